Background: an optimization exercise with open tools, aiming at small area, a short achievable clock period and few clock cycles per item. Do not read the settings as production practice.
Where RTL was checked, it was by simulation tests only, not by an equivalence proof against the original.
The runs stand in the order in which they began. Some may have run side by side, so a run need not build on the results above it, and the first need not be the original design.
Not every run is shown, and edits may drop behaviour that the tests do not exercise.
The RTL of runs 2 to 8, 10, 11, 22 and 24 was laid out without a check of its function.
Power figures rest on the tool's default switching activity, not on a simulated workload.

[flow/run.sh]
#!/bin/bash
# synth_recipe.tcl (not shown) runs the flow's synth.tcl, then flattens the netlist and writes it again
# the make line also repeats each setting of config.mk as NAME=value (left out here)
make -C /OpenROAD-flow-scripts/flow DESIGN_CONFIG=/design/flow/config.mk WORK_HOME=/design/flow/orfs CLKGATE_MAP_FILE= SYNTH_SCRIPT=/design/flow/synth_recipe.tcl finish
[flow/constraint.sdc]
create_clock -name core_clock -period 6.0 [get_ports {clk}]
set_input_delay 1.2000 -clock core_clock [delete_from_list [all_inputs] [get_ports {clk}]]
set_output_delay 1.2000 -clock core_clock [all_outputs]
set_load 0.01 [all_outputs]
[flow/config.mk]
export PLATFORM = sky130hd
export DESIGN_NAME = booth
export DESIGN_NICKNAME = booth
export VERILOG_FILES = /design/flow/design.v
export SDC_FILE = /design/flow/constraint.sdc
export NUM_CORES = 4
export LEC_CHECK = 0
export CAP_MARGIN = 20
export CORE_MARGIN = 2
export CORE_UTILIZATION = 40
export PLACE_DENSITY = 0.6
export SLEW_MARGIN = 20
[flow/design.v]
module booth(clk, rst, inp, mtpr, mtpd, done, adds, subs, prod);
    input clk;
    input rst;
    input inp;
    input [31:0] mtpr;
    input [31:0] mtpd;
    output reg done;
    output reg [5:0] adds;
    output reg [5:0] subs;
    output reg [63:0] prod;
    reg signed [63:0] multiplier;
    reg signed [63:0] multiplicand;
    localparam [63:0] tmp = 64'b1111111111111111111111111111111111111111111111111111111111111111;
    reg [5:0] pos;
    reg k;
    always @(posedge clk) begin
        if (rst == 1) begin
            done <= 1;
            pos <= 32;
        end
        else if (inp == 1) begin
            multiplier <= $signed(mtpr << 1);
            multiplicand <= $signed(mtpd);
            adds <= 0;
            subs <= 0;
            prod <= 0;
            done <= 0;
            pos <= 0;
        end
        else if (pos < 32) begin
            if (multiplier[0] == 1 && multiplier[1] == 0) begin
                adds = adds + 1;
                prod = prod + multiplicand;
            end
            else if (multiplier[1] == 1 && multiplier[0] == 0) begin
                subs = subs + 1;
                prod = prod - multiplicand;
            end
            pos <= pos+1;
            multiplier = multiplier >>> 1;
            multiplicand = multiplicand << 1;
            k = multiplier[0];
            if ((k == 0 && multiplier == 0) || (k == 1 && multiplier == tmp)) begin
                done <= 1;
                pos <= 32;
            end
        end
    end
endmodule
==> summary.md, run 1 <==
| Metric | Value |
|---|---|
| Status | `finished clean` |
| Inst Count DP | `roughly 1900` |
| Die X | `189.5 um` |
| Die area | `roughly 0.036 mm^2` |
| Critical path buffer and inverter count | `1` |
| Worst-Margin Slew | `1037 ps` |
| Hpwl dp | `about 26 mm` |
| Leakage power | `~6.2 nW` |
| First-pass GRT wire length | `around 56 mm` |
| Max IR drop VDD | `about 0.21 mV` |
| Gpl congestion | `approximately 0.94` |
| Initial Utilization | `between 40% and 50%` |
| Top delay family on crit path | `simple AND/OR/NAND/NOR gates` |
| Fin cells | `1947` |
| IO buf count | `approximately 140` |
| Post-CTS setup buffers | `0` |
| CTS tree | `yes` |
| Max-cap violation count | `0` |
| Detailed Route WL | `about 36 mm` |
| Synth top area cells | `edfxtp_1, ha_1, mux2_2, xnor2_1, a21oi_1` |
| Die Ht | `189.5 um` |
| Slew Viols, Final | `0` |
| Post-route clock period utilization | `between 90% and 100%` |
| Antenna violations before repair | `0` |
| Commonest non-fill, non-tap cell in the layout | `edfxtp_1` |
| Maximum operating frequency | `about 180 MHz` |
| Post-synth EDFFs | `between 200 and 250` |
| Crit-path cells | `inv_1, ha_1, or4b_2, and4bb_2, and2_1, nor2_1, xor2_1, ha_1, nand4_1, or3_1, a211oi_1, o311ai_2, a21oi_1, o31ai_1, nand2_1, a21boi_0, mux2_2` |
| Post-DRT Antenna Nets | `0` |
| GRT met1 Usage | `between 20 and 30%` |
| Relative slew slack | `30.78%` |
| CTS sink count | `211` |
| Pwr Density | `283.3 mW/mm^2` |
| Sequential share of power | `around two fifths` |
| DR vias/cell | `5.573` |
| Worst reg2reg setup slack | `360 ps` |
| Vias in the first global route | `~10000` |
| CP startpoint kind | `register` |
| Yosys top cell area share | `around 44%` |
| Share of layout cells above drive strength 1 | `under 10%` |
| GRT Residual Overflow | `0` |
| Crit. End Element | `register` |
| CTS buffer count | `26` |
| CP required | `between 6000 and 7000 ps` |
| Top FF cell, synth | `edfxtp_1` |
| Ports | `144` |
| Layout area overhead | `19.69%` |
| Clock buffer depth | `3` |
| Routing usage on met2 | `a little under a third` |
| Synth cell types | `74` |
| Sequential area share after synthesis | `between 40% and 50%` |
| Synth Cell Area | `~0.014 mm^2` |
| Residual DRC | `0` |
| DR vias | `between 10000 and 15000` |
| Clock Power Share | `between 30% and 40%` |
| Synthesized flop and latch total | `roughly 210` |
| Clock latency (worst-skew pair) | `~560 ps` |
| Mapped Avg Cell Area | `~10 um^2` |
| # H-tree levels | `1` |
| Largest net degree at the start of global routing | `88` |
| Final count of hold timing violations | `0` |
| PnR Total Power | `0.004669 W` |
| GRT met3 Usage | `between 2 and 3%` |
| Worst-path clk slew | `roughly 60 ps` |
| Worst Skew | `between 20 and 25 ps` |
| Yosys Warn Count | `1` |
| P_int | `about 0.0032 W` |
| N_diodes | `0` |
| GRT busiest layer | `met2` |
| Pre-CTS setup slack | `399.8 ps` |
| Combinational Power Share | `27.2%` |
| Cells after Synth | `1355` |
| Crit path time final | `5645 ps` |
| Synth area leader | `edfxtp_1` |
| GRT Total Usage | `a little under 20%` |
| Post-DR wirelength/cell | `between 15 and 20 um` |
| Max incr delay on CP | `660 ps` |
| Max FO, Critical Path | `7` |
| CP Class | `register to register` |
| Sw frac | `a little under a third` |
| Hold Path Class | `register to register` |
| Final Net Count | `roughly 1600` |
| Final setup viols | `0` |
| DRT Pass-1 Iters | `5` |
| Most frequent cells in the layout | `edfxtp_1, clkdlybuf4s50_1, nor2_1` |
| Fin Hold WS | `496.8 ps` |
| Worst Path Arrival | `about 6000 ps` |
| Final Util | `approximately 49%` |
| Fill cells | `approximately 3200` |
| Async SR Flop Fraction | `0%` |
| CP most frequent cell | `ha_1` |
| Core area | `0.03370 mm^2` |
| # hold bufs at CTS | `0` |
| Net switching power | `0.001451 W` |
| Clock root cell | `clkbuf_16` |
| Crit path max-delay cell type | `or4b_2` |
| Final setup margin | `355.1 ps` |
| Core Rows | `67` |
| Initial DRC Count | `~680` |
==> power groups by stage <==
stage | logic, W | clock network (W) | registers [W]
3_3_place_gp | 0.00125 | 0 | 0.00190
6_report | 0.00127 | 0.00153 | 0.00187
2_1_floorplan | 0.000877 | 0 | 0.00189
3_5_place_dp | 0.00126 | 0 | 0.00190
5_1_grt | 0.00141 | 0.00162 | 0.00188
4_1_cts | 0.00126 | 0.00157 | 0.00187
==> stage by stage <==
step	cell area, um^2	setup TNS, ps
after global placement	15640	0
final	16480	0
after floorplan	13770	0
after detailed placement	15640	0
after CTS	16460	0
after global routing	16480	-10.18
==> path summary, 6_finish.rpt <==
kind | startpoint | endpoint | cells past startpoint
setup / recovery | multiplicand[1] | prod[51] | 17
hold reg to reg | done | done | 2
hold / removal | done | done | 2
setup reg to reg | multiplicand[1] | prod[51] | 17
==> state kept, by name (all words and copies together) (netlist names) <==
register / cells
pos: 6
subs: 6
prod: 64
done: 1
multiplier: 64
adds: 6
multiplicand: 64
==> layer usage <==
layer,up-vias,share of wire [%]
li1,5293,-
met1,5215,47
met2,291,45
met3,51,5.4
met4,0,2.2
met5,-,0
==> cells by family after synthesis <==
| kind of cell | Yosys count | synth area share, % |
|---|---|---|
| buffers and inverters | 115 | 3.190 |
| AND/OR/NAND/NOR | 406 | 14.89 |
| multiplexers | 63 | 5.144 |
| XOR/XNOR | 125 | 7.952 |
| AO/OA/AOI/OAI | 353 | 15.81 |
| adder cells (fa/ha/maj) | 82 | 7.506 |
| flip-flops | 211 | 45.51 |
==> tightest hold or removal path, cell delays in order, from the launching register on <==
cell and delay (ps):
dfxtp_1 320, o21ai_0 80, nand2b_1 60
==> synthesized netlist by cell type (24+ instances only) <==
cell type  number
a21o_1         63
a21oi_1       105
clkbuf_1       48
edfxtp_1      204
ha_1           81
inv_1          58
mux2_2         62
nand2_1        79
nand4_1        43
nor2_1        138
nor3_1         27
nor4_1         24
o21ai_0        94
xnor2_1        75
xor2_1         50
==> area by class of cell <==
type                            count  area, um^2  area share (%)
Multi-Input combinational cell   1029        7094           43.05
Timing Repair Buffer              154        1513           9.179
Tap cell                          448       560.5           3.401
Clock inverter                     15       152.6          0.9263
Sequential cell                   211        6266           38.02
Clock buffer                       31       669.4           4.062
Inverter                           59       224.0           1.359
==> what timing repair did <==
action	in CTS	in global routing
endpoints found under the hold margin	0	0
gates resized for setup	0	3
endpoints found under the setup margin	0	6
Testbench counts, summed over its fixed seeds: cycles 54,804, items 2,400.
--- run 2: outline of the changes from run 1 ---
flow/design.v: 49 -> 2028 lines; modules unchanged: 0
  booth: edited, 49 -> 2028 lines, shown in part
==> module booth, changes in run 2, first 56 of 2061 lines <==
@@ -7,43 +7,2022 @@
     output reg done;
-    output reg [5:0] adds;
-    output reg [5:0] subs;
-    output reg [63:0] prod;
-    reg signed [63:0] multiplier;
-    reg signed [63:0] multiplicand;
-    localparam [63:0] tmp = 64'b1111111111111111111111111111111111111111111111111111111111111111;
-    reg [5:0] pos;
-    reg k;
+    output [5:0] adds;
+    output [5:0] subs;
+    output [63:0] prod;
+    reg [30:0] r;
+    reg [31:0] d;
     always @(posedge clk) begin
-        if (rst == 1) begin
-            done <= 1;
-            pos <= 32;
-        end
-        else if (inp == 1) begin
-            multiplier <= $signed(mtpr << 1);
-            multiplicand <= $signed(mtpd);
-            adds <= 0;
-            subs <= 0;
-            prod <= 0;
-            done <= 0;
-            pos <= 0;
-        end
-        else if (pos < 32) begin
-            if (multiplier[0] == 1 && multiplier[1] == 0) begin
-                adds = adds + 1;
-                prod = prod + multiplicand;
-            end
-            else if (multiplier[1] == 1 && multiplier[0] == 0) begin
-                subs = subs + 1;
-                prod = prod - multiplicand;
-            end
-            pos <= pos+1;
-            multiplier = multiplier >>> 1;
-            multiplicand = multiplicand << 1;
-            k = multiplier[0];
-            if ((k == 0 && multiplier == 0) || (k == 1 && multiplier == tmp)) begin
-                done <= 1;
-                pos <= 32;
-            end
+        if (rst || inp) done <= 1'b1;
+        if (inp) begin
+            r <= mtpr[30:0];
+            d <= mtpd;
         end
     end
+    wire [31:0] x = {r, 1'b0};
+    wire [30:0] tr = x[30:0] ^ x[31:1];
+    wire [5:0] tc = $countones(tr);
+    assign adds = (tc - r[30]) >> 1;
==> run 2 against run 1 <==
Compared with the run above:
- the layout now fails its checks (setup timing)
- sequential share of layout area decreased by 33 points
- area after synthesis increased by 94%
- count of clock-buffer cells in the layout decreased by 19
- cell count increased by 120%
- global-route usage increased by 12 points
- critical path depth increased by 9
- design area increased by 140%
- worst setup slack got worse by 3100 ps
- flip-flop and latch count decreased by 148
- wire length increased to 3.0 times the previous value
- die area increased by 92%
- fmax decreased by 35%
- critical path type is now register to primary output
==> summary.md, run 2 <==
| Metric | Value |
|---|---|
| Post-DRT Antenna Nets | `0` |
| Final setup margin | `-2713 ps` |
| Clock root cell | `clkbuf_16` |
| Max reg flops | `32` |
| DR vias | `roughly 25000` |
| Area of placed instances | `0.03540 mm^2` |
| Synth top area cells | `fa_1, xnor2_1, a22oi_1, ha_1, edfxtp_1` |
| # hold bufs at CTS | `0` |
| Async SR Flop Fraction | `0%` |
| Yosys Warn Count | `1` |
| Gpl congestion | `0.9344` |
| Initial DRC Count | `between 2000 and 2500` |
| Worst-Margin Slew | `834.5 ps` |
| Cells after Synth | `about 2700` |
| CP most frequent cell | `fa_1` |
| Die Ht | `262.5 um` |
| Synth Area in XOR/XNOR | `between 10% and 20%` |
| DRT Pass-1 Iters | `6` |
| Core area | `~0.066 mm^2` |
| GRT Residual Overflow | `0` |
| Largest registers | `d x32, r x31` |
| Post-synth EDFFs | `between 60 and 70` |
| # H-tree levels | `3` |
| Layout check failures | `setup timing` |
| Critical path startpoint | `r[27]` |
| Most frequent cell after synthesis | `xnor2_1` |
| Hpwl dp | `~83 mm` |
| Die X | `~260 um` |
| Share of layout cells above drive strength 1 | `47.17%` |
| Crit path max-delay cell type | `fa_1` |
| Status | `failed layout checks` |
| Final Util | `between 60% and 70%` |
| Yosys top cell area share | `between 30% and 40%` |
| CP startpoint kind | `register` |
| Main combinational cell family by area after synthesis | `adder cells` |
| Most frequent cells after synthesis | `xnor2_1, a22oi_1, fa_1` |
| Relative slew slack | `44.36%` |
| Core Rows | `94` |
| Most frequent cells in the layout | `buf_4, xnor2_1, a22oi_1` |
| Post-Synth Simple-Gate Area | `3.248%` |
| Slew Viols, Final | `0` |
| Top FF cell, synth | `edfxtp_1` |
| Hold Path Class | `primary input to register` |
| Fin Hold WS | `between 1000 and 1500 ps` |
| Ports | `about 140` |
| Vias in the first global route | `26610` |
| Post-DR wirelength/cell | `~26 um` |
| CTS sink count | `63` |
| FF/Latch Area | `roughly 0.0019 mm^2` |
| CP Class | `register to primary output` |
| Hold Startpoint | `mtpd[10]` |
| CP required | `~4800 ps` |
| Sequential area share after synthesis | `under 10%` |
| Crit path time final | `8713 ps` |
| Layout area overhead | `48.12%` |
| Mapped Avg Cell Area | `9.732 um^2` |
| Commonest non-fill, non-tap cell in the layout | `buf_4` |
| Detailed Route WL | `approximately 110 mm` |
| Synth cell types | `70` |
| Area occupied by multi-input gates | `0.02710 mm^2` |
| Synthesized flop and latch total | `63` |
| IO buf count | `between 100 and 150` |
| Post-route clock period utilization | `145.2%` |
| First-pass GRT wire length | `approximately 160 mm` |
| Compound-Gate Fraction of Synth Area | `19.14%` |
| Die area | `approximately 0.07 mm^2` |
| Hold depth | `1` |
| Post-route cell area | `just under 0.04 mm^2` |
| Post-synthesis mux area share | `about 1.9%` |
| Max incr delay on CP | `between 500 and 600 ps` |
| Final Net Count | `between 4000 and 5000` |
| Synth area leader | `fa_1` |
| Max FO, Critical Path | `8` |
| Worst Path Arrival | `around 7500 ps` |
| Reg with most FFs | `d` |
| Worst-path clk slew | `roughly 60 ps` |
| Fill cells | `between 5000 and 6000` |
| Final count of hold timing violations | `0` |
| Crit. End Element | `primary output` |
| Largest net degree at the start of global routing | `between 60 and 70` |
| CTS buffer count | `9` |
| CTS tree | `yes` |
| RSZ-0062 raised after global routing | `true` |
| DR vias/cell | `between 5 and 6` |
| Maximum operating frequency | `about 110 MHz` |
| Antenna violations before repair | `1` |
| Clock buffer depth | `2` |
| Max-cap violation count | `0` |
| Residual DRC | `0` |
| Initial Utilization | `approximately two fifths` |
| Synth Cell Area | `approximately 0.027 mm^2` |
| Post-Synth Adder-Cell Area | `41.79%` |
| GRT Total Usage | `a little under a third` |
| Final setup viols | `65` |
-- run 2: cell types whose count changed in the layout (fill, tap and decap cells not counted), moves of 71 or more --
cell / before / now
a22oi_1: 0 / 293
a22oi_2: 0 / 172
buf_12: 0 / 87
buf_4: 12 / 549
buf_6: 1 / 100
clkdlybuf4s50_1: 141 / 70
edfxtp_1: 204 / 63
fa_1: 1 / 273
fa_2: 0 / 185
ha_4: 0 / 77
inv_1: 57 / 244
nor2_1: 138 / 29
xnor2_1: 75 / 436
xnor2_2: 0 / 78
-- run 2: what timing repair did --
action	in CTS	in global routing
gates cloned	7	0
setup buffers	94	59
resized for setup	658	205
pin swaps	273	198
endpoints found under the setup margin	65	67
-- run 2: cell type report --
cell class                 count  area share (%)
tap                          864           2.730
sequential                    63           4.778
clock inverter                 4         0.05688
timing repair buffer         879           20.68
clock buffer                  12          0.5972
antenna                        1        0.006320
multi-input combinational   2139           68.44
inverter                     280           2.717
-- run 2: worst paths after layout --
path	end
max	prod[62]
min	d[10]
-- run 2: per-stage QoR --
step	std cells	TNS, ps	worst slack (ps)
floorplan	2748	-67090	-1946
global placement	4081	-136550	-3412
detailed placement	4081	-138780	-3306
CTS	4191	-119740	-2683
global route	4241	-137530	-2915
finish	4242	-125270	-2713
-- run 2: critical path: cells and delay by family (launching register included) --
| family | cells | cell delay, ps |
|---|---|---|
| AOI/OAI and AO/OA | 6 | 1240 |
| xor gates and xnor gates | 2 | 280 |
| adders and majority gates | 9 | 3510 |
| buffers and inverters | 5 | 730 |
| DFF | 1 | 480 |
| muxes | 1 | 370 |
| and+or+nand+nor | 3 | 510 |
-- run 2: cells by family after synthesis --
logic type               after synthesis
buffers and inverters                551
AND/OR/NAND/NOR                      182
flip-flops                            63
adder cells (fa/ha/maj)              618
AO/OA/AOI/OAI                        704
multiplexers                          47
other                                  2
XOR/XNOR                             580
-- run 2: layer usage --
| metal | part of all wire [%] | global-route usage (%) | wire length [um] |
|---|---|---|---|
| met5 | 0 | 0 | 0 |
| met2 | 47 | 51.74 | 51540 |
| met3 | 7.8 | 5.154 | 8497 |
| met1 | 39 | 40.20 | 42700 |
| met4 | 5.4 | 14.26 | 5830 |
Power of run 2 is left out: the tool's default activity adds up to more than one toggle a clock period on the data nets, which glitch-free logic cannot reach.
## Run 3: large edit since run 2, in outline
flow/design.v: 2028 -> 2032 lines; modules unchanged: 0
  booth: edited, 2028 -> 2032 lines, shown in part
==> module booth as of run 3, first 35 of 2032 lines <==
module booth(clk, rst, inp, mtpr, mtpd, done, adds, subs, prod);
    input clk;
    input rst;
    input inp;
    input [31:0] mtpr;
    input [31:0] mtpd;
    output reg done;
    output [5:0] adds;
    output [5:0] subs;
    output [63:0] prod;
    wire [31:0] x = {mtpr[30:0], 1'b0};
    wire [30:0] tr = x[30:0] ^ x[31:1];
    wire [4:0] tc = $countones(tr);
    wire m_0 = mtpr[0] ^ 1'b0;
    wire m_1 = (mtpr[1] & ~mtpr[0] & ~1'b0) | (~mtpr[1] & mtpr[0] & 1'b0);
    wire m_2 = (((m_0 & mtpd[0]) | (m_1 & 1'b0)) ^ mtpr[1]);
    wire m_3 = (((m_0 & mtpd[1]) | (m_1 & mtpd[0])) ^ mtpr[1]);
    wire m_4 = (((m_0 & mtpd[2]) | (m_1 & mtpd[1])) ^ mtpr[1]);
    wire m_5 = (((m_0 & mtpd[3]) | (m_1 & mtpd[2])) ^ mtpr[1]);
    wire m_6 = (((m_0 & mtpd[4]) | (m_1 & mtpd[3])) ^ mtpr[1]);
    wire m_7 = (((m_0 & mtpd[5]) | (m_1 & mtpd[4])) ^ mtpr[1]);
    wire m_8 = (((m_0 & mtpd[6]) | (m_1 & mtpd[5])) ^ mtpr[1]);
    wire m_9 = (((m_0 & mtpd[7]) | (m_1 & mtpd[6])) ^ mtpr[1]);
    wire m_10 = (((m_0 & mtpd[8]) | (m_1 & mtpd[7])) ^ mtpr[1]);
    wire m_11 = (((m_0 & mtpd[9]) | (m_1 & mtpd[8])) ^ mtpr[1]);
    wire m_12 = (((m_0 & mtpd[10]) | (m_1 & mtpd[9])) ^ mtpr[1]);
    wire m_13 = (((m_0 & mtpd[11]) | (m_1 & mtpd[10])) ^ mtpr[1]);
    wire m_14 = (((m_0 & mtpd[12]) | (m_1 & mtpd[11])) ^ mtpr[1]);
    wire m_15 = (((m_0 & mtpd[13]) | (m_1 & mtpd[12])) ^ mtpr[1]);
    wire m_16 = (((m_0 & mtpd[14]) | (m_1 & mtpd[13])) ^ mtpr[1]);
    wire m_17 = (((m_0 & mtpd[15]) | (m_1 & mtpd[14])) ^ mtpr[1]);
    wire m_18 = (((m_0 & mtpd[16]) | (m_1 & mtpd[15])) ^ mtpr[1]);
    wire m_19 = (((m_0 & mtpd[17]) | (m_1 & mtpd[16])) ^ mtpr[1]);
    wire m_20 = (((m_0 & mtpd[18]) | (m_1 & mtpd[17])) ^ mtpr[1]);
    wire m_21 = (((m_0 & mtpd[19]) | (m_1 & mtpd[18])) ^ mtpr[1]);
==> run 3 against run 2 <==
Compared with the run above:
- the layout still fails its checks (setup timing)
- worst setup slack better by 2700 ps
- non-clock buffer count down 522
- area after synthesis up 21%
- fmax up 45%
- via count up 0.26%
- count of clock-buffer cells in the layout up 24
- cell count down 0.75%
- first-iteration DRC count up 42%
- core utilization down 14 points
- wire length up 1.5%
- synthesized cell count up 9.8%
- critical path type unchanged
- sequential share of layout area up 15 points
==> summary.md, run 3 <==
| Metric | Value |
|---|---|
| Status | `failed layout checks` |
| Layout check failures | `setup timing` |
| # hold bufs at CTS | `0` |
| Synthesized flop and latch total | `roughly 240` |
| Yosys Warn Count | `1` |
| CTS tree | `yes` |
| CTS buffer count | `28` |
| Crit path time final | `around 6000 ps` |
| Fill cells | `7466` |
| Final Net Count | `between 3000 and 4000` |
| Layout area overhead | `15.31%` |
| FF/Latch Area | `approximately 0.0072 mm^2` |
| Max reg flops | `around 230` |
| Detailed Route WL | `~110 mm` |
| Die Ht | `around 290 um` |
| Relative slew slack | `about a third` |
| Final setup margin | `-12.59 ps` |
| Largest net degree at the start of global routing | `around 130` |
| Hpwl dp | `between 70 and 80 mm` |
| Fin Hold WS | `1048 ps` |
| Most frequent cell after synthesis | `xnor2_1` |
| Synth Cell Area | `between 0.03 and 0.04 mm^2` |
| Hold depth | `1` |
| Synth Area in XOR/XNOR | `15.57%` |
| Hold Path Class | `primary input to register` |
| # H-tree levels | `1` |
| Post-synthesis mux area share | `roughly 1.6%` |
| Post-Synth Simple-Gate Area | `2.779%` |
| Die X | `approximately 290 um` |
| Clock buffer depth | `3` |
| Cells after Synth | `about 3000` |
| Maximum operating frequency | `166.3 MHz` |
| Post-Synth Adder-Cell Area | `34.57%` |
| Worst-Margin Slew | `just under 1000 ps` |
| Top FF cell, synth | `edfxtp_1` |
| Gpl congestion | `between 0.9 and 1` |
| Die area | `around 0.083 mm^2` |
| Crit. End Element | `primary output` |
| Hold Startpoint | `inp` |
| CP Class | `register to primary output` |
| Critical path startpoint | `q[33]` |
| Final Util | `around 46%` |
| Final setup viols | `2` |
| RSZ-0062 raised after global routing | `true` |
| Yosys top cell area share | `between 20% and 30%` |
| Final count of hold timing violations | `0` |
| Clock root cell | `clkbuf_16` |
| CTS sink count | `approximately 240` |
| Most frequent cells in the layout | `xnor2_1, a22oi_1, fa_1` |
| Core Rows | `~100` |
| Post-route clock period utilization | `100.2%` |
| CP startpoint kind | `register` |
| Area occupied by multi-input gates | `0.02333 mm^2` |
| Share of layout cells above drive strength 1 | `a little over an eighth` |
| Worst Path Arrival | `~4800 ps` |
| Hold Path Sink | `q[162]` |
| Residual DRC | `0` |
| Compound-Gate Fraction of Synth Area | `15.49%` |
| DR vias/cell | `5.862` |
| GRT Residual Overflow | `0` |
| Worst-path clk slew | `70 ps` |
| Slew Viols, Final | `0` |
| Synth cell types | `66` |
| Core area | `0.08016 mm^2` |
| Vias in the first global route | `~26000` |
| Pre-CTS setup slack | `-703.4 ps` |
| Commonest non-fill, non-tap cell in the layout | `xnor2_1` |
| First-pass GRT wire length | `approximately 160 mm` |
| Mapped Avg Cell Area | `around 11 um^2` |
| Max FO, Critical Path | `5` |
| Post-DRT Antenna Nets | `0` |
| Reg with most FFs | `q` |
| Max-cap violation count | `0` |
| CP required | `roughly 4800 ps` |
| Post-DR wirelength/cell | `~26 um` |
| DR vias | `between 20000 and 25000` |
| Initial DRC Count | `between 2000 and 3000` |
| Synth top area cells | `fa_1, edfxtp_1, xnor2_1, a22oi_1, ha_1` |
| IO buf count | `~140` |
| Post-synth EDFFs | `239` |
| Main combinational cell family by area after synthesis | `adder cells` |
| Sequential area share after synthesis | `22.27%` |
| Most frequent cells after synthesis | `xnor2_1, a22oi_1, fa_1` |
| Synth area leader | `fa_1` |
| DRT Pass-1 Iters | `7` |
| GRT Total Usage | `a little over a quarter` |
| Ports | `between 100 and 150` |
| Largest registers | `q x234, half x4, sgn x1` |
| Async SR Flop Fraction | `0%` |
| Antenna violations before repair | `3` |
| Initial Utilization | `40.21%` |
==> run 3: timing repair <==
action | CTS | global route
setup buffers | 8 | 11
pin swaps | 19 | 38
gates resized for setup | 118 | 92
setup endpoints to repair | 40 | 35
==> run 3: critical path, cell delays in order, from the launching register on <==
cell and delay [ps]:
edfxtp_1 400, fa_2 640, fa_1 430, ha_1 320, buf_4 140, buf_6 120, a21oi_4 190, o21ai_4 110
a221oi_4 370, buf_6 160, a21oi_4 90, o31ai_4 240, buf_12 170, buf_8 110, o221ai_4 130, o21ai_2 200
buf_4 150, xnor2_2 90, buf_2 140
==> run 3: per-layer routing <==
layer,vias to the layer above,global-route usage (%),part of all wire [%]
li1,10430,-,-
met3,274,7.559,11
met1,12440,35.36,40
met4,2,10.83,4.3
met5,-,0,0.011
met2,1538,40.58,45
==> run 3: stage by stage <==
stage               instance area (um^2)  setup TNS [ps]  std cells
CTS                                36800          -77.26       4199
global placement                   35620           -3481       4141
detailed placement                 35620           -3852       4141
finish                             37170          -22.81       4210
global route                       37170          -675.1       4209
floorplan                          32600          -113.2       3018
==> run 3: worst max path at each step <==
stage | to | depth (start not counted) | slack (ps)
after floorplan | half[3] | 20 | -110
after global placement | half[3] | 19 | -740
after detailed placement | half[3] | 19 | -700
after CTS | prod[60] | 20 | -60
after global routing | prod[60] | 19 | -160
final | prod[55] | 18 | -10
==> run 3: kinds of logic (layout without fill, tap and decap cells) <==
logic type                 after synthesis  after routing
AOI/OAI and AO/OA                      699            699
xor gates and xnor gates               573            573
adders and majority gates              617            617
buffers and inverters                  653            782
DFF                                    239            239
muxes                                   47             47
other                                    2              7
and+or+nand+nor                        186            186
==> run 3: final cells by class <==
class,instances,area share [%]
Antenna cell,3,0.02020
Clock buffer,36,2.023
Clock inverter,15,0.2222
Inverter,374,3.777
Multi-Input combinational cell,2126,62.78
Sequential cell,239,19.31
Tap cell,1060,3.568
Timing Repair Buffer,357,8.301
Power of run 3 is left out for the same reason.
--- run 4: outline of the changes from run 3 ---
flow/design.v: 2032 -> 2032 lines; modules unchanged: 0
  booth: edited, 2032 -> 2032 lines, shown in part
==> module booth as of run 4, first 35 of 2032 lines <==
module booth(clk, rst, inp, mtpr, mtpd, done, adds, subs, prod);
    input clk;
    input rst;
    input inp;
    input [31:0] mtpr;
    input [31:0] mtpd;
    output reg done;
    output [5:0] adds;
    output [5:0] subs;
    output [63:0] prod;
    wire [31:0] x = {mtpr[30:0], 1'b0};
    wire [30:0] tr = x[30:0] ^ x[31:1];
    wire [4:0] tc = $countones(tr);
    wire m_0 = mtpr[0] ^ 1'b0;
    wire m_1 = (mtpr[1] & ~mtpr[0] & ~1'b0) | (~mtpr[1] & mtpr[0] & 1'b0);
    wire m_2 = (((m_0 & mtpd[0]) | (m_1 & 1'b0)) ^ mtpr[1]);
    wire m_3 = (((m_0 & mtpd[1]) | (m_1 & mtpd[0])) ^ mtpr[1]);
    wire m_4 = (((m_0 & mtpd[2]) | (m_1 & mtpd[1])) ^ mtpr[1]);
    wire m_5 = (((m_0 & mtpd[3]) | (m_1 & mtpd[2])) ^ mtpr[1]);
    wire m_6 = (((m_0 & mtpd[4]) | (m_1 & mtpd[3])) ^ mtpr[1]);
    wire m_7 = (((m_0 & mtpd[5]) | (m_1 & mtpd[4])) ^ mtpr[1]);
    wire m_8 = (((m_0 & mtpd[6]) | (m_1 & mtpd[5])) ^ mtpr[1]);
    wire m_9 = (((m_0 & mtpd[7]) | (m_1 & mtpd[6])) ^ mtpr[1]);
    wire m_10 = (((m_0 & mtpd[8]) | (m_1 & mtpd[7])) ^ mtpr[1]);
    wire m_11 = (((m_0 & mtpd[9]) | (m_1 & mtpd[8])) ^ mtpr[1]);
    wire m_12 = (((m_0 & mtpd[10]) | (m_1 & mtpd[9])) ^ mtpr[1]);
    wire m_13 = (((m_0 & mtpd[11]) | (m_1 & mtpd[10])) ^ mtpr[1]);
    wire m_14 = (((m_0 & mtpd[12]) | (m_1 & mtpd[11])) ^ mtpr[1]);
    wire m_15 = (((m_0 & mtpd[13]) | (m_1 & mtpd[12])) ^ mtpr[1]);
    wire m_16 = (((m_0 & mtpd[14]) | (m_1 & mtpd[13])) ^ mtpr[1]);
    wire m_17 = (((m_0 & mtpd[15]) | (m_1 & mtpd[14])) ^ mtpr[1]);
    wire m_18 = (((m_0 & mtpd[16]) | (m_1 & mtpd[15])) ^ mtpr[1]);
    wire m_19 = (((m_0 & mtpd[17]) | (m_1 & mtpd[16])) ^ mtpr[1]);
    wire m_20 = (((m_0 & mtpd[18]) | (m_1 & mtpd[17])) ^ mtpr[1]);
    wire m_21 = (((m_0 & mtpd[19]) | (m_1 & mtpd[18])) ^ mtpr[1]);
removed: flow/run.sh
==> flow/flow/run.sh (new file) <==
#!/bin/bash
set -euo pipefail
export ADDER_MAP_FILE=
bash standard.sh > flow_make.log 2>&1
==> flow/standard.sh (new file) <==
#!/bin/bash
# synth_recipe.tcl (not shown) runs the flow's synth.tcl, then flattens the netlist and writes it again
# the make line also repeats each setting of config.mk as NAME=value (left out here)
make -C /OpenROAD-flow-scripts/flow DESIGN_CONFIG=/design/flow/config.mk WORK_HOME=/design/flow/orfs CLKGATE_MAP_FILE= SYNTH_SCRIPT=/design/flow/synth_recipe.tcl "${@:-finish}"
--- a/flow/config.mk
+++ b/flow/config.mk
@@ -7,2 +7,3 @@
 export LEC_CHECK = 0
+export ABC_AREA = 1
 export CAP_MARGIN = 20
==> run 4 against run 3 <==
Compared with the run above:
- wire length increased by 22%
- sequential share of layout area decreased by 9.5 points
- die area increased by 12%
- critical path depth increased by 4
- count of clock-buffer cells in the layout decreased by 18
- area after synthesis increased by 12%
- global-route usage increased by 1.7 points
- the run now finishes clean
- first-iteration DRC count increased by 19%
- synthesized cell count increased by 100%
- cell count increased by 77%
- via count increased by 60%
- critical path type unchanged
==> summary.md, run 4 <==
| Metric | Value |
|---|---|
| Most frequent cells in the layout | `nand2_1, inv_1, xor2_1` |
| Post-Route Setup TNS | `0 ps` |
| DR vias | `slightly below 40000` |
| CTS tree | `yes` |
| Slew Viols, Final | `0` |
| IO buf count | `137` |
| Share of layout cells above drive strength 1 | `between 7 and 8%` |
| Die area | `0.09243 mm^2` |
| Async SR Flop Fraction | `0%` |
| Synth Cell Area | `around 0.036 mm^2` |
| Max-cap violation count | `0` |
| Reg with most FFs | `sa` |
| Hpwl dp | `approximately 110 mm` |
| Clock buffer depth | `2` |
| Layout area overhead | `9.518%` |
| # hold bufs at CTS | `0` |
| Final setup margin | `331.7 ps` |
| Gpl congestion | `between 0.9 and 1` |
| RSZ-0062 raised after global routing | `false` |
| Max incr delay on CP | `590 ps` |
| Status | `finished clean` |
| Crit. End Element | `primary output` |
| First-pass GRT wire length | `a little over 200 mm` |
| GRT Residual Overflow | `0` |
| Synth top area cells | `nand2_1, xor2_1, edfxtp_1, inv_1, o22ai_1` |
| Final setup viols | `0` |
| Crit-path cells | `or2_2, nand2_1, nand2_1, nand2_1, nor2_1, nor2_2, o21bai_2, nand2_1, nand2_1, a21o_1, nand3_1, nand2_1, nand2_1, nand2_1, nand2_1, nand2_1, nand2_1, nand2_1, a21oi_1, o21bai_1, xor2_1, clkdlybuf4s50_1` |
| Antenna violations before repair | `5` |
| CP required | `4800 ps` |
| Die Ht | `about 300 um` |
| # H-tree levels | `4` |
| Sequential area share after synthesis | `10.76%` |
| Post-CTS setup buffers | `0` |
| Largest registers | `sa x63, sb x61, half x4` |
| Max reg flops | `63` |
| Final count of hold timing violations | `0` |
| Leakage power | `20.73 nW` |
| Worst-Margin Slew | `around 1100 ps` |
| Largest net degree at the start of global routing | `between 90 and 100` |
| FF/Latch Area | `0.003874 mm^2` |
| Post-DR wirelength/cell | `~18 um` |
| CTS sink count | `around 130` |
| Crit path time final | `5668 ps` |
| Die X | `304.0 um` |
| Clock root cell | `clkbuf_16` |
| Fill cells | `9523` |
| CP startpoint kind | `register` |
| End of the critical path | `prod[45]` |
| Cells after Synth | `6176` |
| Detailed Route WL | `roughly 130 mm` |
| Yosys top cell area share | `between 10% and 20%` |
| Critical path startpoint | `sb[2]` |
| Residual DRC | `0` |
| Top FF cell, synth | `edfxtp_1` |
| Commonest non-fill, non-tap cell in the layout | `nand2_1` |
| Core area | `~0.090 mm^2` |
| GRT Total Usage | `approximately 28%` |
| Area occupied by multi-input gates | `about 0.028 mm^2` |
| Post-route clock period utilization | `94.47%` |
| Pre-CTS setup slack | `~330 ps` |
| Yosys Warn Count | `1` |
| Worst Path Arrival | `~4500 ps` |
| Synthesized flop and latch total | `between 100 and 150` |
| Max FO, Critical Path | `3` |
| Mapped Avg Cell Area | `just under 6 um^2` |
| Worst-path clk slew | `about 60 ps` |
| Final Net Count | `between 6000 and 7000` |
| Initial Utilization | `between 40% and 50%` |
| DRT Pass-1 Iters | `6` |
| Initial DRC Count | `between 3000 and 4000` |
| CP Class | `register to primary output` |
| Hold Path Class | `primary input to register` |
| Maximum operating frequency | `approximately 180 MHz` |
| Synth cell types | `between 60 and 70` |
| Most frequent cell after synthesis | `nand2_1` |
| Ports | `~140` |
| Synth area leader | `nand2_1` |
| Relative slew slack | `around 23%` |
| Vias in the first global route | `35430` |
| Pwr Density | `between 500 and 600 mW/mm^2` |
| Post-synth EDFFs | `approximately 130` |
| Most frequent cells after synthesis | `nand2_1, inv_1, xor2_1` |
| Core Rows | `110` |
| Post-DRT Antenna Nets | `0` |
| CTS buffer count | `17` |
| Max IR drop VDD | `around 0.27 mV` |
| CP most frequent cell | `nand2_1` |
| DR vias/cell | `roughly 5.3` |
| Crit path max-delay cell type | `clkdlybuf4s50_1` |
run 4: cell type report:
type | count | area share (%)
multi-input cells | 4987 | 70.01
flip-flops and latches | 129 | 9.824
inverters | 803 | 7.720
repair buffers | 317 | 7.095
well taps | 1176 | 3.731
clock buffers | 18 | 1.088
clock inverters | 14 | 0.5172
diodes | 3 | 0.01904
run 4: worst min path at each step:
stage	start	end	slack, ps	cells past startpoint
floorplan	mtpr[1]	sb[0]	1300	0
CTS	inp	half[3]	1180	1
global placement	inp	half[3]	1720	1
finish	inp	sb[0]	1210	1
detailed placement	inp	half[3]	1720	1
global route	inp	half[1]	1200	1
run 4: kinds of logic after synthesis:
| kind of cell | count (synthesis) | synth area share [%] |
|---|---|---|
| xor gates and xnor gates | 897 | 22.11 |
| and+or+nand+nor | 3024 | 35.56 |
| AOI/OAI and AO/OA | 1010 | 17.44 |
| buffers and inverters | 1062 | 12.66 |
| DFF | 129 | 10.76 |
| other | 2 | 0.02086 |
| adders and majority gates | 52 | 1.459 |
run 4: stage by stage:
step / std cells / instance area, um^2 / power (W) / util (%) / hold WS [ps]
after floorplan: 6178 / 36010 / 0.01614 / - / 1299
after global placement: 7412 / 38770 / 0.02175 / 43.27 / 1724
after detailed placement: 7412 / 38770 / 0.02205 / 43.27 / 1723
after CTS: 7444 / 39410 / 0.02330 / 43.98 / 1181
after global routing: 7447 / 39430 / 0.02601 / 44.01 / 1201
final: 7447 / 39430 / 0.02340 / 44.01 / 1209
run 4: what timing repair did:
| action | CTS | global route |
|---|---|---|
| setup endpoints to repair | 7 | 14 |
| endpoints found under the hold margin | 0 | 0 |
| gates resized for setup | 3 | 8 |
run 4: critical path, delay by kind of cell (launching register included):
kind | cells | cell delay [ps]
buffers and inverters | 1 | 590
xor gates and xnor gates | 1 | 240
DFF | 1 | 380
and+or+nand+nor | 16 | 1780
AOI/OAI and AO/OA | 4 | 1000
run 4: metal layers:
metal / vias to the layer above / track usage, % / wire length (um) / part of all wire (%)
li1: 20030 / - / - / -
met1: 17680 / 37.71 / 58750 / 44
met2: 1567 / 44.42 / 57280 / 43
met3: 296 / 4.346 / 11340 / 8.5
met4: 2 / 13.22 / 6580 / 4.9
met5: - / 0 / 13 / 0.0097
run 4: where the power goes:
group | switching (W) | internal, W
sequential | 0.000223 | 0.00204
clock | 0.000460 | 0.000699
combinational | 0.0127 | 0.00725
==> run 5: too many edits to list; what changed since run 4 <==
flow/design.v: 2032 -> 2107 lines; modules unchanged: 0
  booth: edited, 2032 -> 2107 lines, shown in part
==> module booth as of run 5, first 35 of 2107 lines <==
module booth(clk, rst, inp, mtpr, mtpd, done, adds, subs, prod);
    input clk;
    input rst;
    input inp;
    input [31:0] mtpr;
    input [31:0] mtpd;
    output reg done;
    output [5:0] adds;
    output [5:0] subs;
    output [63:0] prod;
    wire [31:0] x = {mtpr[30:0], 1'b0};
    wire [30:0] tr = x[30:0] ^ x[31:1];
    wire [4:0] tc;
    wire m_0 = mtpr[0] ^ 1'b0;
    wire m_1 = (mtpr[1] & ~mtpr[0] & ~1'b0) | (~mtpr[1] & mtpr[0] & 1'b0);
    wire m_2 = (((m_0 & mtpd[0]) | (m_1 & 1'b0)) ^ mtpr[1]);
    wire m_3 = (((m_0 & mtpd[1]) | (m_1 & mtpd[0])) ^ mtpr[1]);
    wire m_4 = (((m_0 & mtpd[2]) | (m_1 & mtpd[1])) ^ mtpr[1]);
    wire m_5 = (((m_0 & mtpd[3]) | (m_1 & mtpd[2])) ^ mtpr[1]);
    wire m_6 = (((m_0 & mtpd[4]) | (m_1 & mtpd[3])) ^ mtpr[1]);
    wire m_7 = (((m_0 & mtpd[5]) | (m_1 & mtpd[4])) ^ mtpr[1]);
    wire m_8 = (((m_0 & mtpd[6]) | (m_1 & mtpd[5])) ^ mtpr[1]);
    wire m_9 = (((m_0 & mtpd[7]) | (m_1 & mtpd[6])) ^ mtpr[1]);
    wire m_10 = (((m_0 & mtpd[8]) | (m_1 & mtpd[7])) ^ mtpr[1]);
    wire m_11 = (((m_0 & mtpd[9]) | (m_1 & mtpd[8])) ^ mtpr[1]);
    wire m_12 = (((m_0 & mtpd[10]) | (m_1 & mtpd[9])) ^ mtpr[1]);
    wire m_13 = (((m_0 & mtpd[11]) | (m_1 & mtpd[10])) ^ mtpr[1]);
    wire m_14 = (((m_0 & mtpd[12]) | (m_1 & mtpd[11])) ^ mtpr[1]);
    wire m_15 = (((m_0 & mtpd[13]) | (m_1 & mtpd[12])) ^ mtpr[1]);
    wire m_16 = (((m_0 & mtpd[14]) | (m_1 & mtpd[13])) ^ mtpr[1]);
    wire m_17 = (((m_0 & mtpd[15]) | (m_1 & mtpd[14])) ^ mtpr[1]);
    wire m_18 = (((m_0 & mtpd[16]) | (m_1 & mtpd[15])) ^ mtpr[1]);
    wire m_19 = (((m_0 & mtpd[17]) | (m_1 & mtpd[16])) ^ mtpr[1]);
    wire m_20 = (((m_0 & mtpd[18]) | (m_1 & mtpd[17])) ^ mtpr[1]);
    wire m_21 = (((m_0 & mtpd[19]) | (m_1 & mtpd[18])) ^ mtpr[1]);
removed: flow/flow/run.sh
removed: flow/standard.sh
==> flow/run.sh (new file) <==
#!/bin/bash
# synth_recipe.tcl (not shown) runs the flow's synth.tcl, then flattens the netlist and writes it again
# the make line also repeats each setting of config.mk as NAME=value (left out here)
make -C /OpenROAD-flow-scripts/flow DESIGN_CONFIG=/design/flow/config.mk WORK_HOME=/design/flow/orfs CLKGATE_MAP_FILE= SYNTH_SCRIPT=/design/flow/synth_recipe.tcl finish
--- a/flow/config.mk
+++ b/flow/config.mk
@@ -7,7 +7,6 @@
 export LEC_CHECK = 0
-export ABC_AREA = 1
 export CAP_MARGIN = 20
 export CORE_MARGIN = 2
-export CORE_UTILIZATION = 40
-export PLACE_DENSITY = 0.6
+export CORE_UTILIZATION = 65
+export PLACE_DENSITY = 0.75
 export SLEW_MARGIN = 20
==> run 5 against run 4 <==
Compared with the run above:
- worst setup slack worse by 230 ps
- critical path depth is 8 lower
- design area is 14% lower
- core utilization is 29 points higher
- critical endpoint is now prod[56]
- largest cell class unchanged
==> summary.md, run 5 <==
| Metric | Value |
|---|---|
| Status | `finished clean` |
| Pre-CTS setup slack | `-120.1 ps` |
| Synth Cell Area | `approximately 0.031 mm^2` |
| Die Ht | `between 200 and 250 um` |
| CTS buffer count | `17` |
| Crit path time final | `between 5000 and 6000 ps` |
| Relative slew slack | `between 30 and 40%` |
| Clock root cell | `clkbuf_16` |
| Max-cap violation count | `0` |
| Synth cell types | `about 70` |
| Sequential area share after synthesis | `18.30%` |
| Most frequent cells in the layout | `xnor2_1, fa_1, a22oi_1` |
| FF/Latch Area | `about 0.0056 mm^2` |
| Post-route clock period utilization | `a little over nine tenths` |
| Most frequent cells after synthesis | `xnor2_1, fa_1, a22oi_1` |
| Hpwl dp | `roughly 74 mm` |
| Clock buffer depth | `2` |
| IO buf count | `around 140` |
| Cells after Synth | `approximately 3000` |
| Fin cells | `roughly 3600` |
| Final setup margin | `around 100 ps` |
| Largest registers | `q x182, half x4, sgn x1` |
| GRT Residual Overflow | `0` |
| Vias in the first global route | `25340` |
| Max incr delay on CP | `between 500 and 600 ps` |
| Largest net degree at the start of global routing | `95` |
| DR vias/cell | `6.693` |
| CTS tree | `yes` |
| Die area | `0.04896 mm^2` |
| Synth top area cells | `fa_1, edfxtp_1, xnor2_1, a22oi_1, ha_1` |
| Gpl congestion | `approximately 0.98` |
| CP Class | `register to primary output` |
| Hold Path Class | `primary input to register` |
| CP startpoint kind | `register` |
| Max FO, Critical Path | `6` |
| Critical path startpoint | `q[35]` |
| Maximum operating frequency | `~170 MHz` |
| Synth area leader | `fa_1` |
| Top FF cell, synth | `edfxtp_1` |
| Final Net Count | `approximately 3700` |
| Share of layout cells above drive strength 1 | `between 10% and 20%` |
| Commonest non-fill, non-tap cell in the layout | `xnor2_1` |
| CP required | `roughly 4800 ps` |
| Worst Path Arrival | `about 4700 ps` |
| Area occupied by multi-input gates | `roughly 0.023 mm^2` |
| DRT Pass-1 Iters | `7` |
| Mapped Avg Cell Area | `~10 um^2` |
| Post-synth EDFFs | `187` |
| Async SR Flop Fraction | `0%` |
| Residual DRC | `0` |
| Inst Count DP | `3611` |
| Crit path max-delay cell type | `clkdlybuf4s50_1` |
| Core area | `between 0.04 and 0.05 mm^2` |
| Initial DRC Count | `between 3000 and 4000` |
| Die X | `between 200 and 250 um` |
| Antenna violations before repair | `3` |
| GRT Total Usage | `between 40% and 50%` |
| Worst-Margin Slew | `956.5 ps` |
| Ports | `144` |
| Crit-path cells | `fa_1, ha_1, a21oi_1, o211ai_1, a21boi_1, nand3_2, buf_12, a2111oi_4, buf_4, o21ai_4, a21oi_4, o221ai_1, xnor2_1, clkdlybuf4s50_1` |
| # H-tree levels | `4` |
| Worst-path clk slew | `80 ps` |
| Core Rows | `79` |
| Initial Utilization | `65.90%` |
| End of the critical path | `prod[56]` |
| Final count of hold timing violations | `0` |
| Yosys Warn Count | `1` |
| CTS sink count | `roughly 190` |
| Slew Viols, Final | `0` |
| Most frequent cell after synthesis | `xnor2_1` |
| Synthesized flop and latch total | `roughly 190` |
| Fill cells | `between 3000 and 4000` |
| Yosys top cell area share | `between 20% and 30%` |
| Post-DRT Antenna Nets | `0` |
| Detailed Route WL | `around 100 mm` |
| First-pass GRT wire length | `150.2 mm` |
| Reg with most FFs | `q` |
| Post-DR wirelength/cell | `around 27 um` |
| Max reg flops | `between 150 and 200` |
| DR vias | `24420` |
| Final setup viols | `0` |
| Layout area overhead | `11.04%` |
| Crit. End Element | `primary output` |
## run 5: changes by cell type after synthesis, moves of 365 or more
cell	before	now
a22oi_1	0	434
fa_1	0	456
inv_1	769	302
nand2_1	1781	85
nand3_1	418	12
nor2_1	527	53
o22ai_1	424	2
xnor2_1	137	502
xor2_1	746	69
## run 5: kinds of logic after synthesis
| family | after synthesis | share of synthesized area (%) |
|---|---|---|
| flip-flops | 187 | 18.30 |
| adder cells (fa/ha/maj) | 617 | 36.32 |
| other | 2 | 0.02448 |
| AO/OA/AOI/OAI | 724 | 16.72 |
| multiplexers | 46 | 1.607 |
| AND/OR/NAND/NOR | 225 | 3.389 |
| buffers and inverters | 591 | 7.332 |
| XOR/XNOR | 571 | 16.30 |
## run 5: repair_timing
action,CTS,global route
cloned,0,0
endpoints found under the setup margin,16,20
hold buffers,0,0
buffers inserted,2,5
pin swaps,1,10
resized for setup,10,25
## run 5: worst min-delay path by stage
stage	endpoint	startpoint	cells after the start
6_report	q[179]	inp	1
5_1_grt	q[178]	inp	1
4_1_cts	q[179]	inp	1
3_5_place_dp	q[179]	inp	1
3_3_place_gp	q[181]	inp	1
2_1_floorplan	q[1]	mtpr[1]	0
## run 5: critical path: cells and delay by family, from the launching register on
kind | cells | cell delay, ps
compound gates | 7 | 1490
xor+xnor | 1 | 240
fa+ha+maj | 2 | 950
buf+inv | 3 | 950
flops | 1 | 420
simple gates | 1 | 140
## run 5: through the flow
stage / util (%) / TNS (ps) / area, um^2 / hold slack (ps)
floorplan: - / 0 / 30690 / 1299
CTS: 72.80 / -12.25 / 33890 / 1262
global route: 73.18 / -4.370 / 34070 / 1303
global placement: 71.51 / -84.38 / 33290 / 1778
detailed placement: 71.51 / -176.8 / 33290 / 1801
finish: 73.18 / 0 / 34070 / 1239
## run 5: cell type report
class | count | area share (%)
timing repair buffer | 321 | 8.488
clock buffer | 19 | 1.271
inverter | 316 | 3.482
antenna | 1 | 0.007345
multi-input combinational | 2187 | 67.75
sequential | 187 | 16.48
tap | 607 | 2.229
clock inverter | 11 | 0.2938
## run 5: per-layer routing
layer	GRT usage [%]	part of all wire [%]	wire length [um]	vias to the layer above
met1	54.23	38	36450	12020
met3	14.65	14	13920	376
li1	-	-	-	10190
met2	59.23	43	41900	1821
met4	17.17	4.8	4707	8
met5	1.955	0.16	157	-
Power of run 5 is not shown: the default activity estimate is doubtful for this run.
==> inputs of run 6 (changes only) <==
--- a/flow/config.mk
+++ b/flow/config.mk
@@ -9,4 +9,4 @@
 export CORE_MARGIN = 2
-export CORE_UTILIZATION = 65
-export PLACE_DENSITY = 0.75
+export CORE_UTILIZATION = 40
+export PLACE_DENSITY = 0.6
 export SLEW_MARGIN = 20
==> run 6 against run 5 <==
Compared with the run above:
- critical path depth shrank 2
- wire length grew 5.7%
- area after synthesis unchanged
- critical path type unchanged
==> summary.md, run 6 <==
| Metric | Value |
|---|---|
| Maximum operating frequency | `170.1 MHz` |
| Async SR Flop Fraction | `0%` |
| Status | `finished clean` |
| Post-synthesis mux area share | `between 1.5 and 2%` |
| Initial DRC Count | `2543` |
| Largest net degree at the start of global routing | `around 110` |
| CTS tree | `yes` |
| Hold Startpoint | `inp` |
| Die Ht | `about 280 um` |
| Area of placed instances | `0.03398 mm^2` |
| Fin Hold WS | `1226 ps` |
| Worst Path Arrival | `around 4700 ps` |
| Reg with most FFs | `q` |
| Worst-Margin Slew | `approximately 980 ps` |
| CTS sink count | `roughly 190` |
| Hpwl dp | `79.60 mm` |
| End of the critical path | `prod[58]` |
| Post-route cell area | `about 0.035 mm^2` |
| Commonest non-fill, non-tap cell in the layout | `xnor2_1` |
| Gpl congestion | `between 0.9 and 1` |
| Yosys top cell area share | `between 20% and 30%` |
| Max FO, Critical Path | `7` |
| Synth area leader | `fa_1` |
| Post-synth EDFFs | `roughly 190` |
| Ports | `144` |
| Fill cells | `~7000` |
| Critical path startpoint | `q[47]` |
| # H-tree levels | `4` |
| Most frequent cells in the layout | `xnor2_1, fa_1, a22oi_1` |
| Synth top area cells | `fa_1, edfxtp_1, xnor2_1, a22oi_1, ha_1` |
| Slew Viols, Final | `0` |
| Worst-path clk slew | `about 80 ps` |
| Detailed Route WL | `between 100 and 150 mm` |
| Sequential area share after synthesis | `a little under a fifth` |
| GRT Total Usage | `approximately a quarter` |
| Post-Synth Adder-Cell Area | `between 30% and 40%` |
| CTS buffer count | `17` |
| Hold Path Class | `primary input to register` |
| Core Rows | `between 100 and 150` |
| Post-route clock period utilization | `97.98%` |
| DR vias | `23910` |
| Core area | `around 0.076 mm^2` |
| Synthesized flop and latch total | `187` |
| Crit path time final | `5879 ps` |
| RSZ-0062 raised after global routing | `true` |
| Die X | `approximately 280 um` |
| Residual DRC | `0` |
| Main combinational cell family by area after synthesis | `adder cells` |
| Synth Cell Area | `approximately 0.031 mm^2` |
| Most frequent cell after synthesis | `xnor2_1` |
| Crit. End Element | `primary output` |
| IO buf count | `137` |
| Final Net Count | `roughly 3700` |
| Initial Utilization | `40.40%` |
| Post-Synth Simple-Gate Area | `about 3.4%` |
| Final count of hold timing violations | `0` |
| Most frequent cells after synthesis | `xnor2_1, fa_1, a22oi_1` |
| Clock root cell | `clkbuf_16` |
| CP required | `4800 ps` |
| Max-cap violation count | `0` |
| CP startpoint kind | `register` |
| Cells after Synth | `a little under 3000` |
| Post-DRT Antenna Nets | `0` |
| Compound-Gate Fraction of Synth Area | `around 17%` |
| CP Class | `register to primary output` |
| Synth Area in XOR/XNOR | `between 15 and 20%` |
| Antenna violations before repair | `4` |
| Largest registers | `q x182, half x4, sgn x1` |
| Yosys Warn Count | `1` |
| Synth cell types | `a little under 70` |
| Mapped Avg Cell Area | `just over 10 um^2` |
| DR vias/cell | `slightly below 6` |
| Clock buffer depth | `2` |
| Hold depth | `1` |
| First-pass GRT wire length | `157.6 mm` |
| # hold bufs at CTS | `0` |
| GRT Residual Overflow | `0` |
| DRT Pass-1 Iters | `6` |
| Max reg flops | `between 150 and 200` |
| Die area | `slightly below 0.08 mm^2` |
| Share of layout cells above drive strength 1 | `a little over a tenth` |
| Post-DR wirelength/cell | `between 20 and 30 um` |
| Top FF cell, synth | `edfxtp_1` |
| Relative slew slack | `34.59%` |
| Vias in the first global route | `between 20000 and 30000` |
| Layout area overhead | `13.27%` |
| Final setup viols | `0` |
==> run 6: cell counts after synthesis <==
No cell type changed its count.
==> run 6: layer usage <==
layer,routed length [um],track usage (%),vias to the layer above
met1,42520,36.10,12130
met5,0,0,-
met4,3939,10.64,0
met3,9492,5.969,238
li1,-,-,10220
met2,46730,41.47,1325
==> run 6: logic make-up after synthesis <==
| logic type | count (synthesis) |
|---|---|
| fa+ha+maj | 617 |
| simple gates | 225 |
| other cells | 2 |
| xor+xnor | 571 |
| buf+inv | 591 |
| compound gates | 724 |
| flops | 187 |
| mux | 46 |
==> run 6: timing repair <==
action,4_1_cts,5_1_grt
gates resized for setup,14,18
pin swaps,1,11
buffers inserted,1,4
setup endpoints to repair,16,15
gates cloned,0,0
==> run 6: critical path, cell delays in order, from the launching register on <==
cell and delay [ps]:
edfxtp_1 400, fa_1 490, ha_2 420, nand4_1 340
or4_4 610, o22ai_4 220, or2_2 240, a31oi_4 120
o21ai_1 170, buf_4 190, a41oi_2 200, xnor2_1 210
clkdlybuf4s50_1 560
==> run 6: layout make-up <==
class,count,area (um^2),area share (%)
Inverter,316,1186,3.413
Tap cell,1030,1289,3.709
Multi-Input combinational cell,2187,23060,66.35
Clock inverter,13,141.4,0.4069
Clock buffer,18,429.2,1.235
Antenna cell,4,10.01,0.02880
Sequential cell,187,5615,16.16
Timing Repair Buffer,330,3022,8.695
==> run 6: worst min path at each step <==
stage | to | slack [ps]
global placement | half[3] | 1780
CTS | half[2] | 1230
global route | half[2] | 1270
finish | half[2] | 1230
floorplan | q[1] | 1300
detailed placement | half[2] | 1790
==> run 6: per-stage QoR <==
step / TNS, ps / cells / util (%) / setup WS (ps)
final: 0 / 4085 / 45.76 / 121.1
after global routing: -51.20 / 4085 / 45.76 / -42.82
after CTS: 0 / 4077 / 45.59 / 0.02220
after detailed placement: -471.9 / 4045 / 44.74 / -187.6
after global placement: -655.2 / 4045 / 44.74 / -229.0
after floorplan: 0 / 2965 / - / 28.36
Power of run 6 is not shown: the default activity estimate is doubtful for this run.
==> run 7: too many edits to list; what changed since run 6 <==
flow/design.v: 2107 -> 2109 lines; modules unchanged: 0
  booth: edited, 2107 -> 2109 lines, shown in part
==> module booth as of run 7, first 35 of 2109 lines <==
module booth(clk, rst, inp, mtpr, mtpd, done, adds, subs, prod);
    input clk;
    input rst;
    input inp;
    input [31:0] mtpr;
    input [31:0] mtpd;
    output reg done;
    output [5:0] adds;
    output [5:0] subs;
    output [63:0] prod;
    wire [31:0] x = {mtpr[30:0], 1'b0};
    wire [30:0] tr = x[30:0] ^ x[31:1];
    wire [4:0] tc;
    wire m_0 = mtpr[0] ^ 1'b0;
    wire m_1 = (mtpr[1] & ~mtpr[0] & ~1'b0) | (~mtpr[1] & mtpr[0] & 1'b0);
    wire m_2 = (((m_0 & mtpd[0]) | (m_1 & 1'b0)) ^ mtpr[1]);
    wire m_3 = (((m_0 & mtpd[1]) | (m_1 & mtpd[0])) ^ mtpr[1]);
    wire m_4 = (((m_0 & mtpd[2]) | (m_1 & mtpd[1])) ^ mtpr[1]);
    wire m_5 = (((m_0 & mtpd[3]) | (m_1 & mtpd[2])) ^ mtpr[1]);
    wire m_6 = (((m_0 & mtpd[4]) | (m_1 & mtpd[3])) ^ mtpr[1]);
    wire m_7 = (((m_0 & mtpd[5]) | (m_1 & mtpd[4])) ^ mtpr[1]);
    wire m_8 = (((m_0 & mtpd[6]) | (m_1 & mtpd[5])) ^ mtpr[1]);
    wire m_9 = (((m_0 & mtpd[7]) | (m_1 & mtpd[6])) ^ mtpr[1]);
    wire m_10 = (((m_0 & mtpd[8]) | (m_1 & mtpd[7])) ^ mtpr[1]);
    wire m_11 = (((m_0 & mtpd[9]) | (m_1 & mtpd[8])) ^ mtpr[1]);
    wire m_12 = (((m_0 & mtpd[10]) | (m_1 & mtpd[9])) ^ mtpr[1]);
    wire m_13 = (((m_0 & mtpd[11]) | (m_1 & mtpd[10])) ^ mtpr[1]);
    wire m_14 = (((m_0 & mtpd[12]) | (m_1 & mtpd[11])) ^ mtpr[1]);
    wire m_15 = (((m_0 & mtpd[13]) | (m_1 & mtpd[12])) ^ mtpr[1]);
    wire m_16 = (((m_0 & mtpd[14]) | (m_1 & mtpd[13])) ^ mtpr[1]);
    wire m_17 = (((m_0 & mtpd[15]) | (m_1 & mtpd[14])) ^ mtpr[1]);
    wire m_18 = (((m_0 & mtpd[16]) | (m_1 & mtpd[15])) ^ mtpr[1]);
    wire m_19 = (((m_0 & mtpd[17]) | (m_1 & mtpd[16])) ^ mtpr[1]);
    wire m_20 = (((m_0 & mtpd[18]) | (m_1 & mtpd[17])) ^ mtpr[1]);
    wire m_21 = (((m_0 & mtpd[19]) | (m_1 & mtpd[18])) ^ mtpr[1]);
--- a/flow/config.mk
+++ b/flow/config.mk
@@ -11,2 +11,3 @@
 export PLACE_DENSITY = 0.6
+export SETUP_SLACK_MARGIN = 0.8
 export SLEW_MARGIN = 20
==> run 7 against run 6 <==
Compared with the run above:
- design area decreased by 1.2%
- critical endpoint is now prod[63]
- cell count decreased by 4.0%
- synthesized cell count decreased by 3.6%
- global-route usage increased by 1.5 points
- via count increased by 0.95%
- wire length increased by 3.3%
- worst setup slack improved by 480 ps
==> summary.md, run 7 <==
| Metric | Value |
|---|---|
| CTS buffer count | `17` |
| Post-Synth Simple-Gate Area | `3.242%` |
| Async SR Flop Fraction | `0%` |
| Max reg flops | `~140` |
| # H-tree levels | `4` |
| Worst-path clk slew | `~70 ps` |
| Max FO, Critical Path | `3` |
| CP startpoint kind | `register` |
| DR vias/cell | `about 6.2` |
| Hold Path Class | `primary input to register` |
| Yosys top cell area share | `around a third` |
| Vias in the first global route | `roughly 25000` |
| DR vias | `roughly 24000` |
| End of the critical path | `prod[63]` |
| Antenna violations before repair | `5` |
| Post-route cell area | `0.03434 mm^2` |
| Core Rows | `around 100` |
| RSZ-0062 raised after global routing | `true` |
| DRT Pass-1 Iters | `9` |
| CTS tree | `yes` |
| Slew Viols, Final | `0` |
| Fin Hold WS | `roughly 1200 ps` |
| Top FF cell, synth | `edfxtp_1` |
| Worst Path Arrival | `around 4200 ps` |
| Synth Cell Area | `~0.03 mm^2` |
| Compound-Gate Fraction of Synth Area | `around 17%` |
| Core area | `about 0.072 mm^2` |
| Yosys Warn Count | `1` |
| Max-cap violation count | `0` |
| Critical path startpoint | `q[5]` |
| CP required | `4800 ps` |
| Most frequent cells in the layout | `xnor2_1, fa_1, a22oi_1` |
| GRT Residual Overflow | `0` |
| Area of placed instances | `around 0.032 mm^2` |
| Routing usage on met2 | `between 40% and 50%` |
| Relative slew slack | `about 41%` |
| Largest registers | `q x139, half x4, sgn x1` |
| Post-route clock period utilization | `90.01%` |
| Residual DRC | `0` |
| Crit. End Element | `primary output` |
| Largest net degree at the start of global routing | `89` |
| GRT busiest layer | `met2` |
| Synthesized flop and latch total | `~140` |
| Initial Utilization | `~41%` |
| Final count of hold timing violations | `0` |
| Fill cells | `about 6600` |
| Worst-Margin Slew | `slightly below 900 ps` |
| Synth area leader | `fa_1` |
| Mapped Avg Cell Area | `just over 10 um^2` |
| Final setup viols | `0` |
| Main combinational cell family by area after synthesis | `adder cells` |
| Most frequent cell after synthesis | `xnor2_1` |
| Cells after Synth | `~2900` |
| CP Class | `register to primary output` |
| Die X | `273.9 um` |
| Post-synthesis mux area share | `roughly 1.7%` |
| Crit path time final | `approximately 5400 ps` |
| Synth top area cells | `fa_1, xnor2_1, edfxtp_1, a22oi_1, ha_1` |
| Initial DRC Count | `about 2900` |
| Post-DR wirelength/cell | `between 20 and 30 um` |
| CTS sink count | `approximately 140` |
| Most frequent cells after synthesis | `xnor2_1, fa_1, a22oi_1` |
| Clock buffer depth | `2` |
| Gpl congestion | `0.8784` |
| Detailed Route WL | `106.0 mm` |
| Share of layout cells above drive strength 1 | `between 15 and 20%` |
| Post-DRT Antenna Nets | `0` |
| Post-Synth Adder-Cell Area | `between 30% and 40%` |
| Sequential area share after synthesis | `about 15%` |
| IO buf count | `137` |
| Synth cell types | `66` |
| GRT met3 Usage | `about 8.8%` |
| Die area | `approximately 0.075 mm^2` |
| Synth Area in XOR/XNOR | `between 10% and 20%` |
| # hold bufs at CTS | `0` |
| Commonest non-fill, non-tap cell in the layout | `xnor2_1` |
| Final Net Count | `3641` |
| Reg with most FFs | `q` |
| Ports | `between 100 and 150` |
| Layout area overhead | `17.84%` |
| Die Ht | `~270 um` |
| Clock root cell | `clkbuf_16` |
| First-pass GRT wire length | `between 150 and 200 mm` |
| Hpwl dp | `71.17 mm` |
| GRT met1 Usage | `35.73%` |
| Maximum operating frequency | `185.2 MHz` |
| GRT Total Usage | `around 28%` |
| Status | `finished clean` |
| Post-synth EDFFs | `144` |
run 7: cell count changes after synthesis, sizes merged, moves of 4 or more:
cell / delta
a21o: -9
nand4: -8
xor2: -4
o31ai: -10
edfxtp: -43
xnor2: +6
nand2: +4
inv: -30
and3: +4
a21oi: -4
nor2: -16
a311oi: +4
run 7: worst min path at each step:
stage / start / endpoint / slack (ps) / cells past startpoint
finish: inp / q[138] / 1240 / 1
global placement: inp / q[136] / 1790 / 1
CTS: inp / q[138] / 1260 / 1
detailed placement: inp / q[138] / 1800 / 1
global route: inp / q[138] / 1300 / 1
floorplan: mtpr[1] / q[1] / 1300 / 0
run 7: per-layer routing:
layer,vias to the layer above,routed length [um]
met3,431,12450
met2,1683,46790
met4,6,6137
met1,12100,40540
li1,9919,-
met5,-,116
run 7: what timing repair did:
item	CTS	global route
gates cloned	11	4
pin swaps	40	43
setup endpoints to repair	100	85
buffers inserted	30	27
gates resized for setup	193	130
run 7: cells by family after synthesis:
family	count (synthesis)
fa+ha+maj	616
xor+xnor	573
compound gates	704
simple gates	207
buf+inv	565
other cells	2
mux	46
flops	144
run 7: final cells by class:
type / instances / area (um^2) / share of cell area (%)
timing repair buffer: 343 / 3368 / 9.810
clock buffer: 17 / 425.4 / 1.239
multi-input combinational: 2165 / 23740 / 69.14
clock inverter: 15 / 183.9 / 0.5357
tap: 950 / 1189 / 3.462
inverter: 287 / 1102 / 3.210
antenna: 2 / 5.005 / 0.01458
sequential: 144 / 4324 / 12.59
run 7: critical path: stages (launching register included):
cell	delay, ps
edfxtp_1	410
fa_2	440
ha_4	290
and3_4	180
and2b_2	260
o31ai_4	320
buf_6	160
o21ai_4	60
a211oi_2	210
buf_6	180
o2111ai_4	160
a2111oi_4	450
buf_4	180
o22ai_2	70
xnor2_2	150
buf_2	150
run 7: stage by stage:
| stage | setup WS, ps | cells | util [%] | TNS (ps) |
|---|---|---|---|---|
| after floorplan | 792.3 | 2859 | - | 0 |
| after global placement | -5.354 | 3817 | 45.22 | -5.354 |
| after detailed placement | -62.82 | 3817 | 45.22 | -131.9 |
| after CTS | 544.3 | 3890 | 46.86 | 0 |
| after global routing | 471.2 | 3922 | 47.78 | 0 |
| final | 599.7 | 3923 | 47.79 | 0 |
Power of run 7 is not shown: the default activity estimate is doubtful for this run.
==> inputs of run 8 (changes only) <==
--- a/flow/config.mk
+++ b/flow/config.mk
@@ -11,3 +11,3 @@
 export PLACE_DENSITY = 0.6
-export SETUP_SLACK_MARGIN = 0.8
+export SETUP_SLACK_MARGIN = 0.3
 export SLEW_MARGIN = 20
==> run 8 against run 7 <==
Compared with the run above:
- hold slack lost 110 ps
- sequential share of layout area grew 0.31 points
- die area is the same
- wire length shrank 5.3%
- critical path type unchanged
==> summary.md, run 8 <==
| Metric | Value |
|---|---|
| Gpl congestion | `between 0.9 and 1` |
| # hold bufs at CTS | `0` |
| Crit-path cells | `ha_1, ha_1, a21oi_1, o21ai_0, a221oi_1, o21ai_1, a41oi_4, o211ai_4, buf_12, a221oi_4, xnor2_1, clkdlybuf4s50_1` |
| Largest registers | `q x139, half x4, sgn x1` |
| Crit path time final | `around 5600 ps` |
| Max-cap violation count | `0` |
| Post-DRT Antenna Nets | `0` |
| Clock root cell | `clkbuf_16` |
| Ports | `between 100 and 150` |
| Core Rows | `slightly below 100` |
| CP Class | `register to primary output` |
| Post-route cell area | `about 0.034 mm^2` |
| # H-tree levels | `4` |
| Share of layout cells above drive strength 1 | `approximately an eighth` |
| Hold Startpoint | `inp` |
| Max FO, Critical Path | `8` |
| DRT Pass-1 Iters | `6` |
| Residual DRC | `0` |
| Die Ht | `between 200 and 300 um` |
| Synthesized flop and latch total | `between 100 and 150` |
| GRT Residual Overflow | `0` |
| First-pass GRT wire length | `between 150 and 200 mm` |
| Largest net degree at the start of global routing | `a little over 60` |
| Mapped Avg Cell Area | `between 10 and 15 um^2` |
| Relative slew slack | `a little under half` |
| Hold Path Class | `primary input to register` |
| Antenna violations before repair | `4` |
| Initial DRC Count | `between 2000 and 3000` |
| Post-route clock period utilization | `93.25%` |
| Detailed Route WL | `100.4 mm` |
| Crit path max-delay cell type | `clkdlybuf4s50_1` |
| Reg with most FFs | `q` |
| Hold depth | `1` |
| Worst-path clk slew | `about 70 ps` |
| Hpwl dp | `79.67 mm` |
| CP required | `4800 ps` |
| Crit. End Element | `primary output` |
| Final Util | `a little under half` |
| CTS tree | `yes` |
| Critical path startpoint | `q[36]` |
| Sequential area share after synthesis | `between 10 and 15%` |
| GRT Total Usage | `a little over a quarter` |
| Fin Hold WS | `~1100 ps` |
| Most frequent cells after synthesis | `xnor2_1, fa_1, a22oi_1` |
| CTS buffer count | `17` |
| Die X | `between 200 and 300 um` |
| Final count of hold timing violations | `0` |
| Worst Path Arrival | `roughly 4400 ps` |
| CP startpoint kind | `register` |
| CP most frequent cell | `ha_1` |
| Post-DR wirelength/cell | `25.50 um` |
| DR vias/cell | `5.871` |
| Yosys top cell area share | `between 30% and 40%` |
| Synth area leader | `fa_1` |
| Layout area overhead | `15.02%` |
| CTS sink count | `approximately 140` |
| Synth cell types | `66` |
| Maximum operating frequency | `approximately 180 MHz` |
| Cells after Synth | `roughly 2900` |
| Initial Utilization | `approximately two fifths` |
| Synth top area cells | `fa_1, xnor2_1, edfxtp_1, a22oi_1, ha_1` |
| Critical path buffer and inverter count | `2` |
| RSZ-0062 raised after global routing | `true` |
| Most frequent cell after synthesis | `xnor2_1` |
| DR vias | `roughly 23000` |
| Final Net Count | `between 3000 and 4000` |
| Commonest non-fill, non-tap cell in the layout | `xnor2_1` |
| Area of placed instances | `about 0.033 mm^2` |
| Yosys Warn Count | `1` |
| Top delay family on crit path | `compound AO/OA/AOI/OAI gates` |
| Die area | `~0.075 mm^2` |
| Slew Viols, Final | `0` |
| Clock buffer depth | `2` |
| IO buf count | `around 140` |
| Synth Cell Area | `between 0.02 and 0.03 mm^2` |
| Vias in the first global route | `about 24000` |
| Post-synth EDFFs | `about 140` |
| Max reg flops | `between 100 and 150` |
| Worst-Margin Slew | `about 800 ps` |
| Core area | `approximately 0.07 mm^2` |
| Critical path depth | `12` |
| Final setup viols | `0` |
| Fill cells | `6735` |
| Status | `finished clean` |
| Async SR Flop Fraction | `0%` |
| Max incr delay on CP | `approximately 560 ps` |
| Most frequent cells in the layout | `xnor2_1, fa_1, a22oi_1` |
| Top FF cell, synth | `edfxtp_1` |
run 8: area by class of cell:
type	instances	area, um^2	area share [%]
antenna	4	10.01	0.02987
clock buffer	19	432.9	1.292
clock inverter	13	162.7	0.4854
inverter	287	1077	3.215
multi-input combinational	2150	22890	68.29
sequential	144	4324	12.90
tap	950	1189	3.547
timing repair buffer	370	3430	10.23
run 8: kinds of logic after synthesis:
kind of cell	share of synthesized area, %
AOI/OAI and AO/OA	17.38
xor gates and xnor gates	17.22
adders and majority gates	38.23
buffers and inverters	7.365
DFF	14.84
muxes	1.696
other	0.02578
and+or+nand+nor	3.242
run 8: worst paths after layout:
check / slack, ps / endpoint
worst max-delay path: 400 / prod[57]
worst min-delay path: 1130 / q[136]
run 8: metrics by stage:
| step | TNS (ps) | setup WS (ps) | cells |
|---|---|---|---|
| floorplan | 0 | 317.6 | 2859 |
| global placement | -6.307 | -6.307 | 3894 |
| detailed placement | -22.63 | -22.63 | 3894 |
| CTS | 0 | 279.3 | 3932 |
| global route | 0 | 215.9 | 3936 |
| finish | 0 | 404.9 | 3937 |
run 8: per-layer routing:
metal	up-vias	global-route usage [%]	wire (um)
li1	9924	-	-
met4	2	11.13	4056
met2	1190	42.91	46270
met3	212	6.235	9462
met1	11790	36.50	40610
met5	-	0	11
run 8: what timing repair did:
item / in CTS / in global routing
setup endpoints to repair: 25 / 21
pin swaps: 11 / 7
buffers inserted: 6 / 1
gates resized for setup: 25 / 25
Power of run 8 is not shown: the default activity estimate is doubtful for this run.
==> inputs of run 9 (changes only) <==
--- a/flow/design.v
+++ b/flow/design.v
@@ -2099,9 +2099,7 @@
     wire o_132 = q[134] & q[135];
-    wire o_133 = ~q[136];
-    wire o_134 = q[137] ^ o_133;
-    wire o_135 = q[137] & o_133;
-    wire o_136 = q[138] ^ q[136];
-    wire o_137 = q[138] & q[136];
-    wire [62:0] ta = {o_135, o_132, o_130, o_128, o_126, o_124, o_122, o_120, o_118, o_116, o_114, o_112, o_110, o_108, o_106, o_104, o_102, o_100, o_98, o_96, o_94, o_91, o_88, o_85, o_82, o_79, o_76, o_73, o_70, o_67, o_64, o_61, o_58, o_55, o_52, o_50, o_48, o_46, o_44, o_42, o_40, o_38, o_36, o_34, o_32, o_30, o_28, o_26, o_24, o_22, o_20, o_18, o_16, o_14, o_12, o_10, o_8, o_6, o_4, o_2, o_1, q[2], q[0]};
-    wire [62:0] tb = {o_136, o_134, o_131, o_129, o_127, o_125, o_123, o_121, o_119, o_117, o_115, o_113, o_111, o_109, o_107, o_105, o_103, o_101, o_99, o_97, o_95, o_93, o_90, o_87, o_84, o_81, o_78, o_75, o_72, o_69, o_66, o_63, o_60, o_57, o_54, o_51, o_49, o_47, o_45, o_43, o_41, o_39, o_37, o_35, o_33, o_31, o_29, o_27, o_25, o_23, o_21, o_19, o_17, o_15, o_13, o_11, o_9, o_7, o_5, o_3, 1'b0, 1'b0, q[1]};
+    wire o_133 = q[136] ^ q[137];
+    wire o_134 = o_133 ^ 1'b1;
+    wire o_135 = (q[136] & q[137]) | (o_133 & 1'b1);
+    wire [62:0] ta = {q[138], o_134, o_131, o_129, o_127, o_125, o_123, o_121, o_119, o_117, o_115, o_113, o_111, o_109, o_107, o_105, o_103, o_101, o_99, o_97, o_95, o_93, o_90, o_87, o_84, o_81, o_78, o_75, o_72, o_69, o_66, o_63, o_60, o_57, o_54, o_51, o_49, o_47, o_45, o_43, o_41, o_39, o_37, o_35, o_33, o_31, o_29, o_27, o_25, o_23, o_21, o_19, o_17, o_15, o_13, o_11, o_9, o_7, o_5, o_3, o_1, q[2], q[0]};
+    wire [62:0] tb = {o_135, o_132, o_130, o_128, o_126, o_124, o_122, o_120, o_118, o_116, o_114, o_112, o_110, o_108, o_106, o_104, o_102, o_100, o_98, o_96, o_94, o_91, o_88, o_85, o_82, o_79, o_76, o_73, o_70, o_67, o_64, o_61, o_58, o_55, o_52, o_50, o_48, o_46, o_44, o_42, o_40, o_38, o_36, o_34, o_32, o_30, o_28, o_26, o_24, o_22, o_20, o_18, o_16, o_14, o_12, o_10, o_8, o_6, o_4, o_2, 1'b0, 1'b0, q[1]};
     wire [62:0] hi = ta + tb;
==> flow/flow/run.sh (new file) <==
#!/bin/bash
# The standard layout, with the port buffers that global placement inserts made
# sky130_fd_sc_hd__buf_4 instead of the delay cell buffer_ports picks by default.
set -euo pipefail
export BUFFER_PORTS_ARGS="-buffer_cell sky130_fd_sc_hd__buf_4"
bash standard.sh > flow_make.log 2>&1
==> flow/standard.sh (new file) <==
#!/bin/bash
# synth_recipe.tcl (not shown) runs the flow's synth.tcl, then flattens the netlist and writes it again
# the make line also repeats each setting of config.mk as NAME=value (left out here)
make -C /OpenROAD-flow-scripts/flow DESIGN_CONFIG=/design/flow/config.mk WORK_HOME=/design/flow/orfs CLKGATE_MAP_FILE= SYNTH_SCRIPT=/design/flow/synth_recipe.tcl "${@:-finish}"
removed: flow/run.sh
==> run 9 against run 8 <==
Compared with the run above:
- sequential share of layout area increased by 0.74 points
- synthesized cell count is 0.60% lower
- critical path depth increased by 1
- non-clock buffer count down 136
- first-iteration DRC count shrank 2.1%
- core utilization fell by 2.4 points
- worst setup slack got worse by 1.5 ps
- via count is 1.1% lower
- design area is 5.4% lower
- cell count decreased by 4.0%
- global-route usage decreased by 1.0 points
- fmax barely moved
- critical path type unchanged
- highest routed layer is now met4
==> summary.md, run 9 <==
| Metric | Value |
|---|---|
| Worst-Margin Slew | `between 900 and 1000 ps` |
| CP Class | `register to primary output` |
| N_diodes | `0` |
| Crit path time final | `roughly 5600 ps` |
| Slew Viols, Final | `0` |
| DR vias/cell | `around 6.0` |
| Yosys Warn Count | `1` |
| Mapped Avg Cell Area | `10.21 um^2` |
| Synth Cell Area | `roughly 0.029 mm^2` |
| Area occupied by multi-input gates | `about 0.023 mm^2` |
| Synth area leader | `fa_1` |
| Sequential area share after synthesis | `between 10% and 20%` |
| CTS sink count | `between 100 and 150` |
| Metal2 WL | `around 43 mm` |
| Crit path max-delay cell type | `fa_1` |
| Post-DRT Antenna Nets | `0` |
| Pre-CTS setup slack | `about 330 ps` |
| Max reg flops | `around 140` |
| Worst-path clk slew | `70 ps` |
| CP most frequent cell | `buf_4` |
| Hold Startpoint | `mtpr[30]` |
| Fill cells | `slightly below 7000` |
| Met3 wire len | `approximately 11 mm` |
| Hold Path Class | `primary input to register` |
| Final Net Count | `between 3000 and 4000` |
| Hpwl dp | `between 70 and 80 mm` |
| Max incr delay on CP | `roughly 500 ps` |
| Detailed Route WL | `97.96 mm` |
| CTS tree | `yes` |
| Crit. End Element | `primary output` |
| Cells after Synth | `~2800` |
| Die X | `~270 um` |
| Ports | `between 100 and 150` |
| # H-tree levels | `4` |
| Final setup margin | `around 400 ps` |
| Synth cell types | `74` |
| DR vias | `between 20000 and 25000` |
| Hold depth | `1` |
| Synthesized flop and latch total | `roughly 140` |
| Initial DRC Count | `~2500` |
| Post-DR wirelength/cell | `~26 um` |
| CP startpoint kind | `register` |
| Post-route clock period utilization | `between 90% and 100%` |
| Synth top area cells | `fa_1, xnor2_1, edfxtp_1, a22oi_1, ha_1` |
| First-pass GRT wire length | `148.3 mm` |
| Largest registers | `q x139, half x4, sgn x1` |
| Top FF cell, synth | `edfxtp_1` |
| Max FO, Critical Path | `8` |
| DRT met1 WL | `between 30 and 40 mm` |
| Critical path buffer and inverter count | `2` |
| Clock root cell | `clkbuf_16` |
| Top sig layer | `met4` |
| Die Ht | `about 270 um` |
| Layout area overhead | `9.338%` |
| Core area | `around 0.07 mm^2` |
| Residual DRC | `0` |
| Reg with most FFs | `q` |
| Most frequent cell after synthesis | `xnor2_1` |
| GRT Residual Overflow | `0` |
| Initial Utilization | `40.49%` |
| CP required | `between 4000 and 5000 ps` |
| CTS buffer count | `17` |
| Largest net degree at the start of global routing | `approximately 150` |
| IO buf count | `between 100 and 150` |
| Async SR Flop Fraction | `0%` |
| Relative slew slack | `between 30% and 40%` |
| Antenna violations before repair | `0` |
| Core Rows | `98` |
| Maximum operating frequency | `178.7 MHz` |
| RSZ-0062 raised after global routing | `false` |
| Yosys top cell area share | `between 30% and 40%` |
| Commonest non-fill, non-tap cell in the layout | `xnor2_1` |
| Status | `finished clean` |
| Vias in the first global route | `between 20000 and 25000` |
| Hold Path Sink | `sgn` |
| DRT Pass-1 Iters | `7` |
| Most frequent cells after synthesis | `xnor2_1, fa_1, a22oi_1` |
| Final setup viols | `0` |
| Max-cap violation count | `0` |
| FF/Latch Area | `around 0.0043 mm^2` |
| Clock buffer depth | `2` |
| Final count of hold timing violations | `0` |
| Share of layout cells above drive strength 1 | `12.05%` |
| GRT Total Usage | `approximately a quarter` |
| Most frequent cells in the layout | `xnor2_1, fa_1, a22oi_1` |
| Die area | `roughly 0.075 mm^2` |
| Crit-path cells | `fa_1, ha_2, nand4_1, nor4_2, nand2_1, o211ai_1, nor3_1, buf_4, a21bo_1, o31a_1, o31ai_1, xor2_1, buf_4` |
| Top delay family on crit path | `compound AO/OA/AOI/OAI gates` |
| Post-Route Setup TNS | `0 ps` |
| Gpl congestion | `about 0.94` |
| Worst Path Arrival | `around 4400 ps` |
| Post-synth EDFFs | `144` |
run 9: changes by cell type after synthesis, moves of 4 or more:
cell | previous run | this run
o21bai_1 | 18 | 13
nand4_1 | 16 | 20
buf_2 | 5 | 10
inv_1 | 272 | 266
o31ai_1 | 5 | 11
a21oi_1 | 94 | 88
o21ai_2 | 7 | 1
o21ai_0 | 61 | 69
nand2_1 | 89 | 83
nor2_1 | 38 | 33
xnor2_1 | 508 | 504
run 9: through the flow:
stage	hold slack, ps	utilization, %	instance area [um^2]	cells
2_1_floorplan	1299	-	29020	2842
3_3_place_gp	1634	43.29	31000	3745
3_5_place_dp	1630	43.29	31000	3745
4_1_cts	1098	44.23	31670	3779
5_1_grt	1118	44.27	31700	3780
6_report	1143	44.27	31700	3780
run 9: repair_timing:
| item | 4_1_cts | 5_1_grt |
|---|---|---|
| hold buffers | 0 | 0 |
| buffers inserted | 2 | 1 |
| pin swaps | 3 | 2 |
| endpoints found under the setup margin | 10 | 5 |
| resized for setup | 7 | 7 |
run 9: worst max-delay path by stage:
| stage | start | end | slack [ps] | depth (start not counted) |
|---|---|---|---|---|
| after floorplan | mtpr[17] | q[91] | 320 | 15 |
| after CTS | q[62] | prod[58] | 320 | 13 |
| after detailed placement | q[3] | prod[59] | 330 | 12 |
| after global routing | q[83] | prod[57] | 300 | 12 |
| after global placement | q[3] | prod[59] | 360 | 12 |
| final | q[62] | prod[58] | 400 | 13 |
run 9: area by class of cell:
cell class	count	share of cell area, %
sequential	144	13.64
tap	950	3.749
multi-input combinational	2139	71.62
clock inverter	12	0.5762
clock buffer	20	1.377
timing repair buffer	234	5.711
inverter	281	3.331
run 9: logic make-up (layout without fill, tap and decap cells):
family | count (synthesis) | after routing | synth area share (%)
AO/OA/AOI/OAI | 696 | 696 | 16.89
XOR/XNOR | 572 | 572 | 17.28
adder cells (fa/ha/maj) | 616 | 616 | 38.41
buffers and inverters | 559 | 547 | 7.370
flip-flops | 144 | 144 | 14.91
multiplexers | 48 | 48 | 1.774
other | 2 | 4 | 0.02590
AND/OR/NAND/NOR | 203 | 203 | 3.340
run 9: layer usage:
| layer | global-route usage, % | vias up |
|---|---|---|
| met1 | 35.01 | 11530 |
| li1 | - | 9592 |
| met4 | 11.43 | 0 |
| met3 | 7.298 | 305 |
| met5 | 0 | - |
| met2 | 40.13 | 1437 |
Testbench counts for the RTL of run 9, summed over its fixed seeds: cycles 2,400, items 2,400.
Power of run 9 is not shown: the default activity estimate is doubtful for this run.
==> inputs of run 10 (changes only) <==
--- a/flow/design.v
+++ b/flow/design.v
@@ -2104,3 +2104,563 @@
     wire [62:0] tb = {o_135, o_132, o_130, o_128, o_126, o_124, o_122, o_120, o_118, o_116, o_114, o_112, o_110, o_108, o_106, o_104, o_102, o_100, o_98, o_96, o_94, o_91, o_88, o_85, o_82, o_79, o_76, o_73, o_70, o_67, o_64, o_61, o_58, o_55, o_52, o_50, o_48, o_46, o_44, o_42, o_40, o_38, o_36, o_34, o_32, o_30, o_28, o_26, o_24, o_22, o_20, o_18, o_16, o_14, o_12, o_10, o_8, o_6, o_4, o_2, 1'b0, 1'b0, q[1]};
-    wire [62:0] hi = ta + tb;
+    wire c_0 = ta[0] ^ tb[0];
+    wire c_1 = ta[1] ^ tb[1];
+    wire c_2 = ta[2] ^ tb[2];
+    wire c_3 = ta[3] ^ tb[3];
+    wire c_4 = ta[4] ^ tb[4];
+    wire c_5 = ta[5] ^ tb[5];
+    wire c_6 = ta[6] ^ tb[6];
+    wire c_7 = ta[7] ^ tb[7];
+    wire c_8 = ta[8] ^ tb[8];
+    wire c_9 = ta[9] ^ tb[9];
+    wire c_10 = ta[10] ^ tb[10];
+    wire c_11 = ta[11] ^ tb[11];
+    wire c_12 = ta[12] ^ tb[12];
+    wire c_13 = ta[13] ^ tb[13];
+    wire c_14 = ta[14] ^ tb[14];
+    wire c_15 = ta[15] ^ tb[15];
+    wire c_16 = ta[16] ^ tb[16];
+    wire c_17 = ta[17] ^ tb[17];
+    wire c_18 = ta[18] ^ tb[18];
+    wire c_19 = ta[19] ^ tb[19];
+    wire c_20 = ta[20] ^ tb[20];
+    wire c_21 = ta[21] ^ tb[21];
+    wire c_22 = ta[22] ^ tb[22];
+    wire c_23 = ta[23] ^ tb[23];
+    wire c_24 = ta[24] ^ tb[24];
+    wire c_25 = ta[25] ^ tb[25];
+    wire c_26 = ta[26] ^ tb[26];
+    wire c_27 = ta[27] ^ tb[27];
+    wire c_28 = ta[28] ^ tb[28];
+    wire c_29 = ta[29] ^ tb[29];
+    wire c_30 = ta[30] ^ tb[30];
+    wire c_31 = ta[31] ^ tb[31];
+    wire c_32 = ta[32] ^ tb[32];
+    wire c_33 = ta[33] ^ tb[33];
+    wire c_34 = ta[34] ^ tb[34];
+    wire c_35 = ta[35] ^ tb[35];
+    wire c_36 = ta[36] ^ tb[36];
+    wire c_37 = ta[37] ^ tb[37];
+    wire c_38 = ta[38] ^ tb[38];
+    wire c_39 = ta[39] ^ tb[39];
+    wire c_40 = ta[40] ^ tb[40];
+    wire c_41 = ta[41] ^ tb[41];
+    wire c_42 = ta[42] ^ tb[42];
+    wire c_43 = ta[43] ^ tb[43];
+    wire c_44 = ta[44] ^ tb[44];
+    wire c_45 = ta[45] ^ tb[45];
+    wire c_46 = ta[46] ^ tb[46];
+    wire c_47 = ta[47] ^ tb[47];
+    wire c_48 = ta[48] ^ tb[48];
+    wire c_49 = ta[49] ^ tb[49];
+    wire c_50 = ta[50] ^ tb[50];
+    wire c_51 = ta[51] ^ tb[51];
+    wire c_52 = ta[52] ^ tb[52];
+    wire c_53 = ta[53] ^ tb[53];
+    wire c_54 = ta[54] ^ tb[54];
+    wire c_55 = ta[55] ^ tb[55];
+    wire c_56 = ta[56] ^ tb[56];
+    wire c_57 = ta[57] ^ tb[57];
+    wire c_58 = ta[58] ^ tb[58];
+    wire c_59 = ta[59] ^ tb[59];
+    wire c_60 = ta[60] ^ tb[60];
+    wire c_61 = ta[61] ^ tb[61];
+    wire c_62 = ta[62] ^ tb[62];
+    wire c_63 = ta[0] & tb[0];
+    wire c_64 = ta[1] & tb[1];
+    wire c_65 = ta[2] & tb[2];
+    wire c_66 = ta[3] & tb[3];
+    wire c_67 = ta[4] & tb[4];
+    wire c_68 = ta[5] & tb[5];
+    wire c_69 = ta[6] & tb[6];
+    wire c_70 = ta[7] & tb[7];
+    wire c_71 = ta[8] & tb[8];
+    wire c_72 = ta[9] & tb[9];
+    wire c_73 = ta[10] & tb[10];
+    wire c_74 = ta[11] & tb[11];
+    wire c_75 = ta[12] & tb[12];
+    wire c_76 = ta[13] & tb[13];
+    wire c_77 = ta[14] & tb[14];
+    wire c_78 = ta[15] & tb[15];
+    wire c_79 = ta[16] & tb[16];
+    wire c_80 = ta[17] & tb[17];
+    wire c_81 = ta[18] & tb[18];
+    wire c_82 = ta[19] & tb[19];
+    wire c_83 = ta[20] & tb[20];
+    wire c_84 = ta[21] & tb[21];
+    wire c_85 = ta[22] & tb[22];
+    wire c_86 = ta[23] & tb[23];
+    wire c_87 = ta[24] & tb[24];
+    wire c_88 = ta[25] & tb[25];
+    wire c_89 = ta[26] & tb[26];
+    wire c_90 = ta[27] & tb[27];
+    wire c_91 = ta[28] & tb[28];
+    wire c_92 = ta[29] & tb[29];
+    wire c_93 = ta[30] & tb[30];
+    wire c_94 = ta[31] & tb[31];
+    wire c_95 = ta[32] & tb[32];
+    wire c_96 = ta[33] & tb[33];
+    wire c_97 = ta[34] & tb[34];
+    wire c_98 = ta[35] & tb[35];
+    wire c_99 = ta[36] & tb[36];
+    wire c_100 = ta[37] & tb[37];
+    wire c_101 = ta[38] & tb[38];
+    wire c_102 = ta[39] & tb[39];
+    wire c_103 = ta[40] & tb[40];
+    wire c_104 = ta[41] & tb[41];
+    wire c_105 = ta[42] & tb[42];
+    wire c_106 = ta[43] & tb[43];
+    wire c_107 = ta[44] & tb[44];
+    wire c_108 = ta[45] & tb[45];
+    wire c_109 = ta[46] & tb[46];
+    wire c_110 = ta[47] & tb[47];
+    wire c_111 = ta[48] & tb[48];
+    wire c_112 = ta[49] & tb[49];
+    wire c_113 = ta[50] & tb[50];
+    wire c_114 = ta[51] & tb[51];
+    wire c_115 = ta[52] & tb[52];
+    wire c_116 = ta[53] & tb[53];
+    wire c_117 = ta[54] & tb[54];
+    wire c_118 = ta[55] & tb[55];
+    wire c_119 = ta[56] & tb[56];
+    wire c_120 = ta[57] & tb[57];
+    wire c_121 = ta[58] & tb[58];
+    wire c_122 = ta[59] & tb[59];
+    wire c_123 = ta[60] & tb[60];
+    wire c_124 = ta[61] & tb[61];
+    wire c_125 = ta[62] & tb[62];
+    wire c_126 = c_64 | (c_1 & c_63);
+    wire c_127 = c_1 & c_0;
+    wire c_128 = c_66 | (c_3 & c_65);
+    wire c_129 = c_3 & c_2;
+    wire c_130 = c_68 | (c_5 & c_67);
+    wire c_131 = c_5 & c_4;
+    wire c_132 = c_70 | (c_7 & c_69);
+    wire c_133 = c_7 & c_6;
+    wire c_134 = c_72 | (c_9 & c_71);
+    wire c_135 = c_9 & c_8;
+    wire c_136 = c_74 | (c_11 & c_73);
+    wire c_137 = c_11 & c_10;
+    wire c_138 = c_76 | (c_13 & c_75);
+    wire c_139 = c_13 & c_12;
+    wire c_140 = c_78 | (c_15 & c_77);
+    wire c_141 = c_15 & c_14;
+    wire c_142 = c_80 | (c_17 & c_79);
+    wire c_143 = c_17 & c_16;
+    wire c_144 = c_82 | (c_19 & c_81);
+    wire c_145 = c_19 & c_18;
+    wire c_146 = c_84 | (c_21 & c_83);
+    wire c_147 = c_21 & c_20;
+    wire c_148 = c_86 | (c_23 & c_85);
+    wire c_149 = c_23 & c_22;
+    wire c_150 = c_88 | (c_25 & c_87);
+    wire c_151 = c_25 & c_24;
+    wire c_152 = c_90 | (c_27 & c_89);
+    wire c_153 = c_27 & c_26;
+    wire c_154 = c_92 | (c_29 & c_91);
+    wire c_155 = c_29 & c_28;
+    wire c_156 = c_94 | (c_31 & c_93);
+    wire c_157 = c_31 & c_30;
+    wire c_158 = c_96 | (c_33 & c_95);
+    wire c_159 = c_33 & c_32;
+    wire c_160 = c_98 | (c_35 & c_97);
+    wire c_161 = c_35 & c_34;
+    wire c_162 = c_100 | (c_37 & c_99);
+    wire c_163 = c_37 & c_36;
+    wire c_164 = c_102 | (c_39 & c_101);
+    wire c_165 = c_39 & c_38;
+    wire c_166 = c_104 | (c_41 & c_103);
+    wire c_167 = c_41 & c_40;
+    wire c_168 = c_106 | (c_43 & c_105);
+    wire c_169 = c_43 & c_42;
+    wire c_170 = c_108 | (c_45 & c_107);
+    wire c_171 = c_45 & c_44;
+    wire c_172 = c_110 | (c_47 & c_109);
+    wire c_173 = c_47 & c_46;
+    wire c_174 = c_112 | (c_49 & c_111);
+    wire c_175 = c_49 & c_48;
+    wire c_176 = c_114 | (c_51 & c_113);
+    wire c_177 = c_51 & c_50;
+    wire c_178 = c_116 | (c_53 & c_115);
+    wire c_179 = c_53 & c_52;
+    wire c_180 = c_118 | (c_55 & c_117);
+    wire c_181 = c_55 & c_54;
+    wire c_182 = c_120 | (c_57 & c_119);
+    wire c_183 = c_57 & c_56;
+    wire c_184 = c_122 | (c_59 & c_121);
+    wire c_185 = c_59 & c_58;
+    wire c_186 = c_124 | (c_61 & c_123);
+    wire c_187 = c_61 & c_60;
+    wire c_188 = c_65 | (c_2 & c_126);
+    wire c_189 = c_2 & c_127;
+    wire c_190 = c_128 | (c_129 & c_126);
+    wire c_191 = c_129 & c_127;
+    wire c_192 = c_69 | (c_6 & c_130);
+    wire c_193 = c_6 & c_131;
+    wire c_194 = c_132 | (c_133 & c_130);
+    wire c_195 = c_133 & c_131;
+    wire c_196 = c_73 | (c_10 & c_134);
+    wire c_197 = c_10 & c_135;
+    wire c_198 = c_136 | (c_137 & c_134);
+    wire c_199 = c_137 & c_135;
+    wire c_200 = c_77 | (c_14 & c_138);
+    wire c_201 = c_14 & c_139;
+    wire c_202 = c_140 | (c_141 & c_138);
+    wire c_203 = c_141 & c_139;
+    wire c_204 = c_81 | (c_18 & c_142);
+    wire c_205 = c_18 & c_143;
+    wire c_206 = c_144 | (c_145 & c_142);
+    wire c_207 = c_145 & c_143;
+    wire c_208 = c_85 | (c_22 & c_146);
+    wire c_209 = c_22 & c_147;
+    wire c_210 = c_148 | (c_149 & c_146);
+    wire c_211 = c_149 & c_147;
+    wire c_212 = c_89 | (c_26 & c_150);
+    wire c_213 = c_26 & c_151;
+    wire c_214 = c_152 | (c_153 & c_150);
+    wire c_215 = c_153 & c_151;
+    wire c_216 = c_93 | (c_30 & c_154);
+    wire c_217 = c_30 & c_155;
+    wire c_218 = c_156 | (c_157 & c_154);
+    wire c_219 = c_157 & c_155;
+    wire c_220 = c_97 | (c_34 & c_158);
+    wire c_221 = c_34 & c_159;
+    wire c_222 = c_160 | (c_161 & c_158);
+    wire c_223 = c_161 & c_159;
+    wire c_224 = c_101 | (c_38 & c_162);
+    wire c_225 = c_38 & c_163;
+    wire c_226 = c_164 | (c_165 & c_162);
+    wire c_227 = c_165 & c_163;
+    wire c_228 = c_105 | (c_42 & c_166);
+    wire c_229 = c_42 & c_167;
+    wire c_230 = c_168 | (c_169 & c_166);
+    wire c_231 = c_169 & c_167;
+    wire c_232 = c_109 | (c_46 & c_170);
+    wire c_233 = c_46 & c_171;
+    wire c_234 = c_172 | (c_173 & c_170);
+    wire c_235 = c_173 & c_171;
+    wire c_236 = c_113 | (c_50 & c_174);
+    wire c_237 = c_50 & c_175;
+    wire c_238 = c_176 | (c_177 & c_174);
+    wire c_239 = c_177 & c_175;
+    wire c_240 = c_117 | (c_54 & c_178);
+    wire c_241 = c_54 & c_179;
+    wire c_242 = c_180 | (c_181 & c_178);
+    wire c_243 = c_181 & c_179;
+    wire c_244 = c_121 | (c_58 & c_182);
+    wire c_245 = c_58 & c_183;
+    wire c_246 = c_184 | (c_185 & c_182);
+    wire c_247 = c_185 & c_183;
+    wire c_248 = c_125 | (c_62 & c_186);
+    wire c_249 = c_62 & c_187;
+    wire c_250 = c_67 | (c_4 & c_190);
+    wire c_251 = c_4 & c_191;
+    wire c_252 = c_130 | (c_131 & c_190);
+    wire c_253 = c_131 & c_191;
+    wire c_254 = c_192 | (c_193 & c_190);
+    wire c_255 = c_193 & c_191;
+    wire c_256 = c_194 | (c_195 & c_190);
+    wire c_257 = c_195 & c_191;
+    wire c_258 = c_75 | (c_12 & c_198);
+    wire c_259 = c_12 & c_199;
+    wire c_260 = c_138 | (c_139 & c_198);
+    wire c_261 = c_139 & c_199;
+    wire c_262 = c_200 | (c_201 & c_198);
+    wire c_263 = c_201 & c_199;
+    wire c_264 = c_202 | (c_203 & c_198);
+    wire c_265 = c_203 & c_199;
+    wire c_266 = c_83 | (c_20 & c_206);
+    wire c_267 = c_20 & c_207;
+    wire c_268 = c_146 | (c_147 & c_206);
+    wire c_269 = c_147 & c_207;
+    wire c_270 = c_208 | (c_209 & c_206);
+    wire c_271 = c_209 & c_207;
+    wire c_272 = c_210 | (c_211 & c_206);
+    wire c_273 = c_211 & c_207;
+    wire c_274 = c_91 | (c_28 & c_214);
+    wire c_275 = c_28 & c_215;
+    wire c_276 = c_154 | (c_155 & c_214);
+    wire c_277 = c_155 & c_215;
+    wire c_278 = c_216 | (c_217 & c_214);
+    wire c_279 = c_217 & c_215;
+    wire c_280 = c_218 | (c_219 & c_214);
+    wire c_281 = c_219 & c_215;
+    wire c_282 = c_99 | (c_36 & c_222);
+    wire c_283 = c_36 & c_223;
+    wire c_284 = c_162 | (c_163 & c_222);
+    wire c_285 = c_163 & c_223;
+    wire c_286 = c_224 | (c_225 & c_222);
+    wire c_287 = c_225 & c_223;
+    wire c_288 = c_226 | (c_227 & c_222);
+    wire c_289 = c_227 & c_223;
+    wire c_290 = c_107 | (c_44 & c_230);
+    wire c_291 = c_44 & c_231;
+    wire c_292 = c_170 | (c_171 & c_230);
+    wire c_293 = c_171 & c_231;
+    wire c_294 = c_232 | (c_233 & c_230);
+    wire c_295 = c_233 & c_231;
+    wire c_296 = c_234 | (c_235 & c_230);
+    wire c_297 = c_235 & c_231;
+    wire c_298 = c_115 | (c_52 & c_238);
+    wire c_299 = c_52 & c_239;
+    wire c_300 = c_178 | (c_179 & c_238);
+    wire c_301 = c_179 & c_239;
+    wire c_302 = c_240 | (c_241 & c_238);
+    wire c_303 = c_241 & c_239;
+    wire c_304 = c_242 | (c_243 & c_238);
+    wire c_305 = c_243 & c_239;
+    wire c_306 = c_123 | (c_60 & c_246);
+    wire c_307 = c_60 & c_247;
+    wire c_308 = c_186 | (c_187 & c_246);
+    wire c_309 = c_187 & c_247;
+    wire c_310 = c_248 | (c_249 & c_246);
+    wire c_311 = c_249 & c_247;
+    wire c_312 = c_71 | (c_8 & c_256);
+    wire c_313 = c_8 & c_257;
+    wire c_314 = c_134 | (c_135 & c_256);
+    wire c_315 = c_135 & c_257;
+    wire c_316 = c_196 | (c_197 & c_256);
+    wire c_317 = c_197 & c_257;
+    wire c_318 = c_198 | (c_199 & c_256);
+    wire c_319 = c_199 & c_257;
+    wire c_320 = c_258 | (c_259 & c_256);
+    wire c_321 = c_259 & c_257;
+    wire c_322 = c_260 | (c_261 & c_256);
+    wire c_323 = c_261 & c_257;
+    wire c_324 = c_262 | (c_263 & c_256);
+    wire c_325 = c_263 & c_257;
+    wire c_326 = c_264 | (c_265 & c_256);
+    wire c_327 = c_265 & c_257;
+    wire c_328 = c_87 | (c_24 & c_272);
+    wire c_329 = c_24 & c_273;
+    wire c_330 = c_150 | (c_151 & c_272);
+    wire c_331 = c_151 & c_273;
+    wire c_332 = c_212 | (c_213 & c_272);
+    wire c_333 = c_213 & c_273;
+    wire c_334 = c_214 | (c_215 & c_272);
+    wire c_335 = c_215 & c_273;
+    wire c_336 = c_274 | (c_275 & c_272);
+    wire c_337 = c_275 & c_273;
+    wire c_338 = c_276 | (c_277 & c_272);
+    wire c_339 = c_277 & c_273;
+    wire c_340 = c_278 | (c_279 & c_272);
+    wire c_341 = c_279 & c_273;
+    wire c_342 = c_280 | (c_281 & c_272);
+    wire c_343 = c_281 & c_273;
+    wire c_344 = c_103 | (c_40 & c_288);
+    wire c_345 = c_40 & c_289;
+    wire c_346 = c_166 | (c_167 & c_288);
+    wire c_347 = c_167 & c_289;
+    wire c_348 = c_228 | (c_229 & c_288);
+    wire c_349 = c_229 & c_289;
+    wire c_350 = c_230 | (c_231 & c_288);
+    wire c_351 = c_231 & c_289;
+    wire c_352 = c_290 | (c_291 & c_288);
+    wire c_353 = c_291 & c_289;
+    wire c_354 = c_292 | (c_293 & c_288);
+    wire c_355 = c_293 & c_289;
+    wire c_356 = c_294 | (c_295 & c_288);
+    wire c_357 = c_295 & c_289;
+    wire c_358 = c_296 | (c_297 & c_288);
+    wire c_359 = c_297 & c_289;
+    wire c_360 = c_119 | (c_56 & c_304);
+    wire c_361 = c_56 & c_305;
+    wire c_362 = c_182 | (c_183 & c_304);
+    wire c_363 = c_183 & c_305;
+    wire c_364 = c_244 | (c_245 & c_304);
+    wire c_365 = c_245 & c_305;
+    wire c_366 = c_246 | (c_247 & c_304);
+    wire c_367 = c_247 & c_305;
+    wire c_368 = c_306 | (c_307 & c_304);
+    wire c_369 = c_307 & c_305;
+    wire c_370 = c_308 | (c_309 & c_304);
+    wire c_371 = c_309 & c_305;
+    wire c_372 = c_310 | (c_311 & c_304);
+    wire c_373 = c_311 & c_305;
+    wire c_374 = c_79 | (c_16 & c_326);
+    wire c_375 = c_16 & c_327;
+    wire c_376 = c_142 | (c_143 & c_326);
+    wire c_377 = c_143 & c_327;
+    wire c_378 = c_204 | (c_205 & c_326);
+    wire c_379 = c_205 & c_327;
+    wire c_380 = c_206 | (c_207 & c_326);
+    wire c_381 = c_207 & c_327;
+    wire c_382 = c_266 | (c_267 & c_326);
+    wire c_383 = c_267 & c_327;
+    wire c_384 = c_268 | (c_269 & c_326);
+    wire c_385 = c_269 & c_327;
+    wire c_386 = c_270 | (c_271 & c_326);
+    wire c_387 = c_271 & c_327;
+    wire c_388 = c_272 | (c_273 & c_326);
+    wire c_389 = c_273 & c_327;
+    wire c_390 = c_328 | (c_329 & c_326);
+    wire c_391 = c_329 & c_327;
+    wire c_392 = c_330 | (c_331 & c_326);
+    wire c_393 = c_331 & c_327;
+    wire c_394 = c_332 | (c_333 & c_326);
+    wire c_395 = c_333 & c_327;
+    wire c_396 = c_334 | (c_335 & c_326);
+    wire c_397 = c_335 & c_327;
+    wire c_398 = c_336 | (c_337 & c_326);
+    wire c_399 = c_337 & c_327;
+    wire c_400 = c_338 | (c_339 & c_326);
+    wire c_401 = c_339 & c_327;
+    wire c_402 = c_340 | (c_341 & c_326);
+    wire c_403 = c_341 & c_327;
+    wire c_404 = c_342 | (c_343 & c_326);
+    wire c_405 = c_343 & c_327;
+    wire c_406 = c_111 | (c_48 & c_358);
+    wire c_407 = c_48 & c_359;
+    wire c_408 = c_174 | (c_175 & c_358);
+    wire c_409 = c_175 & c_359;
+    wire c_410 = c_236 | (c_237 & c_358);
+    wire c_411 = c_237 & c_359;
+    wire c_412 = c_238 | (c_239 & c_358);
+    wire c_413 = c_239 & c_359;
+    wire c_414 = c_298 | (c_299 & c_358);
+    wire c_415 = c_299 & c_359;
+    wire c_416 = c_300 | (c_301 & c_358);
+    wire c_417 = c_301 & c_359;
+    wire c_418 = c_302 | (c_303 & c_358);
+    wire c_419 = c_303 & c_359;
+    wire c_420 = c_304 | (c_305 & c_358);
+    wire c_421 = c_305 & c_359;
+    wire c_422 = c_360 | (c_361 & c_358);
+    wire c_423 = c_361 & c_359;
+    wire c_424 = c_362 | (c_363 & c_358);
+    wire c_425 = c_363 & c_359;
+    wire c_426 = c_364 | (c_365 & c_358);
+    wire c_427 = c_365 & c_359;
+    wire c_428 = c_366 | (c_367 & c_358);
+    wire c_429 = c_367 & c_359;
+    wire c_430 = c_368 | (c_369 & c_358);
+    wire c_431 = c_369 & c_359;
+    wire c_432 = c_370 | (c_371 & c_358);
+    wire c_433 = c_371 & c_359;
+    wire c_434 = c_372 | (c_373 & c_358);
+    wire c_435 = c_373 & c_359;
+    wire c_436 = c_95 | (c_32 & c_404);
+    wire c_437 = c_32 & c_405;
+    wire c_438 = c_158 | (c_159 & c_404);
+    wire c_439 = c_159 & c_405;
+    wire c_440 = c_220 | (c_221 & c_404);
+    wire c_441 = c_221 & c_405;
+    wire c_442 = c_222 | (c_223 & c_404);
+    wire c_443 = c_223 & c_405;
+    wire c_444 = c_282 | (c_283 & c_404);
+    wire c_445 = c_283 & c_405;
+    wire c_446 = c_284 | (c_285 & c_404);
+    wire c_447 = c_285 & c_405;
+    wire c_448 = c_286 | (c_287 & c_404);
+    wire c_449 = c_287 & c_405;
+    wire c_450 = c_288 | (c_289 & c_404);
+    wire c_451 = c_289 & c_405;
+    wire c_452 = c_344 | (c_345 & c_404);
+    wire c_453 = c_345 & c_405;
+    wire c_454 = c_346 | (c_347 & c_404);
+    wire c_455 = c_347 & c_405;
+    wire c_456 = c_348 | (c_349 & c_404);
+    wire c_457 = c_349 & c_405;
+    wire c_458 = c_350 | (c_351 & c_404);
+    wire c_459 = c_351 & c_405;
+    wire c_460 = c_352 | (c_353 & c_404);
+    wire c_461 = c_353 & c_405;
+    wire c_462 = c_354 | (c_355 & c_404);
+    wire c_463 = c_355 & c_405;
+    wire c_464 = c_356 | (c_357 & c_404);
+    wire c_465 = c_357 & c_405;
+    wire c_466 = c_358 | (c_359 & c_404);
+    wire c_467 = c_359 & c_405;
+    wire c_468 = c_406 | (c_407 & c_404);
+    wire c_469 = c_407 & c_405;
+    wire c_470 = c_408 | (c_409 & c_404);
+    wire c_471 = c_409 & c_405;
+    wire c_472 = c_410 | (c_411 & c_404);
+    wire c_473 = c_411 & c_405;
+    wire c_474 = c_412 | (c_413 & c_404);
+    wire c_475 = c_413 & c_405;
+    wire c_476 = c_414 | (c_415 & c_404);
+    wire c_477 = c_415 & c_405;
+    wire c_478 = c_416 | (c_417 & c_404);
+    wire c_479 = c_417 & c_405;
+    wire c_480 = c_418 | (c_419 & c_404);
+    wire c_481 = c_419 & c_405;
+    wire c_482 = c_420 | (c_421 & c_404);
+    wire c_483 = c_421 & c_405;
+    wire c_484 = c_422 | (c_423 & c_404);
+    wire c_485 = c_423 & c_405;
+    wire c_486 = c_424 | (c_425 & c_404);
+    wire c_487 = c_425 & c_405;
+    wire c_488 = c_426 | (c_427 & c_404);
+    wire c_489 = c_427 & c_405;
+    wire c_490 = c_428 | (c_429 & c_404);
+    wire c_491 = c_429 & c_405;
+    wire c_492 = c_430 | (c_431 & c_404);
+    wire c_493 = c_431 & c_405;
+    wire c_494 = c_432 | (c_433 & c_404);
+    wire c_495 = c_433 & c_405;
+    wire c_496 = c_434 | (c_435 & c_404);
+    wire c_497 = c_435 & c_405;
+    wire c_498 = c_1 ^ c_63;
+    wire c_499 = c_2 ^ c_126;
+    wire c_500 = c_3 ^ c_188;
+    wire c_501 = c_4 ^ c_190;
+    wire c_502 = c_5 ^ c_250;
+    wire c_503 = c_6 ^ c_252;
+    wire c_504 = c_7 ^ c_254;
+    wire c_505 = c_8 ^ c_256;
+    wire c_506 = c_9 ^ c_312;
+    wire c_507 = c_10 ^ c_314;
+    wire c_508 = c_11 ^ c_316;
+    wire c_509 = c_12 ^ c_318;
+    wire c_510 = c_13 ^ c_320;
+    wire c_511 = c_14 ^ c_322;
+    wire c_512 = c_15 ^ c_324;
+    wire c_513 = c_16 ^ c_326;
+    wire c_514 = c_17 ^ c_374;
+    wire c_515 = c_18 ^ c_376;
+    wire c_516 = c_19 ^ c_378;
+    wire c_517 = c_20 ^ c_380;
+    wire c_518 = c_21 ^ c_382;
+    wire c_519 = c_22 ^ c_384;
+    wire c_520 = c_23 ^ c_386;
+    wire c_521 = c_24 ^ c_388;
+    wire c_522 = c_25 ^ c_390;
+    wire c_523 = c_26 ^ c_392;
+    wire c_524 = c_27 ^ c_394;
+    wire c_525 = c_28 ^ c_396;
+    wire c_526 = c_29 ^ c_398;
+    wire c_527 = c_30 ^ c_400;
+    wire c_528 = c_31 ^ c_402;
+    wire c_529 = c_32 ^ c_404;
+    wire c_530 = c_33 ^ c_436;
+    wire c_531 = c_34 ^ c_438;
+    wire c_532 = c_35 ^ c_440;
+    wire c_533 = c_36 ^ c_442;
+    wire c_534 = c_37 ^ c_444;
+    wire c_535 = c_38 ^ c_446;
+    wire c_536 = c_39 ^ c_448;
+    wire c_537 = c_40 ^ c_450;
+    wire c_538 = c_41 ^ c_452;
+    wire c_539 = c_42 ^ c_454;
+    wire c_540 = c_43 ^ c_456;
+    wire c_541 = c_44 ^ c_458;
+    wire c_542 = c_45 ^ c_460;
+    wire c_543 = c_46 ^ c_462;
+    wire c_544 = c_47 ^ c_464;
+    wire c_545 = c_48 ^ c_466;
+    wire c_546 = c_49 ^ c_468;
+    wire c_547 = c_50 ^ c_470;
+    wire c_548 = c_51 ^ c_472;
+    wire c_549 = c_52 ^ c_474;
+    wire c_550 = c_53 ^ c_476;
+    wire c_551 = c_54 ^ c_478;
+    wire c_552 = c_55 ^ c_480;
+    wire c_553 = c_56 ^ c_482;
+    wire c_554 = c_57 ^ c_484;
+    wire c_555 = c_58 ^ c_486;
+    wire c_556 = c_59 ^ c_488;
+    wire c_557 = c_60 ^ c_490;
+    wire c_558 = c_61 ^ c_492;
+    wire c_559 = c_62 ^ c_494;
+    wire [62:0] hi = {c_559, c_558, c_557, c_556, c_555, c_554, c_553, c_552, c_551, c_550, c_549, c_548, c_547, c_546, c_545, c_544, c_543, c_542, c_541, c_540, c_539, c_538, c_537, c_536, c_535, c_534, c_533, c_532, c_531, c_530, c_529, c_528, c_527, c_526, c_525, c_524, c_523, c_522, c_521, c_520, c_519, c_518, c_517, c_516, c_515, c_514, c_513, c_512, c_511, c_510, c_509, c_508, c_507, c_506, c_505, c_504, c_503, c_502, c_501, c_500, c_499, c_498, c_0};
     assign prod = {hi[62], hi};
==> run 10 against run 9 <==
Compared with the run above:
- worst setup slack better by 45 ps
- first-iteration DRC count is 3.1% higher
- design area is 2.8% lower
- count of clock-buffer cells in the layout is 2 lower
- still clean
- wire length is 3.0% lower
- cell count is 4.2% lower
- global-route usage hardly changed
- fmax is 0.82% higher
- critical endpoint is now prod[26]
- core utilization is 1.0 points lower
==> summary.md, run 10 <==
| Metric | Value |
|---|---|
| CP Class | `register to primary output` |
| Synth top area cells | `fa_1, edfxtp_1, xnor2_1, a22oi_1, ha_1` |
| Top FF cell, synth | `edfxtp_1` |
| Vias in the first global route | `about 23000` |
| Clock buffer depth | `2` |
| CTS tree | `yes` |
| Residual DRC | `0` |
| Synth Area in XOR/XNOR | `15.97%` |
| Async SR Flop Fraction | `0%` |
| Layout area overhead | `7.408%` |
| Hold Path Class | `primary input to register` |
| Maximum operating frequency | `around 180 MHz` |
| Most frequent cell after synthesis | `xnor2_1` |
| Initial Utilization | `40.26%` |
| Post-Synth Adder-Cell Area | `between 30 and 40%` |
| GRT Total Usage | `a little over a quarter` |
| Die X | `around 270 um` |
| # H-tree levels | `4` |
| Hpwl dp | `~68 mm` |
| Post-Route Setup TNS | `0 ps` |
| Yosys top cell area share | `about 32%` |
| Most frequent cells in the layout | `xnor2_1, fa_1, a22oi_1` |
| Sequential area share after synthesis | `15.08%` |
| Cells after Synth | `roughly 2700` |
| Worst Path Arrival | `roughly 4400 ps` |
| Share of layout cells above drive strength 1 | `between 10% and 20%` |
| CP required | `4800 ps` |
| Worst-Margin Slew | `roughly 800 ps` |
| Main combinational cell family by area after synthesis | `adder cells` |
| Clock root cell | `clkbuf_16` |
| CTS buffer count | `17` |
| Worst-path clk slew | `around 60 ps` |
| First-pass GRT wire length | `~150 mm` |
| PostCTS Resize Cnt | `2` |
| Slew Viols, Final | `0` |
| Post-DRT Antenna Nets | `0` |
| CTS sink count | `between 100 and 150` |
| Commonest non-fill, non-tap cell in the layout | `xnor2_1` |
| Max reg flops | `between 100 and 150` |
| Post-synth EDFFs | `~140` |
| GRT Residual Overflow | `0` |
| Largest net degree at the start of global routing | `76` |
| Final Net Count | `around 3300` |
| Post-CTS setup buffers | `0` |
| Status | `finished clean` |
| RSZ-0062 raised after global routing | `true` |
| Detailed Route WL | `about 95 mm` |
| Gpl congestion | `~0.95` |
| # hold bufs at CTS | `0` |
| Max FO, Critical Path | `4` |
| Reg with most FFs | `q` |
| Yosys Warn Count | `1` |
| Most frequent cells after synthesis | `xnor2_1, fa_1, a22oi_1` |
| Final count of hold timing violations | `0` |
| DRT Pass-1 Iters | `6` |
| Post-route clock period utilization | `a little over 90%` |
| DR vias/cell | `between 5 and 6` |
| Core Rows | `between 90 and 100` |
| Die area | `~0.074 mm^2` |
| CP startpoint kind | `register` |
| Synth Cell Area | `roughly 0.029 mm^2` |
| Core area | `roughly 0.071 mm^2` |
| Synthesized flop and latch total | `between 100 and 150` |
| Largest registers | `q x139, half x4, sgn x1` |
| Synth cell types | `67` |
| Max-cap violation count | `0` |
| Compound-Gate Fraction of Synth Area | `15.60%` |
| Ports | `approximately 140` |
| DR vias | `roughly 22000` |
| Post-Synth Simple-Gate Area | `3.311%` |
| Crit path time final | `~5600 ps` |
| Synth area leader | `fa_1` |
| N_diodes | `0` |
| Final setup viols | `0` |
| Antenna violations before repair | `0` |
| Post-synthesis mux area share | `under 10%` |
| Crit. End Element | `primary output` |
| Relative slew slack | `46.92%` |
| IO buf count | `between 100 and 150` |
| Post-DR wirelength/cell | `between 20 and 30 um` |
| Mapped Avg Cell Area | `around 10 um^2` |
| Die Ht | `approximately 270 um` |
| Initial DRC Count | `between 2000 and 3000` |
## run 10: stage by stage
stage	std cells	utilization [%]	setup slack (ps)	hold WS (ps)	area (um^2)
floorplan	2739	-	316.7	1299	28700
global placement	3591	42.41	381.1	1507	30210
detailed placement	3591	42.41	345.2	1514	30210
CTS	3623	43.21	297.3	960.4	30780
global route	3623	43.24	296.4	976.1	30800
finish	3623	43.24	448.7	1004	30800
## run 10: cells by family (layout without fill, tap and decap cells)
kind of cell               Yosys count  after routing
buffers and inverters              598            532
and+or+nand+nor                    188            188
AOI/OAI and AO/OA                  604            604
other                                2              4
DFF                                144            144
muxes                               57             57
xor gates and xnor gates           523            523
adders and majority gates          621            621
## run 10: cell type report
cell class	count	area [um^2]
Inverter	279	1047
Tap cell	950	1189
Sequential cell	144	4324
Fill cell	6670	40440
Clock inverter	14	132.6
Multi-Input combinational cell	1997	21980
Timing Repair Buffer	221	1700
Clock buffer	18	429.2
## run 10: worst paths after layout
check	startpoint	to	slack, ps	cells after the start
worst max-delay path	q[3]	prod[26]	450	11
worst min-delay path	mtpr[3]	q[5]	1000	1
## run 10: per-layer routing
layer	global-route usage, %	up-vias	share of wire, %
met5	0	-	0
met4	11.31	0	4.1
met3	7.660	252	11
met2	40.27	1363	45
met1	34.73	11080	40
li1	-	9025	-
## run 10: worst max-delay path, stage by stage, from the launching register on
cell and delay, ps:
edfxtp_1 400, fa_1 450, ha_1 340, a31oi_2 160
a221oi_4 470, nand2_1 310, a211oi_1 440, o21bai_2 300
a21boi_1 300, nor2_1 110, o311ai_2 350, buf_4 200
Power of run 10 is not shown: the default activity estimate is doubtful for this run.
==> inputs of run 11 (changes only) <==
==> flow/flow/run.sh (replaced) <==
#!/bin/bash
# The standard layout (standard.sh) with two changes:
#  - synthesis runs Yosys's synth with -noabc, so the early "abc -fast" does not remap the
#    generated adder trees before extract_fa; the full adders then come out without the
#    inverters that the remapped polarity needs. Everything else in the synthesis script
#    (synth_recipe.tcl, ORFS synth.tcl, flatten, renaming) is unchanged, so are the registers.
#  - the port buffers that global placement inserts are sky130_fd_sc_hd__buf_4 instead of
#    the delay cell buffer_ports picks by default.
# Each tool's output goes to its own log in this folder (make's to flow_make.log; ORFS
# keeps per-step logs under orfs/logs).
set -euo pipefail
here=$(pwd)
sed 's/yosys synth -nofsm -noshare /yosys synth -nofsm -noshare -noabc /' synth_recipe.tcl > my_synth.tcl
grep -q -- '-noabc' my_synth.tcl
sed "s#SYNTH_SCRIPT=[^ ]*#SYNTH_SCRIPT=$here/my_synth.tcl#" standard.sh > my_standard.sh
grep -q "SYNTH_SCRIPT=$here/my_synth.tcl" my_standard.sh
export BUFFER_PORTS_ARGS="-buffer_cell sky130_fd_sc_hd__buf_4"
bash my_standard.sh > flow_make.log 2>&1
==> run 11 against run 10 <==
Compared with the run above:
- still clean
- global-route usage decreased by 2.1 points
- sequential share of layout area up 0.42 points
- hold slack got worse by 36 ps
- cell count shrank 7.0%
- die area is 3.2% lower
- critical path type unchanged
==> summary.md, run 11 <==
| Metric | Value |
|---|---|
| CTS sink count | `between 100 and 150` |
| Sequential area share after synthesis | `15.58%` |
| Core area | `approximately 0.07 mm^2` |
| Most frequent cells in the layout | `xnor2_1, a22oi_1, fa_1` |
| Die area | `just over 0.07 mm^2` |
| CP Class | `register to primary output` |
| DRT met1 WL | `between 30 and 40 mm` |
| Top FF cell, synth | `edfxtp_1` |
| CTS buffer count | `17` |
| Post-DRT Antenna Nets | `0` |
| Async SR Flop Fraction | `0%` |
| Hold depth | `1` |
| Fin Hold WS | `between 900 and 1000 ps` |
| Yosys Warn Count | `1` |
| # H-tree levels | `4` |
| Fill cells | `around 6400` |
| Critical path startpoint | `q[3]` |
| Gpl congestion | `around 0.88` |
| Area of placed instances | `slightly below 0.03 mm^2` |
| Die X | `267.4 um` |
| Synthesized flop and latch total | `144` |
| Synth Cell Area | `about 0.028 mm^2` |
| Final Net Count | `~3100` |
| Crit. End Element | `primary output` |
| CP startpoint kind | `register` |
| Top delay family on crit path | `compound AO/OA/AOI/OAI gates` |
| Hold Path Sink | `q[1]` |
| Hold Startpoint | `mtpr[1]` |
| Post-synth EDFFs | `approximately 140` |
| Final count of hold timing violations | `0` |
| Top sig layer | `met4` |
| Synth area leader | `fa_1` |
| Slew Viols, Final | `0` |
| Post-Route Setup TNS | `0 ps` |
| Max reg flops | `139` |
| Maximum operating frequency | `~180 MHz` |
| CP required | `roughly 4800 ps` |
| Crit path time final | `between 5000 and 6000 ps` |
| Reg with most FFs | `q` |
| GRT Residual Overflow | `0` |
| Yosys top cell area share | `between 30% and 40%` |
| Crit-path cells | `fa_1, ha_1, nand3_1, a22oi_2, a32oi_2, o211ai_4, a22oi_4, or3_4, a21boi_1, o21ai_1, a211oi_1, buf_4` |
| Post-route clock period utilization | `90.48%` |
| Hpwl dp | `between 60 and 70 mm` |
| Core Rows | `between 90 and 100` |
| Synth top area cells | `fa_1, xnor2_1, edfxtp_1, a22oi_1, ha_1` |
| Ports | `144` |
| Commonest non-fill, non-tap cell in the layout | `xnor2_1` |
| Vias in the first global route | `~22000` |
| Hold Path Class | `primary input to register` |
| Worst-path clk slew | `~60 ps` |
| RSZ-0062 raised after global routing | `false` |
| Worst Path Arrival | `4230 ps` |
| Max incr delay on CP | `around 490 ps` |
| Most frequent cell after synthesis | `xnor2_1` |
| Residual DRC | `0` |
| Layout area overhead | `7.742%` |
| Relative slew slack | `slightly above 50%` |
| Antenna violations before repair | `3` |
| Worst-Margin Slew | `a little over 700 ps` |
| Met3 wire len | `7.428 mm` |
| Clock root cell | `clkbuf_16` |
| Largest net degree at the start of global routing | `62` |
| Die Ht | `267.4 um` |
| CTS tree | `yes` |
| GRT Total Usage | `24.27%` |
| DR vias/cell | `around 6.0` |
| Crit path max-delay cell type | `or3_4` |
| DRT Pass-1 Iters | `7` |
| Clock buffer depth | `2` |
| Cells after Synth | `between 2000 and 3000` |
| Initial Utilization | `about two fifths` |
| Synth cell types | `60` |
| Post-DR wirelength/cell | `around 25 um` |
| Initial DRC Count | `2319` |
| Metal2 WL | `roughly 40 mm` |
| DR vias | `around 20000` |
| Share of layout cells above drive strength 1 | `between 10% and 20%` |
| Max-cap violation count | `0` |
| Final setup viols | `0` |
| Critical path buffer and inverter count | `1` |
| Mapped Avg Cell Area | `around 11 um^2` |
| Most frequent cells after synthesis | `xnor2_1, a22oi_1, fa_1` |
| Detailed Route WL | `about 84 mm` |
| Max FO, Critical Path | `4` |
| Status | `finished clean` |
| First-pass GRT wire length | `approximately 130 mm` |
| Largest registers | `q x139, half x4, sgn x1` |
| Post-route cell area | `between 0.02 and 0.03 mm^2` |
| IO buf count | `137` |
run 11: changes by cell type in the layout (fill, tap and decap cells not counted), sizes merged, moves of 12 or more:
cell / delta
a211oi: -13
a22oi: +27
a31oi: -12
inv: -162
mux2i: -22
nand2: -13
nand2b: -16
nand3: -12
o21ai: -12
xnor2: +33
run 11: timing repair:
action                                  CTS  global route
hold buffers                              0             0
setup buffers                             0             1
gates resized for setup                   0             4
endpoints found under the setup margin    0             7
run 11: cells by family after synthesis:
logic type	share of synthesized area (%)
fa+ha+maj	40.50
xor+xnor	17.64
buf+inv	6.790
flops	15.58
simple gates	2.133
mux	1.831
compound gates	15.50
other cells	0.02706
run 11: worst max path at each step:
stage                    end  slack [ps]  cells past startpoint
floorplan              q[67]         390                     14
global placement      q[111]         470                     13
detailed placement    q[111]         420                     13
CTS                 prod[60]         310                     12
global route        prod[47]         340                     12
finish              prod[60]         570                     12
run 11: layer usage:
layer	global-route usage (%)	vias up
li1	-	8426
met1	30.91	10390
met2	39.85	1089
met3	5.480	199
met4	9.976	0
met5	0	-
run 11: stage by stage:
step / utilization (%) / setup WS (ps) / instances
final: 43.59 / 571.3 / 3370
after global routing: 43.59 / 335.1 / 3370
after CTS: 43.53 / 310.3 / 3366
after detailed placement: 42.61 / 416.0 / 3334
after global placement: 42.61 / 472.4 / 3334
after floorplan: - / 393.4 / 2512
run 11: area by class of cell:
| cell class | instances | area (um^2) | share of cell area (%) |
|---|---|---|---|
| Antenna cell | 3 | 7.507 | 0.02511 |
| Clock buffer | 17 | 425.4 | 1.423 |
| Clock inverter | 15 | 203.9 | 0.6821 |
| Inverter | 113 | 424.2 | 1.419 |
| Multi-Input combinational cell | 1934 | 21680 | 72.52 |
| Sequential cell | 144 | 4324 | 14.46 |
| Tap cell | 931 | 1165 | 3.896 |
| Timing Repair Buffer | 213 | 1665 | 5.570 |
Power of run 11 is not shown: the default activity estimate is doubtful for this run.
--- run 12: outline of the changes from run 11 ---
flow/design.v: 2667 -> 2680 lines; modules unchanged: 0
  booth: edited, 2667 -> 2680 lines, shown in part
==> module booth, changes in run 12, first 46 of 2908 lines <==
@@ -573,1305 +573,1375 @@
     wire m_559 = ~(((m_525 & mtpd[31]) | (m_526 & mtpd[31])) ^ mtpr[30]);
-    wire m_560 = mtpr[5] ^ m_6;
-    wire m_561 = m_560 ^ m_39;
-    wire m_562 = (mtpr[5] & m_6) | (m_560 & m_39);
-    wire m_563 = m_7 ^ m_40;
-    wire m_564 = m_563 ^ m_73;
-    wire m_565 = (m_7 & m_40) | (m_563 & m_73);
-    wire m_566 = mtpr[7] ^ m_8;
-    wire m_567 = m_566 ^ m_41;
-    wire m_568 = (mtpr[7] & m_8) | (m_566 & m_41);
-    wire m_569 = m_74 ^ m_107;
+    wire m_560 = mtpr[3] ^ m_4;
+    wire m_561 = m_560 ^ m_37;
+    wire m_562 = (mtpr[3] & m_4) | (m_560 & m_37);
+    wire m_563 = m_5 ^ m_38;
+    wire m_564 = m_563 ^ m_562;
+    wire m_565 = (m_5 & m_38) | (m_563 & m_562);
+    wire m_566 = mtpr[5] ^ m_6;
+    wire m_567 = m_566 ^ m_39;
+    wire m_568 = (mtpr[5] & m_6) | (m_566 & m_39);
+    wire m_569 = m_72 ^ m_567;
     wire m_570 = m_569 ^ m_565;
-    wire m_571 = (m_74 & m_107) | (m_569 & m_565);
-    wire m_572 = m_9 ^ m_42;
-    wire m_573 = m_572 ^ m_75;
-    wire m_574 = (m_9 & m_42) | (m_572 & m_75);
-    wire m_575 = m_108 ^ m_568;
-    wire m_576 = m_575 ^ m_573;
-    wire m_577 = (m_108 & m_568) | (m_575 & m_573);
-    wire m_578 = mtpr[9] ^ m_10;
-    wire m_579 = m_578 ^ m_43;
-    wire m_580 = (mtpr[9] & m_10) | (m_578 & m_43);
-    wire m_581 = m_76 ^ m_109;
-    wire m_582 = m_581 ^ m_142;
-    wire m_583 = (m_76 & m_109) | (m_581 & m_142);
-    wire m_584 = m_574 ^ m_579;
-    wire m_585 = m_584 ^ m_582;
-    wire m_586 = (m_574 & m_579) | (m_584 & m_582);
-    wire m_587 = m_11 ^ m_44;
-    wire m_588 = m_587 ^ m_77;
-    wire m_589 = (m_11 & m_44) | (m_587 & m_77);
-    wire m_590 = m_110 ^ m_143;
-    wire m_591 = m_590 ^ m_580;
-    wire m_592 = (m_110 & m_143) | (m_590 & m_580);
-    wire m_593 = m_583 ^ m_588;
==> run 12 against run 11 <==
Compared with the run above:
- fmax grew 0.41%
- synthesized cell count shrank 2.4%
- first-iteration DRC count shrank 4.9%
- cell count shrank 2.9%
- count of clock-buffer cells in the layout grew 3
- global-route usage grew 1.3 points
- non-clock buffer count grew 22
- critical path depth is the same
- hold slack gained 190 ps
- flip-flop and latch count shrank 18
- die area shrank 2.4%
- critical path type is now primary input to register
- largest cell class unchanged
==> summary.md, run 12 <==
| Metric | Value |
|---|---|
| Status | `finished clean` |
| Antenna violations before repair | `3` |
| Critical path startpoint | `mtpr[19]` |
| Worst-Margin Slew | `a little under 900 ps` |
| Crit path time final | `between 5000 and 6000 ps` |
| Detailed Route WL | `about 88 mm` |
| Synth area leader | `fa_1` |
| PostCTS Resize Cnt | `0` |
| Cells after Synth | `2449` |
| GRT Residual Overflow | `0` |
| IO buf count | `between 100 and 150` |
| Largest registers | `q x121, half x4, sgn x1` |
| Crit. End Element | `register` |
| Hpwl dp | `roughly 63 mm` |
| Critical path buffer and inverter count | `2` |
| Final count of hold timing violations | `0` |
| Mapped Avg Cell Area | `around 11 um^2` |
| DR vias/cell | `a little over 6` |
| # hold bufs at CTS | `0` |
| Core Rows | `between 90 and 100` |
| Layout area overhead | `8.065%` |
| Die Ht | `about 260 um` |
| CP most frequent cell | `fa_1` |
| First-pass GRT wire length | `approximately 130 mm` |
| Crit-path cells | `buf_4, inv_1, ha_1, mux2_2, a22oi_1, xnor2_1, fa_1, fa_1, fa_1, fa_1, fa_1, fa_1` |
| Core area | `about 0.067 mm^2` |
| Die X | `264.2 um` |
| Async SR Flop Fraction | `0%` |
| Max incr delay on CP | `between 500 and 600 ps` |
| DR vias | `approximately 20000` |
| Commonest non-fill, non-tap cell in the layout | `xnor2_1` |
| Most frequent cells in the layout | `xnor2_1, fa_1, a22oi_1` |
| CTS tree | `yes` |
| Reg with most FFs | `q` |
| Post-DR wirelength/cell | `between 20 and 30 um` |
| Fin Hold WS | `1154 ps` |
| Critical path depth | `12` |
| Slew Viols, Final | `0` |
| End of the critical path | `q[46]` |
| Die area | `around 0.07 mm^2` |
| Vias in the first global route | `between 20000 and 25000` |
| Final setup viols | `0` |
| Top delay family on crit path | `adder cells` |
| Residual DRC | `0` |
| Yosys Warn Count | `1` |
| Max reg flops | `between 100 and 150` |
| Yosys top cell area share | `between 30% and 40%` |
| Max-cap violation count | `0` |
| Fill cells | `about 6200` |
| Synth cell types | `61` |
| Crit path max-delay cell type | `fa_1` |
| Post-DRT Antenna Nets | `0` |
| Gpl congestion | `between 0.8 and 0.9` |
| Post-route clock period utilization | `90.11%` |
| Relative slew slack | `a little over two fifths` |
| CTS sink count | `between 100 and 150` |
| Clock root cell | `clkbuf_16` |
| Top FF cell, synth | `edfxtp_1` |
| Final Net Count | `slightly above 3000` |
| GRT Total Usage | `~26%` |
| CTS buffer count | `17` |
| Post-Route Setup TNS | `0 ps` |
| Hold Path Class | `primary input to register` |
| Sequential area share after synthesis | `between 10% and 20%` |
| Ports | `roughly 140` |
| Clock buffer depth | `2` |
| # H-tree levels | `4` |
| Worst Path Arrival | `~5600 ps` |
| Post-synth EDFFs | `approximately 130` |
| Initial DRC Count | `2206` |
| Largest net degree at the start of global routing | `68` |
| RSZ-0062 raised after global routing | `false` |
| Maximum operating frequency | `about 180 MHz` |
| Share of layout cells above drive strength 1 | `about 14%` |
| Post-CTS setup buffers | `0` |
| Initial Utilization | `40.34%` |
| Synth top area cells | `fa_1, xnor2_1, edfxtp_1, a22oi_1, ha_1` |
| Most frequent cells after synthesis | `xnor2_1, fa_1, a22oi_1` |
| Hold depth | `1` |
| CP required | `6220 ps` |
| Max FO, Critical Path | `16` |
| CP startpoint kind | `primary input` |
| Worst-path clk slew | `about 60 ps` |
| Synth Cell Area | `0.02709 mm^2` |
| Most frequent cell after synthesis | `xnor2_1` |
| CP Class | `primary input to register` |
| Synthesized flop and latch total | `126` |
| DRT Pass-1 Iters | `6` |
[run 12: cell types whose count changed in the layout (fill, tap and decap cells not counted), moves of 6 or more]
cell and change:
a31oi_1 +6, buf_4 +19, edfxtp_1 -18, fa_1 +11, ha_1 -24, nand4_1 +6
nor2_1 -14, o21a_1 -10, xnor2_1 +6
[run 12: layer usage]
metal  vias to the layer above  GRT usage (%)  wire length, um
met3                       249          6.861             9310
met1                     10250          33.40            34630
met5                         -              0                8
met2                      1154          39.59            39770
li1                       8249              -                -
met4                         2          12.22             3872
[run 12: area by class of cell]
| cell class | count | area (um^2) | area share, % |
|---|---|---|---|
| clock buffer | 20 | 436.7 | 1.492 |
| sequential | 126 | 3784 | 12.93 |
| multi-input combinational | 1895 | 21550 | 73.61 |
| timing repair buffer | 235 | 1877 | 6.411 |
| tap | 873 | 1092 | 3.731 |
| clock inverter | 12 | 121.4 | 0.4146 |
| inverter | 109 | 409.1 | 1.398 |
| antenna | 2 | 5.005 | 0.01710 |
[run 12: per-stage QoR]
stage               std cells  worst slack (ps)  util (%)  area, um^2
floorplan                2451             321.9         -       27100
global placement         3238             241.1     42.75       28710
detailed placement       3238             179.6     42.75       28710
CTS                      3270             635.2     43.58       29270
global route             3272             470.6     43.59       29270
finish                   3272             593.4     43.59       29270
[run 12: worst min path at each step]
stage              from  endpoint  slack, ps
6_report       mtpr[30]       sgn       1150
5_1_grt        mtpr[30]       sgn       1150
4_1_cts        mtpr[30]       sgn       1120
3_5_place_dp   mtpr[30]       sgn       1660
3_3_place_gp   mtpr[30]       sgn       1650
2_1_floorplan   mtpr[1]      q[1]       1300
[run 12: cells by family (layout without fill, tap and decap cells)]
| group | after synthesis | after routing | synth area share (%) |
|---|---|---|---|
| buf+inv | 430 | 376 | 6.901 |
| xor+xnor | 567 | 567 | 18.33 |
| compound gates | 573 | 573 | 15.79 |
| simple gates | 97 | 97 | 1.917 |
| fa+ha+maj | 608 | 608 | 41.19 |
| other cells | 2 | 6 | 0.02772 |
| mux | 46 | 46 | 1.875 |
| flops | 126 | 126 | 13.97 |
Testbench counts for the RTL of run 12, summed over its fixed seeds: cycles 2,400, items 2,400.
Power of run 12 is not shown: the default activity estimate is doubtful for this run.
==> inputs of run 13 (changes only) <==
--- a/flow/config.mk
+++ b/flow/config.mk
@@ -9,4 +9,4 @@
 export CORE_MARGIN = 2
-export CORE_UTILIZATION = 40
-export PLACE_DENSITY = 0.6
+export CORE_UTILIZATION = 55
+export PLACE_DENSITY = 0.7
 export SETUP_SLACK_MARGIN = 0.3
==> run 13 against run 12 <==
Compared with the run above:
- flip-flop and latch count unchanged
- first-iteration DRC count increased by 1.2%
- critical path depth increased by 1
- via count decreased by 0.45%
- wire length decreased by 9.7%
- count of clock-buffer cells in the layout decreased by 1
- core utilization increased by 16 points
- die area decreased by 27%
- worst setup slack got worse by 76 ps
- area after synthesis unchanged
- critical endpoint is now q[75]
==> summary.md, run 13 <==
| Metric | Value |
|---|---|
| Final setup viols | `0` |
| Initial DRC Count | `around 2200` |
| Crit path max-delay cell type | `mux2_2` |
| Clock buffer depth | `2` |
| Main combinational cell family by area after synthesis | `adder cells` |
| Max FO, Critical Path | `25` |
| Final Net Count | `between 3000 and 4000` |
| Final setup margin | `around 520 ps` |
| Post-DRT Antenna Nets | `0` |
| Status | `finished clean` |
| Post-CTS setup buffers | `0` |
| Max reg flops | `roughly 120` |
| Compound-Gate Fraction of Synth Area | `approximately 16%` |
| Antenna violations before repair | `2` |
| Top FF cell, synth | `edfxtp_1` |
| Cells after Synth | `about 2400` |
| Worst Path Arrival | `around 5700 ps` |
| Synth top area cells | `fa_1, xnor2_1, edfxtp_1, a22oi_1, ha_1` |
| CP required | `~6200 ps` |
| Clock root cell | `clkbuf_16` |
| Hold Path Class | `primary input to register` |
| Detailed Route WL | `79.05 mm` |
| Pre-CTS setup slack | `135.7 ps` |
| Max-cap violation count | `0` |
| Largest registers | `q x121, half x4, sgn x1` |
| Yosys Warn Count | `1` |
| Max incr delay on CP | `between 500 and 600 ps` |
| Initial Utilization | `55.57%` |
| Layout area overhead | `6.550%` |
| Crit. End Element | `register` |
| Worst-Margin Slew | `about 1200 ps` |
| Slew Viols, Final | `0` |
| Fill cells | `around 4000` |
| Core area | `around 0.049 mm^2` |
| PostCTS Resize Cnt | `0` |
| Hpwl dp | `approximately 60 mm` |
| Post-route clock period utilization | `91.38%` |
| Gpl congestion | `0.9297` |
| Die X | `about 230 um` |
| CP Class | `primary input to register` |
| Post-Synth Adder-Cell Area | `between 40% and 50%` |
| Async SR Flop Fraction | `0%` |
| Most frequent cells after synthesis | `xnor2_1, fa_1, a22oi_1` |
| Synth area leader | `fa_1` |
| Crit path time final | `roughly 5500 ps` |
| Commonest non-fill, non-tap cell in the layout | `xnor2_1` |
| Post-synth EDFFs | `around 130` |
| Synthesized flop and latch total | `roughly 130` |
| Die Ht | `between 200 and 250 um` |
| Most frequent cell after synthesis | `xnor2_1` |
| Die area | `0.05104 mm^2` |
| # H-tree levels | `4` |
| DR vias | `around 20000` |
| GRT Total Usage | `between 30% and 40%` |
| Post-Synth Simple-Gate Area | `1.917%` |
| Synth Cell Area | `approximately 0.027 mm^2` |
| Synth Area in XOR/XNOR | `18.33%` |
| RSZ-0062 raised after global routing | `false` |
| Core Rows | `81` |
| Most frequent cells in the layout | `xnor2_1, fa_1, a22oi_1` |
| IO buf count | `about 140` |
| Mapped Avg Cell Area | `approximately 11 um^2` |
| Residual DRC | `0` |
| CTS tree | `yes` |
| Maximum operating frequency | `about 180 MHz` |
| Post-synthesis mux area share | `1.875%` |
| Reg with most FFs | `q` |
| Share of layout cells above drive strength 1 | `a little over an eighth` |
| Vias in the first global route | `between 20000 and 25000` |
| Crit-path cells | `buf_4, inv_1, ha_1, mux2_2, a22oi_1, xnor2_1, fa_1, fa_1, inv_1, fa_1, fa_1, fa_1, fa_1` |
| Post-DR wirelength/cell | `25.88 um` |
| CTS buffer count | `17` |
| CP startpoint kind | `primary input` |
| Yosys top cell area share | `34.96%` |
| Relative slew slack | `between 20 and 25%` |
| Synth cell types | `between 60 and 70` |
| Sequential area share after synthesis | `between 10% and 20%` |
| Final count of hold timing violations | `0` |
| Largest net degree at the start of global routing | `70` |
| Worst-path clk slew | `around 60 ps` |
| GRT Residual Overflow | `0` |
| Ports | `between 100 and 150` |
| Post-Route Setup TNS | `0 ps` |
| DR vias/cell | `about 6.5` |
| # hold bufs at CTS | `0` |
| CP most frequent cell | `fa_1` |
| CTS sink count | `roughly 130` |
| First-pass GRT wire length | `roughly 120 mm` |
| DRT Pass-1 Iters | `6` |
run 13: cell counts after synthesis:
Identical to the previous run, type by type.
run 13: cell type report:
| type | instances | area [um^2] | area share, % |
|---|---|---|---|
| timing repair buffer | 229 | 1757 | 6.086 |
| sequential | 126 | 3784 | 13.11 |
| clock buffer | 19 | 432.9 | 1.500 |
| clock inverter | 11 | 96.34 | 0.3338 |
| antenna | 2 | 5.005 | 0.01734 |
| multi-input combinational | 1895 | 21550 | 74.66 |
| tap | 664 | 830.8 | 2.878 |
| inverter | 109 | 409.1 | 1.418 |
run 13: worst paths after layout:
path | startpoint | to | slack, ps | cells after the start
setup / recovery | mtpr[9] | q[75] | 520 | 13
hold / removal | mtpd[0] | q[0] | 1320 | 3
run 13: critical path, delay by kind of cell:
family / cells / cell delay [ps]
buffers and inverters: 3 / 420
AOI/OAI and AO/OA: 1 / 210
adders and majority gates: 7 / 3100
xor gates and xnor gates: 1 / 180
muxes: 1 / 580
run 13: cell families after synthesis:
group | count (synthesis)
AO/OA/AOI/OAI | 573
XOR/XNOR | 567
adder cells (fa/ha/maj) | 608
buffers and inverters | 430
flip-flops | 126
multiplexers | 46
other | 2
AND/OR/NAND/NOR | 97
run 13: metal layers:
| layer | track usage (%) | wire length, um |
|---|---|---|
| met5 | 0 | 0 |
| met4 | 14.89 | 3445 |
| met3 | 9.133 | 9304 |
| met2 | 50.63 | 36230 |
| met1 | 42.09 | 30080 |
run 13: through the flow:
step / utilization (%) / instances / hold WS [ps] / cell area, um^2
2_1_floorplan: - / 2451 / 1299 / 27100
3_3_place_gp: 58.11 / 3023 / 1660 / 28330
3_5_place_dp: 58.11 / 3023 / 1660 / 28330
4_1_cts: 59.20 / 3053 / 1269 / 28860
5_1_grt: 59.21 / 3055 / 1320 / 28860
6_report: 59.21 / 3055 / 1321 / 28860
Power of run 13 is not shown: the default activity estimate is doubtful for this run.
==> inputs of run 14 (changes only) <==
--- a/flow/config.mk
+++ b/flow/config.mk
@@ -9,5 +9,5 @@
 export CORE_MARGIN = 2
-export CORE_UTILIZATION = 55
-export PLACE_DENSITY = 0.7
-export SETUP_SLACK_MARGIN = 0.3
+export CORE_UTILIZATION = 40
+export PLACE_DENSITY = 0.6
+export SETUP_SLACK_MARGIN = 2.0
 export SLEW_MARGIN = 20
==> run 14 against run 13 <==
Compared with the run above:
- area after synthesis did not move
- design area is 28% higher
- cell count grew 16%
- via count rose by 14%
- critical path depth is 3 lower
- fmax is 12% higher
- worst setup slack improved by 570 ps
- die area up 37%
- count of clock-buffer cells in the layout fell by 1
- critical endpoint is now prod[51]
==> summary.md, run 14 <==
| Metric | Value |
|---|---|
| # H-tree levels | `4` |
| Final setup viols | `0` |
| CTS tree | `yes` |
| Largest net degree at the start of global routing | `55` |
| CP required | `roughly 4800 ps` |
| Hold Path Class | `primary input to register` |
| Most frequent cells in the layout | `xnor2_1, fa_2, buf_4` |
| Crit path time final | `4911 ps` |
| Status | `finished clean` |
| Top delay family on crit path | `compound AO/OA/AOI/OAI gates` |
| Max-cap violation count | `0` |
| RSZ-0062 raised after global routing | `true` |
| Cells after Synth | `approximately 2400` |
| Residual DRC | `0` |
| CP startpoint kind | `register` |
| Die X | `264.2 um` |
| Final count of hold timing violations | `0` |
| DR vias | `approximately 23000` |
| Largest registers | `q x121, half x4, sgn x1` |
| Sequential area share after synthesis | `roughly 14%` |
| Initial Utilization | `between 40% and 50%` |
| CTS sink count | `about 130` |
| Final Util | `a little under three fifths` |
| Pre-CTS setup slack | `~390 ps` |
| Critical path buffer and inverter count | `2` |
| Max reg flops | `121` |
| GRT Total Usage | `between 30% and 40%` |
| GRT Residual Overflow | `0` |
| Post-DRT Antenna Nets | `0` |
| Maximum operating frequency | `203.6 MHz` |
| Synth cell types | `61` |
| Die area | `0.06982 mm^2` |
| IO buf count | `about 140` |
| Final setup margin | `between 1000 and 1500 ps` |
| Ports | `around 140` |
| Max FO, Critical Path | `5` |
| Vias in the first global route | `between 20000 and 25000` |
| Post-synth EDFFs | `126` |
| Post-DR wirelength/cell | `30.79 um` |
| Relative slew slack | `between 40% and 50%` |
| Final Net Count | `about 3300` |
| Hpwl dp | `roughly 62 mm` |
| Yosys Warn Count | `1` |
| Worst-path clk slew | `approximately 60 ps` |
| Most frequent cell after synthesis | `xnor2_1` |
| Initial DRC Count | `around 2800` |
| Clock buffer depth | `2` |
| Synth area leader | `fa_1` |
| Gpl congestion | `0.8625` |
| Synth Cell Area | `between 0.02 and 0.03 mm^2` |
| CP most frequent cell | `buf_4` |
| Crit. End Element | `primary output` |
| Post-Route Setup TNS | `0 ps` |
| Crit-path cells | `fa_1, ha_4, nand4_1, o41a_1, a311oi_4, nor3_4, o21ai_2, buf_4, xor2_1, buf_4` |
| Worst Path Arrival | `about 3700 ps` |
| Reg with most FFs | `q` |
| Post-route clock period utilization | `between 80% and 90%` |
| Async SR Flop Fraction | `0%` |
| Layout area overhead | `36.61%` |
| Share of layout cells above drive strength 1 | `between 50 and 60%` |
| DRT Pass-1 Iters | `8` |
| Yosys top cell area share | `roughly a third` |
| Crit path max-delay cell type | `fa_1` |
| Clock root cell | `clkbuf_16` |
| Mapped Avg Cell Area | `between 10 and 15 um^2` |
| Max incr delay on CP | `550 ps` |
| DR vias/cell | `around 6.4` |
| Core Rows | `95` |
| Most frequent cells after synthesis | `xnor2_1, fa_1, a22oi_1` |
| First-pass GRT wire length | `roughly 160 mm` |
| Die Ht | `approximately 260 um` |
| Synth top area cells | `fa_1, xnor2_1, edfxtp_1, a22oi_1, ha_1` |
| Top FF cell, synth | `edfxtp_1` |
| Synthesized flop and latch total | `126` |
| Antenna violations before repair | `3` |
| Detailed Route WL | `108.7 mm` |
| Worst-Margin Slew | `861.8 ps` |
| Commonest non-fill, non-tap cell in the layout | `xnor2_1` |
| Slew Viols, Final | `0` |
| Core area | `between 0.06 and 0.07 mm^2` |
| CP Class | `register to primary output` |
| CTS buffer count | `17` |
## run 14: kinds of logic after synthesis
kind of cell,after synthesis,synth area share [%]
adders and majority gates,608,41.19
buffers and inverters,430,6.901
and+or+nand+nor,97,1.917
other,2,0.02772
muxes,46,1.875
xor gates and xnor gates,567,18.33
AOI/OAI and AO/OA,573,15.79
DFF,126,13.97
## run 14: through the flow
| stage | cells | area [um^2] | hold WS (ps) |
|---|---|---|---|
| floorplan | 2451 | 29010 | 1299 |
| global placement | 3207 | 29740 | 1634 |
| detailed placement | 3207 | 29740 | 1639 |
| CTS | 3468 | 35480 | 1094 |
| global route | 3529 | 37000 | 1116 |
| finish | 3530 | 37010 | 1136 |
## run 14: layer usage
metal / global-route usage (%) / routed length (um) / vias to the layer above
met1: 36.77 / 37770 / 11490
met3: 10.93 / 13310 / 585
met2: 47.48 / 48490 / 1695
met5: 0.4851 / 30 / -
met4: 21.04 / 9070 / 4
li1: - / - / 8836
## run 14: final timing paths
| kind | start | cells after the start | slack (ps) | to |
|---|---|---|---|---|
| max | q[59] | 10 | 1090 | prod[51] |
| min | mtpr[30] | 1 | 1140 | sgn |
## run 14: repair_timing
| action | in CTS | in global routing |
|---|---|---|
| setup buffers | 199 | 56 |
| setup endpoints to repair | 148 | 148 |
| gates cloned | 31 | 5 |
| resized for setup | 634 | 190 |
| hold buffers | 0 | 0 |
| pin swaps | 392 | 221 |
## run 14: final cells by class
class | instances | area, um^2
clock buffers | 18 | 429.2
inverters | 109 | 534.3
well taps | 873 | 1092
multi-input cells | 1921 | 25880
repair buffers | 469 | 5115
flip-flops and latches | 126 | 3784
clock inverters | 13 | 163.9
diodes | 1 | 2.502
fillers | 5370 | 30150
Power of run 14 is not shown: the default activity estimate is doubtful for this run.
==> inputs of run 15 (changes only) <==
--- a/flow/config.mk
+++ b/flow/config.mk
@@ -11,3 +11,3 @@
 export PLACE_DENSITY = 0.6
-export SETUP_SLACK_MARGIN = 2.0
+export SETUP_SLACK_MARGIN = 1.5
 export SLEW_MARGIN = 20
==> run 15 against run 14 <==
Compared with the run above:
- wire length down 1.1%
- area after synthesis unchanged
- count of clock-buffer cells in the layout unchanged
- cell count down 0.79%
- non-clock buffer count down 29
- critical path depth unchanged
- worst setup slack worse by 43 ps
==> summary.md, run 15 <==
| Metric | Value |
|---|---|
| Relative slew slack | `a little over two fifths` |
| Core area | `about 0.067 mm^2` |
| # H-tree levels | `4` |
| Yosys top cell area share | `a little over a third` |
| Final Net Count | `about 3300` |
| Layout area overhead | `33.57%` |
| Most frequent cell after synthesis | `xnor2_1` |
| Synth cell types | `between 60 and 70` |
| Synthesized flop and latch total | `roughly 130` |
| # hold bufs at CTS | `0` |
| Antenna violations before repair | `2` |
| Post-synth EDFFs | `roughly 130` |
| CP Class | `register to primary output` |
| Sequential area share after synthesis | `13.97%` |
| CP required | `about 4800 ps` |
| Synth top area cells | `fa_1, xnor2_1, edfxtp_1, a22oi_1, ha_1` |
| Detailed Route WL | `107.4 mm` |
| Cells after Synth | `2449` |
| CTS buffer count | `17` |
| DR vias/cell | `around 6.4` |
| Most frequent cells in the layout | `xnor2_1, buf_4, fa_2` |
| Share of layout cells above drive strength 1 | `49.37%` |
| Crit path time final | `4954 ps` |
| Max reg flops | `121` |
| Residual DRC | `0` |
| Initial Utilization | `a little over 40%` |
| Ports | `144` |
| Post-DRT Antenna Nets | `0` |
| IO buf count | `about 140` |
| Worst Path Arrival | `between 3000 and 4000 ps` |
| Gpl congestion | `about 0.86` |
| Top FF cell, synth | `edfxtp_1` |
| Synth Cell Area | `roughly 0.027 mm^2` |
| Synth area leader | `fa_1` |
| Hold Path Class | `primary input to register` |
| Slew Viols, Final | `0` |
| Hpwl dp | `between 60 and 70 mm` |
| CP startpoint kind | `register` |
| Commonest non-fill, non-tap cell in the layout | `xnor2_1` |
| First-pass GRT wire length | `154.9 mm` |
| Async SR Flop Fraction | `0%` |
| Vias in the first global route | `around 24000` |
| Post-Route Setup TNS | `0 ps` |
| Post-DR wirelength/cell | `about 31 um` |
| RSZ-0062 raised after global routing | `true` |
| Die area | `~0.070 mm^2` |
| Core Rows | `95` |
| DR vias | `approximately 23000` |
| Max FO, Critical Path | `5` |
| Crit. End Element | `primary output` |
| Most frequent cells after synthesis | `xnor2_1, fa_1, a22oi_1` |
| Worst-path clk slew | `around 60 ps` |
| Die Ht | `between 200 and 300 um` |
| Area occupied by multi-input gates | `roughly 0.026 mm^2` |
| Status | `finished clean` |
| Mapped Avg Cell Area | `about 11 um^2` |
| Fill cells | `around 5500` |
| Post-route clock period utilization | `~83%` |
| Largest registers | `q x121, half x4, sgn x1` |
| Worst-Margin Slew | `roughly 860 ps` |
| GRT Total Usage | `a little under a third` |
| Final Util | `between 50% and 60%` |
| Maximum operating frequency | `between 200 and 250 MHz` |
| Final count of hold timing violations | `0` |
| Clock root cell | `clkbuf_16` |
| FF/Latch Area | `0.003784 mm^2` |
| DRT Pass-1 Iters | `6` |
| Final setup viols | `0` |
| Initial DRC Count | `between 2000 and 3000` |
| Max-cap violation count | `0` |
| CTS sink count | `between 100 and 150` |
| Clock buffer depth | `2` |
| Largest net degree at the start of global routing | `55` |
| Yosys Warn Count | `1` |
| GRT Residual Overflow | `0` |
| CTS tree | `yes` |
| Reg with most FFs | `q` |
| Die X | `264.2 um` |
[run 15: cell counts after synthesis]
Identical to the previous run, type by type.
[run 15: critical path: stages (launching register included)]
cell and delay, ps:
edfxtp_1 400, fa_1 540, ha_4 320, nand4_1 210
o41a_1 500, a311oi_4 460, nor3_4 160, o2111ai_2 230
a31oi_1 130, xnor2_1 160, buf_4 140
[run 15: metal layers]
layer	share of wire, %	global-route usage, %
met1	35	36.29
met2	44	45.71
met3	12	9.657
met4	8.3	20.38
met5	0.069	0.06930
[run 15: worst paths after layout]
path                      from  endpoint  slack, ps  cells after the start
worst min-delay path  mtpr[30]       sgn       1130                      1
worst max-delay path     q[62]  prod[55]       1050                     10
[run 15: cell type report]
class	instances	share of cell area, %
Timing Repair Buffer	440	12.70
Antenna cell	2	0.01383
Clock buffer	18	1.186
Clock inverter	13	0.4530
Multi-Input combinational cell	1921	70.74
Sequential cell	126	10.46
Tap cell	873	3.019
Inverter	109	1.428
[run 15: kinds of logic (layout without fill, tap and decap cells)]
family / after synthesis / after routing / synth area share [%]
other: 2 / 6 / 0.02772
AND/OR/NAND/NOR: 97 / 97 / 1.917
multiplexers: 46 / 72 / 1.875
AO/OA/AOI/OAI: 573 / 573 / 15.79
buffers and inverters: 430 / 580 / 6.901
XOR/XNOR: 567 / 567 / 18.33
adder cells (fa/ha/maj): 608 / 608 / 41.19
flip-flops: 126 / 126 / 13.97
[run 15: repair_timing]
item | in CTS | in global routing
endpoints found under the hold margin | 0 | 0
cloned | 29 | 5
buffers inserted | 149 | 79
endpoints found under the setup margin | 115 | 108
pin swaps | 289 | 277
gates resized for setup | 423 | 276
[run 15: metrics by stage]
step	cell area (um^2)	cells	hold WS (ps)	setup slack, ps
2_1_floorplan	29010	2451	1299	805.8
3_3_place_gp	29740	3207	1634	396.2
3_5_place_dp	29740	3207	1639	386.5
4_1_cts	34070	3416	1094	1012
5_1_grt	36180	3500	1112	925.9
6_report	36180	3502	1134	1046
Power of run 15 is not shown: the default activity estimate is doubtful for this run.
==> inputs of run 16 (changes only) <==
--- a/flow/config.mk
+++ b/flow/config.mk
@@ -11,3 +11,3 @@
 export PLACE_DENSITY = 0.6
-export SETUP_SLACK_MARGIN = 1.5
+export SETUP_SLACK_MARGIN = 1.0
 export SLEW_MARGIN = 20
==> run 16 against run 15 <==
Compared with the run above:
- still clean on timing, DRC and antenna
- design area decreased by 16%
- hold slack got worse by 140 ps
- flip-flop and latch count unchanged
- worst setup slack got worse by 60 ps
- area after synthesis unchanged
- via count decreased by 11%
- die area unchanged
- sequential share of layout area increased by 2.0 points
- first-iteration DRC count decreased by 22%
- largest cell class unchanged
- highest routed layer is now met4
==> summary.md, run 16 <==
| Metric | Value |
|---|---|
| Status | `finished clean` |
| Commonest non-fill, non-tap cell in the layout | `xnor2_1` |
| GRT Total Usage | `roughly 26%` |
| Core area | `~0.067 mm^2` |
| Yosys Warn Count | `1` |
| Largest registers | `q x121, half x4, sgn x1` |
| Hold Startpoint | `mtpr[1]` |
| Die Ht | `264.2 um` |
| Max FO, Critical Path | `5` |
| Area occupied by multi-input gates | `~0.023 mm^2` |
| Reg with most FFs | `q` |
| # H-tree levels | `4` |
| DR vias/cell | `roughly 6.2` |
| Synth top area cells | `fa_1, xnor2_1, edfxtp_1, a22oi_1, ha_1` |
| Post-synth EDFFs | `126` |
| Crit path max-delay cell type | `a311oi_4` |
| Yosys top cell area share | `between 30% and 40%` |
| CP Class | `register to primary output` |
| Inst Count DP | `3187` |
| Final Net Count | `slightly above 3000` |
| Ports | `about 140` |
| GRT Residual Overflow | `0` |
| CP startpoint kind | `register` |
| Most frequent cell after synthesis | `xnor2_1` |
| CTS sink count | `around 130` |
| Synth cell types | `between 60 and 70` |
| Synth Cell Area | `between 0.02 and 0.03 mm^2` |
| Worst-Margin Slew | `between 900 and 1000 ps` |
| Post-DR wirelength/cell | `27.60 um` |
| Vias in the first global route | `22180` |
| Hpwl dp | `between 50 and 60 mm` |
| Post-Route Setup TNS | `0 ps` |
| Max incr delay on CP | `around 520 ps` |
| Crit path time final | `approximately 5000 ps` |
| IO buf count | `between 100 and 150` |
| First-pass GRT wire length | `about 140 mm` |
| Antenna violations before repair | `1` |
| Hold depth | `1` |
| CP required | `between 4000 and 5000 ps` |
| Top delay family on crit path | `adder cells` |
| Critical path buffer and inverter count | `2` |
| Top FF cell, synth | `edfxtp_1` |
| # hold bufs at CTS | `0` |
| RSZ-0062 raised after global routing | `true` |
| Final setup viols | `0` |
| Post-route clock period utilization | `between 80% and 90%` |
| Die area | `0.06982 mm^2` |
| Largest net degree at the start of global routing | `66` |
| Residual DRC | `0` |
| Layout area overhead | `12.42%` |
| Most frequent cells in the layout | `xnor2_1, a22oi_1, fa_1` |
| Worst-path clk slew | `60 ps` |
| Clock root cell | `clkbuf_16` |
| Worst Path Arrival | `approximately 3800 ps` |
| Crit-path cells | `fa_1, ha_2, nand2_1, nor4_4, nand2_2, a311oi_4, nor3_4, buf_12, o2111ai_4, a31oi_1, xnor2_1, buf_4` |
| DRT Pass-1 Iters | `5` |
| Initial DRC Count | `1964` |
| Max-cap violation count | `0` |
| Cells after Synth | `roughly 2400` |
| FF/Latch Area | `between 0.003 and 0.004 mm^2` |
| Detailed Route WL | `89.41 mm` |
| CTS buffer count | `17` |
| CTS tree | `yes` |
| Fin cells | `3239` |
| Synth area leader | `fa_1` |
| Core Rows | `95` |
| Clock buffer depth | `2` |
| Maximum operating frequency | `around 200 MHz` |
| Crit. End Element | `primary output` |
| DR vias | `approximately 20000` |
| Hold Path Sink | `q[1]` |
| Die X | `~260 um` |
| Fill cells | `just over 6000` |
| Mapped Avg Cell Area | `11.06 um^2` |
| Share of layout cells above drive strength 1 | `roughly a quarter` |
| Post-DRT Antenna Nets | `0` |
| Hold Path Class | `primary input to register` |
| Relative slew slack | `between 30% and 40%` |
| Max reg flops | `approximately 120` |
| Initial Utilization | `40.34%` |
| Gpl congestion | `about 0.86` |
| Sequential area share after synthesis | `roughly 14%` |
| Async SR Flop Fraction | `0%` |
| Slew Viols, Final | `0` |
| Most frequent cells after synthesis | `xnor2_1, fa_1, a22oi_1` |
| Final count of hold timing violations | `0` |
| Synthesized flop and latch total | `roughly 130` |
==> run 16: cell type report <==
type,count,area share (%)
Antenna cell,1,0.008217
Timing Repair Buffer,197,5.588
Inverter,109,1.360
Multi-Input combinational cell,1901,75.00
Clock inverter,14,0.6286
Sequential cell,126,12.42
Tap cell,873,3.587
Clock buffer,18,1.409
==> run 16: through the flow <==
| step | instance area, um^2 | hold slack (ps) | util, % | worst slack [ps] |
|---|---|---|---|---|
| after floorplan | 28400 | 1299 | - | 810.0 |
| after global placement | 29180 | 1504 | 43.45 | 487.1 |
| after detailed placement | 29180 | 1505 | 43.45 | 475.2 |
| after CTS | 30050 | 967.7 | 44.74 | 939.2 |
| after global routing | 30450 | 992.7 | 45.35 | 787.6 |
| final | 30450 | 998.0 | 45.35 | 986.1 |
==> run 16: timing repair <==
action | CTS | global route
setup buffers | 6 | 7
cloned | 0 | 6
pin swaps | 18 | 22
gates resized for setup | 24 | 38
endpoints found under the setup margin | 18 | 45
==> run 16: worst max path at each step <==
stage	slack [ps]	depth (start not counted)	start	endpoint
2_1_floorplan	810	14	mtpr[3]	q[37]
3_3_place_gp	490	13	mtpr[5]	q[75]
3_5_place_dp	480	12	mtpr[21]	q[41]
4_1_cts	940	11	q[67]	prod[55]
5_1_grt	790	12	q[71]	prod[55]
6_report	990	12	q[71]	prod[55]
==> run 16: cell families after synthesis <==
| logic type | count (synthesis) | share of synthesized area, % |
|---|---|---|
| buf+inv | 430 | 6.901 |
| simple gates | 97 | 1.917 |
| other cells | 2 | 0.02772 |
| flops | 126 | 13.97 |
| xor+xnor | 567 | 18.33 |
| compound gates | 573 | 15.79 |
| mux | 46 | 1.875 |
| fa+ha+maj | 608 | 41.19 |
==> run 16: routing by layer <==
layer | GRT usage (%) | routed length, um | up-vias
li1 | - | - | 8180
met1 | 31.71 | 33850 | 10390
met2 | 41.67 | 42480 | 1125
met3 | 6.059 | 8181 | 280
met4 | 13.77 | 4899 | 0
met5 | 0.1386 | 0 | -
Power of run 16 is not shown: the default activity estimate is doubtful for this run.
==> inputs of run 17 (changes only) <==
--- a/flow/config.mk
+++ b/flow/config.mk
@@ -11,3 +11,3 @@
 export PLACE_DENSITY = 0.6
-export SETUP_SLACK_MARGIN = 1.0
+export SETUP_SLACK_MARGIN = 1.2
 export SLEW_MARGIN = 20
==> run 17 against run 16 <==
Compared with the run above:
- critical path type unchanged
- synthesized cell count is the same
- die area stayed put
- critical path depth shrank 1
- global-route usage is 1.6 points higher
- design area increased by 7.2%
- still clean on timing, DRC and antenna
- fmax shrank 1.6%
- count of clock-buffer cells in the layout is 1 lower
==> summary.md, run 17 <==
| Metric | Value |
|---|---|
| Status | `finished clean` |
| Final setup viols | `0` |
| Crit path time final | `5093 ps` |
| Post-synth EDFFs | `approximately 130` |
| Synth Cell Area | `0.02709 mm^2` |
| Yosys top cell area share | `a little over a third` |
| Die area | `0.06982 mm^2` |
| Async SR Flop Fraction | `0%` |
| Synth top area cells | `fa_1, xnor2_1, edfxtp_1, a22oi_1, ha_1` |
| Initial Utilization | `between 40 and 50%` |
| Max reg flops | `121` |
| Post-DR wirelength/cell | `28.81 um` |
| Worst-Margin Slew | `around 840 ps` |
| CTS tree | `yes` |
| Synthesized flop and latch total | `between 100 and 150` |
| Crit. End Element | `primary output` |
| Most frequent cell after synthesis | `xnor2_1` |
| Detailed Route WL | `approximately 97 mm` |
| Initial DRC Count | `between 2000 and 3000` |
| First-pass GRT wire length | `approximately 140 mm` |
| IO buf count | `between 100 and 150` |
| Antenna violations before repair | `3` |
| Largest net degree at the start of global routing | `66` |
| Top FF cell, synth | `edfxtp_1` |
| CP most frequent cell | `ha_1` |
| Top delay family on crit path | `simple AND/OR/NAND/NOR gates` |
| Max incr delay on CP | `540 ps` |
| GRT Total Usage | `between 20 and 30%` |
| Most frequent cells in the layout | `xnor2_1, a22oi_1, fa_1` |
| Layout area overhead | `20.50%` |
| Residual DRC | `0` |
| Critical path buffer and inverter count | `1` |
| Largest registers | `q x121, half x4, sgn x1` |
| Clock root cell | `clkbuf_16` |
| Share of layout cells above drive strength 1 | `around 34%` |
| Relative slew slack | `around 44%` |
| Slew Viols, Final | `0` |
| CP Class | `register to primary output` |
| CTS buffer count | `17` |
| Reg with most FFs | `q` |
| Fill cells | `5870` |
| DR vias | `approximately 21000` |
| Final Net Count | `about 3100` |
| GRT Residual Overflow | `0` |
| Synth cell types | `a little over 60` |
| Gpl congestion | `between 0.8 and 0.9` |
| DR vias/cell | `between 6 and 7` |
| CP startpoint kind | `register` |
| Core Rows | `95` |
| Hold Path Class | `primary input to register` |
| CTS sink count | `126` |
| Cells after Synth | `approximately 2400` |
| Die X | `264.2 um` |
| Crit-path cells | `ha_1, ha_1, nand4_1, nor3_1, nand2_1, a211oi_2, nor3_4, o2111ai_2, a31oi_1, xnor2_1, buf_4` |
| Hpwl dp | `approximately 62 mm` |
| Commonest non-fill, non-tap cell in the layout | `xnor2_1` |
| Maximum operating frequency | `slightly below 200 MHz` |
| Synth area leader | `fa_1` |
| CP required | `between 4000 and 5000 ps` |
| Ports | `approximately 140` |
| Post-DRT Antenna Nets | `0` |
| Worst-path clk slew | `~60 ps` |
| RSZ-0062 raised after global routing | `true` |
| DRT Pass-1 Iters | `6` |
| Mapped Avg Cell Area | `between 10 and 15 um^2` |
| Die Ht | `between 200 and 300 um` |
| Crit path max-delay cell type | `a211oi_2` |
| Max-cap violation count | `0` |
| Yosys Warn Count | `1` |
| Max FO, Critical Path | `5` |
| Core area | `0.06716 mm^2` |
| Clock buffer depth | `2` |
| Most frequent cells after synthesis | `xnor2_1, fa_1, a22oi_1` |
| Vias in the first global route | `approximately 23000` |
| Worst Path Arrival | `about 3900 ps` |
| Post-Route Setup TNS | `0 ps` |
| Final count of hold timing violations | `0` |
| Sequential area share after synthesis | `13.97%` |
| Post-route clock period utilization | `84.88%` |
| # H-tree levels | `4` |
[run 17: cell count changes in the layout (fill, tap and decap cells not counted), moves of 6 or more]
cell / previous run / this run
xnor2_1: 526 / 506
a22oi_1: 385 / 331
buf_4: 175 / 250
fa_2: 125 / 199
buf_6: 6 / 18
fa_1: 348 / 274
ha_4: 8 / 29
a22oi_2: 81 / 135
mux2_4: 11 / 24
inv_1: 95 / 89
ha_1: 117 / 94
xnor2_2: 3 / 22
[run 17: area by class of cell]
type,instances,area [um^2],share of cell area (%)
antenna,1,2.502,0.007666
clock buffer,17,425.4,1.303
clock inverter,15,147.6,0.4523
inverter,109,460.4,1.411
multi-input combinational,1917,24030,73.62
sequential,126,3784,11.59
tap,873,1092,3.346
timing repair buffer,298,2698,8.264
[run 17: per-layer routing]
layer  global-route usage, %  share of wire, %  vias to the layer above
li1                        -                 -                     8457
met4                   14.43               5.2                        4
met2                   43.89                47                     1359
met5                       0             0.020                        -
met1                   33.92                37                    11010
met3                   6.879                10                      339
[run 17: cell families (layout without fill, tap and decap cells)]
| group | Yosys count | in the layout | synth area share (%) |
|---|---|---|---|
| AOI/OAI and AO/OA | 573 | 573 | 15.79 |
| xor gates and xnor gates | 567 | 567 | 18.33 |
| adders and majority gates | 608 | 608 | 41.19 |
| buffers and inverters | 430 | 439 | 6.901 |
| DFF | 126 | 126 | 13.97 |
| muxes | 46 | 68 | 1.875 |
| other | 2 | 5 | 0.02772 |
| and+or+nand+nor | 97 | 97 | 1.917 |
[run 17: worst paths after layout]
path | start | endpoint | cells after the start
setup / recovery | q[80] | prod[55] | 11
hold / removal | inp | q[79] | 1
[run 17: what timing repair did]
action,4_1_cts,5_1_grt
hold endpoints to repair,0,0
setup buffers,34,64
setup endpoints to repair,59,68
pin swaps,40,74
gates resized for setup,94,126
hold buffers,0,0
gates cloned,14,8
[run 17: through the flow]
stage / cell area [um^2] / cells / worst slack, ps / util, % / hold WS [ps]
2_1_floorplan: 29050 / 2451 / 805.8 / - / 1299
3_3_place_gp: 29740 / 3203 / 452.2 / 44.28 / 1575
3_5_place_dp: 29740 / 3203 / 425.0 / 44.28 / 1583
4_1_cts: 31360 / 3283 / 1006 / 46.69 / 1053
5_1_grt: 32640 / 3355 / 763.6 / 48.60 / 1064
6_report: 32640 / 3356 / 906.9 / 48.60 / 1085
Power of run 17 is not shown: the default activity estimate is doubtful for this run.
==> inputs of run 18 (changes only) <==
--- a/flow/config.mk
+++ b/flow/config.mk
@@ -11,3 +11,3 @@
 export PLACE_DENSITY = 0.6
-export SETUP_SLACK_MARGIN = 1.2
+export SETUP_SLACK_MARGIN = 0.8
 export SLEW_MARGIN = 20
==> run 18 against run 17 <==
Compared with the run above:
- still clean
- sequential share of layout area increased by 1.2 points
- global-route usage decreased by 2.2 points
- via count decreased by 5.5%
- hold slack improved by 110 ps
- cell count decreased by 3.3%
- fmax about the same
- first-iteration DRC count decreased by 16%
==> summary.md, run 18 <==
| Metric | Value |
|---|---|
| CP most frequent cell | `fa_1` |
| Largest registers | `q x121, half x4, sgn x1` |
| DRT Pass-1 Iters | `7` |
| Crit-path cells | `buf_4, inv_2, ha_1, mux2_2, buf_4, a22oi_1, xnor2_1, fa_1, fa_1, fa_2, fa_1, fa_1` |
| Yosys top cell area share | `between 30% and 40%` |
| Reg with most FFs | `q` |
| Worst-path clk slew | `about 60 ps` |
| Gpl congestion | `0.8879` |
| CP startpoint kind | `primary input` |
| Core area | `approximately 0.067 mm^2` |
| Synth top area cells | `fa_1, xnor2_1, edfxtp_1, a22oi_1, ha_1` |
| Async SR Flop Fraction | `0%` |
| CTS sink count | `around 130` |
| Die Ht | `between 200 and 300 um` |
| Synth Cell Area | `0.02709 mm^2` |
| Clock root cell | `clkbuf_16` |
| Slew Viols, Final | `0` |
| Maximum operating frequency | `between 150 and 200 MHz` |
| Hold Path Sink | `sgn` |
| Die area | `about 0.070 mm^2` |
| Core Rows | `95` |
| DR vias/cell | `approximately 6` |
| Crit path time final | `5089 ps` |
| Worst-Margin Slew | `approximately 1000 ps` |
| Final count of hold timing violations | `0` |
| # H-tree levels | `4` |
| Fill cells | `slightly above 6000` |
| Hold depth | `1` |
| Final Net Count | `slightly above 3000` |
| IO buf count | `between 100 and 150` |
| Sequential area share after synthesis | `between 10% and 20%` |
| CTS buffer count | `17` |
| Crit. End Element | `register` |
| Critical path startpoint | `mtpr[21]` |
| Vias in the first global route | `21900` |
| # hold bufs at CTS | `0` |
| Cells after Synth | `roughly 2400` |
| Area occupied by multi-input gates | `about 0.022 mm^2` |
| Status | `finished clean` |
| Detailed Route WL | `roughly 87 mm` |
| Top FF cell, synth | `edfxtp_1` |
| Post-route clock period utilization | `a little over four fifths` |
| Yosys Warn Count | `1` |
| CTS tree | `yes` |
| Initial DRC Count | `2162` |
| FF/Latch Area | `around 0.0038 mm^2` |
| Max FO, Critical Path | `18` |
| CP Class | `primary input to register` |
| Post-DRT Antenna Nets | `0` |
| Max reg flops | `about 120` |
| Post-DR wirelength/cell | `around 27 um` |
| Hold Path Class | `primary input to register` |
| Mapped Avg Cell Area | `around 11 um^2` |
| Hpwl dp | `slightly above 60 mm` |
| RSZ-0062 raised after global routing | `false` |
| GRT Total Usage | `~25%` |
| Crit path max-delay cell type | `fa_1` |
| Largest net degree at the start of global routing | `67` |
| Relative slew slack | `roughly a third` |
| Synth area leader | `fa_1` |
| Max incr delay on CP | `630 ps` |
| Final setup viols | `0` |
| Residual DRC | `0` |
| Share of layout cells above drive strength 1 | `between 15 and 20%` |
| N_diodes | `0` |
| GRT Residual Overflow | `0` |
| DR vias | `20010` |
| Ports | `roughly 140` |
| Most frequent cell after synthesis | `xnor2_1` |
| Die X | `between 200 and 300 um` |
| Worst Path Arrival | `about 5300 ps` |
| CP required | `roughly 6200 ps` |
| Initial Utilization | `40.34%` |
| Layout area overhead | `8.845%` |
| Post-Route Setup TNS | `0 ps` |
| Hold Startpoint | `mtpr[30]` |
| Synthesized flop and latch total | `around 130` |
| Synth cell types | `61` |
| Commonest non-fill, non-tap cell in the layout | `xnor2_1` |
| Post-synth EDFFs | `126` |
| First-pass GRT wire length | `around 130 mm` |
| Clock buffer depth | `2` |
| Max-cap violation count | `0` |
| Most frequent cells after synthesis | `xnor2_1, fa_1, a22oi_1` |
| Antenna violations before repair | `1` |
| Most frequent cells in the layout | `xnor2_1, a22oi_1, fa_1` |
-- run 18: cell types whose count changed in the layout (fill, tap and decap cells not counted), sizes merged --
cell,previous run,this run
clkbuf,17,19
clkinv,9,7
diode,1,0
mux2,60,40
clkinvlp,4,0
buf,298,211
-- run 18: worst max path at each step --
stage / endpoint / slack [ps]
after floorplan: q[46] / 790
after global placement: q[75] / 430
after detailed placement: q[75] / 320
after CTS: prod[55] / 800
after global routing: q[75] / 790
final: q[75] / 910
-- run 18: cell families (layout without fill, tap and decap cells) --
kind of cell | after synthesis | after routing | synth area share, %
AND/OR/NAND/NOR | 97 | 97 | 1.917
other | 2 | 4 | 0.02772
adder cells (fa/ha/maj) | 608 | 608 | 41.19
flip-flops | 126 | 126 | 13.97
AO/OA/AOI/OAI | 573 | 573 | 15.79
multiplexers | 46 | 48 | 1.875
XOR/XNOR | 567 | 567 | 18.33
buffers and inverters | 430 | 348 | 6.901
-- run 18: through the flow --
stage	utilization, %	hold WS, ps	worst slack, ps	instance area, um^2	instances
5_1_grt	43.90	1170	786.7	29480	3244
6_report	43.90	1191	910.6	29480	3244
4_1_cts	43.73	1157	801.0	29370	3239
3_3_place_gp	42.91	1659	431.7	28820	3210
2_1_floorplan	-	1299	786.6	27570	2451
3_5_place_dp	42.91	1654	321.6	28820	3210
-- run 18: critical path: cells and delay by family --
kind            cells  cell delay (ps)
fa+ha+maj           6             2590
buf+inv             3              590
mux                 1              570
xor+xnor            1              230
compound gates      1              110
-- run 18: cell type report --
type                       instances  share of cell area (%)
inverter                         109                   1.388
timing repair buffer             211                   5.949
multi-input combinational       1897                   74.32
tap                              873                   3.705
clock inverter                     9                  0.3352
clock buffer                      19                   1.468
sequential                       126                   12.83
-- run 18: what timing repair did --
item                                    in CTS  in global routing
buffers inserted                             1                  3
resized for setup                            2                 15
pin swaps                                    1                  4
endpoints found under the setup margin       3                 21
cloned                                       0                  2
-- run 18: per-layer routing --
metal,track usage (%),wire length [um],vias up
met2,40.00,40570,1302
met5,0,13,-
met1,32.19,33780,10240
met3,6.777,9266,270
li1,-,-,8197
met4,10.63,3579,2
Power of run 18 is not shown: the default activity estimate is doubtful for this run.
==> inputs of run 19 (changes only) <==
--- a/flow/config.mk
+++ b/flow/config.mk
@@ -7,2 +7,3 @@
 export LEC_CHECK = 0
+export ABC_AREA = 1
 export CAP_MARGIN = 20
@@ -11,3 +12,3 @@
 export PLACE_DENSITY = 0.6
-export SETUP_SLACK_MARGIN = 0.8
+export SETUP_SLACK_MARGIN = 1.2
 export SLEW_MARGIN = 20
==> run 19 against run 18 <==
Compared with the run above:
- design area rose by 11%
- synthesized cell count is 18% higher
- die area increased by 2.1%
- hold slack got worse by 200 ps
- flip-flop and latch count unchanged
- count of clock-buffer cells in the layout stayed put
- non-clock buffer count is 157 higher
- core utilization increased by 4.0 points
- critical path depth increased by 2
- sequential share of layout area decreased by 1.3 points
- worst setup slack better by 270 ps
- first-iteration DRC count is 6.9% lower
==> summary.md, run 19 <==
| Metric | Value |
|---|---|
| Hpwl dp | `between 70 and 80 mm` |
| Pwr Density | `between 600 and 700 mW/mm^2` |
| Relative slew slack | `between 30% and 40%` |
| P_int | `0.01045 W` |
| CP startpoint kind | `primary input` |
| Sequential share of power | `about an eighth` |
| IO buf count | `around 140` |
| Most frequent cells after synthesis | `xor2_1, fa_1, o22ai_1` |
| Clock root cell | `clkbuf_16` |
| Most frequent cells in the layout | `xor2_1, o22ai_1, nand2_1, fa_1, buf_4` |
| Synth Cell Area | `about 0.028 mm^2` |
| Gpl congestion | `between 0.9 and 1` |
| Hold Path Class | `primary input to register` |
| Post-Route Setup TNS | `0 ps` |
| DR vias/cell | `between 5 and 6` |
| N_diodes | `0` |
| CTS sink count | `between 100 and 150` |
| Final count of hold timing violations | `0` |
| Synthesized flop and latch total | `~130` |
| Mapped Avg Cell Area | `between 9 and 10 um^2` |
| DR vias | `22460` |
| Commonest non-fill, non-tap cell in the layout | `xor2_1` |
| Sw frac | `roughly half` |
| Status | `finished clean` |
| Area of placed instances | `slightly above 0.03 mm^2` |
| CP Class | `primary input to register` |
| Max-cap violation count | `0` |
| Die Ht | `approximately 270 um` |
| Largest registers | `q x121, half x4, sgn x1` |
| Slew Viols, Final | `0` |
| Fill cells | `between 6000 and 7000` |
| Final setup viols | `0` |
| Layout area overhead | `18.74%` |
| Post-route cell area | `0.03285 mm^2` |
| Cells after Synth | `roughly 2900` |
| Core Rows | `96` |
| Maximum operating frequency | `around 210 MHz` |
| Post-route clock period utilization | `around four fifths` |
| DRT met1 WL | `38.46 mm` |
| Post-DR wirelength/cell | `25.08 um` |
| Final Util | `47.89%` |
| Initial Utilization | `about 40%` |
| Top FF cell, synth | `edfxtp_1` |
| Max reg flops | `approximately 120` |
| PnR Total Power | `roughly 0.02 W` |
| Max IR drop VDD | `between 0.5 and 0.6 mV` |
| Yosys Warn Count | `1` |
| Clock Power Share | `5.2%` |
| Fin Hold WS | `994.4 ps` |
| Sequential area share after synthesis | `approximately 14%` |
| CP required | `6230 ps` |
| Clock buffer depth | `2` |
| First-pass GRT wire length | `~150 mm` |
| Worst-Margin Slew | `~1000 ps` |
| Post-DRT Antenna Nets | `0` |
| Crit. End Element | `register` |
| GRT Total Usage | `27.56%` |
| Residual DRC | `0` |
| Hold Startpoint | `mtpr[1]` |
| Final Net Count | `3618` |
| Hold depth | `1` |
| Core area | `0.06859 mm^2` |
| Ports | `between 100 and 150` |
| Share of layout cells above drive strength 1 | `about a quarter` |
| RSZ-0062 raised after global routing | `true` |
| Vias in the first global route | `about 23000` |
| # hold bufs at CTS | `0` |
| Top sig layer | `met5` |
| CTS tree | `yes` |
| Antenna violations before repair | `1` |
| Crit path time final | `roughly 4800 ps` |
| Hold Path Sink | `q[1]` |
| GRT Residual Overflow | `0` |
| Met3 wire len | `~7.7 mm` |
| # H-tree levels | `4` |
| Leakage power | `13.86 nW` |
| Combinational Power Share | `81.7%` |
| Initial DRC Count | `about 2000` |
| Metal2 WL | `between 40 and 50 mm` |
| Reg with most FFs | `q` |
| Async SR Flop Fraction | `0%` |
| Synth top area cells | `fa_1, xor2_1, edfxtp_1, o22ai_1, ha_1` |
| Post-synth EDFFs | `between 100 and 150` |
| Max FO, Critical Path | `6` |
| Most frequent cell after synthesis | `xor2_1` |
| DRT Pass-1 Iters | `6` |
| Worst-path clk slew | `~60 ps` |
| CTS buffer count | `17` |
| Worst Path Arrival | `just over 5000 ps` |
| Detailed Route WL | `slightly below 100 mm` |
| Net switching power | `approximately 0.0097 W` |
| Die area | `slightly above 0.07 mm^2` |
| Largest net degree at the start of global routing | `72` |
| Die X | `roughly 270 um` |
| Synth area leader | `fa_1` |
| Yosys top cell area share | `about a third` |
| Synth cell types | `38` |
run 19: power by group through the flow:
stage | Combinational, W | Clock [W] | Sequential, W
detailed placement | 0.0161 | 0 | 0.00266
CTS | 0.0166 | 0.00107 | 0.00264
global placement | 0.0158 | 0 | 0.00265
finish | 0.0164 | 0.00104 | 0.00264
global route | 0.0187 | 0.00110 | 0.00269
floorplan | 0.0116 | 0 | 0.00262
run 19: routing by layer:
layer	GRT usage, %	vias to the layer above
met5	0	-
met4	11.83	2
met3	4.078	200
met2	46.04	1139
met1	35.62	11450
li1	-	9671
run 19: final cells by class:
class | instances | area [um^2] | share of cell area, %
clock buffer | 19 | 432.9 | 1.318
inverter | 240 | 985.9 | 3.001
timing repair buffer | 368 | 3777 | 11.50
tap | 931 | 1165 | 3.546
clock inverter | 11 | 120.1 | 0.3657
sequential | 126 | 3784 | 11.52
multi-input combinational | 2190 | 22580 | 68.75
run 19: kinds of logic (layout without fill, tap and decap cells):
logic type	count (synthesis)	count (layout)	synth area share, %
other cells	2	4	0.02715
buf+inv	566	638	9.141
compound gates	582	582	12.85
fa+ha+maj	608	608	40.33
flops	126	126	13.68
xor+xnor	517	517	16.37
mux	14	14	0.5065
simple gates	465	465	7.096
run 19: worst max-delay path by stage:
stage	from	end	slack (ps)	cells after the start
floorplan	mtpr[3]	q[41]	1000	13
detailed placement	mtpr[17]	q[39]	470	13
finish	mtpr[7]	q[75]	1180	14
CTS	mtpr[10]	q[39]	1190	13
global route	mtpr[12]	q[75]	1130	14
global placement	mtpr[17]	q[39]	460	13
run 19: critical path, cell delays in order:
cell and delay, ps:
buf_16 100, clkinv_8 50, ha_4 150, mux2i_4 190, buf_12 140, bufbuf_16 280
o22ai_1 90, xor2_1 200, fa_2 420, fa_2 410, fa_2 420, fa_2 420
fa_2 540, fa_2 430
run 19: timing repair:
action,4_1_cts,5_1_grt
setup buffers,42,32
gates resized for setup,57,93
pin swaps,18,63
setup endpoints to repair,81,45
gates cloned,11,3
run 19: metrics by stage:
stage	worst slack, ps	std cells
2_1_floorplan	999.9	2882
3_3_place_gp	458.5	3767
3_5_place_dp	469.6	3767
4_1_cts	1194	3850
5_1_grt	1131	3885
6_report	1182	3885
==> inputs of run 20 (changes only) <==
--- a/flow/config.mk
+++ b/flow/config.mk
@@ -12,3 +12,3 @@
 export PLACE_DENSITY = 0.6
-export SETUP_SLACK_MARGIN = 1.2
+export SETUP_SLACK_MARGIN = 0.9
 export SLEW_MARGIN = 20
==> run 20 against run 19 <==
Compared with the run above:
- still clean
- fmax decreased by 4.3%
- area after synthesis did not move
- synthesized cell count unchanged
- worst setup slack lost 220 ps
- die area did not move
- first-iteration DRC count is 7.3% higher
- flip-flop and latch count did not move
- count of clock-buffer cells in the layout down 1
- sequential share of layout area rose by 1.1 points
- hold slack worse by 45 ps
- highest routed layer unchanged
==> summary.md, run 20 <==
| Metric | Value |
|---|---|
| Status | `finished clean` |
| GRT Residual Overflow | `0` |
| Maximum operating frequency | `around 200 MHz` |
| Hold Path Class | `primary input to register` |
| Core Rows | `between 90 and 100` |
| Hold depth | `1` |
| CP required | `approximately 6200 ps` |
| Post-DR wirelength/cell | `~23 um` |
| Synth Cell Area | `approximately 0.028 mm^2` |
| Cells after Synth | `roughly 2900` |
| Hold Startpoint | `mtpr[1]` |
| Reg with most FFs | `q` |
| Core area | `a little under 0.07 mm^2` |
| CTS sink count | `126` |
| Yosys top cell area share | `34.23%` |
| CP Class | `primary input to register` |
| Ports | `around 140` |
| Most frequent cells after synthesis | `xor2_1, fa_1, o22ai_1` |
| Crit path time final | `just over 5000 ps` |
| Slew Viols, Final | `0` |
| Worst-Margin Slew | `~900 ps` |
| Die Ht | `around 270 um` |
| Synth cell types | `38` |
| Max FO, Critical Path | `20` |
| Final Net Count | `3499` |
| Residual DRC | `0` |
| Sequential area share after synthesis | `a little over an eighth` |
| Largest registers | `q x121, half x4, sgn x1` |
| Clock buffer depth | `2` |
| Crit. End Element | `register` |
| Top FF cell, synth | `edfxtp_1` |
| Final setup viols | `0` |
| Met3 wire len | `~9.5 mm` |
| Share of layout cells above drive strength 1 | `13.39%` |
| Antenna violations before repair | `4` |
| Die area | `0.07128 mm^2` |
| Most frequent cells in the layout | `xor2_1, o22ai_1, fa_1` |
| Layout area overhead | `8.571%` |
| DR vias/cell | `a little under 6` |
| Final count of hold timing violations | `0` |
| Initial DRC Count | `around 2200` |
| Mapped Avg Cell Area | `approximately 9.6 um^2` |
| # H-tree levels | `4` |
| Worst Path Arrival | `around 5300 ps` |
| Synthesized flop and latch total | `approximately 130` |
| Commonest non-fill, non-tap cell in the layout | `xor2_1` |
| Post-synth EDFFs | `around 130` |
| First-pass GRT wire length | `between 100 and 150 mm` |
| Clock root cell | `clkbuf_16` |
| Metal2 WL | `38.39 mm` |
| CTS tree | `yes` |
| Vias in the first global route | `roughly 23000` |
| Post-Route Setup TNS | `0 ps` |
| Initial Utilization | `about 40%` |
| Gpl congestion | `roughly 0.90` |
| Hold Path Sink | `q[1]` |
| Most frequent cell after synthesis | `xor2_1` |
| Yosys Warn Count | `1` |
| Detailed Route WL | `85.79 mm` |
| DRT met1 WL | `35.51 mm` |
| CP startpoint kind | `primary input` |
| Max reg flops | `121` |
| Worst-path clk slew | `approximately 60 ps` |
| Synth area leader | `fa_1` |
| GRT Total Usage | `between 20% and 30%` |
| IO buf count | `around 140` |
| Post-DRT Antenna Nets | `0` |
| Final Util | `43.79%` |
| Relative slew slack | `40.27%` |
| Synth top area cells | `fa_1, xor2_1, edfxtp_1, o22ai_1, ha_1` |
| # hold bufs at CTS | `0` |
| Die X | `~270 um` |
| Top sig layer | `met5` |
| Async SR Flop Fraction | `0%` |
| Hpwl dp | `between 60 and 70 mm` |
| Post-route clock period utilization | `between 80% and 90%` |
| Max-cap violation count | `0` |
| Fill cells | `about 6500` |
| RSZ-0062 raised after global routing | `true` |
| DRT Pass-1 Iters | `5` |
| Largest net degree at the start of global routing | `72` |
| DR vias | `about 22000` |
| CTS buffer count | `17` |
-- run 20: cell counts after synthesis --
Identical to the previous run, type by type.
-- run 20: cell type report --
class                      instances  area, um^2  area share [%]
timing repair buffer             249        1997           6.649
clock inverter                    14       239.0          0.7957
inverter                         240       902.1           3.004
sequential                       126        3784           12.60
tap                              931        1165           3.878
antenna                            2       5.005         0.01666
clock buffer                      18       429.2           1.429
multi-input combinational       2190       21510           71.63
-- run 20: cells by family after synthesis --
kind of cell / count (synthesis) / synth area share, %
adder cells (fa/ha/maj): 608 / 40.33
AND/OR/NAND/NOR: 465 / 7.096
multiplexers: 14 / 0.5065
flip-flops: 126 / 13.68
buffers and inverters: 566 / 9.141
XOR/XNOR: 517 / 16.37
other: 2 / 0.02715
AO/OA/AOI/OAI: 582 / 12.85
-- run 20: per-stage QoR --
| step | instances | hold slack (ps) | cell area, um^2 | worst slack, ps |
|---|---|---|---|---|
| final | 3770 | 949.5 | 30040 | 965.2 |
| after global routing | 3769 | 933.2 | 30030 | 866.7 |
| after CTS | 3768 | 911.6 | 29990 | 901.8 |
| after detailed placement | 3736 | 1448 | 29320 | 367.2 |
| after global placement | 3736 | 1446 | 29320 | 452.1 |
| after floorplan | 2882 | 1299 | 27970 | 879.5 |
-- run 20: worst max path at each step --
stage	from	to	slack (ps)	cells past startpoint
floorplan	mtpr[3]	q[13]	880	13
global placement	mtpr[19]	half[3]	450	15
detailed placement	mtpr[19]	q[46]	370	13
CTS	mtpr[19]	q[44]	900	13
global route	mtpr[21]	q[44]	870	12
finish	mtpr[11]	q[75]	970	12
-- run 20: critical path, stage by stage --
cell and delay, ps:
buf_4 120, buf_6 300, mux2i_2 290, buf_4 290, o22ai_1 120, xor2_1 200, fa_1 500, fa_1 490
fa_2 440, fa_2 480, fa_2 360, fa_1 470
-- run 20: what timing repair did --
item,in CTS,in global routing
resized for setup,0,11
setup buffers,0,0
endpoints found under the setup margin,0,48
-- run 20: routing by layer --
layer	global-route usage, %	up-vias
li1	-	9422
met1	33.31	11020
met2	37.37	1232
met3	7.538	198
met4	8.837	4
met5	0	-
Power of run 20 is not shown: the default activity estimate is doubtful for this run.
==> inputs of run 21 (changes only) <==
--- a/flow/flow/run.sh
+++ b/flow/flow/run.sh
@@ -6,3 +6,3 @@
 #    (synth_recipe.tcl, ORFS synth.tcl, flatten, renaming) is unchanged, so are the registers.
-#  - the port buffers that global placement inserts are sky130_fd_sc_hd__buf_4 instead of
+#  - the port buffers that global placement inserts are sky130_fd_sc_hd__buf_2 instead of
 #    the delay cell buffer_ports picks by default.
@@ -16,3 +16,3 @@
 grep -q "SYNTH_SCRIPT=$here/my_synth.tcl" my_standard.sh
-export BUFFER_PORTS_ARGS="-buffer_cell sky130_fd_sc_hd__buf_4"
+export BUFFER_PORTS_ARGS="-buffer_cell sky130_fd_sc_hd__buf_2"
 bash my_standard.sh > flow_make.log 2>&1
--- a/flow/config.mk
+++ b/flow/config.mk
@@ -7,3 +7,2 @@
 export LEC_CHECK = 0
-export ABC_AREA = 1
 export CAP_MARGIN = 20
==> run 21 against run 20 <==
Compared with the run above:
- still clean on timing, DRC and antenna
- fmax shrank 0.74%
- first-iteration DRC count shrank 7.6%
- non-clock buffer count down 10
- die area fell by 2.1%
- cell count shrank 13%
- synthesized cell count fell by 15%
- highest routed layer unchanged
==> summary.md, run 21 <==
| Metric | Value |
|---|---|
| Clock root cell | `clkbuf_16` |
| CP required | `just over 6000 ps` |
| Residual DRC | `0` |
| Die area | `about 0.07 mm^2` |
| Synth Cell Area | `0.02709 mm^2` |
| Post-route clock period utilization | `a little over four fifths` |
| CP most frequent cell | `fa_1` |
| Main combinational cell family by area after synthesis | `adder cells` |
| CTS sink count | `between 100 and 150` |
| Maximum operating frequency | `197.2 MHz` |
| Crit-path cells | `clkbuf_4, inv_2, ha_1, mux2_2, a22oi_1, xnor2_1, fa_1, fa_1, fa_2, fa_1, fa_1, ha_1` |
| Max-cap violation count | `0` |
| Post-DRT Antenna Nets | `0` |
| Synth cell types | `61` |
| Synth area leader | `fa_1` |
| Slew Viols, Final | `0` |
| Fin cells | `between 3000 and 4000` |
| Post-Synth Adder-Cell Area | `41.19%` |
| Post-Route Setup TNS | `0 ps` |
| Async SR Flop Fraction | `0%` |
| Relative slew slack | `34.66%` |
| Yosys Warn Count | `1` |
| DRT Pass-1 Iters | `5` |
| Synth Area in XOR/XNOR | `18.33%` |
| Core Rows | `95` |
| Post-route cell area | `a little under 0.03 mm^2` |
| GRT Residual Overflow | `0` |
| Layout area overhead | `10.12%` |
| Hold Startpoint | `inp` |
| Largest net degree at the start of global routing | `62` |
| Hold depth | `1` |
| Core area | `around 0.067 mm^2` |
| Post-DR wirelength/cell | `~27 um` |
| Most frequent cells after synthesis | `xnor2_1, fa_1, a22oi_1` |
| Hold Path Class | `primary input to register` |
| Ports | `about 140` |
| Post-Synth Simple-Gate Area | `1.917%` |
| Initial DRC Count | `1996` |
| Share of layout cells above drive strength 1 | `about 20%` |
| Hold Path Sink | `q[9]` |
| CP Class | `primary input to register` |
| DR vias/cell | `about 6` |
| Area of placed instances | `roughly 0.029 mm^2` |
| Top FF cell, synth | `edfxtp_1` |
| Worst Path Arrival | `around 5300 ps` |
| Max FO, Critical Path | `13` |
| Status | `finished clean` |
| Die Ht | `approximately 260 um` |
| Reg with most FFs | `q` |
| Synthesized flop and latch total | `126` |
| CTS tree | `yes` |
| Crit. End Element | `register` |
| Die X | `around 260 um` |
| Crit path time final | `between 5000 and 6000 ps` |
| Sequential area share after synthesis | `between 10% and 20%` |
| Commonest non-fill, non-tap cell in the layout | `xnor2_1` |
| Yosys top cell area share | `between 30% and 40%` |
| Cells after Synth | `2449` |
| Final count of hold timing violations | `0` |
| Final Net Count | `3068` |
| Post-synthesis mux area share | `under 10%` |
| Most frequent cells in the layout | `xnor2_1, a22oi_1, fa_1` |
| Antenna violations before repair | `9` |
| RSZ-0062 raised after global routing | `true` |
| Synth top area cells | `fa_1, xnor2_1, edfxtp_1, a22oi_1, ha_1` |
| Vias in the first global route | `around 22000` |
| DR vias | `19990` |
| Hpwl dp | `just over 60 mm` |
| Crit path max-delay cell type | `fa_1` |
| # hold bufs at CTS | `0` |
| Initial Utilization | `between 40% and 50%` |
| Compound-Gate Fraction of Synth Area | `between 10% and 20%` |
| Worst-path clk slew | `approximately 60 ps` |
| Final setup viols | `0` |
| Worst-Margin Slew | `around 980 ps` |
| CP startpoint kind | `primary input` |
| Max incr delay on CP | `about 560 ps` |
| Post-synth EDFFs | `between 100 and 150` |
| CTS buffer count | `17` |
| Inst Count DP | `~3200` |
| Clock buffer depth | `2` |
| Gpl congestion | `between 0.8 and 0.9` |
| Largest registers | `q x121, half x4, sgn x1` |
| GRT Total Usage | `between 20% and 30%` |
| # H-tree levels | `4` |
| Detailed Route WL | `88.77 mm` |
| Max reg flops | `roughly 120` |
| First-pass GRT wire length | `between 100 and 150 mm` |
| Mapped Avg Cell Area | `about 11 um^2` |
| IO buf count | `around 140` |
| Most frequent cell after synthesis | `xnor2_1` |
run 21: worst max path at each step:
stage          startpoint        to  slack (ps)  cells after the start
6_report         mtpr[17]     q[31]         930                     12
5_1_grt             q[64]  prod[55]         860                     11
2_1_floorplan     mtpr[7]     q[46]         840                     13
3_3_place_gp     mtpr[13]     q[67]         300                     12
4_1_cts             q[78]  prod[62]         920                     11
3_5_place_dp     mtpr[11]     q[70]         290                     12
run 21: cell families after synthesis:
| logic type | count (synthesis) |
|---|---|
| AOI/OAI and AO/OA | 573 |
| xor gates and xnor gates | 567 |
| adders and majority gates | 608 |
| buffers and inverters | 430 |
| DFF | 126 |
| muxes | 46 |
| other | 2 |
| and+or+nand+nor | 97 |
run 21: area by class of cell:
class,count,area (um^2)
antenna,4,10.01
clock buffer,18,429.2
clock inverter,14,239.0
fill,6212,37330
inverter,109,414.1
multi-input combinational,1900,22250
sequential,126,3784
tap,873,1092
timing repair buffer,239,1610
run 21: repair_timing:
action | CTS | global route
setup endpoints to repair | 32 | 34
gates cloned | 0 | 5
gates resized for setup | 10 | 29
pin swaps | 5 | 13
buffers inserted | 0 | 5
run 21: metal layers:
layer / routed length, um / vias to the layer above / share of wire (%) / GRT usage (%)
met5: 61 / - / 0.069 / 0
met4: 3438 / 10 / 3.9 / 10.23
met3: 9612 / 254 / 11 / 7.504
met2: 40650 / 1171 / 46 / 39.60
met1: 35000 / 10280 / 39 / 32.72
li1: - / 8270 / - / -
run 21: metrics by stage:
stage | hold slack (ps) | setup slack (ps) | util (%)
finish | 1014 | 927.8 | 44.42
floorplan | 1299 | 840.3 | -
global placement | 1501 | 302.9 | 42.90
detailed placement | 1507 | 290.0 | 42.90
CTS | 974.2 | 918.8 | 43.97
global route | 995.5 | 858.0 | 44.41
run 21: worst max-delay path: cells and delay by family:
family,cells,cell delay [ps]
buffers and inverters,2,310
AOI/OAI and AO/OA,1,160
xor gates and xnor gates,1,200
muxes,1,550
adders and majority gates,7,2870
Power of run 21 is not shown: the default activity estimate is doubtful for this run.
## Run 22: large edit since run 21, in outline
flow/design.v: 2680 -> 2673 lines; modules unchanged: 0
  booth: edited, 2680 -> 2673 lines, shown in part
==> module booth, changes in run 22, first 46 of 2819 lines <==
@@ -607,15 +607,15 @@
     wire m_593 = m_583 ^ m_591;
-    wire m_594 = m_593 ^ m_586;
-    wire m_595 = (m_583 & m_591) | (m_593 & m_586);
-    wire m_596 = mtpr[9] ^ m_10;
-    wire m_597 = m_596 ^ m_43;
-    wire m_598 = (mtpr[9] & m_10) | (m_596 & m_43);
-    wire m_599 = m_76 ^ m_109;
-    wire m_600 = m_599 ^ m_142;
-    wire m_601 = (m_76 & m_109) | (m_599 & m_142);
-    wire m_602 = m_589 ^ m_597;
-    wire m_603 = m_602 ^ m_600;
-    wire m_604 = (m_589 & m_597) | (m_602 & m_600);
-    wire m_605 = m_592 ^ m_603;
-    wire m_606 = m_592 & m_603;
+    wire m_594 = m_583 & m_591;
+    wire m_595 = mtpr[9] ^ m_10;
+    wire m_596 = m_595 ^ m_43;
+    wire m_597 = (mtpr[9] & m_10) | (m_595 & m_43);
+    wire m_598 = m_76 ^ m_109;
+    wire m_599 = m_598 ^ m_142;
+    wire m_600 = (m_76 & m_109) | (m_598 & m_142);
+    wire m_601 = m_589 ^ m_596;
+    wire m_602 = m_601 ^ m_599;
+    wire m_603 = (m_589 & m_596) | (m_601 & m_599);
+    wire m_604 = m_592 ^ m_602;
+    wire m_605 = m_604 ^ m_594;
+    wire m_606 = (m_592 & m_602) | (m_604 & m_594);
     wire m_607 = m_11 ^ m_44;
@@ -624,10 +624,10 @@
     wire m_610 = m_110 ^ m_143;
-    wire m_611 = m_610 ^ m_598;
-    wire m_612 = (m_110 & m_143) | (m_610 & m_598);
-    wire m_613 = m_601 ^ m_608;
-    wire m_614 = m_613 ^ m_604;
-    wire m_615 = (m_601 & m_608) | (m_613 & m_604);
-    wire m_616 = m_611 ^ m_606;
-    wire m_617 = m_616 ^ m_614;
-    wire m_618 = (m_611 & m_606) | (m_616 & m_614);
+    wire m_611 = m_610 ^ m_597;
+    wire m_612 = (m_110 & m_143) | (m_610 & m_597);
+    wire m_613 = m_600 ^ m_608;
+    wire m_614 = m_613 ^ m_603;
+    wire m_615 = (m_600 & m_608) | (m_613 & m_603);
+    wire m_616 = m_611 ^ m_614;
+    wire m_617 = m_616 ^ m_606;
--- a/flow/flow/run.sh
+++ b/flow/flow/run.sh
@@ -6,3 +6,3 @@
 #    (synth_recipe.tcl, ORFS synth.tcl, flatten, renaming) is unchanged, so are the registers.
-#  - the port buffers that global placement inserts are sky130_fd_sc_hd__buf_2 instead of
+#  - the port buffers that global placement inserts are sky130_fd_sc_hd__buf_4 instead of
 #    the delay cell buffer_ports picks by default.
@@ -16,3 +16,3 @@
 grep -q "SYNTH_SCRIPT=$here/my_synth.tcl" my_standard.sh
-export BUFFER_PORTS_ARGS="-buffer_cell sky130_fd_sc_hd__buf_2"
+export BUFFER_PORTS_ARGS="-buffer_cell sky130_fd_sc_hd__buf_4"
 bash my_standard.sh > flow_make.log 2>&1
--- a/flow/config.mk
+++ b/flow/config.mk
@@ -7,2 +7,3 @@
 export LEC_CHECK = 0
+export ABC_AREA = 1
 export CAP_MARGIN = 20
==> run 22 against run 21 <==
Compared with the run above:
- flip-flop and latch count up 34
- die area grew 5.8%
- sequential share of layout area increased by 2.8 points
- wire length down 0.43%
- critical path depth up 1
- cell count increased by 17%
- area after synthesis is 5.9% higher
- design area increased by 4.0%
- count of clock-buffer cells in the layout is 1 lower
- global-route usage is 1.3 points lower
==> summary.md, run 22 <==
| Metric | Value |
|---|---|
| CTS buffer count | `17` |
| RSZ-0062 raised after global routing | `true` |
| GRT Total Usage | `23.93%` |
| # H-tree levels | `4` |
| Largest registers | `q x155, half x4, sgn x1` |
| Final count of hold timing violations | `0` |
| Initial DRC Count | `between 2000 and 3000` |
| Hold Startpoint | `mtpr[1]` |
| Post-DR wirelength/cell | `22.95 um` |
| Ports | `around 140` |
| Sequential area share after synthesis | `16.75%` |
| Fill cells | `6730` |
| Commonest non-fill, non-tap cell in the layout | `xor2_1` |
| CP startpoint kind | `primary input` |
| Worst-path clk slew | `70 ps` |
| Yosys Warn Count | `1` |
| Max reg flops | `between 150 and 200` |
| Synth area leader | `fa_1` |
| Die area | `between 0.07 and 0.08 mm^2` |
| Critical path startpoint | `mtpr[13]` |
| CP Class | `primary input to register` |
| Met3 wire len | `around 9.3 mm` |
| Gpl congestion | `a little over 0.9` |
| Async SR Flop Fraction | `0%` |
| Worst Path Arrival | `5190 ps` |
| Vias in the first global route | `between 20000 and 25000` |
| Most frequent cells in the layout | `xor2_1, fa_1, o22ai_1` |
| Max FO, Critical Path | `17` |
| CP most frequent cell | `fa_1` |
| Largest net degree at the start of global routing | `97` |
| Synthesized flop and latch total | `160` |
| Max incr delay on CP | `about 670 ps` |
| Detailed Route WL | `roughly 88 mm` |
| Most frequent cells after synthesis | `xor2_1, fa_1, o22ai_1` |
| Slew Viols, Final | `0` |
| Top sig layer | `met5` |
| Core Rows | `between 90 and 100` |
| Residual DRC | `0` |
| Final Net Count | `3563` |
| Core area | `around 0.071 mm^2` |
| Die Ht | `271.8 um` |
| Crit-path cells | `buf_6, inv_1, ha_1, mux2i_2, buf_4, o22ai_1, xor2_1, fa_1, fa_1, fa_1, fa_1, ha_1, ha_1` |
| Max-cap violation count | `0` |
| # hold bufs at CTS | `0` |
| Synth cell types | `38` |
| Post-synth EDFFs | `between 150 and 200` |
| Most frequent cell after synthesis | `xor2_1` |
| Yosys top cell area share | `roughly 33%` |
| Crit path time final | `about 5000 ps` |
| IO buf count | `137` |
| Metal2 WL | `about 40 mm` |
| GRT Residual Overflow | `0` |
| DR vias | `between 20000 and 25000` |
| Cells after Synth | `2923` |
| Post-DRT Antenna Nets | `0` |
| Post-Route Setup TNS | `0 ps` |
| Synth Cell Area | `~0.029 mm^2` |
| Post-route clock period utilization | `slightly above 80%` |
| Maximum operating frequency | `~200 MHz` |
| DRT Pass-1 Iters | `9` |
| Relative slew slack | `roughly 44%` |
| Hpwl dp | `approximately 67 mm` |
| DRT met1 WL | `36.37 mm` |
| Clock buffer depth | `2` |
| First-pass GRT wire length | `approximately 140 mm` |
| Top FF cell, synth | `edfxtp_1` |
| Worst-Margin Slew | `837.4 ps` |
| Share of layout cells above drive strength 1 | `between 10% and 20%` |
| CTS tree | `yes` |
| Synth top area cells | `fa_1, edfxtp_1, xor2_1, o22ai_1, ha_1` |
| CP required | `between 6000 and 7000 ps` |
| Layout area overhead | `8.176%` |
| FF/Latch Area | `0.004805 mm^2` |
| Antenna violations before repair | `5` |
| CTS sink count | `160` |
| Reg with most FFs | `q` |
| Crit path max-delay cell type | `fa_1` |
| Die X | `around 270 um` |
| Clock root cell | `clkbuf_16` |
| Area occupied by multi-input gates | `approximately 0.021 mm^2` |
| DR vias/cell | `approximately 6` |
| Mapped Avg Cell Area | `slightly below 10 um^2` |
| Initial Utilization | `around 40%` |
| Status | `finished clean` |
| Hold Path Class | `primary input to register` |
| Crit. End Element | `register` |
| Final setup viols | `0` |
run 22: changes by cell type after synthesis, moves of 126 or more:
cell / before / now
a22oi_1: 466 / 0
inv_1: 109 / 235
nand2_1: 30 / 319
o22ai_1: 0 / 465
xnor2_1: 529 / 0
xor2_1: 38 / 514
run 22: worst paths after layout:
path                  slack [ps]     to  cells after the start
worst max-delay path        1040  q[29]                     13
worst min-delay path         970   q[1]                      1
run 22: area by class of cell:
type | instances | share of cell area (%)
well taps | 950 | 3.832
inverters | 241 | 2.920
clock buffers | 17 | 1.371
multi-input cells | 2200 | 69.05
flip-flops and latches | 160 | 15.49
clock inverters | 15 | 0.4356
diodes | 2 | 0.01613
repair buffers | 266 | 6.889
run 22: cell families (layout without fill, tap and decap cells):
logic type,count (synthesis),after routing,synth area share [%]
other,2,6,0.02619
adder cells (fa/ha/maj),610,610,38.89
XOR/XNOR,514,514,15.70
flip-flops,160,160,16.75
AO/OA/AOI/OAI,581,581,12.38
AND/OR/NAND/NOR,477,477,6.998
multiplexers,14,14,0.4886
buffers and inverters,565,539,8.761
run 22: repair_timing:
| action | 4_1_cts | 5_1_grt |
|---|---|---|
| setup endpoints to repair | 0 | 32 |
| buffers inserted | 0 | 0 |
| resized for setup | 0 | 3 |
run 22: layer usage:
| layer | up-vias | track usage [%] |
|---|---|---|
| met1 | 11200 | 32.22 |
| met5 | - | 0.3209 |
| met3 | 270 | 6.201 |
| li1 | 9617 | - |
| met2 | 1377 | 36.65 |
| met4 | 8 | 9.803 |
run 22: critical path: cells and delay by family:
family	cells	cell delay [ps]
adder cells (fa/ha/maj)	7	2750
buffers and inverters	3	730
AO/OA/AOI/OAI	1	110
XOR/XNOR	1	200
multiplexers	1	180
run 22: metrics by stage:
stage / worst slack (ps) / utilization [%] / hold slack (ps) / std cells / cell area, um^2
detailed placement: 494.4 / 42.74 / 1466 / 3817 / 30450
floorplan: 932.0 / - / 1299 / 2925 / 28690
finish: 1040 / 43.55 / 973.6 / 3851 / 31020
global route: 887.3 / 43.54 / 969.9 / 3850 / 31020
CTS: 955.9 / 43.52 / 947.2 / 3849 / 31010
global placement: 537.6 / 42.74 / 1464 / 3817 / 30450
Power of run 22 is not shown: the default activity estimate is doubtful for this run.
==> inputs of run 23 (changes only) <==
==> flow/design.v: back to that of run 12 <==
--- a/flow/config.mk
+++ b/flow/config.mk
@@ -7,3 +7,2 @@
 export LEC_CHECK = 0
-export ABC_AREA = 1
 export CAP_MARGIN = 20
==> run 23 against run 22 <==
Compared with the run above:
- still clean
- global-route usage up 1.6 points
- sequential share of layout area down 2.8 points
- critical path depth down 2
- synthesized cell count is 16% lower
- first-iteration DRC count shrank 13%
- worst setup slack got worse by 50 ps
- area after synthesis shrank 5.5%
- via count decreased by 11%
- flip-flop and latch count decreased by 34
- wire length down 0.21%
- cell count is 16% lower
==> summary.md, run 23 <==
| Metric | Value |
|---|---|
| CP required | `between 6000 and 7000 ps` |
| Antenna violations before repair | `1` |
| Share of layout cells above drive strength 1 | `a little under a fifth` |
| Layout area overhead | `9.677%` |
| Max-cap violation count | `0` |
| CTS tree | `yes` |
| Final Net Count | `about 3000` |
| Crit path time final | `about 5000 ps` |
| Post-synth EDFFs | `roughly 130` |
| Core area | `0.06716 mm^2` |
| DR vias | `20010` |
| Async SR Flop Fraction | `0%` |
| Max reg flops | `121` |
| Largest registers | `q x121, half x4, sgn x1` |
| Synthesized flop and latch total | `approximately 130` |
| Status | `finished clean` |
| Residual DRC | `0` |
| # H-tree levels | `4` |
| First-pass GRT wire length | `roughly 130 mm` |
| CP Class | `primary input to register` |
| Synth Cell Area | `roughly 0.027 mm^2` |
| Mapped Avg Cell Area | `roughly 11 um^2` |
| Clock buffer depth | `2` |
| DR vias/cell | `6.183` |
| Cells after Synth | `2449` |
| RSZ-0062 raised after global routing | `true` |
| Detailed Route WL | `roughly 88 mm` |
| Fill cells | `roughly 6000` |
| Slew Viols, Final | `0` |
| # hold bufs at CTS | `0` |
| Most frequent cells in the layout | `xnor2_1, a22oi_1, fa_1` |
| Yosys top cell area share | `roughly a third` |
| Initial Utilization | `40.34%` |
| Synth cell types | `slightly above 60` |
| Core Rows | `95` |
| DRT Pass-1 Iters | `7` |
| Worst-Margin Slew | `882.6 ps` |
| Commonest non-fill, non-tap cell in the layout | `xnor2_1` |
| Post-Synth Simple-Gate Area | `approximately 1.9%` |
| Reg with most FFs | `q` |
| IO buf count | `137` |
| Post-DR wirelength/cell | `27.24 um` |
| Clock root cell | `clkbuf_16` |
| Die Ht | `about 260 um` |
| Synth area leader | `fa_1` |
| Hold Path Class | `primary input to register` |
| Synth Area in XOR/XNOR | `18.33%` |
| Die area | `between 0.06 and 0.07 mm^2` |
| Vias in the first global route | `~22000` |
| Synth top area cells | `fa_1, xnor2_1, edfxtp_1, a22oi_1, ha_1` |
| Maximum operating frequency | `199.6 MHz` |
| Most frequent cell after synthesis | `xnor2_1` |
| FF/Latch Area | `0.003784 mm^2` |
| Post-route clock period utilization | `between 80% and 90%` |
| CTS buffer count | `17` |
| Worst-path clk slew | `roughly 60 ps` |
| CTS sink count | `roughly 130` |
| Gpl congestion | `roughly 0.86` |
| Initial DRC Count | `~2200` |
| Hpwl dp | `60.18 mm` |
| Max FO, Critical Path | `16` |
| Ports | `between 100 and 150` |
| Yosys Warn Count | `1` |
| Post-synthesis mux area share | `1.875%` |
| Sequential area share after synthesis | `between 10% and 20%` |
| Largest net degree at the start of global routing | `67` |
| Die X | `264.2 um` |
| Most frequent cells after synthesis | `xnor2_1, fa_1, a22oi_1` |
| Post-Synth Adder-Cell Area | `between 40% and 50%` |
| Main combinational cell family by area after synthesis | `adder cells` |
| Area occupied by multi-input gates | `0.02219 mm^2` |
| Final count of hold timing violations | `0` |
| CP startpoint kind | `primary input` |
| Compound-Gate Fraction of Synth Area | `around 16%` |
| GRT Residual Overflow | `0` |
| GRT Total Usage | `between 20% and 30%` |
| Worst Path Arrival | `5250 ps` |
| Post-Route Setup TNS | `0 ps` |
| Top FF cell, synth | `edfxtp_1` |
| Final setup viols | `0` |
| Post-DRT Antenna Nets | `0` |
| Relative slew slack | `~41%` |
| Crit. End Element | `register` |
run 23: logic make-up after synthesis:
| family | after synthesis |
|---|---|
| AOI/OAI and AO/OA | 573 |
| other | 2 |
| DFF | 126 |
| xor gates and xnor gates | 567 |
| adders and majority gates | 608 |
| buffers and inverters | 430 |
| muxes | 46 |
| and+or+nand+nor | 97 |
run 23: path summary, 6_finish.rpt:
path	start	cells past startpoint	endpoint	slack, ps
max	mtpr[7]	11	q[73]	990
min	inp	1	q[9]	950
run 23: cell type report:
type	count	area share (%)
clock buffer	18	1.445
tap	873	3.677
multi-input combinational	1897	74.69
antenna	1	0.008423
sequential	126	12.74
inverter	109	1.394
clock inverter	14	0.5643
timing repair buffer	199	5.487
run 23: timing repair:
| item | 4_1_cts | 5_1_grt |
|---|---|---|
| setup endpoints to repair | 10 | 34 |
| setup buffers | 2 | 0 |
| gates cloned | 0 | 2 |
| resized for setup | 8 | 27 |
| pin swaps | 3 | 6 |
run 23: metal layers:
layer  vias up  wire length (um)  GRT usage, %
met5         -                 0             0
met4         0              4259         13.02
met3       296              9334         6.898
met2      1290             40450         40.04
met1     10260             34150         32.31
li1       8170                 -             -
run 23: through the flow:
| stage | instances | worst slack, ps | util [%] | area [um^2] | hold slack (ps) |
|---|---|---|---|---|---|
| global route | 3237 | 854.1 | 44.24 | 29710 | 931.6 |
| detailed placement | 3200 | 425.6 | 42.99 | 28870 | 1442 |
| floorplan | 2451 | 840.3 | - | 27960 | 1299 |
| finish | 3237 | 990.3 | 44.24 | 29710 | 950.4 |
| global placement | 3200 | 478.1 | 42.99 | 28870 | 1439 |
| CTS | 3234 | 921.8 | 43.98 | 29540 | 912.0 |
run 23: worst max-delay path, cell delays in order:
cell and delay (ps):
buf_4 220, ha_1 360, mux2_4 430, a22oi_1 160, xnor2_1 290, fa_2 520, fa_1 430, fa_1 490
fa_1 420, fa_1 430, ha_1 280
Testbench counts for the RTL of run 23, summed over its fixed seeds: cycles 2,400, items 2,400.
Power of run 23 is not shown: the default activity estimate is doubtful for this run.
==> run 24: too many edits to list; what changed since run 23 <==
flow/design.v: 2680 -> 2620 lines; modules unchanged: 0
  booth: edited, 2680 -> 2620 lines, shown in part
==> module booth as of run 24, first 35 of 2620 lines <==
module booth(clk, rst, inp, mtpr, mtpd, done, adds, subs, prod);
    input clk;
    input rst;
    input inp;
    input [31:0] mtpr;
    input [31:0] mtpd;
    output reg done;
    output [5:0] adds;
    output [5:0] subs;
    output [63:0] prod;
    wire [31:0] x = {mtpr[30:0], 1'b0};
    wire [30:0] tr = x[30:0] ^ x[31:1];
    wire [4:0] tc;
    wire m_0 = mtpd[0] ^ 1'b0;
    wire m_1 = (mtpd[1] & ~mtpd[0] & ~1'b0) | (~mtpd[1] & mtpd[0] & 1'b0);
    wire m_2 = (((m_0 & mtpr[0]) | (m_1 & 1'b0)) ^ mtpd[1]);
    wire m_3 = (((m_0 & mtpr[1]) | (m_1 & mtpr[0])) ^ mtpd[1]);
    wire m_4 = (((m_0 & mtpr[2]) | (m_1 & mtpr[1])) ^ mtpd[1]);
    wire m_5 = (((m_0 & mtpr[3]) | (m_1 & mtpr[2])) ^ mtpd[1]);
    wire m_6 = (((m_0 & mtpr[4]) | (m_1 & mtpr[3])) ^ mtpd[1]);
    wire m_7 = (((m_0 & mtpr[5]) | (m_1 & mtpr[4])) ^ mtpd[1]);
    wire m_8 = (((m_0 & mtpr[6]) | (m_1 & mtpr[5])) ^ mtpd[1]);
    wire m_9 = (((m_0 & mtpr[7]) | (m_1 & mtpr[6])) ^ mtpd[1]);
    wire m_10 = (((m_0 & mtpr[8]) | (m_1 & mtpr[7])) ^ mtpd[1]);
    wire m_11 = (((m_0 & mtpr[9]) | (m_1 & mtpr[8])) ^ mtpd[1]);
    wire m_12 = (((m_0 & mtpr[10]) | (m_1 & mtpr[9])) ^ mtpd[1]);
    wire m_13 = (((m_0 & mtpr[11]) | (m_1 & mtpr[10])) ^ mtpd[1]);
    wire m_14 = (((m_0 & mtpr[12]) | (m_1 & mtpr[11])) ^ mtpd[1]);
    wire m_15 = (((m_0 & mtpr[13]) | (m_1 & mtpr[12])) ^ mtpd[1]);
    wire m_16 = (((m_0 & mtpr[14]) | (m_1 & mtpr[13])) ^ mtpd[1]);
    wire m_17 = (((m_0 & mtpr[15]) | (m_1 & mtpr[14])) ^ mtpd[1]);
    wire m_18 = (((m_0 & mtpr[16]) | (m_1 & mtpr[15])) ^ mtpd[1]);
    wire m_19 = (((m_0 & mtpr[17]) | (m_1 & mtpr[16])) ^ mtpd[1]);
    wire m_20 = (((m_0 & mtpr[18]) | (m_1 & mtpr[17])) ^ mtpd[1]);
    wire m_21 = (((m_0 & mtpr[19]) | (m_1 & mtpr[18])) ^ mtpd[1]);
--- a/flow/config.mk
+++ b/flow/config.mk
@@ -7,2 +7,3 @@
 export LEC_CHECK = 0
+export ABC_AREA = 1
 export CAP_MARGIN = 20
==> run 24 against run 23 <==
Compared with the run above:
- first-iteration DRC count decreased by 13%
- design area decreased by 0.15%
- global-route usage increased by 0.39 points
- via count increased by 9.0%
- worst setup slack got worse by 45 ps
- area after synthesis decreased by 0.58%
- die area decreased by 0.57%
- hold slack improved by 170 ps
- critical endpoint is now q[35]
- cell count increased by 14%
- synthesized cell count increased by 15%
==> summary.md, run 24 <==
| Metric | Value |
|---|---|
| First-pass GRT wire length | `roughly 140 mm` |
| Worst-path clk slew | `around 60 ps` |
| Die Ht | `263.5 um` |
| RSZ-0062 raised after global routing | `true` |
| Synthesized flop and latch total | `between 100 and 150` |
| Crit path time final | `5054 ps` |
| CP Class | `primary input to register` |
| Initial DRC Count | `~1900` |
| Die area | `0.06942 mm^2` |
| Synth Cell Area | `approximately 0.027 mm^2` |
| Top FF cell, synth | `edfxtp_1` |
| Crit path max-delay cell type | `fa_1` |
| CTS buffer count | `17` |
| Reg with most FFs | `q` |
| Hold Path Sink | `sgn` |
| N_diodes | `0` |
| Most frequent cells after synthesis | `xor2_1, o22ai_1, fa_1` |
| Top delay family on crit path | `adder cells` |
| Async SR Flop Fraction | `0%` |
| Clock root cell | `clkbuf_16` |
| CTS sink count | `roughly 120` |
| Gpl congestion | `0.9830` |
| Clock buffer depth | `2` |
| Cells after Synth | `between 2000 and 3000` |
| Maximum operating frequency | `197.9 MHz` |
| CP required | `about 6200 ps` |
| Hold depth | `1` |
| CP startpoint kind | `primary input` |
| IO buf count | `around 140` |
| Final Net Count | `between 3000 and 4000` |
| Detailed Route WL | `slightly below 90 mm` |
| Pre-CTS setup slack | `between 90 and 100 ps` |
| DR vias/cell | `about 5.9` |
| Largest registers | `q x118, half x4, sgn x1` |
| Mapped Avg Cell Area | `about 9.6 um^2` |
| Max-cap violation count | `0` |
| Post-route clock period utilization | `roughly 84%` |
| Hold Path Class | `primary input to register` |
| Worst-Margin Slew | `approximately 1100 ps` |
| Sequential area share after synthesis | `between 10% and 20%` |
| Antenna violations before repair | `2` |
| Initial Utilization | `between 40% and 50%` |
| Worst Path Arrival | `5290 ps` |
| CTS tree | `yes` |
| Synth cell types | `40` |
| Final count of hold timing violations | `0` |
| Post-DR wirelength/cell | `~24 um` |
| Synth top area cells | `fa_1, xor2_1, edfxtp_1, o22ai_1, ha_1` |
| Post-DRT Antenna Nets | `0` |
| Final setup viols | `0` |
| Relative slew slack | `27.75%` |
| Residual DRC | `0` |
| Post-Route Setup TNS | `0 ps` |
| GRT Residual Overflow | `0` |
| Core area | `between 0.06 and 0.07 mm^2` |
| Final setup margin | `945.8 ps` |
| Area occupied by multi-input gates | `0.02111 mm^2` |
| Final Util | `around 44%` |
| Crit. End Element | `register` |
| Max incr delay on CP | `about 540 ps` |
| Slew Viols, Final | `0` |
| Commonest non-fill, non-tap cell in the layout | `xor2_1` |
| Share of layout cells above drive strength 1 | `between 10 and 15%` |
| Ports | `~140` |
| Status | `finished clean` |
| Yosys Warn Count | `1` |
| GRT Total Usage | `between 20 and 30%` |
| Max reg flops | `roughly 120` |
| Die X | `about 260 um` |
| Critical path buffer and inverter count | `4` |
| Post-synth EDFFs | `about 120` |
| Synth area leader | `fa_1` |
| Critical path startpoint | `mtpd[11]` |
| Fill cells | `around 6300` |
| # H-tree levels | `4` |
| Max FO, Critical Path | `12` |
| Hold Startpoint | `mtpr[30]` |
| Hpwl dp | `66.28 mm` |
| Core Rows | `95` |
| Largest net degree at the start of global routing | `58` |
| Vias in the first global route | `22640` |
| FF/Latch Area | `approximately 0.0037 mm^2` |
| Crit-path cells | `buf_4, buf_6, nand2_1, nand2_4, buf_4, buf_6, o22ai_1, xor2_1, fa_1, fa_1, fa_1, fa_1, fa_1, ha_1` |
| DR vias | `about 22000` |
| CP most frequent cell | `fa_1` |
| DRT Pass-1 Iters | `5` |
| Most frequent cell after synthesis | `xor2_1` |
| Layout area overhead | `10.15%` |
| Most frequent cells in the layout | `xor2_1, o22ai_1, fa_1` |
| Yosys top cell area share | `between 30% and 40%` |
-- run 24: cell count changes in the layout (fill, tap and decap cells not counted), moves of 97 or more --
cell     delta
a22oi_1   -418
inv_1      +97
nand2_1   +232
o22ai_1   +479
xnor2_1   -526
xor2_1    +521
-- run 24: layer usage --
| layer | global-route usage [%] | part of all wire, % | vias to the layer above |
|---|---|---|---|
| li1 | - | - | 9350 |
| met1 | 34.47 | 41 | 10950 |
| met2 | 40.04 | 46 | 1283 |
| met3 | 6.613 | 10 | 216 |
| met4 | 10.81 | 3.9 | 4 |
| met5 | 0 | 0.025 | - |
-- run 24: final cells by class --
| cell class | count | area share (%) |
|---|---|---|
| Multi-Input combinational cell | 2167 | 71.16 |
| Sequential cell | 123 | 12.45 |
| Timing Repair Buffer | 283 | 8.073 |
| Tap cell | 873 | 3.682 |
| Inverter | 200 | 2.531 |
| Clock buffer | 17 | 1.434 |
| Clock inverter | 15 | 0.6664 |
-- run 24: per-stage QoR --
| stage | instances | instance area, um^2 | hold WS (ps) |
|---|---|---|---|
| after global routing | 3678 | 29660 | 1104 |
| after floorplan | 2817 | 27050 | 1299 |
| after CTS | 3666 | 29420 | 1083 |
| final | 3678 | 29660 | 1116 |
| after global placement | 3634 | 28760 | 1622 |
| after detailed placement | 3634 | 28760 | 1619 |
-- run 24: cells by family after synthesis --
family / Yosys count / share of synthesized area, %
buf+inv: 528 / 8.636
other cells: 2 / 0.02788
mux: 1 / 0.04181
simple gates: 459 / 7.238
fa+ha+maj: 565 / 39.04
compound gates: 587 / 13.41
xor+xnor: 550 / 17.89
flops: 123 / 13.71
-- run 24: timing repair --
| action | CTS | global route |
|---|---|---|
| gates resized for setup | 7 | 23 |
| cloned | 0 | 2 |
| endpoints found under the setup margin | 39 | 34 |
| pin swaps | 0 | 5 |
| buffers inserted | 0 | 10 |
| hold buffers | 0 | 0 |
-- run 24: worst max-delay path by stage --
stage,end,slack [ps],cells after the start
final,q[35],950,14
after global routing,q[72],860,14
after global placement,q[72],210,11
after floorplan,q[72],870,13
after detailed placement,q[72],100,11
after CTS,q[44],910,13
Power of run 24 is not shown: the default activity estimate is doubtful for this run.
## Run 25: large edit since run 24, in outline
flow/design.v: 2620 -> 2617 lines; modules unchanged: 0
  booth: edited, 2620 -> 2617 lines, shown in part
==> module booth, changes in run 25, first 46 of 2690 lines <==
@@ -591,15 +591,15 @@
     wire m_577 = m_567 ^ m_575;
-    wire m_578 = m_577 ^ m_570;
-    wire m_579 = (m_567 & m_575) | (m_577 & m_570);
-    wire m_580 = mtpd[9] ^ m_10;
-    wire m_581 = m_580 ^ m_42;
-    wire m_582 = (mtpd[9] & m_10) | (m_580 & m_42);
-    wire m_583 = m_74 ^ m_106;
-    wire m_584 = m_583 ^ m_138;
-    wire m_585 = (m_74 & m_106) | (m_583 & m_138);
-    wire m_586 = m_573 ^ m_581;
-    wire m_587 = m_586 ^ m_584;
-    wire m_588 = (m_573 & m_581) | (m_586 & m_584);
-    wire m_589 = m_576 ^ m_587;
-    wire m_590 = m_576 & m_587;
+    wire m_578 = m_567 & m_575;
+    wire m_579 = mtpd[9] ^ m_10;
+    wire m_580 = m_579 ^ m_42;
+    wire m_581 = (mtpd[9] & m_10) | (m_579 & m_42);
+    wire m_582 = m_74 ^ m_106;
+    wire m_583 = m_582 ^ m_138;
+    wire m_584 = (m_74 & m_106) | (m_582 & m_138);
+    wire m_585 = m_573 ^ m_580;
+    wire m_586 = m_585 ^ m_583;
+    wire m_587 = (m_573 & m_580) | (m_585 & m_583);
+    wire m_588 = m_576 ^ m_586;
+    wire m_589 = m_588 ^ m_578;
+    wire m_590 = (m_576 & m_586) | (m_588 & m_578);
     wire m_591 = m_11 ^ m_43;
@@ -608,10 +608,10 @@
     wire m_594 = m_107 ^ m_139;
-    wire m_595 = m_594 ^ m_582;
-    wire m_596 = (m_107 & m_139) | (m_594 & m_582);
-    wire m_597 = m_585 ^ m_592;
-    wire m_598 = m_597 ^ m_588;
-    wire m_599 = (m_585 & m_592) | (m_597 & m_588);
-    wire m_600 = m_595 ^ m_590;
-    wire m_601 = m_600 ^ m_598;
-    wire m_602 = (m_595 & m_590) | (m_600 & m_598);
+    wire m_595 = m_594 ^ m_581;
+    wire m_596 = (m_107 & m_139) | (m_594 & m_581);
+    wire m_597 = m_584 ^ m_592;
+    wire m_598 = m_597 ^ m_587;
+    wire m_599 = (m_584 & m_592) | (m_597 & m_587);
+    wire m_600 = m_595 ^ m_598;
+    wire m_601 = m_600 ^ m_590;
--- a/flow/config.mk
+++ b/flow/config.mk
@@ -12,3 +12,3 @@
 export PLACE_DENSITY = 0.6
-export SETUP_SLACK_MARGIN = 0.9
+export SETUP_SLACK_MARGIN = 1.1
 export SLEW_MARGIN = 20
==> run 25 against run 24 <==
Compared with the run above:
- non-clock buffer count grew 6
- die area grew 0.84%
- still clean on timing, DRC and antenna
- sequential share of layout area is 0.68 points higher
- largest cell class unchanged
- count of clock-buffer cells in the layout unchanged
- critical endpoint is now q[57]
- synthesized cell count rose by 0.85%
- via count increased by 1.9%
- flip-flop and latch count increased by 8
==> summary.md, run 25 <==
| Metric | Value |
|---|---|
| IO buf count | `roughly 140` |
| Final count of hold timing violations | `0` |
| Most frequent cells in the layout | `xor2_1, o22ai_1, fa_1` |
| Initial Utilization | `between 40% and 50%` |
| Fill cells | `around 6300` |
| Core area | `about 0.067 mm^2` |
| Post-route clock period utilization | `roughly 81%` |
| Layout area overhead | `10.33%` |
| Residual DRC | `0` |
| Synth area leader | `fa_1` |
| Clock buffer depth | `2` |
| CTS sink count | `roughly 130` |
| Yosys Warn Count | `1` |
| Slew Viols, Final | `0` |
| Crit. End Element | `register` |
| Max FO, Critical Path | `13` |
| CP startpoint kind | `primary input` |
| Die X | `about 260 um` |
| Worst Path Arrival | `5100 ps` |
| Share of layout cells above drive strength 1 | `between 10% and 20%` |
| GRT Total Usage | `26.62%` |
| Core Rows | `95` |
| Commonest non-fill, non-tap cell in the layout | `xor2_1` |
| Die Ht | `about 260 um` |
| CTS buffer count | `17` |
| Post-synth EDFFs | `between 100 and 150` |
| Initial DRC Count | `2411` |
| Detailed Route WL | `91.44 mm` |
| CTS tree | `yes` |
| Synth top area cells | `fa_1, xor2_1, edfxtp_1, o22ai_1, ha_1` |
| Mapped Avg Cell Area | `9.567 um^2` |
| Maximum operating frequency | `around 210 MHz` |
| Synthesized flop and latch total | `around 130` |
| Critical path startpoint | `mtpr[16]` |
| Hold Startpoint | `mtpd[1]` |
| Largest registers | `q x126, half x4, sgn x1` |
| Worst-Margin Slew | `between 800 and 900 ps` |
| Cells after Synth | `around 2800` |
| Post-Route Setup TNS | `0 ps` |
| Top FF cell, synth | `edfxtp_1` |
| Sequential area share after synthesis | `approximately 14%` |
| RSZ-0062 raised after global routing | `true` |
| DR vias/cell | `about 6.0` |
| Yosys top cell area share | `~34%` |
| Status | `finished clean` |
| Ports | `between 100 and 150` |
| Most frequent cell after synthesis | `xor2_1` |
| Gpl congestion | `0.9659` |
| Final Net Count | `3457` |
| # H-tree levels | `4` |
| Final setup viols | `0` |
| Most frequent cells after synthesis | `xor2_1, o22ai_1, fa_1` |
| Post-DRT Antenna Nets | `0` |
| DR vias | `22220` |
| Antenna violations before repair | `5` |
| Vias in the first global route | `23280` |
| Max reg flops | `~130` |
| Relative slew slack | `41.29%` |
| Synth Cell Area | `approximately 0.027 mm^2` |
| DRT Pass-1 Iters | `6` |
| Clock root cell | `clkbuf_16` |
| Worst-path clk slew | `~60 ps` |
| Post-DR wirelength/cell | `24.65 um` |
| GRT Residual Overflow | `0` |
| CP required | `between 6000 and 7000 ps` |
| Hold Path Class | `primary input to register` |
| CP Class | `primary input to register` |
| First-pass GRT wire length | `141.1 mm` |
| Max-cap violation count | `0` |
| Die area | `about 0.07 mm^2` |
| Hpwl dp | `67.05 mm` |
| Reg with most FFs | `q` |
| Largest net degree at the start of global routing | `between 50 and 60` |
| Synth cell types | `40` |
| Async SR Flop Fraction | `0%` |
| Crit path time final | `slightly below 5000 ps` |
run 25: cell types whose count changed after synthesis, sizes merged, moves of 3 or more:
cell | previous run | this run
edfxtp | 123 | 131
fa | 459 | 456
ha | 106 | 112
inv | 200 | 208
nand2 | 280 | 298
xor2 | 546 | 541
run 25: cell type report:
cell class / count / area (um^2) / area share [%]
clock buffer: 17 / 425.4 / 1.420
tap: 873 / 1092 / 3.645
antenna: 2 / 5.005 / 0.01670
sequential: 131 / 3934 / 13.13
timing repair buffer: 289 / 2381 / 7.946
clock inverter: 14 / 187.7 / 0.6263
inverter: 208 / 834.6 / 2.785
multi-input combinational: 2175 / 21110 / 70.43
run 25: timing repair:
item,in CTS,in global routing
hold buffers,0,0
cloned,0,1
setup endpoints to repair,81,43
pin swaps,3,6
buffers inserted,9,15
gates resized for setup,16,58
run 25: logic make-up (layout without fill, tap and decap cells):
family          count (synthesis)  count (layout)  share of synthesized area, %
flops                         131             131                         14.48
simple gates                  474             474                         7.297
mux                             1               2                       0.04146
fa+ha+maj                     568             568                         38.77
buf+inv                       536             528                         8.674
xor+xnor                      543             543                         17.51
other cells                     2               6                       0.02765
compound gates                584             584                         13.20
run 25: per-layer routing:
| metal | track usage (%) | part of all wire (%) | vias up |
|---|---|---|---|
| met2 | 40.43 | 44 | 1440 |
| met5 | 0 | 0.024 | - |
| met1 | 34.28 | 39 | 11060 |
| met3 | 8.286 | 11 | 309 |
| met4 | 13.51 | 5.4 | 4 |
| li1 | - | - | 9411 |
run 25: stage by stage:
step / worst slack (ps) / hold slack, ps / area (um^2) / util (%) / cells
final: 1133 / 1128 / 29970 / 44.62 / 3709
after CTS: 1101 / 1077 / 29560 / 44.01 / 3691
after global placement: 239.4 / 1612 / 28780 / 42.85 / 3651
after floorplan: 1087 / 1299 / 27260 / - / 2841
after global routing: 1083 / 1106 / 29970 / 44.62 / 3709
after detailed placement: 222.6 / 1615 / 28780 / 42.85 / 3651
run 25: final timing paths:
check	slack (ps)	cells past startpoint	end
setup / recovery	1130	10	q[57]
hold / removal	1130	1	q[1]
run 25: critical path, cell delays in order:
cell,delay [ps]
buf_4,140
inv_1,590
o22ai_1,240
xor2_1,210
fa_1,480
fa_1,510
fa_1,510
fa_1,490
fa_1,430
ha_1,300
Testbench counts for the RTL of run 25, summed over its fixed seeds: cycles 2,400, items 2,400.
Power of run 25 is not shown: the default activity estimate is doubtful for this run.
==> inputs of run 26 (changes only) <==
--- a/flow/config.mk
+++ b/flow/config.mk
@@ -12,3 +12,3 @@
 export PLACE_DENSITY = 0.6
-export SETUP_SLACK_MARGIN = 1.1
+export SETUP_SLACK_MARGIN = 0.9
 export SLEW_MARGIN = 20
==> run 26 against run 25 <==
Compared with the run above:
- non-clock buffer count down 11
- wire length is 2.9% lower
- die area is the same
- still clean on timing, DRC and antenna
==> summary.md, run 26 <==
| Metric | Value |
|---|---|
| Status | `finished clean` |
| GRT Total Usage | `between 20% and 30%` |
| Hold Path Sink | `sgn` |
| Die X | `about 260 um` |
| DR vias/cell | `between 5 and 6` |
| Sequential area share after synthesis | `between 10% and 20%` |
| Hold depth | `1` |
| Hpwl dp | `between 60 and 70 mm` |
| Synth top area cells | `fa_1, xor2_1, edfxtp_1, o22ai_1, ha_1` |
| IO buf count | `about 140` |
| CTS sink count | `~130` |
| Max-cap violation count | `0` |
| Antenna violations before repair | `3` |
| Initial Utilization | `40.44%` |
| Gpl congestion | `0.9985` |
| Crit. End Element | `register` |
| Clock buffer depth | `2` |
| Commonest non-fill, non-tap cell in the layout | `xor2_1` |
| Crit path time final | `about 5000 ps` |
| Core area | `0.06716 mm^2` |
| Post-DRT Antenna Nets | `0` |
| Yosys Warn Count | `1` |
| Crit path max-delay cell type | `fa_1` |
| Clock root cell | `clkbuf_16` |
| Core Rows | `95` |
| Top delay family on crit path | `adder cells` |
| CP startpoint kind | `primary input` |
| Residual DRC | `0` |
| Yosys top cell area share | `around 34%` |
| Worst Path Arrival | `5250 ps` |
| Post-DR wirelength/cell | `roughly 24 um` |
| Critical path buffer and inverter count | `2` |
| Synth Cell Area | `about 0.027 mm^2` |
| Vias in the first global route | `about 23000` |
| Initial DRC Count | `about 2100` |
| Largest registers | `q x126, half x4, sgn x1` |
| Final Net Count | `approximately 3400` |
| Synthesized flop and latch total | `between 100 and 150` |
| Layout area overhead | `8.941%` |
| First-pass GRT wire length | `138.1 mm` |
| Hold Path Class | `primary input to register` |
| Max reg flops | `roughly 130` |
| Die Ht | `roughly 260 um` |
| GRT Residual Overflow | `0` |
| Async SR Flop Fraction | `0%` |
| Max FO, Critical Path | `17` |
| # H-tree levels | `4` |
| Share of layout cells above drive strength 1 | `12.72%` |
| # hold bufs at CTS | `0` |
| CTS buffer count | `17` |
| Synth cell types | `40` |
| Maximum operating frequency | `between 150 and 200 MHz` |
| Worst-path clk slew | `60 ps` |
| Most frequent cells in the layout | `xor2_1, o22ai_1, fa_1` |
| Crit-path cells | `buf_4, inv_1, o21ai_4, o22ai_1, xor2_1, fa_1, fa_1, fa_1, fa_1, fa_1, ha_1` |
| Max incr delay on CP | `roughly 550 ps` |
| Most frequent cell after synthesis | `xor2_1` |
| Final setup viols | `0` |
| CTS tree | `yes` |
| Hold Startpoint | `mtpr[30]` |
| Reg with most FFs | `q` |
| Die area | `~0.070 mm^2` |
| Worst-Margin Slew | `just under 900 ps` |
| Post-route clock period utilization | `between 80% and 90%` |
| DRT Pass-1 Iters | `5` |
| Detailed Route WL | `slightly below 90 mm` |
| CP Class | `primary input to register` |
| CP required | `~6200 ps` |
| Cells after Synth | `about 2800` |
| Final count of hold timing violations | `0` |
| Slew Viols, Final | `0` |
| Mapped Avg Cell Area | `roughly 9.6 um^2` |
| Largest net degree at the start of global routing | `between 70 and 80` |
| Relative slew slack | `about two fifths` |
| RSZ-0062 raised after global routing | `false` |
| Ports | `144` |
| Post-Route Setup TNS | `0 ps` |
| CP most frequent cell | `fa_1` |
| Synth area leader | `fa_1` |
| Most frequent cells after synthesis | `xor2_1, o22ai_1, fa_1` |
| Top FF cell, synth | `edfxtp_1` |
| Post-synth EDFFs | `approximately 130` |
| DR vias | `~22000` |
-- run 26: cell counts after synthesis --
Identical to the previous run, type by type.
-- run 26: stage by stage --
step                      instance area [um^2]  setup WS [ps]  util, %  std cells  hold slack [ps]
after floorplan                          27170          948.4        -       2841             1299
after global placement                   28890          278.1    43.02       3659             1629
after detailed placement                 28890          242.8    43.02       3659             1627
after CTS                                29490          903.3    43.91       3691             1086
after global routing                     29590          902.6    44.06       3696             1122
final                                    29590          993.2    44.06       3697             1123
-- run 26: layer usage --
metal / GRT usage, % / share of wire [%] / wire length (um) / vias up
met5: 0 / 0.030 / 27 / -
met4: 13.44 / 5.4 / 4817 / 4
met3: 7.051 / 11 / 9343 / 274
met2: 39.86 / 45 / 39750 / 1409
met1: 33.42 / 39 / 34840 / 10920
li1: - / - / - / 9378
-- run 26: cell families (layout without fill, tap and decap cells) --
kind of cell	after synthesis	after routing	synth area share (%)
AND/OR/NAND/NOR	474	474	7.297
multiplexers	1	1	0.04146
flip-flops	131	131	14.48
AO/OA/AOI/OAI	584	584	13.20
adder cells (fa/ha/maj)	568	568	38.77
other	2	5	0.02765
buffers and inverters	536	518	8.674
XOR/XNOR	543	543	17.51
-- run 26: repair_timing --
action	CTS	global route
endpoints found under the setup margin	20	32
buffers inserted	0	5
pin swaps	0	2
resized for setup	1	12
-- run 26: final cells by class --
| type | instances | area [um^2] |
|---|---|---|
| timing repair buffer | 278 | 2211 |
| multi-input combinational | 2174 | 20980 |
| tap | 873 | 1092 |
| clock buffer | 18 | 429.2 |
| inverter | 208 | 780.7 |
| antenna | 1 | 2.502 |
| clock inverter | 14 | 162.7 |
| sequential | 131 | 3934 |
| fill | 6294 | 37570 |
-- run 26: worst max path at each step --
stage,from,to,depth (start not counted)
after global placement,mtpd[21],q[54],11
after detailed placement,mtpd[21],q[54],11
after CTS,mtpd[7],q[57],11
final,mtpd[7],q[57],11
after global routing,mtpd[15],q[54],13
after floorplan,mtpd[7],q[81],13
Power of run 26 is not shown: the default activity estimate is doubtful for this run.
==> inputs of run 27 (changes only) <==
--- a/flow/config.mk
+++ b/flow/config.mk
@@ -12,3 +12,3 @@
 export PLACE_DENSITY = 0.6
-export SETUP_SLACK_MARGIN = 0.9
+export SETUP_SLACK_MARGIN = 1.2
 export SLEW_MARGIN = 20
==> run 27 against run 26 <==
Compared with the run above:
- still clean
- hold slack lost 150 ps
- global-route usage decreased by 0.059 points
- count of clock-buffer cells in the layout unchanged
- flip-flop and latch count stayed put
- critical path depth did not move
- die area unchanged
- critical path type unchanged
==> summary.md, run 27 <==
| Metric | Value |
|---|---|
| Status | `finished clean` |
| Crit path max-delay cell type | `fa_1` |
| Hold Startpoint | `mtpd[1]` |
| IO buf count | `~140` |
| Fin Hold WS | `between 900 and 1000 ps` |
| Top FF cell, synth | `edfxtp_1` |
| Max-cap violation count | `0` |
| Fin cells | `~3700` |
| Synth area leader | `fa_1` |
| Residual DRC | `0` |
| FF/Latch Area | `between 0.003 and 0.004 mm^2` |
| Largest registers | `q x126, half x4, sgn x1` |
| Synth Cell Area | `around 0.027 mm^2` |
| Net switching power | `0.009239 W` |
| Max incr delay on CP | `roughly 500 ps` |
| Clock buffer depth | `2` |
| Die X | `roughly 260 um` |
| Area occupied by multi-input gates | `~0.021 mm^2` |
| RSZ-0062 raised after global routing | `false` |
| Yosys top cell area share | `about a third` |
| Clock Power Share | `under 10%` |
| Die Ht | `approximately 260 um` |
| Final Net Count | `3462` |
| Initial DRC Count | `2630` |
| Vias in the first global route | `about 23000` |
| Die area | `between 0.07 and 0.08 mm^2` |
| GRT Total Usage | `between 20% and 30%` |
| Hpwl dp | `roughly 67 mm` |
| GRT Residual Overflow | `0` |
| Reg with most FFs | `q` |
| CP Class | `primary input to register` |
| P_int | `0.009627 W` |
| Most frequent cells after synthesis | `xor2_1, o22ai_1, fa_1` |
| Yosys Warn Count | `1` |
| Detailed Route WL | `~91 mm` |
| Share of layout cells above drive strength 1 | `between 10% and 20%` |
| Mapped Avg Cell Area | `approximately 9.6 um^2` |
| DR vias | `between 20000 and 25000` |
| # H-tree levels | `4` |
| Synthesized flop and latch total | `131` |
| CTS tree | `yes` |
| Antenna violations before repair | `3` |
| Relative slew slack | `roughly two fifths` |
| CP most frequent cell | `fa_1` |
| Max IR drop VDD | `0.4546 mV` |
| Most frequent cells in the layout | `xor2_1, o22ai_1, fa_1` |
| Crit-path cells | `buf_4, clkinvlp_4, buf_4, o22ai_1, xor2_1, fa_1, fa_1, fa_2, fa_1, fa_1, ha_1` |
| Slew Viols, Final | `0` |
| Inst Count DP | `between 3000 and 4000` |
| Post-route clock period utilization | `around four fifths` |
| Leakage power | `between 10 and 15 nW` |
| First-pass GRT wire length | `137.9 mm` |
| Post-synth EDFFs | `roughly 130` |
| Pwr Density | `between 600 and 700 mW/mm^2` |
| Layout area overhead | `11.63%` |
| Core area | `~0.067 mm^2` |
| Post-DRT Antenna Nets | `0` |
| CP required | `between 6000 and 7000 ps` |
| Worst-path clk slew | `around 60 ps` |
| DR vias/cell | `5.971` |
| CP startpoint kind | `primary input` |
| Sequential area share after synthesis | `14.48%` |
| Hold Path Class | `primary input to register` |
| Async SR Flop Fraction | `0%` |
| Crit. End Element | `register` |
| Crit path time final | `approximately 4800 ps` |
| Most frequent cell after synthesis | `xor2_1` |
| Cells after Synth | `2839` |
| Worst-Margin Slew | `about 900 ps` |
| Synth cell types | `40` |
| Worst Path Arrival | `around 5000 ps` |
| Sw frac | `between 40% and 50%` |
| Fill cells | `around 6300` |
| Hold Path Sink | `q[1]` |
| Synth top area cells | `fa_1, xor2_1, edfxtp_1, o22ai_1, ha_1` |
| Post-DR wirelength/cell | `about 24 um` |
| Final setup margin | `between 1000 and 1500 ps` |
| Core Rows | `between 90 and 100` |
| Maximum operating frequency | `208.7 MHz` |
| Gpl congestion | `0.9754` |
| Hold depth | `1` |
| Combinational Power Share | `80.7%` |
| Clock root cell | `clkbuf_16` |
| Post-Route Setup TNS | `0 ps` |
| Ports | `about 140` |
| Final count of hold timing violations | `0` |
| Final setup viols | `0` |
| Pre-CTS setup slack | `~440 ps` |
| CTS sink count | `around 130` |
| Initial Utilization | `between 40% and 50%` |
| Sequential share of power | `about 14%` |
| Commonest non-fill, non-tap cell in the layout | `xor2_1` |
| Max FO, Critical Path | `15` |
| DRT Pass-1 Iters | `8` |
| CTS buffer count | `17` |
| Max reg flops | `about 130` |
| Largest net degree at the start of global routing | `69` |
## run 27: cell counts after synthesis
No cell type changed its count.
## run 27: critical path, delay by kind of cell
kind	cells	cell delay, ps
compound gates	1	200
xor+xnor	1	210
fa+ha+maj	6	2550
buf+inv	3	860
## run 27: worst max-delay path by stage
stage	end	start
2_1_floorplan	q[81]	mtpd[3]
4_1_cts	q[81]	mtpd[25]
6_report	q[81]	mtpr[22]
3_3_place_gp	q[81]	mtpd[5]
3_5_place_dp	q[81]	mtpd[5]
5_1_grt	q[86]	mtpd[11]
## run 27: cell type report
type                       instances  share of cell area [%]
multi-input combinational       2174                   70.12
sequential                       131                   12.97
timing repair buffer             295                   8.654
tap                              873                   3.603
inverter                         208                   2.757
clock buffer                      18                   1.415
clock inverter                    13                  0.4539
antenna                            3                 0.02476
## run 27: layer usage
layer / part of all wire (%) / global-route usage (%) / vias to the layer above
met3: 11 / 7.041 / 252
met2: 45 / 39.83 / 1446
met4: 3.6 / 10.43 / 2
met5: 0.076 / 2.633 / -
met1: 40 / 34.23 / 11070
li1: - / - / 9417
## run 27: cell families after synthesis
logic type	Yosys count	share of synthesized area, %
adder cells (fa/ha/maj)	568	38.77
multiplexers	1	0.04146
flip-flops	131	14.48
buffers and inverters	536	8.674
AO/OA/AOI/OAI	584	13.20
AND/OR/NAND/NOR	474	7.297
XOR/XNOR	543	17.51
other	2	0.02765
## run 27: stage by stage
stage / cell area (um^2) / total power (W) / utilization [%]
final: 30320 / 0.01887 / 45.15
after global routing: 30320 / 0.02120 / 45.15
after CTS: 29580 / 0.01905 / 44.04
after detailed placement: 28970 / 0.01791 / 43.13
after global placement: 28970 / 0.01755 / 43.13
after floorplan: 27460 / 0.01392 / -
## run 27: repair_timing
action	4_1_cts	5_1_grt
hold buffers	0	0
gates resized for setup	10	85
cloned	0	5
pin swaps	1	11
setup endpoints to repair	47	73
setup buffers	0	27
## run 27: power by group through the flow
stage          combinational [W]  clock [W]  sequential [W]
2_1_floorplan             0.0113          0         0.00259
3_3_place_gp              0.0149          0         0.00262
4_1_cts                   0.0154    0.00107         0.00262
3_5_place_dp              0.0153          0         0.00264
5_1_grt                   0.0174    0.00109         0.00267
6_report                  0.0152    0.00103         0.00262
==> inputs of run 28 (changes only) <==
--- a/flow/config.mk
+++ b/flow/config.mk
@@ -12,3 +12,3 @@
 export PLACE_DENSITY = 0.6
-export SETUP_SLACK_MARGIN = 1.2
+export SETUP_SLACK_MARGIN = 1.5
 export SLEW_MARGIN = 20
==> run 28 against run 27 <==
Compared with the run above:
- count of clock-buffer cells in the layout is 1 higher
- highest routed layer unchanged
- still clean
- design area rose by 7.0%
- flip-flop and latch count is the same
- sequential share of layout area decreased by 0.85 points
- global-route usage up 0.45 points
==> summary.md, run 28 <==
| Metric | Value |
|---|---|
| Final Util | `48.31%` |
| Residual DRC | `0` |
| # hold bufs at CTS | `0` |
| Hold Path Class | `primary input to register` |
| GRT met3 Usage | `approximately 7.5%` |
| Initial DRC Count | `about 2600` |
| Die area | `0.07000 mm^2` |
| IO buf count | `roughly 140` |
| DR vias/cell | `just over 6` |
| Most frequent cells after synthesis | `xor2_1, o22ai_1, fa_1` |
| GRT met1 Usage | `around a third` |
| Max reg flops | `around 130` |
| Sequential area share after synthesis | `approximately 14%` |
| Most frequent cells in the layout | `xor2_1, o22ai_1, fa_1` |
| Commonest non-fill, non-tap cell in the layout | `xor2_1` |
| Post-DRT Antenna Nets | `0` |
| Slew Viols, Final | `0` |
| Die X | `about 260 um` |
| GRT busiest layer | `met2` |
| CTS tree | `yes` |
| Worst Path Arrival | `about 4700 ps` |
| Fill cells | `6018` |
| Synth top area cells | `fa_1, xor2_1, edfxtp_1, o22ai_1, ha_1` |
| Max-cap violation count | `0` |
| CP startpoint kind | `primary input` |
| Maximum operating frequency | `221.9 MHz` |
| # H-tree levels | `4` |
| Largest registers | `q x126, half x4, sgn x1` |
| Initial Utilization | `~40%` |
| Clock root cell | `clkbuf_16` |
| Final Net Count | `around 3500` |
| Gpl congestion | `0.9041` |
| Layout area overhead | `19.44%` |
| Yosys Warn Count | `1` |
| Top FF cell, synth | `edfxtp_1` |
| RSZ-0062 raised after global routing | `true` |
| Mapped Avg Cell Area | `approximately 9.6 um^2` |
| GRT Total Usage | `26.28%` |
| Final count of hold timing violations | `0` |
| Synthesized flop and latch total | `131` |
| Core Rows | `95` |
| Crit path time final | `~4500 ps` |
| DRT Pass-1 Iters | `6` |
| Relative slew slack | `between 40% and 50%` |
| Reg with most FFs | `q` |
| Yosys top cell area share | `roughly a third` |
| Cells after Synth | `approximately 2800` |
| Detailed Route WL | `approximately 96 mm` |
| CP Class | `primary input to register` |
| DR vias | `~23000` |
| Die Ht | `between 200 and 300 um` |
| Synth area leader | `fa_1` |
| Worst-path clk slew | `approximately 60 ps` |
| Share of layout cells above drive strength 1 | `26.00%` |
| Max FO, Critical Path | `7` |
| Synth Cell Area | `roughly 0.027 mm^2` |
| Post-route cell area | `0.03244 mm^2` |
| Status | `finished clean` |
| CP required | `roughly 6200 ps` |
| GRT Residual Overflow | `0` |
| Core area | `around 0.067 mm^2` |
| Largest net degree at the start of global routing | `between 60 and 70` |
| N_diodes | `0` |
| Post-synth EDFFs | `131` |
| Most frequent cell after synthesis | `xor2_1` |
| CTS buffer count | `17` |
| Antenna violations before repair | `2` |
| First-pass GRT wire length | `between 100 and 150 mm` |
| Post-DR wirelength/cell | `about 26 um` |
| Post-Route Setup TNS | `0 ps` |
| Routing usage on met2 | `between 40% and 50%` |
| Post-route clock period utilization | `around 75%` |
| Ports | `144` |
| Final setup viols | `0` |
| Hpwl dp | `about 63 mm` |
| Synth cell types | `40` |
| Async SR Flop Fraction | `0%` |
| Vias in the first global route | `23710` |
| Worst-Margin Slew | `~800 ps` |
| Clock buffer depth | `2` |
| Area of placed instances | `about 0.030 mm^2` |
| Crit. End Element | `register` |
| CTS sink count | `131` |
==> run 28: cell counts after synthesis <==
No cell type changed its count.
==> run 28: worst max-delay path, cell delays in order <==
cell and delay, ps:
buf_12 130, clkinv_8 70, nor2_4 40, o21ai_4 300, buf_12 170, clkbuf_16 170
o22ai_2 70, xor2_1 170, fa_1 600, fa_2 460, fa_2 370, fa_2 550
fa_1 420
==> run 28: metal layers <==
| metal | share of wire [%] | wire length (um) |
|---|---|---|
| met1 | 38 | 36690 |
| met3 | 11 | 10930 |
| met2 | 44 | 42570 |
| met5 | 0.027 | 26 |
| met4 | 6.1 | 5836 |
==> run 28: logic make-up after synthesis <==
group / share of synthesized area, %
flip-flops: 14.48
AO/OA/AOI/OAI: 13.20
XOR/XNOR: 17.51
multiplexers: 0.04146
other: 0.02765
adder cells (fa/ha/maj): 38.77
AND/OR/NAND/NOR: 7.297
buffers and inverters: 8.674
==> run 28: area by class of cell <==
class | count | area, um^2 | area share, %
Clock inverter | 12 | 187.7 | 0.5785
Tap cell | 873 | 1092 | 3.367
Inverter | 208 | 883.3 | 2.723
Sequential cell | 131 | 3934 | 12.13
Clock buffer | 19 | 432.9 | 1.334
Timing Repair Buffer | 309 | 3138 | 9.673
Timing Repair inverter | 4 | 27.53 | 0.08485
Multi-Input combinational cell | 2178 | 22750 | 70.11
==> run 28: metrics by stage <==
stage / instances / worst slack (ps) / hold WS [ps]
final: 3734 / 1494 / 1155
after global routing: 3734 / 1444 / 1156
after CTS: 3682 / 1500 / 1105
after detailed placement: 3616 / 348.6 / 1629
after global placement: 3616 / 429.3 / 1636
after floorplan: 2841 / 1303 / 1299
==> run 28: what timing repair did <==
item | 4_1_cts | 5_1_grt
setup endpoints to repair | 108 | 73
setup buffers | 29 | 32
pin swaps | 6 | 60
gates resized for setup | 74 | 163
endpoints found under the hold margin | 0 | 0
gates cloned | 6 | 20
==> run 28: final timing paths <==
| check | startpoint | end | cells after the start |
|---|---|---|---|
| setup / recovery | mtpd[15] | q[88] | 13 |
| hold / removal | inp | q[80] | 1 |
Power of run 28 is not shown: the default activity estimate is doubtful for this run.
==> inputs of run 29 (changes only) <==
--- a/flow/config.mk
+++ b/flow/config.mk
@@ -12,3 +12,3 @@
 export PLACE_DENSITY = 0.6
-export SETUP_SLACK_MARGIN = 1.5
+export SETUP_SLACK_MARGIN = 1.3
 export SLEW_MARGIN = 20
==> run 29 against run 28 <==
Compared with the run above:
- fmax decreased by 3.4%
- flip-flop and latch count unchanged
- area after synthesis unchanged
- critical path depth is 1 lower
- non-clock buffer count shrank 22
==> summary.md, run 29 <==
| Metric | Value |
|---|---|
| Largest net degree at the start of global routing | `between 60 and 70` |
| Hold Path Class | `primary input to register` |
| Yosys Warn Count | `1` |
| Critical path buffer and inverter count | `4` |
| GRT met1 Usage | `approximately a third` |
| Post-synth EDFFs | `about 130` |
| Die area | `approximately 0.070 mm^2` |
| Synth cell types | `40` |
| Status | `finished clean` |
| DR vias/cell | `5.881` |
| Antenna violations before repair | `3` |
| Synth top area cells | `fa_1, xor2_1, edfxtp_1, o22ai_1, ha_1` |
| CP most frequent cell | `fa_2` |
| Synth Cell Area | `0.02716 mm^2` |
| IO buf count | `around 140` |
| Inst Count DP | `3643` |
| CP startpoint kind | `primary input` |
| Worst-Margin Slew | `856.3 ps` |
| Post-route clock period utilization | `between 70% and 80%` |
| Critical path startpoint | `mtpr[28]` |
| Die X | `264.6 um` |
| First-pass GRT wire length | `approximately 140 mm` |
| Cells after Synth | `between 2000 and 3000` |
| Most frequent cell after synthesis | `xor2_1` |
| Clock buffer depth | `2` |
| Async SR Flop Fraction | `0%` |
| Sequential area share after synthesis | `between 10% and 20%` |
| Maximum operating frequency | `approximately 210 MHz` |
| Top FF cell, synth | `edfxtp_1` |
| Max reg flops | `126` |
| GRT busiest layer | `met2` |
| GRT met3 Usage | `roughly 5.7%` |
| Crit path time final | `around 4700 ps` |
| DR vias | `approximately 22000` |
| Max incr delay on CP | `between 500 and 600 ps` |
| Synthesized flop and latch total | `about 130` |
| CP required | `~6200 ps` |
| Routing usage on met2 | `a little over 40%` |
| Max-cap violation count | `0` |
| Crit. End Element | `register` |
| Vias in the first global route | `roughly 23000` |
| Core Rows | `between 90 and 100` |
| Detailed Route WL | `between 80 and 90 mm` |
| Most frequent cells in the layout | `xor2_1, o22ai_1, fa_1` |
| CTS sink count | `about 130` |
| Fill cells | `roughly 6300` |
| RSZ-0062 raised after global routing | `true` |
| Commonest non-fill, non-tap cell in the layout | `xor2_1` |
| Synth area leader | `fa_1` |
| Max FO, Critical Path | `32` |
| Clock root cell | `clkbuf_16` |
| Initial DRC Count | `2459` |
| Critical path depth | `12` |
| Post-Route Setup TNS | `0 ps` |
| Share of layout cells above drive strength 1 | `18.88%` |
| Reg with most FFs | `q` |
| End of the critical path | `q[78]` |
| Worst-path clk slew | `roughly 60 ps` |
| CTS tree | `yes` |
| Fin cells | `about 3700` |
| Initial Utilization | `between 40 and 50%` |
| Post-DRT Antenna Nets | `0` |
| Largest registers | `q x126, half x4, sgn x1` |
| Final setup viols | `0` |
| Ports | `approximately 140` |
| Crit path max-delay cell type | `fa_2` |
| DRT Pass-1 Iters | `5` |
| Gpl congestion | `a little over 0.9` |
| GRT Total Usage | `around a quarter` |
| Final count of hold timing violations | `0` |
| Core area | `between 0.06 and 0.07 mm^2` |
| Die Ht | `around 260 um` |
| CP Class | `primary input to register` |
| Hpwl dp | `65.01 mm` |
| Slew Viols, Final | `0` |
| Yosys top cell area share | `33.61%` |
| Worst Path Arrival | `roughly 4900 ps` |
| Relative slew slack | `approximately 43%` |
| Mapped Avg Cell Area | `~9.6 um^2` |
| GRT Residual Overflow | `0` |
| Residual DRC | `0` |
| Final Net Count | `around 3500` |
| Most frequent cells after synthesis | `xor2_1, o22ai_1, fa_1` |
| Top delay family on crit path | `adder cells` |
| Layout area overhead | `12.07%` |
| Post-DR wirelength/cell | `approximately 24 um` |
| # hold bufs at CTS | `0` |
| CTS buffer count | `17` |
| Crit-path cells | `buf_4, inv_1, buf_4, o22ai_1, xor2_1, fa_2, inv_1, fa_1, fa_2, fa_2, fa_1, ha_1` |
| Hold Startpoint | `inp` |
| # H-tree levels | `4` |
==> run 29: changes by cell type in the layout (fill, tap and decap cells not counted), sizes merged, moves of 2 or more <==
cell	before	now
clkbuf	35	18
buf	292	286
bufinv	5	2
clkinv	7	9
clkinvlp	17	15
nand2	300	298
==> run 29: worst min path at each step <==
stage               endpoint  cells after the start
floorplan               q[1]                      0
global placement       q[12]                      1
detailed placement     q[10]                      1
CTS                    q[10]                      1
global route           q[10]                      1
finish                 q[10]                      1
==> run 29: layer usage <==
metal / wire (um) / up-vias
met5: 13 / -
met4: 2953 / 2
met3: 8821 / 175
met2: 40730 / 1137
met1: 35700 / 11050
li1: - / 9438
==> run 29: area by class of cell <==
cell class	count	area [um^2]	share of cell area, %
multi-input cells	2177	21560	70.84
clock inverters	14	140.1	0.4604
well taps	873	1092	3.588
flip-flops and latches	131	3934	12.92
clock buffers	17	425.4	1.398
inverters	208	834.6	2.742
diodes	1	2.502	0.008221
repair buffers	287	2449	8.044
==> run 29: stage by stage <==
step	util [%]	cell area [um^2]	setup WS, ps	hold slack, ps
global route	45.33	30440	1248	1104
CTS	44.42	29830	1298	1079
finish	45.33	30440	1334	1116
detailed placement	43.23	29030	538.2	1613
floorplan	-	27760	1217	1299
global placement	43.23	29030	530.4	1606
==> run 29: timing repair <==
action,CTS,global route
buffers inserted,3,26
resized for setup,34,83
gates cloned,2,2
pin swaps,2,9
setup endpoints to repair,96,82
==> run 29: cell families (layout without fill, tap and decap cells) <==
family,count (synthesis),after routing,share of synthesized area [%]
AOI/OAI and AO/OA,584,584,13.20
DFF,131,131,14.48
adders and majority gates,568,568,38.77
and+or+nand+nor,474,475,7.297
xor gates and xnor gates,543,543,17.51
muxes,1,3,0.04146
other,2,5,0.02765
buffers and inverters,536,526,8.674
Power of run 29 is not shown: the default activity estimate is doubtful for this run.

[separate check: timing with driven ports]
The flow's constraints put no driver on any port. The routed layouts listed below were extracted and timed again, unchanged, in two steps. Step 1, drivers: a clkbuf_16 drives clk and a buf_2 each remaining input, both assumed. Step 2 moves the port delays by t, midway between the first and last clock arrival at a register: inputs arrive t later, outputs are due t later. That takes back most of the time a late clock gives input paths. a / b / c = no drivers / after step 1 / after step 2; a / b = the first two.
| run | t, ns | setup WS [ns] | worst setup path at the end | worst data-port slew with drivers (ns) |
|---|---|---|---|---|
| run 1 | 0.596 | 0.355 / 0.355 / 0.355 | register to register | 0.05 |
| run 2 | 0.382 | -2.713 / -2.760 / -2.378 | register to output | 0.08 |
| run 3 | 0.643 | -0.013 / -0.079 / -0.479 | input to register | 0.08 |
| run 4 | 0.549 | 0.332 / 0.267 / 0.227 | input to register | 0.10 |
| run 5 | 0.557 | 0.101 / 0.040 / -0.035 | input to register | 0.12 |
| run 6 | 0.558 | 0.121 / 0.058 / -0.041 | input to register | 0.14 |
| run 7 | 0.565 | 0.600 / 0.534 / 0.274 | input to register | 0.08 |
| run 8 | 0.544 | 0.405 / 0.343 / -0.053 | input to register | 0.09 |
| run 9 | 0.536 | 0.403 / 0.340 / 0.311 | input to register | 0.09 |
| run 10 | 0.565 | 0.449 / 0.383 / 0.335 | input to register | 0.07 |
| run 11 | 0.548 | 0.571 / 0.508 / 0.374 | input to register | 0.08 |
| run 12 | 0.544 | 0.593 / 0.610 / 0.065 | input to register | 0.13 |
| run 13 | 0.537 | 0.517 / 0.516 / -0.021 | input to register | 0.13 |
| run 14 | 0.561 | 1.089 / 1.016 / 0.606 | input to register | 0.13 |
| run 15 | 0.562 | 1.046 / 0.973 / 0.560 | input to register | 0.13 |
| run 16 | 0.559 | 0.986 / 0.920 / 0.516 | input to register | 0.09 |
| run 17 | 0.556 | 0.907 / 0.841 / 0.509 | input to register | 0.12 |
| run 18 | 0.534 | 0.911 / 0.919 / 0.395 | input to register | 0.13 |
| run 19 | 0.552 | 1.182 / 1.158 / 0.607 | input to register | 0.10 |
| run 20 | 0.550 | 0.965 / 0.951 / 0.401 | input to register | 0.13 |
| run 21 | 0.543 | 0.928 / 0.880 / 0.337 | input to register | 0.14 |
| run 22 | 0.535 | 1.040 / 1.060 / 0.525 | input to register | 0.15 |
| run 23 | 0.540 | 0.990 / 0.959 / 0.418 | input to register | 0.12 |
| run 24 | 0.542 | 0.946 / 0.973 / 0.431 | input to register | 0.20 |
| run 25 | 0.555 | 1.133 / 1.084 / 0.528 | input to register | 0.20 |
| run 26 | 0.550 | 0.993 / 0.841 / 0.291 | input to register | 0.23 |
| run 27 | 0.541 | 1.208 / 1.144 / 0.603 | input to register | 0.21 |
| run 28 | 0.556 | 1.494 / 1.425 / 0.869 | input to register | 0.23 |
| run 29 | 0.537 | 1.334 / 1.302 / 0.765 | input to register | 0.20 |
With both steps, setup timing fails in run 5, run 6, run 8 and run 13, where it was met with ideal ports. For run 26, which loses most, drivers alone change the setup slack by -0.152 ns; drivers and shift together by -0.702 ns.
